This design comes from an exercise in tuning for small area on the open sky130 flow, not from production work.
Where RTL was checked, it was by simulation tests only, not by an equivalence proof against the original.
The runs stand in the order in which they began. Some may have run side by side, so a run need not build on the results above it, and the first need not be the original design.
Some runs may be left out. An edit can pass the tests and still lose a function that they never use.
No functional check of the RTL was part of run 3.
No activity file was given, so power comes from the tool's default toggle rates.

==> constraint.sdc <==
create_clock -name core_clock -period 10.0 [get_ports {clk}]
set_input_delay 2.0000 -clock core_clock [delete_from_list [all_inputs] [get_ports {clk}]]
set_output_delay 2.0000 -clock core_clock [all_outputs]
set_load 0.01 [all_outputs]
==> config.mk <==
export PLATFORM = sky130hd
export DESIGN_NAME = top_module
export DESIGN_NICKNAME = top_module
export VERILOG_FILES = /design/flow/design.v
export SDC_FILE = /design/flow/constraint.sdc
export NUM_CORES = 4
export LEC_CHECK = 0
export CAP_MARGIN = 20
export CORE_MARGIN = 2
export CORE_UTILIZATION = 40
export PLACE_DENSITY = 0.6
export SLEW_MARGIN = 20
==> run.sh <==
#!/bin/bash
# synth_recipe.tcl (not shown) runs the flow's synth.tcl, then flattens the netlist and writes it again
# the make line also repeats each setting of config.mk as NAME=value (left out here)
make -C /OpenROAD-flow-scripts/flow DESIGN_CONFIG=/design/flow/config.mk WORK_HOME=/design/flow/orfs CLKGATE_MAP_FILE= SYNTH_SCRIPT=/design/flow/synth_recipe.tcl finish
==> design.v <==
`timescale 1ns / 1ps
module clk_divider(
	input clk_in,
	input rst,
	output reg divided_clk,
	output tick
    );
parameter toggle_value = 24;  
reg [24:0] cnt; 
assign tick = (cnt==toggle_value) && !divided_clk;
always@(posedge clk_in or posedge rst)
begin
	if (rst) begin
		cnt <= 0;
		divided_clk <= 0;
	end
	else begin
		if (cnt==toggle_value) begin
			cnt <= 0;
			divided_clk <= ~divided_clk;
		end
		else begin
			cnt <= cnt +1;
			divided_clk <= divided_clk;		
		end
	end
end
endmodule
`timescale 1ns / 1ps
module debouncer(
	input 		clk,
	input 		en,
	input 		rst,
	input 		noisy_in,  
	output reg 	clean_out  
    );
reg noisy_in_reg;
reg clean_out_tmp1;  
reg clean_out_tmp2;  
always@(posedge clk or posedge rst)
begin
	if (rst==1'b1) begin
		noisy_in_reg <= 0;
		clean_out_tmp1 <= 0;
		clean_out_tmp2 <= 0;
		clean_out <= 0;
	end
	else if (en) begin
		noisy_in_reg <= noisy_in; 
		clean_out_tmp1 <= noisy_in_reg;
		clean_out_tmp2 <= clean_out_tmp1;
		clean_out <= ~clean_out_tmp2 & clean_out_tmp1;  
	end
end
endmodule
`timescale 1ns / 1ps
module elevator(
input clk_50hz, rst,
input tick,
input floor_0_p,
floor_1_p,
floor_2_p,
floor_3_p,
floor_4_p,
direction_1,
direction_2,
direction_3,
floor_0_d,
floor_1_d,
floor_2_d,
floor_3_d,
floor_4_d,
output  led_inside_0,
led_inside_1,
led_inside_2,
led_inside_3,
led_inside_4,
led_outside_0,
led_outside_1,
led_outside_2,
led_outside_3,
led_outside_4,
led_busy,
output reg [7:0] a,b,c,d,e,f,g,p
);
reg led_busy_reg;
assign led_busy = led_busy_reg; 
	reg [4:0]Lig_All;
    reg [4:0]Elev_Put;
	reg PosLoc;
	reg [2:0] regression;
    assign led_inside_0 =Lig_All[0];
    assign led_inside_1 =Lig_All[1]; 
	assign led_inside_2 =Lig_All[2]; 
	assign led_inside_3 =Lig_All[3]; 
	assign led_inside_4 =Lig_All[4]; 
    reg Current_way,way_want,push_button;
	reg [9:0] Say;
	reg Layer1,Layer2,Layer3,Layer4,Layer5;
    reg [2:0] pressed,Inner_Me,DirMe,FinishPart;
    assign led_outside_0 = Elev_Put[0];
    assign led_outside_1 = Elev_Put[1]; 
	assign led_outside_2 = Elev_Put[2]; 
	assign led_outside_3 = Elev_Put[3]; 
	assign led_outside_4 = Elev_Put[4]; 
    reg first;
    always @ (posedge clk_50hz)
        begin
            if(rst==0) 
                begin
					first<=0;
					led_busy_reg<=0;
					Lig_All<=0;
					Elev_Put<=0;
                    push_button<=0;
                    Inner_Me<=7;
					PosLoc<=1;
                    Current_way<=0;
                    DirMe<=7;
                    FinishPart<=7;
                    regression<=0;
                    way_want<=0;
                    Say<=1;
                    pressed<=7;
                    Layer1<=0;
                    Layer2<=0;
                    Layer3<=0;
                    Layer4<=0;
                    Layer5<=0;
                end
            else if(tick)
                begin
                   	Layer1<=floor_0_d;
                    Layer2<=floor_1_d;
                    Layer3<=floor_2_d;
                    Layer4<=floor_3_d;
                    Layer5<=floor_4_d;
					p<=8'b11111111;
					a[7]<=1;
					b[7]<=1;
					c[7]<=1;
					d[7]<=1;
					a[6]<=1;
					b[6]<=1;
					c[6]<=1;
					d[6]<=1;
					e[6]<=1;
					f[6]<=1;
					g[6]<=0;
					e[7]<=1;
					f[7]<=1;
					g[7]<=0;
					if(PosLoc)
					   begin
                            a[5]<=1;
                            b[5]<=0;
                            c[5]<=0;
                            d[5]<=1;
                            e[5]<=1;
                            f[5]<=1;
                            g[5]<=1;					   
					   end
					else if(Current_way) 
					   begin
                            a[5]<=1;
                            b[5]<=0;
                            c[5]<=0;
                            d[5]<=0;
                            e[5]<=0;
                            f[5]<=1;
                            g[5]<=0;					   
					   end	
					else
					   begin
                            a[5]<=1;
                            b[5]<=0;
                            c[5]<=0;
                            d[5]<=0;
                            e[5]<=0;
                            f[5]<=0;
                            g[5]<=1;					   
					   end						   
					 if(PosLoc)
					   begin
                            a[4]<=1;
                            b[4]<=0;
                            c[4]<=0;
                            d[4]<=0;
                            e[4]<=0;
                            f[4]<=1;
                            g[4]<=0;					   
					   end							
					 else if(Current_way)
					   begin
                            a[4]<=0;
                            b[4]<=0;
                            c[4]<=0;
                            d[4]<=0;
                            e[4]<=0;
                            f[4]<=0;
                            g[4]<=1;					   
					   end									
				    else 
					   begin
                            a[4]<=0;
                            b[4]<=0;
                            c[4]<=1;
                            d[4]<=1;
                            e[4]<=0;
                            f[4]<=0;
                            g[4]<=0;					   
					   end
					a[3]<=0;
					b[3]<=1;
					c[3]<=1;
					d[3]<=1;
					e[3]<=0;
					f[3]<=0;
					g[3]<=0;
					a[2]<=1;
					b[2]<=1;
					c[2]<=1;
					d[2]<=0;
					e[2]<=0;
					f[2]<=0;
					g[2]<=1;					
					a[1]<=1;
					b[1]<=1;
					c[1]<=1;
					d[1]<=1;
					e[1]<=1;
					f[1]<=1;
					g[1]<=0;					
					if(regression==0)
					   begin
                            a[0]<=0;
                            b[0]<=0;
                            c[0]<=0;
                            d[0]<=0;
                            e[0]<=0;
                            f[0]<=0;
                            g[0]<=1;						   
					   end
					else if(regression==1)
					   begin
                            a[0]<=1;
                            b[0]<=0;
                            c[0]<=0;
                            d[0]<=1;
                            e[0]<=1;
                            f[0]<=1;
                            g[0]<=1;						   
					   end
					else if(regression==2)
					   begin
                            a[0]<=0;
                            b[0]<=0;
                            c[0]<=1;
                            d[0]<=0;
                            e[0]<=0;
                            f[0]<=1;
                            g[0]<=0;						   
					   end
					else if(regression==3)
					   begin
                            a[0]<=0;
                            b[0]<=0;
                            c[0]<=0;
                            d[0]<=0;
                            e[0]<=1;
                            f[0]<=1;
                            g[0]<=0;						   
					   end
					else
					   begin
                            a[0]<=1;
                            b[0]<=1;
                            c[0]<=0;
                            d[0]<=1;
                            e[0]<=1;
                            f[0]<=0;
                            g[0]<=0;						   
					   end					   					   					   					   
                    if(floor_0_p)
                        begin
							way_want<=0;
                            pressed<=0;
                        end
                    else if(floor_1_p)
                        begin
                            way_want<=direction_1;
							pressed<=1;
                        end                
                    else if(floor_2_p)
                        begin
                            way_want<=direction_2;
							pressed<=2;
                        end
                    else if(floor_3_p)
                        begin
							way_want<=direction_3;
                            pressed<=3;
                        end 
                    else if(floor_4_p)
                        begin
							way_want<=1;
                            pressed<=4;
                        end    
                    if(floor_0_d==1 && Layer1==0 ) 
                        begin
							push_button<=1;
                            Inner_Me<=0;
                        end 
                    else if(floor_1_d==1 && Layer2==0 ) 
                        begin
							push_button<=1;
                            Inner_Me<=1;
                        end
                    else if(floor_2_d==1 && Layer3==0 ) 
                        begin
							push_button<=1;
                            Inner_Me<=2;
                        end
                    else if(floor_3_d==1 && Layer4==0 ) 
                        begin
							push_button<=1;
                            Inner_Me<=3;
                        end
                    else if(floor_4_d==1 && Layer5==0 ) 
                        begin
							push_button<=1;
                            Inner_Me<=4;
                        end                                                                        
                    case(regression)
                        3'd0:
                            begin                  
                                if(Say<250)
                                    begin
                                        Say<=Say+1;
                                    end
                                else
                                    begin
										first<=0;
                                        pressed<=7;
                                        Say<=1;
                                        push_button<=0;
										DirMe<=7;
                                        if(pressed!=7 && pressed!=0) 
                                            begin
												regression<=regression+1;
                                                Current_way<=0;
                                                Elev_Put[pressed]<=1;
												PosLoc<=0;
                                                FinishPart<=pressed;   
                                            end     
                                        else if(push_button && Inner_Me!=0)
                                            begin
                                                Lig_All[Inner_Me]<=1;
												FinishPart<=Inner_Me;  
                                                regression<=regression+1;
                                                Current_way<=0;
												PosLoc<=0;
                                            end
										else
										  begin
											  PosLoc<=1;
											  Elev_Put[0]<=0;
										      Lig_All[0]<=0;
											if(first)
											 begin
											     led_busy_reg<=1;
											 end
											else
											     led_busy_reg<=0;
                                          end
                                    end
                            end
                        3'd1:
                            begin
								first<=1;
                                if(Say<250)
                                    begin
                                        Say<=Say+1;
                                    end
                                else
                                    begin       
                                        push_button<=0;
										Say<=1;
                                        pressed<=7;
                                        if(FinishPart==1 && PosLoc==0)    
                                            begin
												led_busy_reg<=1;
												PosLoc<=1;
												Elev_Put[1]<=0;
												FinishPart<=7;
												Lig_All[1]<=0;
                                            end
                                        else if(DirMe==1 && PosLoc==0)    
                                            begin
												led_busy_reg<=1;
                                                DirMe<=7;
												Elev_Put[1]<=0;
                                                Lig_All[1]<=0;
                                            end											
                                        else 
											begin
												led_busy_reg<=0;
												if(PosLoc==0)
													begin
														if(Current_way==0)
															regression<=regression+1;
														else
															regression<=regression-1;
													end
												if(pressed!=7 &&  pressed!=1) 
													begin
														if(PosLoc==1)
															begin
															    Elev_Put[pressed]<=1;
																FinishPart<=pressed;
																PosLoc<=0;
																DirMe<=7;
																if(pressed>1)
																	Current_way<=0;
																else
																	Current_way<=1;
															end
														else if(Current_way==0) 
															begin
																if(pressed<2) 
																    begin
																    end
																else if(pressed<FinishPart && way_want ==Current_way)
																	begin
																	   DirMe<=pressed;
																	   Elev_Put[pressed]<=1;
																	end
															end
														else
															begin
															end                                                    
													end
												else if(push_button && Inner_Me!=1)
													begin
														if(PosLoc==1)
															begin
															    Lig_All[Inner_Me]<=1;
																FinishPart<=Inner_Me;
																PosLoc<=0;
																DirMe<=7;
																if(Inner_Me>1)
																	Current_way<=0;
																else
																	Current_way<=1;
															end													
														else if(Current_way==0)
															begin
																if(Inner_Me<2)
																    begin
																    end
																else if(Inner_Me<FinishPart)
																    begin
																	   DirMe<=Inner_Me;
																	   Lig_All[Inner_Me]<=1;
																	end
															end
														else
															begin
															end
													end
											end
                                    end
                            end
                        3'd2:
                            begin
                                if(Say<250)
                                    begin
                                        Say<=Say+1;
                                    end
                                else
                                    begin   
                                        push_button<=0;
										Say<=1;
                                        pressed<=7;    
                                        if(FinishPart==2 && PosLoc==0)    
                                            begin
												led_busy_reg<=1;
                                                Lig_All[2]<=0;
												Elev_Put[2]<=0;
												FinishPart<=7;
												PosLoc<=1;
                                            end
                                        else if(DirMe==2 && PosLoc==0)    
                                            begin
												led_busy_reg<=1;
                                                Lig_All[2]<=0;
												DirMe<=7;
                                                Elev_Put[2]<=0;
                                            end											
                                        else 
											begin
												led_busy_reg<=0;
												if(PosLoc==0)
													begin
														if(Current_way==0)
															regression<=regression+1;
														else
															regression<=regression-1;
													end
												if(pressed!=7 &&  pressed!=2) 
													begin
														if(PosLoc==1)
															begin
															    Elev_Put[pressed]<=1;
																FinishPart<=pressed;
																PosLoc<=0;
																DirMe<=7;
																if(pressed>2)
																	Current_way<=0;
																else
																	Current_way<=1;
															end
														else if(Current_way==0) 
															begin
																if(pressed<3) 
																    begin
																    end
																else if(pressed<FinishPart && way_want ==Current_way)
																	begin
																		DirMe<=pressed;
																	    Elev_Put[pressed]<=1;
																	end
															end
														else
															begin
																if(pressed>=2) 
																    begin
																    end
																else if(pressed>FinishPart && way_want ==Current_way)
																	begin
																		DirMe<=pressed;
																	   Elev_Put[pressed]<=1;
																	end
															end                                                    
													end
												else if(push_button && Inner_Me!=2)
													begin
														if(PosLoc==1)
															begin
																FinishPart<=Inner_Me;
																PosLoc<=0;
															    Lig_All[Inner_Me]<=1;
																DirMe<=7;
																if(Inner_Me>2)
																	Current_way<=0;
																else
																	Current_way<=1;
															end													
														else if(Current_way==0) 
															begin
																if(Inner_Me<3)
																    begin
																    end
																else if(Inner_Me<FinishPart)
																    begin
																		DirMe<=Inner_Me;
																	   Lig_All[Inner_Me]<=1;
															         end		
															end
														else
															begin
																if(Inner_Me>=2) 
																    begin
																    end
																else if(Inner_Me>FinishPart)
																	begin
																		Lig_All[Inner_Me]<=1;
																		DirMe<=Inner_Me;
																	end
															end
													end
											end
                                    end
                            end				
                        3'd3:
                            begin
                                if(Say<250)
                                    begin
                                        Say<=Say+1;
                                    end
                                else
                                    begin  
                                        push_button<=0;  
                                        pressed<=7;   
										Say<=1;
                                        if(FinishPart==3 && PosLoc==0)    
                                            begin
												led_busy_reg<=1;
												PosLoc<=1;
												Elev_Put[3]<=0;
												FinishPart<=7;
												Lig_All[3]<=0;
                                            end
                                        else if(DirMe==3 && PosLoc==0)    
                                            begin
												led_busy_reg<=1;
                                                Lig_All[3]<=0;
												DirMe<=7;
                                                Elev_Put[3]<=0;
                                            end											
                                        else 
											begin
												led_busy_reg<=0;
												if(PosLoc==0)
													begin
														if(Current_way==0)
															regression<=regression+1;
														else
															regression<=regression-1;
													end
												if(pressed!=7 &&  pressed!=3)
													begin
														if(PosLoc==1)
															begin
															    Elev_Put[pressed]<=1;
																FinishPart<=pressed;
																PosLoc<=0;
																DirMe<=7;
																if(pressed>3)
																	Current_way<=0;
																else
																	Current_way<=1;
															end
														else if(Current_way==0) 
															begin
															end
														else
															begin
																if(pressed>=3) 
																    begin
																    end
																else if(pressed>FinishPart && way_want ==Current_way)
																	begin
																		DirMe<=pressed;
																	    Elev_Put[pressed]<=1;
																	end
															end                                                    
													end
												else if(push_button && Inner_Me!=3)
													begin
														if(PosLoc==1)
															begin
																FinishPart<=Inner_Me;
																PosLoc<=0;
															    Lig_All[Inner_Me]<=1;
																DirMe<=7;
																if(Inner_Me>3)
																	Current_way<=0;
																else
																	Current_way<=1;
															end													
														else if(Current_way==0)
															begin
															end
														else
															begin
																if(Inner_Me>=3)
																    begin
																    end
																else if(Inner_Me>FinishPart)
																	begin
																		DirMe<=Inner_Me;
																	   Lig_All[Inner_Me]<=1;
																	end
															end
													end
											end
                                    end
                            end				
                        3'd4:
                            begin
                                if(Say<250)
                                    begin
                                        Say<=Say+1;
                                    end
                                else
                                    begin   
                                        push_button<=0; 
                                        pressed<=7;   
										Say<=1;
                                        if(FinishPart==4 && PosLoc==0)    
                                            begin
												led_busy_reg<=1;
                                                FinishPart<=7;
												Lig_All[4]<=0;
												Elev_Put[4]<=0;
												PosLoc<=1;
                                            end
                                        else if(DirMe==3 && PosLoc==0)    
                                            begin
												led_busy_reg<=1;
												DirMe<=7;
                                                Lig_All[4]<=0;
                                                Elev_Put[4]<=0;
                                            end											
                                        else 
											begin
												led_busy_reg<=0;
												if(PosLoc==0)
													begin
														regression<=regression-1;
													end
												if(pressed!=7 &&  pressed!=4)
													begin
														if(PosLoc==1)
															begin
																FinishPart<=pressed;
																PosLoc<=0;
															    Elev_Put[pressed]<=1;
																DirMe<=7;
																Current_way<=1;
															end
														else if(Current_way==0) 
															begin
															end
														else
															begin
																if(pressed>FinishPart && way_want ==Current_way)
																	begin
																		DirMe<=pressed;
																	    Elev_Put[pressed]<=1;
																	end
															end                                                    
													end
												else if(push_button && Inner_Me!=4)
													begin
														if(PosLoc==1)
															begin
																FinishPart<=Inner_Me;
																PosLoc<=0;
															   Lig_All[Inner_Me]<=1;
																DirMe<=7;
																Current_way<=1;
															end													
														else if(Current_way==0)
															begin
															end
														else
															begin
																if(Inner_Me>FinishPart)
																	begin
																		Lig_All[Inner_Me]<=1;
																		DirMe<=Inner_Me;
																	end
															end
													end
											end
                                    end
                            end				            
                endcase
                end
        end
endmodule
`timescale 1ns / 1ps
module ssd(clk,reset,a,b,c,d,e,f,g,p,
		a_out,b_out,c_out,d_out,e_out,f_out,g_out,p_out,
		an
          );
input clk, reset; 
input [7:0] a,b,c,d,e,f,g,p;
output reg a_out,b_out,c_out,d_out,e_out,f_out,g_out,p_out;
output reg [7:0] an;
reg [3:0] state; 
reg [19:0] counter; 
always @ (posedge clk) begin  
	if(reset) begin	 
		state <= 0;  
		counter <= 0;
	end 
	else begin  
		if(counter == 20'h186A0) begin	  
			if (state == 4'b1000) 
				state <= 1;
			else
				state <= state + 1;
			counter <= 0;
		end
		else
			counter <= counter + 1;  
	end
end
always@(posedge clk)
begin
	if(reset) 
	begin
		an[7:0] <= 8'b11111111;
		a_out <= 1;
		b_out  <= 1;
		c_out  <= 1;
		d_out  <= 1;
		e_out  <= 1;
		f_out  <= 1;
		g_out  <= 1;
		p_out  <= 1;
	end
	else if(state == 4'b0001) 
	begin
		an[7:0] <= 8'b11111110;
		a_out  <= a[0];
		b_out  <= b[0];
		c_out  <= c[0];
		d_out  <= d[0];
		e_out  <= e[0];
		f_out  <= f[0];
		g_out  <= g[0];
		p_out  <= p[0];
	end
	else if(state == 4'b0010) 
	begin
		an[7:0] <= 8'b11111101;
		a_out  <= a[1];
		b_out  <= b[1];
		c_out  <= c[1];
		d_out  <= d[1];
		e_out  <= e[1];
		f_out  <= f[1];
		g_out  <= g[1];
		p_out  <= p[1];
	end
	else if(state == 4'b0011) 
	begin
		an[7:0] <= 8'b11111011;
		a_out  <= a[2];
		b_out  <= b[2];
		c_out  <= c[2];
		d_out  <= d[2];
		e_out  <= e[2];
		f_out  <= f[2];
		g_out  <= g[2];
		p_out  <= p[2];
	end
	else if(state == 4'b0100)	
	begin
		an[7:0] <= 8'b11110111;
		a_out  <= a[3];
		b_out  <= b[3];
		c_out  <= c[3];
		d_out  <= d[3];
		e_out  <= e[3];
		f_out  <= f[3];
		g_out  <= g[3];
		p_out  <= p[3];
	end
	else if(state == 4'b0101)	
	begin
		an[7:0] <= 8'b11101111;
		a_out  <= a[4];
		b_out  <= b[4];
		c_out  <= c[4];
		d_out  <= d[4];
		e_out  <= e[4];
		f_out  <= f[4];
		g_out  <= g[4];
		p_out  <= p[4];
	end
	else if(state == 4'b0110)	
	begin
		an[7:0] <= 8'b11011111;
		a_out  <= a[5];
		b_out  <= b[5];
		c_out  <= c[5];
		d_out  <= d[5];
		e_out  <= e[5];
		f_out  <= f[5];
		g_out  <= g[5];
		p_out  <= p[5];
	end
	else if(state == 4'b0111)	
	begin
		an[7:0] <= 8'b10111111;
		a_out  <= a[6];
		b_out  <= b[6];
		c_out  <= c[6];
		d_out  <= d[6];
		e_out  <= e[6];
		f_out  <= f[6];
		g_out  <= g[6];
		p_out  <= p[6];
	end
	else if(state == 4'b1000)	
	begin
		an[7:0] <= 8'b01111111;
		a_out  <= a[7];
		b_out  <= b[7];
		c_out  <= c[7];
		d_out  <= d[7];
		e_out  <= e[7];
		f_out  <= f[7];
		g_out  <= g[7];
		p_out  <= p[7];
	end
	else  
	begin
		an[7:0] <= 8'b11111111;
		a_out  <= 1;
		b_out  <= 1;
		c_out  <= 1;
		d_out  <= 1;
		e_out  <= 1;
		f_out  <= 1;
		g_out  <= 1;
		p_out  <= 1;
	end
end
endmodule
`timescale 1ns / 1ps
module top_module(
    input clk,
    rst,
    floor_0_p,
    floor_1_p,
    floor_2_p,
    floor_3_p,
    floor_4_p,
    direction_1,
    direction_2,
    direction_3,
    floor_0_d,
    floor_1_d,
    floor_2_d,
    floor_3_d,
    floor_4_d,
    output led_inside_0,
    led_inside_1,
    led_inside_2,
    led_inside_3,
    led_inside_4,
    led_outside_0,
    led_outside_1,
    led_outside_2,
    led_outside_3,
    led_outside_4,
    led_busy,
    a_out,b_out,c_out,d_out,e_out,f_out,g_out,p_out,
    output [7:0]an
);
 wire [7:0] a,b,c,d,e,f,g,p;
    wire clk50hz;
    wire tick50hz;
    wire floor_0_p_clean,floor_1_p_clean,floor_2_p_clean,floor_3_p_clean,floor_4_p_clean;
    clk_divider divider(.clk_in(clk), .rst(!rst), .divided_clk(clk50hz), .tick(tick50hz));
    debouncer pb0(.clk(clk), .en(tick50hz), .rst(!rst), .noisy_in(floor_0_p), .clean_out(floor_0_p_clean));
    debouncer pb1(.clk(clk), .en(tick50hz), .rst(!rst), .noisy_in(floor_1_p), .clean_out(floor_1_p_clean));
    debouncer pb2(.clk(clk), .en(tick50hz), .rst(!rst), .noisy_in(floor_2_p), .clean_out(floor_2_p_clean));
    debouncer pb3(.clk(clk), .en(tick50hz), .rst(!rst), .noisy_in(floor_3_p), .clean_out(floor_3_p_clean));
    debouncer pb4(.clk(clk), .en(tick50hz), .rst(!rst), .noisy_in(floor_4_p), .clean_out(floor_4_p_clean));
    ssd seven_segment_display(clk,!rst,a,b,c,d,e,f,g,p,
		a_out,b_out,c_out,d_out,e_out,f_out,g_out,p_out,
		an);
	elevator elev(
	clk,rst,tick50hz,
	floor_0_p_clean,floor_1_p_clean,floor_2_p_clean,floor_3_p_clean,floor_4_p_clean,
	direction_1,direction_2,direction_3,
	floor_0_d,floor_1_d,floor_2_d,floor_3_d,floor_4_d,
	led_inside_0,led_inside_1,led_inside_2,led_inside_3,led_inside_4,
	led_outside_0,led_outside_1,led_outside_2,led_outside_3,led_outside_4, led_busy,
	a,b,c,d,e,f,g,p);
endmodule
==> results of run 1 <==
## stage by stage
stage / hold slack, ns / cells / instance area [um2] / setup slack [ns]
6_report: 0.450 / 1379 / 9860 / 5.97
5_1_grt: 0.467 / 1379 / 9860 / 5.70
4_1_cts: 0.452 / 1379 / 9860 / 6.18
3_5_place_dp: 0.442 / 1347 / 9270 / 5.88
3_3_place_gp: 0.433 / 1347 / 9270 / 5.91
2_1_floorplan: 0.427 / 1077 / 8650 / 6.66
## Yosys cell counts (7+ instances only)
cell type / number / area [um2]
nand4_1: 18 / 113
nor2b_1: 12 / 75.1
inv_1: 36 / 135
buf_2: 7 / 35.0
or3_1: 13 / 81.3
o21ai_0: 59 / 295
dfxtp_1: 85 / 1700
nor4b_1: 7 / 61.3
xor2_1: 23 / 201
nand2_1: 149 / 559
nor2_1: 108 / 405
nor3_1: 26 / 130
nor3b_1: 8 / 60.1
nand2b_1: 15 / 93.8
xnor2_1: 27 / 236
and2_1: 7 / 43.8
dfrtp_1: 46 / 1150
ha_1: 36 / 450
nand3_1: 49 / 245
o31ai_1: 8 / 60.1
a211oi_1: 13 / 97.6
nor4_1: 16 / 100
a31oi_1: 10 / 62.6
a21oi_1: 77 / 385
edfxtp_1: 11 / 330
mux2i_1: 14 / 140
o211ai_1: 13 / 97.6
clkbuf_1: 48 / 180
and3_1: 19 / 119
nand3b_1: 8 / 60.1
## routing by layer
layer | vias to the layer above | wire length, um
met3 | 66 | 2260
li1 | 3896 | -
met2 | 394 | 10300
met5 | - | 0
met1 | 3679 | 11200
met4 | 0 | 900
## worst min path at each step
stage | startpoint | to | cells past startpoint
6_report | elev.Layer2$_SDFFE_PN0P_ | elev.Layer2$_SDFFE_PN0P_ | 2
5_1_grt | elev.Layer1$_SDFFE_PN0P_ | elev.Layer1$_SDFFE_PN0P_ | 2
4_1_cts | elev.Layer2$_SDFFE_PN0P_ | elev.Layer2$_SDFFE_PN0P_ | 2
3_5_place_dp | elev.Layer4$_SDFFE_PN0P_ | elev.Layer4$_SDFFE_PN0P_ | 2
3_3_place_gp | elev.Layer2$_SDFFE_PN0P_ | elev.Layer2$_SDFFE_PN0P_ | 2
2_1_floorplan | elev.Layer1$_SDFFE_PN0P_ | elev.Layer1$_SDFFE_PN0P_ | 2
## layout by cell type (no fill, tap or decap), types with 14 or more instances in the layout
master	n
nand4_1	18
nand2b_1	15
nor2_1	108
a21oi_1	77
inv_1	36
nand3_1	49
dfxtp_1	85
clkbuf_16	17
o21ai_0	59
and3_1	19
nor3_1	25
nand2_1	149
ha_1	36
clkdlybuf4s50_1	39
nor4_1	16
dfrtp_1	46
xor2_1	23
mux2i_1	14
buf_4	14
xnor2_1	27
## layout make-up
class	count	area, um2
Fill cell	2043	11300
Multi-Input combinational cell	839	5100
Sequential cell	142	3180
Timing Repair Buffer	54	500
Clock buffer	17	425
Tap cell	275	344
Clock inverter	15	170
Inverter	37	139
## tightest hold or removal path, cell delays in order, from the launching register on
cell	delay, ns
dfxtp_1	0.31
nand2_1	0.05
a21oi_1	0.05
## cell families (layout without fill, tap and decap cells)
group | Yosys count | after routing | share of synthesized area
AO/OA/AOI/OAI | 256 | 256 | 0.191
other | 1 | 1 | 0.000433
buffers and inverters | 96 | 123 | 0.0431
AND/OR/NAND/NOR | 479 | 479 | 0.275
multiplexers | 17 | 17 | 0.0201
flip-flops | 142 | 142 | 0.368
adder cells (fa/ha/maj) | 36 | 36 | 0.0521
XOR/XNOR | 50 | 50 | 0.0506
==> run summary, run 1 <==
Number of global-route vias before repair = 7513
Crit Path Max Fanout = 20
Number of I/O port buffers = 40
Family with the most delay on the worst path = compound AO/OA/AOI/OAI gates
Number of synthesized flops with an enable pin = 11
Critical path arrival = 4.35 ns
Gate count after technology mapping = 1077
Reg2Reg Capture Point = elev.DirMe[1]$_SDFFE_PN1P_
Number of endpoints failing setup at the final stage = 0
Maximum number of pins on one net before global-route repair = 41
Launching element of the worst setup path = elev.regression[2]$_SDFFE_PN0P_
Netlist cell types = 78
Status = no timing/DRC/antenna violations
Classification of the worst-slack hold path = flip-flop to flip-flop
Critical path launch point type = flip-flop
Crit path cell chain = inv_1, ha_1, a21oi_1, a21oi_1, a2111oi_0, a21boi_0, o221a_2, nand4_1, a211o_1
Final number of max-transition violations = 0
GP Congestion = 0.991
Reg-to-reg slack, setup = 5.97 ns
Number of buffers added by the clock tree synthesis step = 17
Source-to-sink clock delay at the later pin of the worst-skew pair = 0.44 ns
Critical path capture point = elev.DirMe[1]$_SDFFE_PN1P_
Part of the Yosys area used for sequential elements = 0.368
Cell at the root of the clock tree = clkbuf_16
Max transition margin = 0.197
Row count = 53
Setup Fix Bufs, Post-CTS = 0
DRT Wirelength = 24700 um
DRT iter0 DRCs = 726
Core area = 21200 um2
Reg-to-reg startpoint = elev.regression[2]$_SDFFE_PN0P_
Most heavily used metal layer in global routing = met2
Req. time, crit path = 10.32 ns
Vias after detailed routing = 8035
Timing-limited maximum frequency = 248 MHz
Stage delay of the slowest cell on the critical path = 0.82 ns
Kind of end point of the critical path = flip-flop
Reg2Reg Depth = 9
Overall overflow remaining after global route = 0
Flip-flop count of the largest register, all copies and words added = 25
Vertical extent of the die = 151 um
Regs by FF count = divider.cnt (25), seven_segment_display.counter (20), elev.Say (10)
Overall die width = 151 um
First-pass GRT wire length = 40000 um
Clock-pin slew on the worst setup and hold paths = 0.07 ns
Async set or reset register ratio after synthesis = 0.324
Global routing met3 resource utilization = 0.0596
Register ranked first by flip-flop count = divider.cnt
Critical Setup Path Class = flip-flop to flip-flop
Tot GR Track Use = 0.225
Total nets after synthesis = 1128
Routed wirelength normalized by instance count = 17.9 um
Transition at the pin with the smallest max-transition slack = 1.20 ns
Syn avg cell area = 8.03 um2
M1 GR Usage = 0.310
Layout cells sized above 1 = 0.0571
Number of top-level pins = 42
Count of final hold-check violations = 0
Clock H-tree levels = 4
Global routing met2 resource utilization = 0.330
Core utilization of the finished layout = 0.466
Flops & latches, synth = 142
CP bufs+invs = 1
Effective utilization at floorplan = 0.409
Cell type of the slowest stage on the worst timing path = a21oi_1
TritonCTS clock tree = yes
Final HPWL from detailed placement = 17100 um
Die Outline Area = 22800 um2
Detail Route Antenna Nets = 0
Ant. Diodes = 0
Post-layout nets = 1142
Netlist area before placement = 8650 um2
DRC viols = 0
Shortest period the worst path allows = 4.03 ns
Clock skew after layout = 0.0135 ns
Total stage count of the critical path = 9
Signed area change from the synthesized netlist to the final layout = 14.0%
Synthesis warning total = 4
Number of detailed-routing iterations run before antenna repair = 6
Via density per instance = 5.83
Total of max-cap violations = 0
Most used DFF post-synth = dfxtp_1
Maximum buffer depth of the clock tree = 2
Number of hold buffers added after cts = 0
Initial antenna violation count = 0
Cell repeated most along the worst path = a21oi_1
Unrepaired setup endpoints after global routing = no
Post-route setup TNS = 0 ns
# clock sinks = 142
Resized Gates After CTS = 0
Part of the cycle the worst path needs = 0.403
Power of run 1 is not shown: the default activity estimate is doubtful for this run.
==> run 2: changes to the inputs <==
==> design.v (replaced) <==
`timescale 1ns / 1ps
module clk_divider(
	input clk_in,
	input rst_n,
	output tick
    );
reg [5:0] q;
assign tick = &q;
always @(posedge clk_in or negedge rst_n)
begin
	if (!rst_n)
		q <= 6'd39;
	else if (tick)
		q <= 6'd14;
	else
		q <= q + 6'd1;
end
endmodule
`timescale 1ns / 1ps
module debouncer(
	input 		clk,
	input 		en,
	input 		rst_n,
	input 		noisy_in,
	output 		rise
    );
reg s0, s1, s2;
assign rise = s1 & ~s2;
always @(posedge clk or negedge rst_n)
begin
	if (!rst_n) begin
		s0 <= 1'b0;
		s1 <= 1'b0;
		s2 <= 1'b0;
	end
	else if (en) begin
		s0 <= noisy_in;
		s1 <= s0;
		s2 <= s1;
	end
end
endmodule
`timescale 1ns / 1ps
module elevator(
	input clk, rst,
	input tick,
	input [4:0] rise,         
	input direction_1, direction_2, direction_3,
	input [4:0] fd,           
	output reg [4:0] Lig_All,
	output reg [4:0] Elev_Put,
	output reg led_busy,
	output reg [4:0] disp     
);
reg [2:0] hall;
always @(posedge clk or negedge rst)
begin
	if (!rst)
		hall <= 3'd7;
	else if (tick)
		hall <= rise[0] ? 3'd0 : rise[1] ? 3'd1 : rise[2] ? 3'd2 :
		        rise[3] ? 3'd3 : rise[4] ? 3'd4 : 3'd7;
end
reg [7:0] Say;            
reg [2:0] pressed;        
reg way_want;
reg [2:0] inner;          
reg [4:0] Layer;
reg PosLoc, Current_way;
reg [2:0] regression;
reg [2:0] FinishPart;     
reg [1:0] DirMe;          
wire step = tick & (&Say);
wire [4:0] car = fd & ~Layer;
wire pv = (pressed != 3'd7) && (pressed != regression);
wire iv = (inner != 3'd7) && (inner != regression);
wire [1:0] dir_stop = (regression == 3'd4) ? 2'd3 : regression[1:0];
always @(posedge clk)
begin
	if (!rst) begin
		led_busy <= 1'b0;
		Lig_All <= 5'd0;
		Elev_Put <= 5'd0;
		inner <= 3'd7;
		PosLoc <= 1'b1;
		regression <= 3'd0;
		Say <= 8'd6;
		pressed <= 3'd7;
		Layer <= 5'd0;
	end
	else if (tick) begin
		Layer <= fd;
		disp <= {PosLoc, Current_way, regression};
		Say <= step ? 8'd6 : Say + 8'd1;
		if (hall != 3'd7) begin
			pressed <= hall;
			way_want <= hall[1] ? (hall[0] ? direction_3 : direction_2) : direction_1;
		end
		if (car[0])      inner <= 3'd0;
		else if (car[1]) inner <= 3'd1;
		else if (car[2]) inner <= 3'd2;
		else if (car[3]) inner <= 3'd3;
		else if (car[4]) inner <= 3'd4;
		if (step) begin
			pressed <= 3'd7;
			inner <= 3'd7;
			if (regression == 3'd0) begin
				if (pv) begin
					regression <= 3'd1;
					Current_way <= 1'b0;
					Elev_Put[pressed] <= 1'b1;
					PosLoc <= 1'b0;
					FinishPart <= pressed;
					DirMe <= 2'd0;
				end
				else if (iv) begin
					regression <= 3'd1;
					Current_way <= 1'b0;
					Lig_All[inner] <= 1'b1;
					PosLoc <= 1'b0;
					FinishPart <= inner;
					DirMe <= 2'd0;
				end
				else begin
					PosLoc <= 1'b1;
					Elev_Put[0] <= 1'b0;
					Lig_All[0] <= 1'b0;
					led_busy <= ~PosLoc;
				end
			end
			else if (!PosLoc && FinishPart == regression) begin
				led_busy <= 1'b1;
				PosLoc <= 1'b1;
				Elev_Put[regression] <= 1'b0;
				Lig_All[regression] <= 1'b0;
			end
			else if (!PosLoc && DirMe == dir_stop) begin
				led_busy <= 1'b1;
				DirMe <= 2'd0;
				Elev_Put[regression] <= 1'b0;
				Lig_All[regression] <= 1'b0;
			end
			else begin
				led_busy <= 1'b0;
				if (!PosLoc)
					regression <= (Current_way || regression == 3'd4) ? regression - 3'd1 : regression + 3'd1;
				if (pv) begin
					if (PosLoc) begin
						Elev_Put[pressed] <= 1'b1;
						FinishPart <= pressed;
						PosLoc <= 1'b0;
						DirMe <= 2'd0;
						Current_way <= !(pressed > regression);
					end
					else if (Current_way ? (pressed < regression && pressed > FinishPart && way_want)
					                     : (pressed > regression && pressed < FinishPart && !way_want)) begin
						DirMe <= pressed[1:0];
						Elev_Put[pressed] <= 1'b1;
					end
				end
				else if (iv) begin
					if (PosLoc) begin
						Lig_All[inner] <= 1'b1;
						FinishPart <= inner;
						PosLoc <= 1'b0;
						DirMe <= 2'd0;
						Current_way <= !(inner > regression);
					end
					else if (Current_way ? (inner < regression && inner > FinishPart)
					                     : (inner > regression && inner < FinishPart)) begin
						DirMe <= inner[1:0];
						Lig_All[inner] <= 1'b1;
					end
				end
			end
		end
	end
end
endmodule
`timescale 1ns / 1ps
module ssd(
	input clk,
	input rst,                  
	input [4:0] disp,           
	output reg a_out, b_out, c_out, d_out, e_out, f_out, g_out,
	output p_out,
	output [7:0] an
);
reg [16:0] cnt;
reg on;                         
reg [2:0] dig;                  
wire adv = &cnt;
wire on_n = rst & (on | adv);
wire [2:0] dig_n = !rst ? 3'd0 : (adv & on) ? dig + 3'd1 : dig;
always @(posedge clk)
begin
	if (!rst)
		cnt <= 17'd31070;
	else if (adv)
		cnt <= 17'd31071;
	else
		cnt <= cnt + 17'd1;
	on <= on_n;
	dig <= dig_n;
end
assign an = on ? ~(8'd1 << dig) : 8'hFF;
assign p_out = 1'b1;
reg [6:0] seg;
always @(*)
begin
	case (dig_n)
	3'd0: case (disp[2:0])
		3'd0: seg = 7'b0000001;
		3'd1: seg = 7'b1001111;
		3'd2: seg = 7'b0010010;
		3'd3: seg = 7'b0000110;
		default: seg = 7'b1101100;
		endcase
	3'd1: seg = 7'b1111110;
	3'd2: seg = 7'b1110001;
	3'd3: seg = 7'b0111000;
	3'd4: seg = disp[4] ? 7'b1000010 : disp[3] ? 7'b0000001 : 7'b0011000;
	3'd5: seg = disp[4] ? 7'b1001111 : disp[3] ? 7'b1000010 : 7'b1000001;
	default: seg = 7'b1111110;
	endcase
end
always @(posedge clk)
begin
	if (!on_n)
		{a_out, b_out, c_out, d_out, e_out, f_out, g_out} <= 7'b1111111;
	else
		{a_out, b_out, c_out, d_out, e_out, f_out, g_out} <= seg;
end
endmodule
`timescale 1ns / 1ps
module top_module(
    input clk,
    rst,
    floor_0_p,
    floor_1_p,
    floor_2_p,
    floor_3_p,
    floor_4_p,
    direction_1,
    direction_2,
    direction_3,
    floor_0_d,
    floor_1_d,
    floor_2_d,
    floor_3_d,
    floor_4_d,
    output led_inside_0,
    led_inside_1,
    led_inside_2,
    led_inside_3,
    led_inside_4,
    led_outside_0,
    led_outside_1,
    led_outside_2,
    led_outside_3,
    led_outside_4,
    led_busy,
    a_out,b_out,c_out,d_out,e_out,f_out,g_out,p_out,
    output [7:0]an
);
    wire tick;
    wire [4:0] rise;
    wire [4:0] disp;
    clk_divider divider(.clk_in(clk), .rst_n(rst), .tick(tick));
    debouncer pb0(.clk(clk), .en(tick), .rst_n(rst), .noisy_in(floor_0_p), .rise(rise[0]));
    debouncer pb1(.clk(clk), .en(tick), .rst_n(rst), .noisy_in(floor_1_p), .rise(rise[1]));
    debouncer pb2(.clk(clk), .en(tick), .rst_n(rst), .noisy_in(floor_2_p), .rise(rise[2]));
    debouncer pb3(.clk(clk), .en(tick), .rst_n(rst), .noisy_in(floor_3_p), .rise(rise[3]));
    debouncer pb4(.clk(clk), .en(tick), .rst_n(rst), .noisy_in(floor_4_p), .rise(rise[4]));
    elevator elev(
        .clk(clk), .rst(rst), .tick(tick), .rise(rise),
        .direction_1(direction_1), .direction_2(direction_2), .direction_3(direction_3),
        .fd({floor_4_d, floor_3_d, floor_2_d, floor_1_d, floor_0_d}),
        .Lig_All({led_inside_4, led_inside_3, led_inside_2, led_inside_1, led_inside_0}),
        .Elev_Put({led_outside_4, led_outside_3, led_outside_2, led_outside_1, led_outside_0}),
        .led_busy(led_busy),
        .disp(disp));
    ssd seven_segment_display(
        .clk(clk), .rst(rst), .disp(disp),
        .a_out(a_out), .b_out(b_out), .c_out(c_out), .d_out(d_out),
        .e_out(e_out), .f_out(f_out), .g_out(g_out), .p_out(p_out),
        .an(an));
endmodule
==> run 2 against run 1 <==
Against the previous run:
- highest routed layer unchanged
- cell area fell by 39%
- non-clock buffer count fell by 12
- setup slack improved by 0.33 ns
- register-to-register slack improved by 0.72 ns
- sequential share of layout area rose by 4.3 points
==> run summary, run 2 <==
Critical path launch point type = flip-flop
Effective utilization at floorplan = 0.413
Count of non-filler cells in the finished layout = 799
Status = no timing/DRC/antenna violations
Setup Fix Bufs, Post-CTS = 0
Total nets after synthesis = 647
Overall die width = 119 um
Final HPWL from detailed placement = 8120 um
First-pass GRT wire length = 18900 um
Proportion of netlist area held by the largest area contributor = 0.236
DRT iter0 DRCs = 211
Ant. Diodes = 0
Number of detailed-routing iterations run before antenna repair = 5
Part of the Yosys area used for sequential elements = 0.421
Multi-input combinational cell area = 2820 um2
Ranking of synthesized cells by area = dfxtp_1, ha_1, nand2_1
Vertical extent of the die = 119 um
Cell at the root of the clock tree = clkbuf_16
Maximum number of pins on one net before global-route repair = 70
Unrepaired setup endpoints after global routing = no
Sequential standard cell area = 2210 um2
Cell taking the most area after synthesis = dfxtp_1
Part of the cycle the worst path needs = 0.370
Number of I/O port buffers = 40
DRT Wirelength = 11200 um
Number of synthesized flops with an enable pin = 12
Post-Route Hold Slack = 0.458 ns
Die Outline Area = 14100 um2
Critical path arrival = 1.70 ns
Register ranked first by flip-flop count = seven_segment_display.cnt
Clock skew after layout = 0.00700 ns
Wire length on met1 = 5280 um
Routed length on met3 = 572 um
Post-layout nets = 675
Post-route setup TNS = 0 ns
TritonCTS clock tree = yes
Number of instances in the placed design = 783
Row count = 41
Req. time, crit path = 8.00 ns
Number of top-level pins = 42
Crit Path Max Fanout = 4
Initial antenna violation count = 0
Number of buffers added by the clock tree synthesis step = 9
Total power density per cell area = 132 nW/um2
Flip-flop count of the largest register, all copies and words added = 17
Tot GR Track Use = 0.167
Vias after detailed routing = 4125
Total of max-cap violations = 0
Placed instance area = 5740 um2
Most common cell after layout, fill and taps aside = nand2_1
Clock-pin slew on the worst setup and hold paths = 0.07 ns
Fillers = 1261
Number of endpoints failing setup at the final stage = 0
Shortest period the worst path allows = 3.70 ns
Kind of end point of the critical path = output pin
GP Congestion = 0.830
Netlist cell types = 69
Worst IR Drop VDD = 0.0000987 V
Flops & latches, synth = 98
Classification of the worst-slack hold path = flip-flop to flip-flop
Cell area after layout = 6040 um2
Most frequent cells in the layout = nand2_1, dfxtp_1, nor2_1
DRC viols = 0
Regs by FF count = seven_segment_display.cnt (17), elev.Say (8), divider.q (6)
Detail Route Antenna Nets = 0
Cell with the most instances after synthesis = nand2_1
Layout cells sized above 1 = 0.0606
Netlist area before placement = 5250 um2
Timing-limited maximum frequency = 270 MHz
Post-synth top cells = nand2_1, dfxtp_1, nor2_1
Number of hold buffers added after cts = 0
Routed wirelength normalized by instance count = 14.1 um
Count of final hold-check violations = 0
Synthesis warning total = 4
Final number of max-transition violations = 0
Static leakage = 0.00258 uW
Signed area change from the synthesized netlist to the final layout = 15.0%
Resized Gates After CTS = 0
Top routing layer in use = met4
Async set or reset register ratio after synthesis = 0.245
Maximum buffer depth of the clock tree = 2
Syn avg cell area = 8.84 um2
# clock sinks = 98
Overall overflow remaining after global route = 0
Source-to-sink clock delay at the later pin of the worst-skew pair = 0.36 ns
Met2 routed wirelength = 5220 um
Max transition margin = 0.364
Critical Setup Path Class = flip-flop to output pin
Clock H-tree levels = 3
Core area = 12700 um2
Via density per instance = 5.16
Total Power Consumption = 796 uW
Number of global-route vias before repair = 3941
Gate count after technology mapping = 594
Most used DFF post-synth = dfxtp_1
Transition at the pin with the smallest max-transition slack = 0.954 ns
==> run 2: cell families (layout without fill, tap and decap cells) <==
| family | after synthesis | count (layout) | share of synthesized area |
|---|---|---|---|
| and+or+nand+nor | 264 | 264 | 0.237 |
| AOI/OAI and AO/OA | 108 | 108 | 0.143 |
| DFF | 98 | 98 | 0.421 |
| buffers and inverters | 48 | 81 | 0.0431 |
| adders and majority gates | 38 | 38 | 0.0919 |
| xor gates and xnor gates | 32 | 32 | 0.0533 |
| muxes | 5 | 5 | 0.00953 |
| other | 1 | 1 | 0.000714 |
==> run 2: area by class of cell <==
type                    count  share of cell area
clock buffers              14              0.0472
clock inverters             2             0.00269
inverters                  23              0.0143
multi-input cells         448               0.466
flip-flops and latches     98               0.366
well taps                 172              0.0356
repair buffers             42              0.0679
==> run 2: final timing paths <==
kind,cells past startpoint,start,slack (ns),end
max in group asynchronous,2,rst,7.75,pb0.s2$_DFFE_PN0P_
worst min-delay path,2,elev.Layer[0]$_SDFFE_PN0P_,0.46,elev.Layer[0]$_SDFFE_PN0P_
min in group asynchronous,2,rst,1.79,divider.q[3]$_DFF_PN0_
worst max-delay path,4,seven_segment_display.dig[1]$_DFF_P_,6.30,an[3]
worst max register to register,7,elev.regression[0]$_SDFFE_PN0P_,6.69,elev.DirMe[1]$_SDFFCE_PP0P_
worst min register to register,2,elev.Layer[0]$_SDFFE_PN0P_,0.46,elev.Layer[0]$_SDFFE_PN0P_
==> run 2: worst max-delay path: stages (launching register included) <==
cell and delay [ns]:
dfxtp_1 0.35, ha_1 0.21, ha_1 0.20, nand2_1 0.06
clkdlybuf4s50_1 0.53
==> run 2: per-stage QoR <==
stage	util	setup slack (ns)
3_3_place_gp	0.451	6.17
4_1_cts	0.475	6.27
3_5_place_dp	0.451	6.07
5_1_grt	0.475	6.20
2_1_floorplan	-	6.66
6_report	0.475	6.30
==> run 2: metal layers <==
metal  track usage  up-vias
met2         0.268       85
met3        0.0507       17
li1              -     2113
met5             0        -
met4        0.0558        0
met1         0.215     1910
==> run 2: power by group <==
group / total [uW] / leakage (uW) / switching (uW) / internal, uW
registers: 407 / 0.000888 / 4.27 / 403
logic: 36.6 / 0.00154 / 20.6 / 16.0
clock network: 352 / 0.000150 / 153 / 199
total: 796 / 0.00258 / 178 / 618
==> run 3: changes to the inputs <==
--- a/design.v
+++ b/design.v
@@ -6,13 +6,12 @@
     );
 reg [5:0] q;
-assign tick = &q;
+assign tick = (q[5:1] == 5'b01101);
+wire fb = ~(q[5] ^ q[4]);
 always @(posedge clk_in or negedge rst_n)
 begin
 	if (!rst_n)
-		q <= 6'd39;
-	else if (tick)
-		q <= 6'd14;
+		q <= 6'd57;
 	else
-		q <= q + 6'd1;
+		q <= {q[4], q[3] ^ tick, q[2:0], fb};
 end
 endmodule
@@ -51,5 +50,5 @@
 	output reg [4:0] Elev_Put,
 	output reg led_busy,
-	output reg [4:0] disp     
+	output [4:0] disp         
 );
 reg [2:0] hall;
@@ -72,8 +71,17 @@
 reg [1:0] DirMe;          
 wire step = tick & (&Say);
+wire step_d = tick & (Say == 8'd6);    
 wire [4:0] car = fd & ~Layer;
 wire pv = (pressed != 3'd7) && (pressed != regression);
 wire iv = (inner != 3'd7) && (inner != regression);
 wire [1:0] dir_stop = (regression == 3'd4) ? 2'd3 : regression[1:0];
+wire in_r0 = (regression == 3'd0);
+wire arrive = !PosLoc && FinishPart == regression;
+wire dstop = !PosLoc && DirMe == dir_stop;
+wire p_mid = Current_way ? (pressed < regression && pressed > FinishPart && way_want)
+                         : (pressed > regression && pressed < FinishPart && !way_want);
+wire i_mid = Current_way ? (inner < regression && inner > FinishPart)
+                         : (inner > regression && inner < FinishPart);
+assign disp = {PosLoc, Current_way, regression};
 always @(posedge clk)
 begin
@@ -91,37 +99,24 @@
 	else if (tick) begin
 		Layer <= fd;
-		disp <= {PosLoc, Current_way, regression};
 		Say <= step ? 8'd6 : Say + 8'd1;
-		if (hall != 3'd7) begin
+		if (hall != 3'd7 && !step) begin
 			pressed <= hall;
 			way_want <= hall[1] ? (hall[0] ? direction_3 : direction_2) : direction_1;
 		end
-		if (car[0])      inner <= 3'd0;
-		else if (car[1]) inner <= 3'd1;
-		else if (car[2]) inner <= 3'd2;
-		else if (car[3]) inner <= 3'd3;
-		else if (car[4]) inner <= 3'd4;
+		else if (step_d)
+			pressed <= 3'd7;
+		if (car[0] && !step)      inner <= 3'd0;
+		else if (car[1] && !step) inner <= 3'd1;
+		else if (car[2] && !step) inner <= 3'd2;
+		else if (car[3] && !step) inner <= 3'd3;
+		else if (car[4] && !step) inner <= 3'd4;
+		else if (step_d)          inner <= 3'd7;
 		if (step) begin
-			pressed <= 3'd7;
-			inner <= 3'd7;
-			if (regression == 3'd0) begin
-				if (pv) begin
-					regression <= 3'd1;
-					Current_way <= 1'b0;
+			if (in_r0) begin
+				if (pv)
 					Elev_Put[pressed] <= 1'b1;
-					PosLoc <= 1'b0;
-					FinishPart <= pressed;
-					DirMe <= 2'd0;
-				end
-				else if (iv) begin
-					regression <= 3'd1;
-					Current_way <= 1'b0;
+				else if (iv)
 					Lig_All[inner] <= 1'b1;
-					PosLoc <= 1'b0;
-					FinishPart <= inner;
-					DirMe <= 2'd0;
-				end
 				else begin
-					PosLoc <= 1'b1;
 					Elev_Put[0] <= 1'b0;
 					Lig_All[0] <= 1'b0;
@@ -129,23 +124,42 @@
 				end
 			end
-			else if (!PosLoc && FinishPart == regression) begin
+			else if (arrive || dstop) begin
 				led_busy <= 1'b1;
-				PosLoc <= 1'b1;
 				Elev_Put[regression] <= 1'b0;
 				Lig_All[regression] <= 1'b0;
 			end
-			else if (!PosLoc && DirMe == dir_stop) begin
-				led_busy <= 1'b1;
-				DirMe <= 2'd0;
-				Elev_Put[regression] <= 1'b0;
-				Lig_All[regression] <= 1'b0;
-			end
 			else begin
 				led_busy <= 1'b0;
+				if (pv) begin
+					if (PosLoc || p_mid)
+						Elev_Put[pressed] <= 1'b1;
+				end
+				else if (iv) begin
+					if (PosLoc || i_mid)
+						Lig_All[inner] <= 1'b1;
+				end
+			end
+		end
+		if (step_d) begin
+			if (in_r0) begin
+				if (pv || iv) begin
+					regression <= 3'd1;
+					Current_way <= 1'b0;
+					PosLoc <= 1'b0;
+					FinishPart <= pv ? pressed : inner;
+					DirMe <= 2'd0;
+				end
+				else
+					PosLoc <= 1'b1;
+			end
+			else if (arrive)
+				PosLoc <= 1'b1;
+			else if (dstop)
+				DirMe <= 2'd0;
+			else begin
 				if (!PosLoc)
 					regression <= (Current_way || regression == 3'd4) ? regression - 3'd1 : regression + 3'd1;
 				if (pv) begin
 					if (PosLoc) begin
-						Elev_Put[pressed] <= 1'b1;
 						FinishPart <= pressed;
 						PosLoc <= 1'b0;
@@ -153,13 +167,9 @@
 						Current_way <= !(pressed > regression);
 					end
-					else if (Current_way ? (pressed < regression && pressed > FinishPart && way_want)
-					                     : (pressed > regression && pressed < FinishPart && !way_want)) begin
+					else if (p_mid)
 						DirMe <= pressed[1:0];
-						Elev_Put[pressed] <= 1'b1;
-					end
 				end
 				else if (iv) begin
 					if (PosLoc) begin
-						Lig_All[inner] <= 1'b1;
 						FinishPart <= inner;
 						PosLoc <= 1'b0;
@@ -167,9 +177,6 @@
 						Current_way <= !(inner > regression);
 					end
-					else if (Current_way ? (inner < regression && inner > FinishPart)
-					                     : (inner > regression && inner < FinishPart)) begin
+					else if (i_mid)
 						DirMe <= inner[1:0];
-						Lig_All[inner] <= 1'b1;
-					end
 				end
 			end
@@ -190,5 +197,8 @@
 reg on;                         
 reg [2:0] dig;                  
-wire adv = &cnt;
+localparam [16:0] TERM = 17'd85105;
+localparam [16:0] TMASK = ~17'h04004;
+wire adv = ((cnt ^ TERM) & TMASK) == 17'd0;
+wire fb = ~(cnt[16] ^ cnt[13]);
 wire on_n = rst & (on | adv);
 wire [2:0] dig_n = !rst ? 3'd0 : (adv & on) ? dig + 3'd1 : dig;
@@ -196,9 +206,7 @@
 begin
 	if (!rst)
-		cnt <= 17'd31070;
-	else if (adv)
-		cnt <= 17'd31071;
+		cnt <= 17'd117873;
 	else
-		cnt <= cnt + 17'd1;
+		cnt <= {cnt[15] ^ adv, cnt[14:0], fb};
 	on <= on_n;
 	dig <= dig_n;
==> run 3 against run 2 <==
Against the previous run:
- final cell count down 1.3%
- die area down 3.1%
- global-route usage up 2.1 points
- largest cell class unchanged
- setup slack worse by 0.49 ns
==> run summary, run 3 <==
Final number of max-transition violations = 0
Async set or reset register ratio after synthesis = 0.258
Transition at the pin with the smallest max-transition slack = 0.875 ns
Overall die width = 117 um
Max transition margin = 0.417
Switching component of the power = 180 uW
Number of I/O port buffers = 40
Core area = 12500 um2
Post-synth top cells = nand2_1, dfxtp_1, ha_1
Cell with the most instances after synthesis = nand2_1
Final Worst Setup Slack = 5.81 ns
Classification of the worst-slack hold path = flip-flop to flip-flop
Number of detailed-routing iterations run before antenna repair = 5
Critical path launch point type = flip-flop
Source-to-sink clock delay at the later pin of the worst-skew pair = 0.35 ns
Status = no timing/DRC/antenna violations
Layout cells sized above 1 = 0.0681
TritonCTS clock tree = yes
First-pass GRT wire length = 20100 um
DRC viols = 0
Unrepaired setup endpoints after global routing = no
Number of endpoints failing setup at the final stage = 0
Multi-input combinational cell area = 2830 um2
Cell taking the most area after synthesis = dfxtp_1
Most common cell after layout, fill and taps aside = nand2_1
GP Congestion = 0.847
Number of instances in the placed design = 773
DRT iter0 DRCs = 350
Cell area after layout = 5910 um2
Post-layout nets = 665
Count of non-filler cells in the finished layout = 789
Cell type of the slowest stage on the worst timing path = dfxtp_1
Number of buffers added by the clock tree synthesis step = 9
Cell at the root of the clock tree = clkbuf_16
Kind of end point of the critical path = output pin
Worst slack at placement = 6.02 ns
Vias after detailed routing = 4316
Initial antenna violation count = 0
Via density per instance = 5.47
Most used DFF post-synth = dfxtp_1
Critical Setup Path Class = flip-flop to output pin
Number of global-route vias before repair = 4040
Flip-flop count of the largest register, all copies and words added = 17
Fraction of power spent switching nets = 0.241
Fillers = 1252
Critical path capture point = an[4]
Ant. Diodes = 0
Total power density per cell area = 127 nW/um2
Reg2Reg Depth = 10
Routed wirelength normalized by instance count = 15.1 um
Reg-to-reg slack, setup = 6.54 ns
Most frequent cells in the layout = nand2_1, dfxtp_1, clkdlybuf4s50_1
Total nets after synthesis = 640
Syn avg cell area = 8.66 um2
Crit path cell chain = clkinv_1, ha_1, nand3_1, clkdlybuf4s50_1
# clock sinks = 93
Shortest period the worst path allows = 4.19 ns
Clock group share of total power = 0.458
Maximum number of pins on one net before global-route repair = 67
Launching element of the worst setup path = seven_segment_display.dig[0]$_DFF_P_
Comb pwr share = 0.029
Detail Route Antenna Nets = 0
Final HPWL from detailed placement = 8700 um
Crit Path Max Fanout = 12
Setup Fix Bufs, Post-CTS = 0
Pint = 568 uW
Resized Gates After CTS = 0
Overall overflow remaining after global route = 0
Regs by FF count = seven_segment_display.cnt (17), elev.Say (8), divider.q (6)
Proportion of netlist area held by the largest area contributor = 0.244
Tot GR Track Use = 0.188
DRT Wirelength = 12000 um
Clock skew after layout = 0.00891 ns
Effective utilization at floorplan = 0.406
Clock-pin slew on the worst setup and hold paths = 0.07 ns
Reg-to-reg startpoint = elev.regression[0]$_SDFFE_PN0P_
Vertical extent of the die = 117 um
Number of hold buffers added after cts = 0
Sequential standard cell area = 2060 um2
Part of the cycle the worst path needs = 0.419
Maximum buffer depth of the clock tree = 2
Flops & latches, synth = 93
Synthesis warning total = 4
Number of top-level pins = 42
Row count = 41
Clock H-tree levels = 3
Stage delay of the slowest cell on the critical path = 0.56 ns
Part of the Yosys area used for sequential elements = 0.405
Placed instance area = 5610 um2
Register ranked first by flip-flop count = seven_segment_display.cnt
Netlist cell types = 74
Static leakage = 0.00239 uW
Post-route setup TNS = 0 ns
Reg2Reg Capture Point = elev.Elev_Put[1]$_SDFFE_PN0P_
Number of synthesized flops with an enable pin = 7
Worst IR Drop VDD = 0.0000773 V
Die Outline Area = 13600 um2
Critical path arrival = 2.19 ns
Sequential cell fraction of total power = 0.513
Total of max-cap violations = 0
Gate count after technology mapping = 587
Count of final hold-check violations = 0
Req. time, crit path = 8.00 ns
Netlist area before placement = 5080 um2
Signed area change from the synthesized netlist to the final layout = 16.2%
Ranking of synthesized cells by area = dfxtp_1, ha_1, dfrtp_1
Timing-limited maximum frequency = 239 MHz
==> run 3: metal layers <==
metal  track usage  share of wire
met4        0.0816          0.020
met1         0.250           0.46
met3        0.0291          0.048
met5             0              0
met2         0.305           0.47
==> run 3: how the worst min path moves through the flow <==
stage,from,endpoint,slack (ns),cells past startpoint
detailed placement,divider.q[1]$_DFF_PN0_,divider.q[2]$_DFF_PN0_,0.37,0
floorplan,divider.q[1]$_DFF_PN0_,divider.q[2]$_DFF_PN0_,0.35,0
CTS,divider.q[1]$_DFF_PN0_,divider.q[2]$_DFF_PN0_,0.39,0
global route,divider.q[4]$_DFF_PN1_,divider.q[5]$_DFF_PN1_,0.40,0
finish,divider.q[1]$_DFF_PN0_,divider.q[2]$_DFF_PN0_,0.38,0
global placement,divider.q[1]$_DFF_PN0_,divider.q[2]$_DFF_PN0_,0.37,0
==> run 3: worst max-delay path: cells and delay by family, from the launching register on <==
kind          cells  cell delay, ns
fa+ha+maj         1            0.31
flops             1            0.56
buf+inv           2            0.88
simple gates      1            0.08
==> run 3: cell families after synthesis <==
family / after synthesis / synth area share
multiplexers: 8 / 0.0170
flip-flops: 93 / 0.405
AND/OR/NAND/NOR: 275 / 0.275
adder cells (fa/ha/maj): 38 / 0.0935
XOR/XNOR: 14 / 0.0241
other: 1 / 0.000738
buffers and inverters: 49 / 0.0379
AO/OA/AOI/OAI: 109 / 0.146
==> run 3: power by group through the flow <==
stage / sequential, uW / clock, uW / combinational (uW)
2_1_floorplan: 391 / 0 / 12.1
3_3_place_gp: 392 / 0 / 22.1
3_5_place_dp: 392 / 0 / 22.4
4_1_cts: 384 / 354 / 22.5
5_1_grt: 384 / 368 / 24.6
6_report: 384 / 343 / 22.1
==> run 3: area by class of cell <==
| type | count | area share |
|---|---|---|
| clock inverter | 7 | 0.0133 |
| tap | 172 | 0.0364 |
| inverter | 19 | 0.0121 |
| sequential | 93 | 0.349 |
| multi-input combinational | 445 | 0.479 |
| timing repair buffer | 44 | 0.0720 |
| clock buffer | 9 | 0.0381 |
==> run 3: per-stage QoR <==
step	power, uW	hold WS, ns	utilization
floorplan	403	0.347	-
global placement	414	0.371	0.448
detailed placement	414	0.372	0.448
CTS	760	0.388	0.472
global route	777	0.405	0.472
finish	748	0.383	0.472
==> run 4: changes to the inputs <==
--- a/design.v
+++ b/design.v
@@ -76,11 +76,14 @@
 wire iv = (inner != 3'd7) && (inner != regression);
 wire [1:0] dir_stop = (regression == 3'd4) ? 2'd3 : regression[1:0];
+wire qv = pv | iv;
+wire [2:0] q = pv ? pressed : inner;
+wire q_way_ok = !pv || (way_want == Current_way);
 wire in_r0 = (regression == 3'd0);
 wire arrive = !PosLoc && FinishPart == regression;
 wire dstop = !PosLoc && DirMe == dir_stop;
-wire p_mid = Current_way ? (pressed < regression && pressed > FinishPart && way_want)
-                         : (pressed > regression && pressed < FinishPart && !way_want);
-wire i_mid = Current_way ? (inner < regression && inner > FinishPart)
-                         : (inner > regression && inner < FinishPart);
+wire q_mid = q_way_ok && (Current_way ? (q < regression && q > FinishPart)
+                                      : (q > regression && q < FinishPart));
+wire start = qv && (in_r0 || PosLoc);
+wire take = start || (qv && !in_r0 && !arrive && !dstop && q_mid);
 assign disp = {PosLoc, Current_way, regression};
 always @(posedge clk)
@@ -114,9 +117,5 @@
 		if (step) begin
 			if (in_r0) begin
-				if (pv)
-					Elev_Put[pressed] <= 1'b1;
-				else if (iv)
-					Lig_All[inner] <= 1'b1;
-				else begin
+				if (!qv) begin
 					Elev_Put[0] <= 1'b0;
 					Lig_All[0] <= 1'b0;
@@ -129,27 +128,18 @@
 				Lig_All[regression] <= 1'b0;
 			end
-			else begin
+			else
 				led_busy <= 1'b0;
-				if (pv) begin
-					if (PosLoc || p_mid)
-						Elev_Put[pressed] <= 1'b1;
-				end
-				else if (iv) begin
-					if (PosLoc || i_mid)
-						Lig_All[inner] <= 1'b1;
-				end
+			if (take) begin
+				if (pv)
+					Elev_Put[q] <= 1'b1;
+				else
+					Lig_All[q] <= 1'b1;
 			end
 		end
 		if (step_d) begin
 			if (in_r0) begin
-				if (pv || iv) begin
+				if (qv)
 					regression <= 3'd1;
-					Current_way <= 1'b0;
-					PosLoc <= 1'b0;
-					FinishPart <= pv ? pressed : inner;
-					DirMe <= 2'd0;
-				end
-				else
-					PosLoc <= 1'b1;
+				PosLoc <= !qv;
 			end
 			else if (arrive)
@@ -157,28 +147,14 @@
 			else if (dstop)
 				DirMe <= 2'd0;
-			else begin
-				if (!PosLoc)
-					regression <= (Current_way || regression == 3'd4) ? regression - 3'd1 : regression + 3'd1;
-				if (pv) begin
-					if (PosLoc) begin
-						FinishPart <= pressed;
-						PosLoc <= 1'b0;
-						DirMe <= 2'd0;
-						Current_way <= !(pressed > regression);
-					end
-					else if (p_mid)
-						DirMe <= pressed[1:0];
-				end
-				else if (iv) begin
-					if (PosLoc) begin
-						FinishPart <= inner;
-						PosLoc <= 1'b0;
-						DirMe <= 2'd0;
-						Current_way <= !(inner > regression);
-					end
-					else if (i_mid)
-						DirMe <= inner[1:0];
-				end
-			end
+			else if (!PosLoc)
+				regression <= (Current_way || regression == 3'd4) ? regression - 3'd1 : regression + 3'd1;
+			if (start) begin
+				FinishPart <= q;
+				PosLoc <= 1'b0;
+				DirMe <= 2'd0;
+				Current_way <= !(q > regression);
+			end
+			else if (take)
+				DirMe <= q[1:0];
 		end
 	end
@@ -190,5 +166,5 @@
 	input rst,                  
 	input [4:0] disp,           
-	output reg a_out, b_out, c_out, d_out, e_out, f_out, g_out,
+	output a_out, b_out, c_out, d_out, e_out, f_out, g_out,
 	output p_out,
 	output [7:0] an
@@ -214,9 +190,12 @@
 assign an = on ? ~(8'd1 << dig) : 8'hFF;
 assign p_out = 1'b1;
+reg [4:0] disp_d;
+always @(posedge clk)
+	disp_d <= disp;
 reg [6:0] seg;
 always @(*)
 begin
-	case (dig_n)
-	3'd0: case (disp[2:0])
+	case (dig)
+	3'd0: case (disp_d[2:0])
 		3'd0: seg = 7'b0000001;
 		3'd1: seg = 7'b1001111;
@@ -228,16 +207,10 @@
 	3'd2: seg = 7'b1110001;
 	3'd3: seg = 7'b0111000;
-	3'd4: seg = disp[4] ? 7'b1000010 : disp[3] ? 7'b0000001 : 7'b0011000;
-	3'd5: seg = disp[4] ? 7'b1001111 : disp[3] ? 7'b1000010 : 7'b1000001;
+	3'd4: seg = disp_d[4] ? 7'b1000010 : disp_d[3] ? 7'b0000001 : 7'b0011000;
+	3'd5: seg = disp_d[4] ? 7'b1001111 : disp_d[3] ? 7'b1000010 : 7'b1000001;
 	default: seg = 7'b1111110;
 	endcase
 end
-always @(posedge clk)
-begin
-	if (!on_n)
-		{a_out, b_out, c_out, d_out, e_out, f_out, g_out} <= 7'b1111111;
-	else
-		{a_out, b_out, c_out, d_out, e_out, f_out, g_out} <= seg;
-end
+assign {a_out, b_out, c_out, d_out, e_out, f_out, g_out} = on ? seg : 7'b1111111;
 endmodule
 `timescale 1ns / 1ps
==> run 4 against run 3 <==
Against the previous run:
- still clean
- core utilization is 0.18 points higher
- clock power increased by 2%
- hold slack got worse by 0.00093 ns
- critical path depth is 4 higher
- first-iteration DRC count down 34%
- cell area is 8.0% lower
- clock skew down 0.0027 ns
- die area down 7.0%
- sequential share of layout area grew 2.3 points
- sequential power shrank 2%
- total power decreased by 0.46%
- global-route usage is 2.5 points lower
- critical path type unchanged
- critical endpoint is now c_out
==> run summary, run 4 <==
Status = no timing/DRC/antenna violations
Regs by FF count = seven_segment_display.cnt (17), elev.Say (8), divider.q (6)
Clock H-tree levels = 3
Overall die width = 113 um
Classification of the worst-slack hold path = flip-flop to flip-flop
Sequential standard cell area = 2020 um2
Flip-flop count of the largest register, all copies and words added = 17
GP Congestion = 0.890
DRT Wirelength = 10100 um
Unrepaired setup endpoints after global routing = no
Total of max-cap violations = 0
Placed instance area = 5130 um2
Cell area after layout = 5430 um2
Fillers = 1121
Critical path arrival = 2.57 ns
DRT iter0 DRCs = 232
Proportion of netlist area held by the largest area contributor = 0.255
Synthesis warning total = 4
Routed wirelength normalized by instance count = 14.3 um
Worst hold start = divider.q[4]$_DFF_PN1_
Reg-to-reg slack, setup = 5.50 ns
Detail Route Antenna Nets = 0
Multi-input combinational cell area = 2430 um2
Ranking of synthesized cells by area = dfxtp_1, dfrtp_1, nand2_1
Row count = 39
Critical path launch point type = flip-flop
Post-route setup TNS = 0 ns
Netlist cell types = 79
Dominant combinational cell family by area after synthesis = simple AND/OR/NAND/NOR gates
Kind of end point of the critical path = output pin
Post-synthesis adder-cell area fraction = 0.0600
Total power density per cell area = 137 nW/um2
Ant. Diodes = 0
# clock sinks = 91
Switching component of the power = 160 uW
Reg2Reg Capture Point = elev.Elev_Put[2]$_SDFFE_PN0P_
Initial antenna violation count = 0
Final number of max-transition violations = 0
Resized Gates After CTS = 0
Effective utilization at floorplan = 0.411
Cell taking the most area after synthesis = dfxtp_1
Max transition margin = 0.455
Setup Fix Bufs, Post-CTS = 0
Worst slack at placement = 5.56 ns
Post-layout nets = 594
Part of the cycle the worst path needs = 0.457
Most used DFF post-synth = dfxtp_1
Sequential cell fraction of total power = 0.504
Final Worst Setup Slack = 5.43 ns
Total nets after synthesis = 568
Clock skew after layout = 0.00621 ns
Reg-to-reg startpoint = elev.regression[1]$_SDFFE_PN0P_
Netlist area before placement = 4710 um2
Number of cells on the worst hold path = 0
Overall overflow remaining after global route = 0
Number of top-level pins = 42
Timing-limited maximum frequency = 219 MHz
Clock-pin slew on the worst setup and hold paths = 0.07 ns
Number of synthesized flops with an enable pin = 7
Cell with the most instances after synthesis = nand2_1
Endpoint of the worst hold path = divider.q[5]$_DFF_PN1_
Most common cell after layout, fill and taps aside = nand2_1
Cell at the root of the clock tree = clkbuf_16
Die Outline Area = 12700 um2
Clock group share of total power = 0.470
Req. time, crit path = 8.00 ns
Xor/xnor share of the synthesized area = 0.0372
Shortest period the worst path allows = 4.57 ns
TritonCTS clock tree = yes
Source-to-sink clock delay at the later pin of the worst-skew pair = 0.34 ns
Gate count after technology mapping = 531
Worst IR Drop VDD = 0.0000950 V
Count of final hold-check violations = 0
Number of detailed-routing iterations run before antenna repair = 4
Async set or reset register ratio after synthesis = 0.264
Share of cell area taken by muxes after synthesis = 0.0135
Signed area change from the synthesized netlist to the final layout = 15.3%
Reg2Reg Depth = 15
Comb pwr share = 0.026
Part of the Yosys area used for sequential elements = 0.429
Static leakage = 0.00211 uW
Register ranked first by flip-flop count = seven_segment_display.cnt
Number of hold buffers added after cts = 0
Via density per instance = 5.27
Maximum buffer depth of the clock tree = 2
Simple-gate share of the synthesized area = 0.254
Core area = 11500 um2
Critical Setup Path Class = flip-flop to output pin
Final HPWL from detailed placement = 7060 um
Vias after detailed routing = 3717
Pint = 585 uW
Number of endpoints failing setup at the final stage = 0
Fraction of power spent switching nets = 0.214
Crit Path Max Fanout = 18
Tot GR Track Use = 0.164
Share of the synthesized area in compound gates (AO/OA/AOI/OAI) = 0.148
Maximum number of pins on one net before global-route repair = 67
Flops & latches, synth = 91
Number of global-route vias before repair = 3618
Number of buffers added by the clock tree synthesis step = 9
Post-synth top cells = nand2_1, dfxtp_1, nor2_1
Layout cells sized above 1 = 0.0836
Number of I/O port buffers = 40
Syn avg cell area = 8.88 um2
DRC viols = 0
Transition at the pin with the smallest max-transition slack = 0.816 ns
Most frequent cells in the layout = nand2_1, dfxtp_1, clkdlybuf4s50_1
Vertical extent of the die = 113 um
First-pass GRT wire length = 16900 um
run 4: changes by cell type in the layout (fill, tap and decap cells not counted), sizes merged, moves of 4 or more:
cell    delta
nand4      -5
a21boi     -5
clkinv     -4
nand4b     -7
nor4       -6
o21ai     +10
nor2       +4
mux2       -5
nand2     -10
a21o       -4
inv        +4
ha        -17
nand3      +4
xnor2      +4
run 4: layout make-up:
cell class / instances / share of cell area
clock inverters: 6 / 0.0124
repair buffers: 43 / 0.0769
clock buffers: 10 / 0.0440
well taps: 143 / 0.0329
flip-flops and latches: 91 / 0.372
multi-input cells: 391 / 0.446
inverters: 21 / 0.0154
run 4: kinds of logic (layout without fill, tap and decap cells):
family                     count (synthesis)  count (layout)
AOI/OAI and AO/OA                        100             100
xor gates and xnor gates                  20              20
adders and majority gates                 22              22
buffers and inverters                     49              80
DFF                                       91              91
muxes                                      6               6
other                                      1               1
and+or+nand+nor                          242             242
run 4: power by group through the flow:
stage	registers (uW)	logic (uW)	clock network (uW)
5_1_grt	376	22.5	372
3_5_place_dp	383	20.2	0
4_1_cts	375	20.4	356
2_1_floorplan	382	10.3	0
3_3_place_gp	383	19.9	0
6_report	375	19.7	350
run 4: critical path, cell delays in order, from the launching register on:
cell	delay [ns]
dfxtp_1	0.66
inv_1	0.16
ha_1	0.25
a211oi_1	0.21
nand2_1	0.10
nand2_1	0.09
a311oi_1	0.07
nand3_1	0.14
clkdlybuf4s50_1	0.54
run 4: per-stage QoR:
stage	util	cells	total power [uW]	hold slack, ns
after floorplan	-	531	393	0.351
after global placement	0.447	689	403	0.372
after detailed placement	0.447	689	403	0.376
after CTS	0.474	705	752	0.383
after global routing	0.474	705	770	0.386
final	0.474	705	745	0.382
run 4: worst max-delay path by stage:
stage | startpoint | to | depth (start not counted) | slack [ns]
floorplan | elev.regression[1]$_SDFFE_PN0P_ | elev.DirMe[0]$_SDFFCE_PP0P_ | 15 | 6.44
global placement | elev.regression[1]$_SDFFE_PN0P_ | elev.DirMe[0]$_SDFFCE_PP0P_ | 14 | 5.79
detailed placement | elev.regression[1]$_SDFFE_PN0P_ | elev.Elev_Put[2]$_SDFFE_PN0P_ | 15 | 5.56
CTS | seven_segment_display.dig[2]$_SDFFE_PN0P_ | e_out | 7 | 5.47
global route | elev.regression[1]$_SDFFE_PN0P_ | elev.Lig_All[4]$_SDFFE_PN0P_ | 15 | 5.09
finish | seven_segment_display.dig[2]$_SDFFE_PN0P_ | c_out | 8 | 5.43
run 4: routing by layer:
| metal | part of all wire | global-route usage | vias up | wire [um] |
|---|---|---|---|---|
| li1 | - | - | 1885 | - |
| met1 | 0.47 | 0.209 | 1741 | 4730 |
| met2 | 0.47 | 0.279 | 77 | 4760 |
| met3 | 0.044 | 0.0248 | 14 | 444 |
| met4 | 0.014 | 0.0642 | 0 | 144 |
| met5 | 0 | 0 | - | 0 |
==> run 5: changes to the inputs <==
--- a/config.mk
+++ b/config.mk
@@ -9,4 +9,5 @@
 export CORE_MARGIN = 2
 export CORE_UTILIZATION = 40
+export CTS_BUF_LIST = sky130_fd_sc_hd__clkbuf_8
 export PLACE_DENSITY = 0.6
 export SLEW_MARGIN = 20
==> run 5 against run 4 <==
Against the previous run:
- highest routed layer unchanged
- global-route usage grew 0.082 points
- largest power group unchanged
- synthesized area is the same
- non-clock buffer count is the same
==> run summary, run 5 <==
Status = no timing/DRC/antenna violations
Critical Setup Path Class = flip-flop to output pin
TritonCTS clock tree = yes
First-pass GRT wire length = 16900 um
Routed wirelength normalized by instance count = 14.3 um
Number of hold buffers added after cts = 0
Setup Fix Bufs, Post-CTS = 0
Ant. Diodes = 0
GP Congestion = 0.890
Unrepaired setup endpoints after global routing = no
Via density per instance = 5.36
Part of the Yosys area used for sequential elements = 0.429
# clock sinks = 91
Detail Route Antenna Nets = 0
Number of detailed-routing iterations run before antenna repair = 4
Row count = 39
Number of synthesized flops with an enable pin = 7
Critical path launch point type = flip-flop
Max transition margin = 0.451
Cell at the root of the clock tree = clkbuf_8
Source-to-sink clock delay at the later pin of the worst-skew pair = 0.38 ns
Core utilization of the finished layout = 0.465
Final HPWL from detailed placement = 7060 um
Register ranked first by flip-flop count = seven_segment_display.cnt
Worst IR Drop VDD = 0.0000897 V
Most frequent cells in the layout = nand2_1, dfxtp_1, clkdlybuf4s50_1
Flops & latches, synth = 91
Number of I/O port buffers = 40
Total nets after synthesis = 568
Count of final hold-check violations = 0
Static leakage = 0.00207 uW
Gate count after technology mapping = 531
Total power density per cell area = 123 nW/um2
Vias after detailed routing = 3776
Maximum buffer depth of the clock tree = 2
Crit Path Max Fanout = 18
Clock-pin slew on the worst setup and hold paths = 0.09 ns
Most used DFF post-synth = dfxtp_1
Post-synth top cells = nand2_1, dfxtp_1, nor2_1
Tot GR Track Use = 0.165
Signed area change from the synthesized netlist to the final layout = 13.1%
Number of top-level pins = 42
Post-route setup TNS = 0 ns
Vertical extent of the die = 113 um
DRC viols = 0
Kind of end point of the critical path = output pin
Effective utilization at floorplan = 0.411
Regs by FF count = seven_segment_display.cnt (17), elev.Say (8), divider.q (6)
Core area = 11500 um2
Overall overflow remaining after global route = 0
Number of global-route vias before repair = 3580
Critical path arrival = 2.60 ns
Flip-flop count of the largest register, all copies and words added = 17
Shortest period the worst path allows = 4.60 ns
Clock H-tree levels = 3
Die Outline Area = 12700 um2
Final number of max-transition violations = 0
DRT Wirelength = 10100 um
Ranking of synthesized cells by area = dfxtp_1, dfrtp_1, nand2_1
Syn avg cell area = 8.88 um2
Resized Gates After CTS = 0
DRT iter0 DRCs = 284
Overall die width = 113 um
Timing-limited maximum frequency = 218 MHz
Netlist area before placement = 4710 um2
Number of endpoints failing setup at the final stage = 0
Total of max-cap violations = 0
Classification of the worst-slack hold path = flip-flop to flip-flop
Layout cells sized above 1 = 0.0836
Clock skew after layout = 0.0111 ns
Proportion of netlist area held by the largest area contributor = 0.255
Most common cell after layout, fill and taps aside = nand2_1
Transition at the pin with the smallest max-transition slack = 0.822 ns
Post-layout nets = 594
Async set or reset register ratio after synthesis = 0.264
Part of the cycle the worst path needs = 0.460
Req. time, crit path = 8.00 ns
Number of buffers added by the clock tree synthesis step = 9
Cell taking the most area after synthesis = dfxtp_1
Cell with the most instances after synthesis = nand2_1
Netlist cell types = 79
Synthesis warning total = 4
Initial antenna violation count = 0
Maximum number of pins on one net before global-route repair = 67
-- run 5: cell counts after synthesis --
No cell type changed its count.
-- run 5: final cells by class --
cell class                      count  area [um2]
Sequential cell                    91        2020
Multi-Input combinational cell    391        2430
Clock inverter                      6        67.6
Clock buffer                       10         138
Fill cell                        1127        6130
Timing Repair Buffer               43         418
Tap cell                          143         179
Inverter                           21        83.8
-- run 5: kinds of logic (layout without fill, tap and decap cells) --
logic type | Yosys count | in the layout | share of synthesized area
XOR/XNOR | 20 | 20 | 0.0372
flip-flops | 91 | 91 | 0.429
AND/OR/NAND/NOR | 242 | 242 | 0.254
multiplexers | 6 | 6 | 0.0135
AO/OA/AOI/OAI | 100 | 100 | 0.148
buffers and inverters | 49 | 80 | 0.0581
other | 1 | 1 | 0.000795
adder cells (fa/ha/maj) | 22 | 22 | 0.0600
-- run 5: metrics by stage --
stage | hold WS [ns] | std cells | total power, uW | setup slack [ns] | area, um2
4_1_cts | 0.388 | 705 | 665 | 5.42 | 5330
2_1_floorplan | 0.351 | 531 | 393 | 6.44 | 4710
3_5_place_dp | 0.376 | 689 | 403 | 5.56 | 5130
6_report | 0.386 | 705 | 658 | 5.40 | 5330
5_1_grt | 0.391 | 705 | 683 | 5.10 | 5330
3_3_place_gp | 0.372 | 689 | 403 | 5.79 | 5130
-- run 5: layer usage --
layer | global-route usage | up-vias | part of all wire
li1 | - | 1881 | -
met4 | 0.0642 | 0 | 0.016
met3 | 0.0286 | 15 | 0.056
met5 | 0 | - | 0
met2 | 0.273 | 106 | 0.47
met1 | 0.214 | 1774 | 0.46
-- run 5: power breakdown --
group | internal (uW) | total (uW) | switching, uW
combinational | 9.48 | 19.8 | 10.3
sequential | 373 | 375 | 2.25
clock | 125 | 263 | 138
total | 507 | 658 | 151
-- run 5: path summary, 6_finish.rpt --
check                                                          start                          end  slack (ns)  cells past startpoint
setup / recovery           seven_segment_display.dig[2]$_SDFFE_PN0P_                        c_out        5.40                      8
hold / removal                                divider.q[4]$_DFF_PN1_       divider.q[5]$_DFF_PN1_        0.39                      0
setup reg to reg                     elev.regression[1]$_SDFFE_PN0P_  elev.DirMe[1]$_SDFFCE_PP0P_        5.53                     14
hold reg to reg                               divider.q[4]$_DFF_PN1_       divider.q[5]$_DFF_PN1_        0.39                      0
max in group asynchronous                                        rst       divider.q[1]$_DFF_PN0_        7.77                      2
min in group asynchronous                                        rst           pb0.s2$_DFFE_PN0N_        1.75                      2
-- run 5: worst max-delay path, cell delays in order (launching register included) --
cell and delay, ns:
dfxtp_1 0.66, inv_1 0.16, ha_1 0.25, a211oi_1 0.21, nand2_1 0.10, nand2_1 0.09
a311oi_1 0.07, nand3_1 0.14, clkdlybuf4s50_1 0.54
==> run 6: changes to the inputs <==
==> flow/run.sh (new file) <==
#!/bin/bash
# The standard layout, with the port buffers made from the smallest buffer cell.
set -euo pipefail
export BUFFER_PORTS_ARGS="-buffer_cell sky130_fd_sc_hd__buf_1"
bash standard.sh > standard.log 2>&1
==> standard.sh (new file) <==
#!/bin/bash
# synth_recipe.tcl (not shown) runs the flow's synth.tcl, then flattens the netlist and writes it again
# the make line also repeats each setting of config.mk as NAME=value (left out here)
make -C /OpenROAD-flow-scripts/flow DESIGN_CONFIG=/design/flow/config.mk WORK_HOME=/design/flow/orfs CLKGATE_MAP_FILE= SYNTH_SCRIPT=/design/flow/synth_recipe.tcl "${@:-finish}"
removed: run.sh
==> run 6 against run 5 <==
Against the previous run:
- sequential share of layout area up 1.9 points
- clock power down 7%
- flip-flop and latch count unchanged
- largest power group unchanged
- count of clock-buffer cells in the layout down 1
- synthesized cell count unchanged
- sequential power about the same
- core utilization down 2.2 points
- synthesized area unchanged
- total power down 3.3%
- cell area down 4.8%
- global-route usage down 0.27 points
==> run summary, run 6 <==
Status = no timing/DRC/antenna violations
Ant. Diodes = 0
Gate count after technology mapping = 531
Critical path launch point type = flip-flop
Number of hold buffers added after cts = 0
Number of endpoints failing setup at the final stage = 0
Post-route setup TNS = 0 ns
Post-synth top cells = nand2_1, dfxtp_1, nor2_1
Crit Path Max Fanout = 16
Clock H-tree levels = 3
Initial antenna violation count = 0
Part of the cycle the worst path needs = 0.442
Max transition margin = 0.477
Worst IR Drop VDD = 0.0000746 V
Vertical extent of the die = 113 um
Row count = 39
Total power density per cell area = 125 nW/um2
Cell area after layout = 5080 um2
Req. time, crit path = 10.06 ns
CP bufs+invs = 2
Post-layout nets = 594
Cell type of the slowest stage on the worst timing path = dfxtp_1
Number of detailed-routing iterations run before antenna repair = 4
Number of global-route vias before repair = 3530
Ranking of synthesized cells by area = dfxtp_1, dfrtp_1, nand2_1
Count of final hold-check violations = 0
Timing-limited maximum frequency = 226 MHz
Clock skew after layout = 0.0124 ns
Vias after detailed routing = 3748
Total nets after synthesis = 568
Core area = 11500 um2
Maximum buffer depth of the clock tree = 2
Via density per instance = 5.32
Source-to-sink clock delay at the later pin of the worst-skew pair = 0.37 ns
First-pass GRT wire length = 17000 um
Async set or reset register ratio after synthesis = 0.264
Total of max-cap violations = 0
Number of synthesized flops with an enable pin = 7
Cell at the root of the clock tree = clkbuf_8
Netlist area before placement = 4710 um2
Overall overflow remaining after global route = 0
Die Outline Area = 12700 um2
Number of buffers added by the clock tree synthesis step = 9
Resized Gates After CTS = 0
Routed wirelength normalized by instance count = 14.1 um
Proportion of netlist area held by the largest area contributor = 0.255
Final number of max-transition violations = 0
DRC viols = 0
Setup Fix Bufs, Post-CTS = 0
Worst slack at placement = 5.68 ns
Part of the Yosys area used for sequential elements = 0.429
Critical path arrival = 4.48 ns
Maximum number of pins on one net before global-route repair = 67
Number of top-level pins = 42
Effective utilization at floorplan = 0.411
Register ranked first by flip-flop count = seven_segment_display.cnt
Number of I/O port buffers = 40
# clock sinks = 91
Signed area change from the synthesized netlist to the final layout = 7.70%
Final Worst Setup Slack = 5.58 ns
Shortest period the worst path allows = 4.42 ns
DRT iter0 DRCs = 208
Final HPWL from detailed placement = 6990 um
Netlist cell types = 79
Most frequent cells in the layout = nand2_1, dfxtp_1, buf_1
Placed instance area = 4880 um2
Number of instances in the placed design = 689
Detail Route Antenna Nets = 0
Flops & latches, synth = 91
Most used DFF post-synth = dfxtp_1
Most common cell after layout, fill and taps aside = nand2_1
Unrepaired setup endpoints after global routing = no
GP Congestion = 0.932
Tot GR Track Use = 0.162
Clock-pin slew on the worst setup and hold paths = 0.10 ns
Transition at the pin with the smallest max-transition slack = 0.784 ns
Cell repeated most along the worst path = inv_1
Overall die width = 113 um
Post-Route Hold Slack = 0.386 ns
TritonCTS clock tree = yes
Synthesis warning total = 4
Static leakage = 0.00195 uW
Flip-flop count of the largest register, all copies and words added = 17
Count of non-filler cells in the finished layout = 705
Classification of the worst-slack hold path = flip-flop to flip-flop
Family with the most delay on the worst path = compound AO/OA/AOI/OAI gates
Crit path cell chain = inv_1, a31oi_1, o32ai_2, nor2_2, mux2i_2, inv_1, ha_1, nand2_1, o21ai_0, mux2i_1, a211o_1, a21oi_4, o21bai_1, a21oi_1
Stage delay of the slowest cell on the critical path = 0.71 ns
Critical Setup Path Class = flip-flop to flip-flop
Kind of end point of the critical path = flip-flop
Layout cells sized above 1 = 0.0836
Syn avg cell area = 8.88 um2
Regs by FF count = seven_segment_display.cnt (17), elev.Say (8), divider.q (6)
Cell with the most instances after synthesis = nand2_1
DRT Wirelength = 9930 um
Cell taking the most area after synthesis = dfxtp_1
## run 6: cell count changes in the layout (fill, tap and decap cells not counted), sizes merged
cell,delta
clkdlybuf4s50,-39
buf,+38
clkinv,+2
bufinv,-1
## run 6: final cells by class
type	instances	area, um2
sequential	91	2020
inverter	21	83.8
fill	1114	6390
clock inverter	7	70.1
clock buffer	9	124
timing repair buffer	43	174
tap	143	179
multi-input combinational	391	2430
## run 6: cell families (layout without fill, tap and decap cells)
family / Yosys count / count (layout) / share of synthesized area
buffers and inverters: 49 / 80 / 0.0581
other: 1 / 1 / 0.000795
flip-flops: 91 / 91 / 0.429
XOR/XNOR: 20 / 20 / 0.0372
multiplexers: 6 / 6 / 0.0135
AO/OA/AOI/OAI: 100 / 100 / 0.148
AND/OR/NAND/NOR: 242 / 242 / 0.254
adder cells (fa/ha/maj): 22 / 22 / 0.0600
## run 6: routing by layer
| metal | vias to the layer above | share of wire | track usage | wire [um] |
|---|---|---|---|---|
| met5 | - | 0 | 0 | 0 |
| met4 | 0 | 0.018 | 0.0618 | 176 |
| met3 | 17 | 0.042 | 0.0270 | 420 |
| met2 | 86 | 0.47 | 0.256 | 4700 |
| met1 | 1762 | 0.47 | 0.222 | 4630 |
| li1 | 1883 | - | - | - |
## run 6: power breakdown
part | total (uW) | internal [uW] | switching, uW
registers | 375 | 373 | 2.32
logic | 16.3 | 6.06 | 10.3
clock network | 244 | 97.7 | 147
## run 6: worst paths after layout
path | end | cells past startpoint | slack, ns | from
worst min-delay path | divider.q[2]$_DFF_PN0_ | 0 | 0.39 | divider.q[1]$_DFF_PN0_
worst max register to register | elev.DirMe[1]$_SDFFCE_PP0P_ | 14 | 5.58 | elev.regression[1]$_SDFFE_PN0P_
min in group asynchronous | pb0.s2$_DFFE_PN0N_ | 2 | 1.76 | rst
worst min register to register | divider.q[2]$_DFF_PN0_ | 0 | 0.39 | divider.q[1]$_DFF_PN0_
worst max-delay path | elev.DirMe[1]$_SDFFCE_PP0P_ | 14 | 5.58 | elev.regression[1]$_SDFFE_PN0P_
max in group asynchronous | divider.q[1]$_DFF_PN0_ | 2 | 7.78 | rst
## run 6: worst reg2reg max path: cells and delay by family, from the launching register on
family,cells,cell delay (ns)
compound gates,7,1.57
mux,2,0.66
flops,1,0.71
buf+inv,2,0.52
fa+ha+maj,1,0.34
simple gates,2,0.32
## run 6: stage by stage
step                      utilization  power [uW]
after CTS                       0.443         647
after global placement          0.426         399
after global routing            0.443         665
after detailed placement        0.426         400
final                           0.443         636
after floorplan                     -         393
==> run 7: changes to the inputs <==
==> run.sh (new file) <==
#!/bin/bash
# synth_recipe.tcl (not shown) runs the flow's synth.tcl, then flattens the netlist and writes it again
# the make line also repeats each setting of config.mk as NAME=value (left out here)
make -C /OpenROAD-flow-scripts/flow DESIGN_CONFIG=/design/flow/config.mk WORK_HOME=/design/flow/orfs CLKGATE_MAP_FILE= SYNTH_SCRIPT=/design/flow/synth_recipe.tcl finish
--- a/config.mk
+++ b/config.mk
@@ -8,6 +8,6 @@
 export CAP_MARGIN = 20
 export CORE_MARGIN = 2
-export CORE_UTILIZATION = 40
+export CORE_UTILIZATION = 60
 export CTS_BUF_LIST = sky130_fd_sc_hd__clkbuf_8
-export PLACE_DENSITY = 0.6
+export PLACE_DENSITY = 0.7
 export SLEW_MARGIN = 20
removed: flow/run.sh
removed: standard.sh
==> run 7 against run 6 <==
Against the previous run:
- clock power increased by 8%
- non-clock buffer count did not move
- count of clock-buffer cells in the layout is 2 higher
- sequential share of layout area decreased by 1.5 points
- sequential power about the same
- critical path depth is 6 lower
- highest routed layer unchanged
==> run summary, run 7 <==
Status = no timing/DRC/antenna violations
Number of instances in the placed design = 648
Flops & latches, synth = 91
Part of the Yosys area used for sequential elements = 0.429
Cell taking the most area after synthesis = dfxtp_1
Layout cells sized above 1 = 0.0819
Flip-flop count of the largest register, all copies and words added = 17
Unrepaired setup endpoints after global routing = no
Routed wirelength normalized by instance count = 14.4 um
Maximum buffer depth of the clock tree = 2
Cell at the root of the clock tree = clkbuf_8
Static leakage = 0.00207 uW
Count of final hold-check violations = 0
Kind of end point of the critical path = output pin
Ranking of synthesized cells by area = dfxtp_1, dfrtp_1, nand2_1
Regs by FF count = seven_segment_display.cnt (17), elev.Say (8), divider.q (6)
Req. time, crit path = 8.00 ns
DRC viols = 0
Initial antenna violation count = 0
Critical Setup Path Class = flip-flop to output pin
Most common cell after layout, fill and taps aside = nand2_1
Fillers = 668
Maximum number of pins on one net before global-route repair = 67
Gate count after technology mapping = 531
Part of the cycle the worst path needs = 0.455
First-pass GRT wire length = 16400 um
Via density per instance = 5.73
Most used DFF post-synth = dfxtp_1
Resized Gates After CTS = 0
Cell repeated most along the worst path = nand2_1
Clock-pin slew on the worst setup and hold paths = 0.09 ns
Number of buffers added by the clock tree synthesis step = 9
DRT iter0 DRCs = 322
Post-layout nets = 594
Total power density per cell area = 125 nW/um2
Cell type of the slowest stage on the worst timing path = dfxtp_1
Most frequent cells in the layout = nand2_1, dfxtp_1, clkdlybuf4s50_1
Timing-limited maximum frequency = 220 MHz
Vias after detailed routing = 3808
Final HPWL from detailed placement = 6750 um
Ant. Diodes = 0
Clock skew after layout = 0.0109 ns
Transition at the pin with the smallest max-transition slack = 0.810 ns
Total nets after synthesis = 568
DRT Wirelength = 9570 um
Number of I/O port buffers = 40
# clock sinks = 91
Register ranked first by flip-flop count = seven_segment_display.cnt
Source-to-sink clock delay at the later pin of the worst-skew pair = 0.37 ns
Row count = 32
Effective utilization at floorplan = 0.613
Cell with the most instances after synthesis = nand2_1
Shortest period the worst path allows = 4.55 ns
Count of non-filler cells in the finished layout = 664
Crit Path Max Fanout = 18
Crit path cell chain = inv_1, ha_1, a211oi_1, nand2_1, nand2_1, a311oi_1, nand3_1, clkdlybuf4s50_1
Number of endpoints failing setup at the final stage = 0
Number of synthesized flops with an enable pin = 7
Critical path arrival = 2.55 ns
Number of top-level pins = 42
Final number of max-transition violations = 0
Worst IR Drop VDD = 0.0000886 V
Netlist cell types = 79
Post-synth top cells = nand2_1, dfxtp_1, nor2_1
Number of detailed-routing iterations run before antenna repair = 5
Core area = 7690 um2
GP Congestion = 0.891
Proportion of netlist area held by the largest area contributor = 0.255
Syn avg cell area = 8.88 um2
Synthesis warning total = 4
Max transition margin = 0.459
TritonCTS clock tree = yes
Critical path launch point type = flip-flop
Overall die width = 92.6 um
Die Outline Area = 8580 um2
Tot GR Track Use = 0.238
Stage delay of the slowest cell on the critical path = 0.67 ns
Detail Route Antenna Nets = 0
Clock H-tree levels = 3
Vertical extent of the die = 92.6 um
Netlist area before placement = 4710 um2
Setup Fix Bufs, Post-CTS = 0
Overall overflow remaining after global route = 0
Number of hold buffers added after cts = 0
Classification of the worst-slack hold path = flip-flop to flip-flop
Signed area change from the synthesized netlist to the final layout = 12.0%
Number of global-route vias before repair = 3526
Post-route setup TNS = 0 ns
Async set or reset register ratio after synthesis = 0.264
Total of max-cap violations = 0
[run 7: cell counts after synthesis]
No cell type changed its count.
[run 7: stage by stage]
| step | instance area (um2) | utilization | power [uW] | hold slack, ns | worst slack, ns |
|---|---|---|---|---|---|
| CTS | 5280 | 0.687 | 664 | 0.387 | 5.47 |
| finish | 5280 | 0.687 | 658 | 0.385 | 5.45 |
| floorplan | 4710 | - | 393 | 0.351 | 6.44 |
| detailed placement | 5070 | 0.660 | 403 | 0.369 | 5.69 |
| global route | 5280 | 0.687 | 679 | 0.394 | 5.22 |
| global placement | 5070 | 0.660 | 403 | 0.368 | 5.84 |
[run 7: cells by family after synthesis]
kind of cell	synth area share
and+or+nand+nor	0.254
AOI/OAI and AO/OA	0.148
DFF	0.429
buffers and inverters	0.0581
adders and majority gates	0.0600
xor gates and xnor gates	0.0372
muxes	0.0135
other	0.000795
[run 7: area by class of cell]
type | instances | area, um2 | area share
repair buffers | 43 | 418 | 0.0792
clock buffers | 11 | 151 | 0.0287
well taps | 102 | 128 | 0.0242
inverters | 21 | 83.8 | 0.0159
clock inverters | 5 | 57.6 | 0.0109
multi-input cells | 391 | 2420 | 0.458
flip-flops and latches | 91 | 2020 | 0.383
[run 7: layer usage]
layer,vias to the layer above,GRT usage,share of wire
li1,1884,-,-
met1,1823,0.317,0.46
met2,88,0.391,0.47
met3,13,0.0472,0.047
met4,0,0.0760,0.015
met5,-,0,0
[run 7: worst paths after layout]
check | from | to | slack, ns | cells past startpoint
worst min register to register | divider.q[1]$_DFF_PN0_ | divider.q[2]$_DFF_PN0_ | 0.38 | 0
worst max-delay path | seven_segment_display.dig[2]$_SDFFE_PN0P_ | c_out | 5.45 | 8
max in group asynchronous | rst | pb4.s1$_DFFE_PN0N_ | 7.81 | 2
worst max register to register | elev.regression[1]$_SDFFE_PN0P_ | elev.DirMe[0]$_SDFFCE_PP0P_ | 5.62 | 14
min in group asynchronous | rst | pb2.s1$_DFFE_PN0N_ | 1.74 | 2
worst min-delay path | divider.q[1]$_DFF_PN0_ | divider.q[2]$_DFF_PN0_ | 0.38 | 0
[run 7: power by group]
part / total, uW / internal (uW) / switching (uW) / leakage (uW)
clock: 263 / 130 / 133 / 0.000112
combinational: 19.5 / 9.48 / 9.99 / 0.00113
sequential: 375 / 373 / 2.37 / 0.000828
[run 7: worst max-delay path, delay by kind of cell (launching register included)]
kind | cells | cell delay [ns]
buf+inv | 2 | 0.68
flops | 1 | 0.67
simple gates | 3 | 0.32
fa+ha+maj | 1 | 0.26
compound gates | 2 | 0.25
==> run 8: changes to the inputs <==
==> flow/run.sh (new file) <==
#!/bin/bash
# The standard layout (standard.sh) with two changes:
#  - ABC maps the logic with an area-oriented script (flow/abc_area.script);
#    everything else in synthesis, the flip-flop mapping included, is the
#    standard synthesis (synth_recipe.tcl), so the registers are the same.
#  - the port buffers are made from the smallest buffer cell.
set -euo pipefail
W=$PWD
cat > "$W/synth_area.tcl" <<EOF
proc abc {args} {
  set i [lsearch \$args -script]
  if {\$i >= 0} { lset args [expr {\$i+1}] $W/flow/abc_area.script }
  yosys abc {*}\$args
}
source $W/synth_recipe.tcl
EOF
export BUFFER_PORTS_ARGS="-buffer_cell sky130_fd_sc_hd__buf_1"
bash standard.sh SYNTH_SCRIPT="$W/synth_area.tcl" finish > standard.log 2>&1
==> flow/abc_area.script (new file) <==
strash
ifraig
scorr
dc2
strash
dch -f
amap
topo
==> standard.sh (new file) <==
#!/bin/bash
# synth_recipe.tcl (not shown) runs the flow's synth.tcl, then flattens the netlist and writes it again
# the make line also repeats each setting of config.mk as NAME=value (left out here)
make -C /OpenROAD-flow-scripts/flow DESIGN_CONFIG=/design/flow/config.mk WORK_HOME=/design/flow/orfs CLKGATE_MAP_FILE= SYNTH_SCRIPT=/design/flow/synth_recipe.tcl "${@:-finish}"
--- a/config.mk
+++ b/config.mk
@@ -8,6 +8,6 @@
 export CAP_MARGIN = 20
 export CORE_MARGIN = 2
-export CORE_UTILIZATION = 60
+export CORE_UTILIZATION = 40
 export CTS_BUF_LIST = sky130_fd_sc_hd__clkbuf_8
-export PLACE_DENSITY = 0.7
+export PLACE_DENSITY = 0.6
 export SLEW_MARGIN = 20
removed: run.sh
==> run 8 against run 7 <==
Against the previous run:
- flip-flop and latch count did not move
- die area rose by 30%
- core utilization down 23 points
- cell area is 12% lower
- fmax fell by 7.1%
- setup slack worse by 0.35 ns
- synthesized cell count is 9.8% lower
- hold slack barely moved
- critical path depth rose by 11
- sequential share of layout area rose by 5.2 points
- critical endpoint is now elev.Elev_Put[4]$_SDFFE_PN0P_
==> run summary, run 8 <==
Most used DFF post-synth = dfxtp_1
Cell with the most instances after synthesis = nor2_1
Crit Path Max Fanout = 10
DRT iter0 DRCs = 186
Total nets after synthesis = 516
Detail Route Antenna Nets = 0
Total Power Consumption = 615 uW
Dominant combinational cell family by area after synthesis = simple AND/OR/NAND/NOR gates
Flip-flop count of the largest register, all copies and words added = 17
Req. time, crit path = 10.31 ns
Clock skew after layout = 0.0148 ns
Async set or reset register ratio after synthesis = 0.264
Reg-to-reg slack, setup = 5.10 ns
Effective utilization at floorplan = 0.407
Most common cell after layout, fill and taps aside = nor2_1
Netlist area before placement = 4140 um2
Number of endpoints failing setup at the final stage = 0
Launching element of the worst setup path = elev.regression[0]$_SDFFE_PN0P_
DRT Wirelength = 8940 um
First-pass GRT wire length = 15200 um
Vertical extent of the die = 106 um
Reg-to-reg startpoint = elev.regression[0]$_SDFFE_PN0P_
Resized Gates After CTS = 0
Reg2Reg Capture Point = elev.Elev_Put[4]$_SDFFE_PN0P_
Register ranked first by flip-flop count = seven_segment_display.cnt
Maximum number of pins on one net before global-route repair = 46
TritonCTS clock tree = yes
Ant. Diodes = 0
Maximum buffer depth of the clock tree = 2
Number of top-level pins = 42
Critical path arrival = 5.21 ns
Worst IR Drop VDD = 0.0000817 V
Via density per instance = 5.10
Syn avg cell area = 8.65 um2
Timing-limited maximum frequency = 204 MHz
GP Congestion = 0.910
Regs by FF count = seven_segment_display.cnt (17), elev.Say (8), divider.q (6)
Xor/xnor share of the synthesized area = 0
Placed instance area = 4470 um2
Gate count after technology mapping = 479
Die Outline Area = 11200 um2
Number of I/O port buffers = 40
Proportion of netlist area held by the largest area contributor = 0.290
Cell area after layout = 4650 um2
Critical path launch point type = flip-flop
Kind of end point of the critical path = flip-flop
Final HPWL from detailed placement = 6480 um
Overall overflow remaining after global route = 0
Stage delay of the slowest cell on the critical path = 0.58 ns
Status = no timing/DRC/antenna violations
Layout cells sized above 1 = 0.0449
Classification of the worst-slack hold path = flip-flop to flip-flop
Post-synthesis adder-cell area fraction = 0.0682
Total power density per cell area = 132 nW/um2
Number of hold buffers added after cts = 0
Share of cell area taken by muxes after synthesis = 0
Number of synthesized flops with an enable pin = 7
# clock sinks = 91
Reg2Reg Depth = 19
Tot GR Track Use = 0.172
Static leakage = 0.00169 uW
Synthesis warning total = 4
Ranking of synthesized cells by area = dfxtp_1, dfrtp_1, nor2_1
Clock-pin slew on the worst setup and hold paths = 0.09 ns
Cell at the root of the clock tree = clkbuf_8
Transition at the pin with the smallest max-transition slack = 0.828 ns
Post-layout nets = 567
Setup Fix Bufs, Post-CTS = 0
Number of detailed-routing iterations run before antenna repair = 4
Crit path cell chain = clkinv_1, a22oi_1, nor3_1, a31oi_1, clkinv_1, a21oi_1, ha_1, nand2_1, a21oi_1, o21a_1, or2_0, nor2_1, nor2_1, a2111oi_0, nor2b_1, or3_1, nor2_1, a21oi_1, nor2_1
Number of buffers added by the clock tree synthesis step = 9
Netlist cell types = 43
Unrepaired setup endpoints after global routing = no
Flops & latches, synth = 91
Shortest period the worst path allows = 4.90 ns
Max transition margin = 0.447
Simple-gate share of the synthesized area = 0.213
Vias after detailed routing = 3421
Clock H-tree levels = 3
Share of the synthesized area in compound gates (AO/OA/AOI/OAI) = 0.174
Most frequent cells in the layout = nor2_1, dfxtp_1, clkinv_1
Cell repeated most along the worst path = nor2_1
Total of max-cap violations = 0
DRC viols = 0
Count of final hold-check violations = 0
Part of the cycle the worst path needs = 0.490
Initial antenna violation count = 0
Part of the Yosys area used for sequential elements = 0.488
Cell taking the most area after synthesis = dfxtp_1
Fillers = 1022
Overall die width = 106 um
Row count = 37
Core area = 10200 um2
Critical Setup Path Class = flip-flop to flip-flop
Routed wirelength normalized by instance count = 13.3 um
Sequential standard cell area = 2020 um2
Signed area change from the synthesized netlist to the final layout = 12.1%
Post-synth top cells = nor2_1, dfxtp_1, clkinv_1
Post-route setup TNS = 0 ns
Worst hold start = divider.q[4]$_DFF_PN1_
Final number of max-transition violations = 0
Source-to-sink clock delay at the later pin of the worst-skew pair = 0.36 ns
Cell type of the slowest stage on the worst timing path = dfxtp_1
Critical path capture point = elev.Elev_Put[4]$_SDFFE_PN0P_
Number of global-route vias before repair = 3290
Multi-input combinational cell area = 1890 um2
run 8: cell count changes after synthesis, sizes merged, moves of 7 or more:
cell and delta:
o22ai +12, nand3 -18, and2 -13, nand2b -13
inv -21, clkbuf -15, o221ai +7, xnor2 -8
nand2 -55, nor2 +45, buf -9, clkinv +58
or2 +8, xor2 -12
run 8: power by group:
group	internal (uW)	switching (uW)
clock	95.6	128
combinational	5.95	11.2
sequential	373	1.84
total	474	141
run 8: per-stage QoR:
stage	hold slack, ns	worst slack [ns]	util	std cells
final	0.385	5.10	0.456	671
after detailed placement	0.369	5.14	0.439	655
after floorplan	0.353	6.10	-	479
after global placement	0.367	5.13	0.439	655
after global routing	0.391	4.54	0.456	671
after CTS	0.385	5.15	0.456	671
run 8: cells by family (layout without fill, tap and decap cells):
group / Yosys count / after routing
AOI/OAI and AO/OA: 110 / 110
adders and majority gates: 22 / 22
buffers and inverters: 61 / 117
DFF: 91 / 91
other: 1 / 1
and+or+nand+nor: 194 / 194
run 8: area by class of cell:
cell class | instances | area share
Clock buffer | 10 | 0.0296
Clock inverter | 6 | 0.00754
Inverter | 58 | 0.0469
Multi-Input combinational cell | 327 | 0.407
Sequential cell | 91 | 0.435
Tap cell | 136 | 0.0366
Timing Repair Buffer | 43 | 0.0374
run 8: worst max-delay path, delay by kind of cell (launching register included):
family | cells | cell delay (ns)
adders and majority gates | 1 | 0.34
AOI/OAI and AO/OA | 7 | 1.79
and+or+nand+nor | 9 | 1.47
DFF | 1 | 0.58
buffers and inverters | 2 | 0.66
run 8: worst min path at each step:
stage,endpoint,depth (start not counted),slack [ns]
floorplan,divider.q[2]$_DFF_PN0_,0,0.35
finish,divider.q[5]$_DFF_PN1_,0,0.39
CTS,divider.q[5]$_DFF_PN1_,0,0.39
global route,divider.q[5]$_DFF_PN1_,0,0.39
detailed placement,divider.q[3]$_DFF_PN1_,0,0.37
global placement,divider.q[5]$_DFF_PN1_,0,0.37
run 8: per-layer routing:
layer,vias to the layer above,GRT usage,share of wire
met5,-,0,0
met4,0,0.0714,0.020
met3,15,0.0421,0.047
met2,68,0.287,0.47
met1,1563,0.212,0.46
li1,1775,-,-
==> run 9: changes to the inputs <==
--- a/design.v
+++ b/design.v
@@ -70,10 +70,19 @@
 reg [2:0] FinishPart;     
 reg [1:0] DirMe;          
+function lt3;
+	input [2:0] a, b;
+	lt3 = ~a[2] & (b[2] | (~a[1] & b[1]) | ((~a[1] | b[1]) & ~a[0] & b[0]));
+endfunction
+function [4:0] dec5;
+	input [2:0] a;
+	dec5 = {a[2], ~a[2] & (a[1:0] == 2'd3), ~a[2] & (a[1:0] == 2'd2),
+	        ~a[2] & (a[1:0] == 2'd1), ~a[2] & (a[1:0] == 2'd0)};
+endfunction
 wire step = tick & (&Say);
 wire step_d = tick & (Say == 8'd6);    
 wire [4:0] car = fd & ~Layer;
-wire pv = (pressed != 3'd7) && (pressed != regression);
-wire iv = (inner != 3'd7) && (inner != regression);
-wire [1:0] dir_stop = (regression == 3'd4) ? 2'd3 : regression[1:0];
+wire pv = ~(pressed[2] & pressed[1]) && (pressed != regression);
+wire iv = ~(inner[2] & inner[1]) && (inner != regression);
+wire [1:0] dir_stop = regression[1:0] | {2{regression[2]}};
 wire qv = pv | iv;
 wire [2:0] q = pv ? pressed : inner;
@@ -82,6 +91,6 @@
 wire arrive = !PosLoc && FinishPart == regression;
 wire dstop = !PosLoc && DirMe == dir_stop;
-wire q_mid = q_way_ok && (Current_way ? (q < regression && q > FinishPart)
-                                      : (q > regression && q < FinishPart));
+wire q_mid = q_way_ok && (Current_way ? (lt3(q, regression) && lt3(FinishPart, q))
+                                      : (lt3(regression, q) && lt3(q, FinishPart)));
 wire start = qv && (in_r0 || PosLoc);
 wire take = start || (qv && !in_r0 && !arrive && !dstop && q_mid);
@@ -103,5 +112,5 @@
 		Layer <= fd;
 		Say <= step ? 8'd6 : Say + 8'd1;
-		if (hall != 3'd7 && !step) begin
+		if (~(hall[2] & hall[1]) && !step) begin
 			pressed <= hall;
 			way_want <= hall[1] ? (hall[0] ? direction_3 : direction_2) : direction_1;
@@ -116,24 +125,15 @@
 		else if (step_d)          inner <= 3'd7;
 		if (step) begin
-			if (in_r0) begin
-				if (!qv) begin
-					Elev_Put[0] <= 1'b0;
-					Lig_All[0] <= 1'b0;
-					led_busy <= ~PosLoc;
-				end
-			end
-			else if (arrive || dstop) begin
-				led_busy <= 1'b1;
-				Elev_Put[regression] <= 1'b0;
-				Lig_All[regression] <= 1'b0;
-			end
-			else
-				led_busy <= 1'b0;
-			if (take) begin
+			if (in_r0 ? !qv : (arrive || dstop)) begin
+				Elev_Put <= Elev_Put & ~dec5(regression);
+				Lig_All <= Lig_All & ~dec5(regression);
+			end
+			else if (take) begin
 				if (pv)
-					Elev_Put[q] <= 1'b1;
+					Elev_Put <= Elev_Put | dec5(q);
 				else
-					Lig_All[q] <= 1'b1;
-			end
+					Lig_All <= Lig_All | dec5(q);
+			end
+			led_busy <= in_r0 ? (qv ? led_busy : ~PosLoc) : (arrive || dstop);
 		end
 		if (step_d) begin
@@ -148,10 +148,10 @@
 				DirMe <= 2'd0;
 			else if (!PosLoc)
-				regression <= (Current_way || regression == 3'd4) ? regression - 3'd1 : regression + 3'd1;
+				regression <= (Current_way || regression[2]) ? regression - 3'd1 : regression + 3'd1;
 			if (start) begin
 				FinishPart <= q;
 				PosLoc <= 1'b0;
 				DirMe <= 2'd0;
-				Current_way <= !(q > regression);
+				Current_way <= !lt3(regression, q);
 			end
 			else if (take)
==> flow/abc_area.script (replaced) <==
strash
dch
amap
topo
dnsize
==> run 9 against run 8 <==
Against the previous run:
- still clean
- hold slack better by 0.0014 ns
- critical path type unchanged
- core utilization is 0.90 points higher
- flip-flop and latch count stayed put
- non-clock buffer count stayed put
- critical path depth is 3 lower
- via count is 2.4% lower
- final cell count is 2.8% lower
- combinational power is 6% higher
- setup slack worse by 0.39 ns
- largest cell class unchanged
==> run summary, run 9 <==
Total nets after synthesis = 486
Maximum buffer depth of the clock tree = 2
Flops & latches, synth = 91
Max transition margin = 0.506
# clock sinks = 91
Status = no timing/DRC/antenna violations
Kind of end point of the critical path = flip-flop
First-pass GRT wire length = 15100 um
Total Power Consumption = 630 uW
DRT iter0 DRCs = 193
Final HPWL from detailed placement = 6140 um
Regs by FF count = seven_segment_display.cnt (17), elev.Say (8), divider.q (6)
Placed instance area = 4310 um2
Routed wirelength normalized by instance count = 13.6 um
Crit path cell chain = clkinv_1, o22ai_1, o32ai_1, clkinv_1, o22ai_1, clkinv_1, o21ai_0, a31o_1, a31oi_1, a2111oi_0, or2_0, nor2_1, a211oi_1, clkinv_1, a311oi_1, nor3_1
Via density per instance = 5.12
Most common cell after layout, fill and taps aside = nor2_1
Core area = 9730 um2
DRC viols = 0
Dominant combinational cell family by area after synthesis = simple AND/OR/NAND/NOR gates
Synthesis warning total = 4
TritonCTS clock tree = yes
Post-synthesis adder-cell area fraction = 0.0333
Ant. Diodes = 0
Static leakage = 0.00163 uW
Stage delay of the slowest cell on the critical path = 0.69 ns
Cell area after layout = 4530 um2
Number of buffers added by the clock tree synthesis step = 9
Cell repeated most along the worst path = clkinv_1
Timing-limited maximum frequency = 189 MHz
Syn avg cell area = 8.64 um2
Netlist area before placement = 3990 um2
Transition at the pin with the smallest max-transition slack = 0.739 ns
Clock-pin slew on the worst setup and hold paths = 0.09 ns
Resized Gates After CTS = 0
Req. time, crit path = 10.25 ns
Final number of max-transition violations = 0
Total of max-cap violations = 0
Overall overflow remaining after global route = 0
Critical path arrival = 5.54 ns
Async set or reset register ratio after synthesis = 0.264
Simple-gate share of the synthesized area = 0.202
Family with the most delay on the worst path = compound AO/OA/AOI/OAI gates
Layout cells sized above 1 = 0.0539
Most frequent cells in the layout = nor2_1, clkinv_1, dfxtp_1
GP Congestion = 0.853
Share of the synthesized area in compound gates (AO/OA/AOI/OAI) = 0.197
Post-synth top cells = nor2_1, clkinv_1, dfxtp_1
Part of the Yosys area used for sequential elements = 0.507
Xor/xnor share of the synthesized area = 0
Clock skew after layout = 0.0109 ns
Flip-flop count of the largest register, all copies and words added = 17
Number of synthesized flops with an enable pin = 7
Final Worst Setup Slack = 4.71 ns
Share of cell area taken by muxes after synthesis = 0
Cell taking the most area after synthesis = dfxtp_1
Cell type of the slowest stage on the worst timing path = o32ai_1
Proportion of netlist area held by the largest area contributor = 0.301
Number of top-level pins = 42
Most used DFF post-synth = dfxtp_1
Detail Route Antenna Nets = 0
Worst slack at placement = 4.88 ns
Ranking of synthesized cells by area = dfxtp_1, dfrtp_1, nor2_1
Maximum number of pins on one net before global-route repair = 41
Clock H-tree levels = 3
Initial antenna violation count = 0
Cell with the most instances after synthesis = nor2_1
Classification of the worst-slack hold path = flip-flop to flip-flop
DRT Wirelength = 8860 um
Die Outline Area = 10800 um2
Post-route setup TNS = 0 ns
Count of final hold-check violations = 0
Number of hold buffers added after cts = 0
Row count = 36
Source-to-sink clock delay at the later pin of the worst-skew pair = 0.36 ns
Total power density per cell area = 139 nW/um2
Gate count after technology mapping = 461
Effective utilization at floorplan = 0.410
Worst IR Drop VDD = 0.0000686 V
Part of the cycle the worst path needs = 0.529
Register ranked first by flip-flop count = seven_segment_display.cnt
CP bufs+invs = 4
Signed area change from the synthesized netlist to the final layout = 13.6%
Crit Path Max Fanout = 10
Vias after detailed routing = 3340
Unrepaired setup endpoints after global routing = no
Overall die width = 104 um
Netlist cell types = 44
Critical Setup Path Class = flip-flop to flip-flop
Post-layout nets = 539
Number of I/O port buffers = 40
Number of global-route vias before repair = 3166
Shortest period the worst path allows = 5.29 ns
Tot GR Track Use = 0.170
Critical path launch point type = flip-flop
Number of endpoints failing setup at the final stage = 0
Setup Fix Bufs, Post-CTS = 0
Vertical extent of the die = 104 um
Cell at the root of the clock tree = clkbuf_8
Number of detailed-routing iterations run before antenna repair = 4
## run 9: changes by cell type in the layout (fill, tap and decap cells not counted), moves of 4 or more
cell / before / now
nor2_1: 85 / 72
ha_1: 21 / 9
a21oi_1: 25 / 18
clkinv_1: 58 / 62
o21a_1: 2 / 6
o21ai_0: 27 / 31
or4_1: 6 / 2
## run 9: final timing paths
kind / start / endpoint / slack [ns] / cells past startpoint
hold / removal: divider.q[2]$_DFF_PN0_ / divider.q[3]$_DFF_PN1_ / 0.39 / 0
min in group asynchronous: rst / pb1.s0$_DFFE_PN0N_ / 1.68 / 2
max in group asynchronous: rst / elev.hall[2]$_DFFE_PN1N_ / 7.96 / 2
hold reg to reg: divider.q[2]$_DFF_PN0_ / divider.q[3]$_DFF_PN1_ / 0.39 / 0
setup reg to reg: elev.regression[2]$_SDFFE_PN0P_ / elev.Lig_All[4]$_SDFFE_PN0P_ / 4.71 / 16
setup / recovery: elev.regression[2]$_SDFFE_PN0P_ / elev.Lig_All[4]$_SDFFE_PN0P_ / 4.71 / 16
## run 9: final cells by class
class	instances	area [um2]
Multi-Input combinational cell	307	1730
Fill cell	998	5200
Clock buffer	11	151
Clock inverter	5	33.8
Inverter	62	233
Sequential cell	91	2020
Tap cell	133	166
Timing Repair Buffer	43	194
## run 9: layer usage
layer / part of all wire / track usage
met3: 0.057 / 0.0403
met1: 0.49 / 0.234
met2: 0.45 / 0.266
met5: 0 / 0
met4: 0.012 / 0.0492
## run 9: cells by family after synthesis
| group | count (synthesis) |
|---|---|
| AOI/OAI and AO/OA | 118 |
| adders and majority gates | 10 |
| buffers and inverters | 63 |
| DFF | 91 |
| other | 1 |
| and+or+nand+nor | 178 |
## run 9: where the power goes
part	switching (uW)	internal (uW)	leakage, uW	total [uW]
Combinational	11.6	6.75	0.000712	18.3
Clock	132	105	0.000100	237
Sequential	2.12	373	0.000819	375
## run 9: per-stage QoR
| step | cells | hold WS [ns] | utilization |
|---|---|---|---|
| after CTS | 651 | 0.388 | 0.462 |
| final | 652 | 0.387 | 0.465 |
| after detailed placement | 635 | 0.373 | 0.443 |
| after global placement | 635 | 0.353 | 0.443 |
| after floorplan | 461 | 0.346 | - |
| after global routing | 652 | 0.392 | 0.465 |
==> run 10: changes to the inputs <==
--- a/config.mk
+++ b/config.mk
@@ -9,5 +9,7 @@
 export CORE_MARGIN = 2
 export CORE_UTILIZATION = 40
-export CTS_BUF_LIST = sky130_fd_sc_hd__clkbuf_8
+export CTS_BUF_LIST = sky130_fd_sc_hd__clkbuf_16
+export CTS_CLUSTER_DIAMETER = 200
+export CTS_CLUSTER_SIZE = 30
 export PLACE_DENSITY = 0.6
 export SLEW_MARGIN = 20
==> run 10 against run 9 <==
Against the previous run:
- clock skew shrank 0.0050 ns
- combinational power is essentially flat
- fmax grew 1.9%
- critical path type unchanged
- highest routed layer unchanged
==> run summary, run 10 <==
Number of global-route vias before repair = 3173
Post-synth top cells = nor2_1, clkinv_1, dfxtp_1
Synthesis warning total = 4
Post-synthesis adder-cell area fraction = 0.0333
GP Congestion = 0.853
Critical path arrival = 5.41 ns
Total of max-cap violations = 0
DRT iter0 DRCs = 227
Number of top-level pins = 42
Syn avg cell area = 8.64 um2
Row count = 36
Overall die width = 104 um
Dominant combinational cell family by area after synthesis = simple AND/OR/NAND/NOR gates
Cell at the root of the clock tree = clkbuf_16
Routed wirelength normalized by instance count = 13.5 um
Stage delay of the slowest cell on the critical path = 0.69 ns
Comb pwr share = 0.026
Vertical extent of the die = 104 um
Via density per instance = 5.11
Ant. Diodes = 0
Async set or reset register ratio after synthesis = 0.264
Die Outline Area = 10800 um2
Resized Gates After CTS = 0
Post-route setup TNS = 0 ns
Critical Setup Path Class = flip-flop to flip-flop
Overall overflow remaining after global route = 0
Post-layout nets = 539
Reg-to-reg startpoint = elev.regression[2]$_SDFFE_PN0P_
Static leakage = 0.00167 uW
Vias after detailed routing = 3329
Proportion of netlist area held by the largest area contributor = 0.301
Layout cells sized above 1 = 0.0501
Fraction of power spent switching nets = 0.218
Family with the most delay on the worst path = compound AO/OA/AOI/OAI gates
Number of detailed-routing iterations run before antenna repair = 4
Reg2Reg Capture Point = elev.Lig_All[4]$_SDFFE_PN0P_
Classification of the worst-slack hold path = flip-flop to flip-flop
Flops & latches, synth = 91
DRT Wirelength = 8810 um
Total nets after synthesis = 486
Number of buffers added by the clock tree synthesis step = 9
Shortest period the worst path allows = 5.19 ns
Initial antenna violation count = 0
Register ranked first by flip-flop count = seven_segment_display.cnt
Req. time, crit path = 10.22 ns
Share of cell area taken by muxes after synthesis = 0
Crit Path Max Fanout = 10
Worst IR Drop VDD = 0.0000854 V
Signed area change from the synthesized netlist to the final layout = 15.6%
Clock-pin slew on the worst setup and hold paths = 0.07 ns
Total power density per cell area = 152 nW/um2
Final HPWL from detailed placement = 6140 um
Cell with the most instances after synthesis = nor2_1
Clock group share of total power = 0.438
Part of the Yosys area used for sequential elements = 0.507
Share of the synthesized area in compound gates (AO/OA/AOI/OAI) = 0.197
Most common cell after layout, fill and taps aside = nor2_1
Endpoint of the worst hold path = divider.q[3]$_DFF_PN1_
Effective utilization at floorplan = 0.410
Critical path launch point type = flip-flop
Switching component of the power = 153 uW
Fillers = 983
CP bufs+invs = 4
Netlist area before placement = 3990 um2
Final number of max-transition violations = 0
Gate count after technology mapping = 461
DRC viols = 0
Xor/xnor share of the synthesized area = 0
Post-Route Hold Slack = 0.379 ns
Status = no timing/DRC/antenna violations
Number of I/O port buffers = 40
# clock sinks = 91
Unrepaired setup endpoints after global routing = no
Tot GR Track Use = 0.171
Clock H-tree levels = 3
Number of hold buffers added after cts = 0
Most frequent cells in the layout = nor2_1, clkinv_1, dfxtp_1
Maximum number of pins on one net before global-route repair = 41
Detail Route Antenna Nets = 0
Part of the cycle the worst path needs = 0.519
Cell taking the most area after synthesis = dfxtp_1
Simple-gate share of the synthesized area = 0.202
Reg-to-reg slack, setup = 4.81 ns
Ranking of synthesized cells by area = dfxtp_1, dfrtp_1, nor2_1
Pint = 547 uW
Timing-limited maximum frequency = 193 MHz
Max transition margin = 0.505
Netlist cell types = 44
Cell repeated most along the worst path = clkinv_1
Core area = 9730 um2
Reg2Reg Depth = 16
First-pass GRT wire length = 15200 um
Most used DFF post-synth = dfxtp_1
Source-to-sink clock delay at the later pin of the worst-skew pair = 0.33 ns
Regs by FF count = seven_segment_display.cnt (17), elev.Say (8), divider.q (6)
Flip-flop count of the largest register, all copies and words added = 17
TritonCTS clock tree = yes
Number of cells on the worst hold path = 0
Number of synthesized flops with an enable pin = 7
Number of endpoints failing setup at the final stage = 0
Count of final hold-check violations = 0
Transition at the pin with the smallest max-transition slack = 0.740 ns
Setup Fix Bufs, Post-CTS = 0
Crit path cell chain = clkinv_1, o22ai_1, o32ai_1, clkinv_1, o22ai_1, clkinv_1, o21ai_0, a31o_1, a31oi_1, a2111oi_0, or2_0, nor2_1, a211oi_1, clkinv_1, a311oi_1, nor3_1
Sequential cell fraction of total power = 0.536
Clock skew after layout = 0.00588 ns
Kind of end point of the critical path = flip-flop
Cell type of the slowest stage on the worst timing path = o32ai_1
Maximum buffer depth of the clock tree = 2
Worst hold start = divider.q[2]$_DFF_PN0_
-- run 10: cell counts after synthesis --
Identical to the previous run, type by type.
-- run 10: power by group through the flow --
stage	registers, uW	clock network (uW)	logic (uW)
after global routing	375	333	21.0
after floorplan	382	0	9.25
after global placement	383	0	17.0
after CTS	375	317	17.3
after detailed placement	383	0	17.2
final	375	307	18.2
-- run 10: kinds of logic (layout without fill, tap and decap cells) --
logic type      count (synthesis)  in the layout
simple gates                  178            178
compound gates                118            118
flops                          91             91
buf+inv                        63            121
fa+ha+maj                      10             10
other cells                     1              1
-- run 10: how the worst max path moves through the flow --
stage / startpoint / to / slack [ns] / cells after the start
2_1_floorplan: divider.q[4]$_DFF_PN1_ / elev.inner[2]$_SDFFE_PN1P_ / 5.18 / 16
3_3_place_gp: elev.regression[2]$_SDFFE_PN0P_ / elev.Lig_All[4]$_SDFFE_PN0P_ / 4.84 / 16
3_5_place_dp: elev.regression[2]$_SDFFE_PN0P_ / elev.Lig_All[4]$_SDFFE_PN0P_ / 4.88 / 16
4_1_cts: elev.regression[2]$_SDFFE_PN0P_ / elev.Lig_All[4]$_SDFFE_PN0P_ / 4.87 / 16
5_1_grt: elev.regression[2]$_SDFFE_PN0P_ / elev.Lig_All[4]$_SDFFE_PN0P_ / 4.27 / 16
6_report: elev.regression[2]$_SDFFE_PN0P_ / elev.Lig_All[4]$_SDFFE_PN0P_ / 4.81 / 16
-- run 10: metal layers --
layer / global-route usage / up-vias / share of wire / wire length (um)
li1: - / 1738 / - / -
met1: 0.234 / 1505 / 0.48 / 4230
met2: 0.269 / 80 / 0.46 / 4020
met3: 0.0415 / 6 / 0.056 / 496
met4: 0.0531 / 0 / 0.0077 / 68
met5: 0 / - / 0 / 0
-- run 10: cell type report --
class	instances	area, um2	area share
Multi-Input combinational cell	307	1730	0.375
Sequential cell	91	2020	0.439
Clock inverter	7	41.3	0.00896
Tap cell	133	166	0.0361
Clock buffer	9	225	0.0489
Inverter	62	233	0.0505
Timing Repair Buffer	43	194	0.0421
-- run 10: stage by stage --
step	setup WS (ns)	std cells	cell area, um2	total power, uW	utilization
final	4.81	652	4610	700	0.474
after global routing	4.27	652	4610	730	0.474
after CTS	4.87	651	4580	709	0.471
after detailed placement	4.88	635	4310	400	0.443
after global placement	4.84	635	4310	400	0.443
after floorplan	5.18	461	3990	391	-
==> run 11: changes to the inputs <==
--- a/config.mk
+++ b/config.mk
@@ -9,7 +9,7 @@
 export CORE_MARGIN = 2
 export CORE_UTILIZATION = 40
-export CTS_BUF_LIST = sky130_fd_sc_hd__clkbuf_16
-export CTS_CLUSTER_DIAMETER = 200
-export CTS_CLUSTER_SIZE = 30
+export CTS_BUF_LIST = sky130_fd_sc_hd__clkbuf_8
+export CTS_CLUSTER_DIAMETER = 150
+export CTS_CLUSTER_SIZE = 16
 export PLACE_DENSITY = 0.6
 export SLEW_MARGIN = 20
==> run 11 against run 10 <==
Against the previous run:
- global-route usage shrank 0.15 points
- synthesized cell count is the same
- critical path depth is the same
- setup slack lost 0.096 ns
- core utilization shrank 0.84 points
- flip-flop and latch count is the same
- synthesized area is the same
- largest cell class unchanged
==> run summary, run 11 <==
Max transition margin = 0.506
Maximum buffer depth of the clock tree = 2
Regs by FF count = seven_segment_display.cnt (17), elev.Say (8), divider.q (6)
GP Congestion = 0.853
Async set or reset register ratio after synthesis = 0.264
Routed length on met3 = 508 um
First-pass GRT wire length = 15100 um
Cell taking the most area after synthesis = dfxtp_1
Part of the Yosys area used for sequential elements = 0.507
Register ranked first by flip-flop count = seven_segment_display.cnt
Number of synthesized flops with an enable pin = 7
Count of final hold-check violations = 0
Number of buffers added by the clock tree synthesis step = 9
Resized Gates After CTS = 0
Top routing layer in use = met4
Placed instance area = 4310 um2
Ant. Diodes = 0
Vias after detailed routing = 3340
Ranking of synthesized cells by area = dfxtp_1, dfrtp_1, nor2_1
Flip-flop count of the largest register, all copies and words added = 17
Syn avg cell area = 8.64 um2
Netlist cell types = 44
Number of endpoints failing setup at the final stage = 0
Source-to-sink clock delay at the later pin of the worst-skew pair = 0.36 ns
Post-layout nets = 539
Die Outline Area = 10800 um2
Post-route setup TNS = 0 ns
Gate count after technology mapping = 461
Maximum number of pins on one net before global-route repair = 41
Transition at the pin with the smallest max-transition slack = 0.739 ns
Via density per instance = 5.12
Total Power Consumption = 630 uW
Cell area after layout = 4530 um2
Flops & latches, synth = 91
Proportion of netlist area held by the largest area contributor = 0.301
Total nets after synthesis = 486
Overall die width = 104 um
TritonCTS clock tree = yes
Core area = 9730 um2
Clock-pin slew on the worst setup and hold paths = 0.09 ns
Wire length on met1 = 4300 um
Final number of max-transition violations = 0
DRC viols = 0
Post-synth top cells = nor2_1, clkinv_1, dfxtp_1
Routed wirelength normalized by instance count = 13.6 um
Part of the cycle the worst path needs = 0.529
DRT Wirelength = 8860 um
Classification of the worst-slack hold path = flip-flop to flip-flop
Status = no timing/DRC/antenna violations
Critical Setup Path Class = flip-flop to flip-flop
Number of I/O port buffers = 40
Synthesis warning total = 4
Most used DFF post-synth = dfxtp_1
Crit Path Max Fanout = 10
Clock H-tree levels = 3
Row count = 36
Tot GR Track Use = 0.170
Worst IR Drop VDD = 0.0000686 V
Initial antenna violation count = 0
Most common cell after layout, fill and taps aside = nor2_1
Timing-limited maximum frequency = 189 MHz
Most frequent cells in the layout = nor2_1, clkinv_1, dfxtp_1
Req. time, crit path = 10.25 ns
Cell at the root of the clock tree = clkbuf_8
Number of top-level pins = 42
Overall overflow remaining after global route = 0
# clock sinks = 91
Final HPWL from detailed placement = 6140 um
Met2 routed wirelength = 3950 um
Number of hold buffers added after cts = 0
Setup Fix Bufs, Post-CTS = 0
Vertical extent of the die = 104 um
Number of global-route vias before repair = 3166
Total power density per cell area = 139 nW/um2
Post-Route Hold Slack = 0.387 ns
Detail Route Antenna Nets = 0
Number of detailed-routing iterations run before antenna repair = 4
Clock skew after layout = 0.0109 ns
Effective utilization at floorplan = 0.410
Total of max-cap violations = 0
DRT iter0 DRCs = 193
Cell with the most instances after synthesis = nor2_1
Netlist area before placement = 3990 um2
Unrepaired setup endpoints after global routing = no
Critical path launch point type = flip-flop
Critical path arrival = 5.54 ns
Layout cells sized above 1 = 0.0539
Shortest period the worst path allows = 5.29 ns
Kind of end point of the critical path = flip-flop
Static leakage = 0.00163 uW
Signed area change from the synthesized netlist to the final layout = 13.6%
-- run 11: cells by family (layout without fill, tap and decap cells) --
kind of cell | Yosys count | count (layout) | synth area share
simple gates | 178 | 178 | 0.202
compound gates | 118 | 118 | 0.197
flops | 91 | 91 | 0.507
buf+inv | 63 | 121 | 0.0603
fa+ha+maj | 10 | 10 | 0.0333
other cells | 1 | 1 | 0.000941
-- run 11: critical path, cell delays in order (launching register included) --
cell and delay (ns):
dfxtp_1 0.45, clkinv_1 0.25, o22ai_1 0.11, o32ai_1 0.69
clkinv_1 0.35, o22ai_1 0.56, clkinv_1 0.33, o21ai_0 0.28
a31o_1 0.13, a31oi_1 0.07, a2111oi_0 0.52, or2_0 0.26
nor2_1 0.09, a211oi_1 0.42, clkinv_1 0.31, a311oi_1 0.28
nor3_1 0.08
-- run 11: final timing paths --
| kind | to | from | slack, ns | cells after the start |
|---|---|---|---|---|
| min in group asynchronous | pb1.s0$_DFFE_PN0N_ | rst | 1.68 | 2 |
| max reg2reg | elev.Lig_All[4]$_SDFFE_PN0P_ | elev.regression[2]$_SDFFE_PN0P_ | 4.71 | 16 |
| min | divider.q[3]$_DFF_PN1_ | divider.q[2]$_DFF_PN0_ | 0.39 | 0 |
| min reg2reg | divider.q[3]$_DFF_PN1_ | divider.q[2]$_DFF_PN0_ | 0.39 | 0 |
| max | elev.Lig_All[4]$_SDFFE_PN0P_ | elev.regression[2]$_SDFFE_PN0P_ | 4.71 | 16 |
| max in group asynchronous | elev.hall[2]$_DFFE_PN1N_ | rst | 7.96 | 2 |
-- run 11: layout make-up --
class	instances	area, um2
multi-input combinational	307	1730
clock inverter	5	33.8
sequential	91	2020
clock buffer	11	151
fill	998	5200
timing repair buffer	43	194
inverter	62	233
tap	133	166
-- run 11: power by group --
group,leakage (uW),switching [uW],internal (uW)
logic,0.000712,11.6,6.75
clock network,0.000100,132,105
registers,0.000819,2.12,373
-- run 11: per-stage QoR --
stage / utilization / setup WS [ns] / cells
floorplan: - / 5.18 / 461
global placement: 0.443 / 4.84 / 635
detailed placement: 0.443 / 4.88 / 635
CTS: 0.462 / 4.87 / 651
global route: 0.465 / 4.26 / 652
finish: 0.465 / 4.71 / 652
-- run 11: routing by layer --
layer / vias to the layer above / track usage
li1: 1729 / -
met1: 1514 / 0.234
met2: 89 / 0.266
met3: 8 / 0.0403
met4: 0 / 0.0492
met5: - / 0
==> run 12: changes to the inputs <==
--- a/flow/run.sh
+++ b/flow/run.sh
@@ -4,4 +4,6 @@
 #    everything else in synthesis, the flip-flop mapping included, is the
 #    standard synthesis (synth_recipe.tcl), so the registers are the same.
+#    Yosys's full/half-adder extraction is skipped (ADDER_MAP_FILE empty), so
+#    ABC sees the adders' logic as plain gates.
 #  - the port buffers are made from the smallest buffer cell.
 set -euo pipefail
@@ -16,3 +18,3 @@
 EOF
 export BUFFER_PORTS_ARGS="-buffer_cell sky130_fd_sc_hd__buf_1"
-bash standard.sh SYNTH_SCRIPT="$W/synth_area.tcl" finish > standard.log 2>&1
+bash standard.sh SYNTH_SCRIPT="$W/synth_area.tcl" ADDER_MAP_FILE= finish > standard.log 2>&1
==> flow/abc_area.script (replaced) <==
strash
&get -n
&deepsyn -T 20 -S 7
&put
dch -f
amap
topo
--- a/config.mk
+++ b/config.mk
@@ -10,6 +10,4 @@
 export CORE_UTILIZATION = 40
 export CTS_BUF_LIST = sky130_fd_sc_hd__clkbuf_8
-export CTS_CLUSTER_DIAMETER = 150
-export CTS_CLUSTER_SIZE = 16
 export PLACE_DENSITY = 0.6
 export SLEW_MARGIN = 20
==> run 12 against run 11 <==
Against the previous run:
- synthesized area decreased by 5.5%
- hold slack got worse by 0.011 ns
- setup slack improved by 0.63 ns
- flip-flop and latch count unchanged
- critical endpoint is now elev.Lig_All[1]$_SDFFE_PN0P_
- die area decreased by 5.3%
- clock power increased by 7%
==> run summary, run 12 <==
Status = no timing/DRC/antenna violations
Setup Fix Bufs, Post-CTS = 0
Total power density per cell area = 155 nW/um2
Flip-flop count of the largest register, all copies and words added = 17
Reg2Reg Capture Point = elev.Lig_All[1]$_SDFFE_PN0P_
Wire length on met1 = 3820 um
Number of detailed-routing iterations run before antenna repair = 4
Tot GR Track Use = 0.173
Count of final hold-check violations = 0
Async set or reset register ratio after synthesis = 0.264
Number of cells on the worst hold path = 0
Reg-to-reg slack, setup = 5.34 ns
Post-synth top cells = nor2_1, clkinv_1, dfxtp_1
Pint = 506 uW
Req. time, crit path = 10.30 ns
Cell taking the most area after synthesis = dfxtp_1
Total Power Consumption = 660 uW
Routed wirelength normalized by instance count = 13.0 um
DRC viols = 0
Clock-pin slew on the worst setup and hold paths = 0.09 ns
DRT iter0 DRCs = 172
Worst IR Drop VDD = 0.0000871 V
Total stage count of the critical path = 22
Part of the cycle the worst path needs = 0.466
Most common cell after layout, fill and taps aside = nor2_1
Part of the Yosys area used for sequential elements = 0.537
Clock H-tree levels = 3
First-pass GRT wire length = 14000 um
Launching element of the worst setup path = elev.regression[0]$_SDFFE_PN0P_
Cell repeated most along the worst path = clkinv_1
Most frequent cells in the layout = nor2_1, clkinv_1, dfxtp_1
Post-route setup TNS = 0 ns
Netlist area before placement = 3760 um2
Synthesis warning total = 4
Kind of end point of the critical path = flip-flop
TritonCTS clock tree = yes
Max transition margin = 0.448
Flops & latches, synth = 91
Classification of the worst-slack hold path = flip-flop to flip-flop
Row count = 35
Effective utilization at floorplan = 0.409
Proportion of netlist area held by the largest area contributor = 0.319
Layout cells sized above 1 = 0.0504
Total nets after synthesis = 474
Critical path capture point = elev.Lig_All[1]$_SDFFE_PN0P_
DRT Wirelength = 8120 um
Critical Setup Path Class = flip-flop to flip-flop
Gate count after technology mapping = 459
Vias after detailed routing = 3236
Cell type of the slowest stage on the worst timing path = dfxtp_1
Top routing layer in use = met4
Critical path launch point type = flip-flop
Crit Path Max Fanout = 9
Die Outline Area = 10200 um2
Multi-input combinational cell area = 1480 um2
Number of synthesized flops with an enable pin = 7
Met2 routed wirelength = 3580 um
Post-layout nets = 526
Ranking of synthesized cells by area = dfxtp_1, dfrtp_1, nor2_1
Maximum buffer depth of the clock tree = 2
Ant. Diodes = 0
Static leakage = 0.00153 uW
GP Congestion = 0.955
Detail Route Antenna Nets = 0
Number of endpoints failing setup at the final stage = 0
Routed length on met3 = 466 um
Clock skew after layout = 0.0103 ns
Cell at the root of the clock tree = clkbuf_8
Signed area change from the synthesized netlist to the final layout = 13.3%
Fraction of power spent switching nets = 0.233
Timing-limited maximum frequency = 215 MHz
Regs by FF count = seven_segment_display.cnt (17), elev.Say (8), divider.q (6)
Core area = 9200 um2
Maximum number of pins on one net before global-route repair = 42
Number of I/O port buffers = 40
Core utilization of the finished layout = 0.464
Source-to-sink clock delay at the later pin of the worst-skew pair = 0.36 ns
CP bufs+invs = 5
Transition at the pin with the smallest max-transition slack = 0.823 ns
Worst hold start = divider.q[4]$_DFF_PN1_
Most used DFF post-synth = dfxtp_1
Vertical extent of the die = 101 um
Shortest period the worst path allows = 4.66 ns
Register ranked first by flip-flop count = seven_segment_display.cnt
Clock group share of total power = 0.384
Total of max-cap violations = 0
Resized Gates After CTS = 0
Switching component of the power = 154 uW
Final number of max-transition violations = 0
Critical path arrival = 4.96 ns
Number of hold buffers added after cts = 0
Via density per instance = 5.16
Reg2Reg Depth = 22
Crit path cell chain = clkinv_1, o22ai_1, clkinv_1, a31oi_1, clkinv_1, nand2_1, nand2_1, o21ai_0, clkinv_1, a21oi_1, nor2_1, o31ai_1, clkinv_1, nor4_1, a31oi_1, nor3_1, nor2b_1, or3_1, or3_1, nor2_1, nor2_1, nor2_1
Comb pwr share = 0.043
Netlist cell types = 36
Initial antenna violation count = 0
Number of buffers added by the clock tree synthesis step = 9
Stage delay of the slowest cell on the critical path = 0.51 ns
Overall die width = 101 um
Fillers = 953
Reg-to-reg startpoint = elev.regression[0]$_SDFFE_PN0P_
Number of top-level pins = 42
Family with the most delay on the worst path = simple AND/OR/NAND/NOR gates
Number of global-route vias before repair = 3098
Sequential standard cell area = 2020 um2
Cell with the most instances after synthesis = nor2_1
Final HPWL from detailed placement = 5780 um
Syn avg cell area = 8.20 um2
Sequential cell fraction of total power = 0.573
# clock sinks = 91
Unrepaired setup endpoints after global routing = no
Overall overflow remaining after global route = 0
## run 12: area by class of cell
cell class | instances | share of cell area
clock buffers | 10 | 0.0323
inverters | 70 | 0.0616
well taps | 111 | 0.0326
clock inverters | 6 | 0.0144
flip-flops and latches | 91 | 0.474
multi-input cells | 297 | 0.347
repair buffers | 42 | 0.0390
## run 12: worst reg2reg max path: cells and delay by family, from the launching register on
family,cells,cell delay [ns]
buffers and inverters,5,1.00
flip-flops,1,0.51
AO/OA/AOI/OAI,6,1.28
AND/OR/NAND/NOR,11,1.81
## run 12: metal layers
metal | up-vias | track usage
met1 | 1438 | 0.223
li1 | 1657 | -
met2 | 111 | 0.270
met3 | 30 | 0.0472
met5 | - | 0
met4 | 0 | 0.0852
## run 12: through the flow
step	worst slack (ns)	std cells	hold WS (ns)	instance area, um2
after CTS	5.48	627	0.376	4270
after global routing	4.87	627	0.389	4270
after global placement	5.66	611	0.367	4070
after detailed placement	5.55	611	0.370	4070
after floorplan	5.18	459	0.354	3760
final	5.34	627	0.375	4270
## run 12: cell families after synthesis
| kind of cell | synth area share |
|---|---|
| AO/OA/AOI/OAI | 0.170 |
| buffers and inverters | 0.0718 |
| flip-flops | 0.537 |
| other | 0.000996 |
| AND/OR/NAND/NOR | 0.220 |
## run 12: how the worst min path moves through the flow
stage / slack, ns / end
2_1_floorplan: 0.35 / divider.q[2]$_DFF_PN0_
3_3_place_gp: 0.37 / divider.q[2]$_DFF_PN0_
3_5_place_dp: 0.37 / divider.q[2]$_DFF_PN0_
4_1_cts: 0.38 / divider.q[5]$_DFF_PN1_
5_1_grt: 0.39 / divider.q[5]$_DFF_PN1_
6_report: 0.38 / divider.q[5]$_DFF_PN1_
## run 12: power groups by stage
stage	Clock [uW]	Sequential [uW]	Combinational, uW
final	254	378	28.2
after global routing	277	379	32.5
after CTS	262	378	28.3
after detailed placement	0	386	28.1
after global placement	0	386	27.8
after floorplan	0	385	17.9
==> run 13: changes to the inputs <==
--- a/config.mk
+++ b/config.mk
@@ -10,4 +10,6 @@
 export CORE_UTILIZATION = 40
 export CTS_BUF_LIST = sky130_fd_sc_hd__clkbuf_8
+export CTS_CLUSTER_DIAMETER = 300
+export CTS_CLUSTER_SIZE = 24
 export PLACE_DENSITY = 0.6
 export SLEW_MARGIN = 20
==> run 13 against run 12 <==
Against the previous run:
- count of clock-buffer cells in the layout decreased by 1
- fmax up 12%
- final cell count fell by 3.8%
- critical path depth decreased by 16
- hold slack improved by 0.0024 ns
- largest cell class unchanged
- total power up 2.4%
- global-route usage shrank 0.74 points
- sequential share of layout area is 0.42 points higher
- first-iteration DRC count is 15% lower
- wire length fell by 4.0%
- non-clock buffer count unchanged
- clock power rose by 6%
==> run summary, run 13 <==
Critical path arrival = 2.15 ns
Synthesis warning total = 4
Maximum buffer depth of the clock tree = 2
Signed area change from the synthesized netlist to the final layout = 14.0%
Req. time, crit path = 8.00 ns
Row count = 35
Layout cells sized above 1 = 0.0528
Ant. Diodes = 0
Clock group share of total power = 0.399
Vias after detailed routing = 3116
Ranking of synthesized cells by area = dfxtp_1, dfrtp_1, nor2_1
Total Power Consumption = 676 uW
Number of detailed-routing iterations run before antenna repair = 4
Netlist cell types = 38
Number of hold buffers added after cts = 0
Post-route setup TNS = 0 ns
Clock H-tree levels = 3
Share of the synthesized area in compound gates (AO/OA/AOI/OAI) = 0.182
Max transition margin = 0.537
Number of buffers added by the clock tree synthesis step = 9
Register ranked first by flip-flop count = seven_segment_display.cnt
Netlist area before placement = 3710 um2
Crit path cell chain = clkinv_1, nand2_1, o211ai_1, and3_1, or3_1, buf_1
Number of I/O port buffers = 40
Initial antenna violation count = 0
Final number of max-transition violations = 0
Fraction of power spent switching nets = 0.224
Setup Fix Bufs, Post-CTS = 0
Timing-limited maximum frequency = 241 MHz
Worst slack at placement = 5.84 ns
DRT Wirelength = 7800 um
Post-layout nets = 502
Shortest period the worst path allows = 4.15 ns
Tot GR Track Use = 0.166
Fillers = 921
Source-to-sink clock delay at the later pin of the worst-skew pair = 0.36 ns
Effective utilization at floorplan = 0.407
Unrepaired setup endpoints after global routing = no
Syn avg cell area = 8.53 um2
Die Outline Area = 10100 um2
Critical Setup Path Class = flip-flop to output pin
Xor/xnor share of the synthesized area = 0
Classification of the worst-slack hold path = flip-flop to flip-flop
Status = no timing/DRC/antenna violations
Switching component of the power = 151 uW
Worst IR Drop VDD = 0.000102 V
Cell with the most instances after synthesis = nor2_1
CP bufs+invs = 2
Number of top-level pins = 42
Comb pwr share = 0.042
Gate count after technology mapping = 435
Routed wirelength normalized by instance count = 12.9 um
Vertical extent of the die = 100 um
Share of cell area taken by muxes after synthesis = 0
Total nets after synthesis = 450
Dominant combinational cell family by area after synthesis = simple AND/OR/NAND/NOR gates
Family with the most delay on the worst path = simple AND/OR/NAND/NOR gates
Number of endpoints failing setup at the final stage = 0
Via density per instance = 5.17
Total of max-cap violations = 0
Critical path launch point type = flip-flop
TritonCTS clock tree = yes
Post-synthesis adder-cell area fraction = 0
Sequential cell fraction of total power = 0.559
Crit Path Max Fanout = 9
Final Worst Setup Slack = 5.85 ns
Most frequent cells in the layout = nor2_1, dfxtp_1, clkinv_1
Count of final hold-check violations = 0
Part of the Yosys area used for sequential elements = 0.545
DRC viols = 0
DRT iter0 DRCs = 146
Total power density per cell area = 160 nW/um2
Cell at the root of the clock tree = clkbuf_8
Most used DFF post-synth = dfxtp_1
Flops & latches, synth = 91
Transition at the pin with the smallest max-transition slack = 0.690 ns
Final HPWL from detailed placement = 5490 um
Clock-pin slew on the worst setup and hold paths = 0.08 ns
Post-synth top cells = nor2_1, dfxtp_1, clkinv_1
Number of global-route vias before repair = 2915
Cell taking the most area after synthesis = dfxtp_1
Core area = 9110 um2
Part of the cycle the worst path needs = 0.415
GP Congestion = 0.901
Resized Gates After CTS = 0
Maximum number of pins on one net before global-route repair = 47
First-pass GRT wire length = 13300 um
Number of synthesized flops with an enable pin = 7
Overall overflow remaining after global route = 0
Pint = 525 uW
# clock sinks = 91
Clock skew after layout = 0.00941 ns
Cell type of the slowest stage on the worst timing path = dfxtp_1
Detail Route Antenna Nets = 0
Async set or reset register ratio after synthesis = 0.264
Regs by FF count = seven_segment_display.cnt (17), elev.Say (8), divider.q (6)
Kind of end point of the critical path = output pin
Simple-gate share of the synthesized area = 0.210
Post-Route Hold Slack = 0.378 ns
Static leakage = 0.00151 uW
Most common cell after layout, fill and taps aside = nor2_1
Overall die width = 100 um
Flip-flop count of the largest register, all copies and words added = 17
Proportion of netlist area held by the largest area contributor = 0.324
Stage delay of the slowest cell on the critical path = 0.51 ns
## run 13: metal layers
layer  global-route usage  part of all wire  up-vias
met5                    0                 0        -
met4               0.0537             0.011        0
met3               0.0460             0.041        9
met2                0.280              0.49       50
met1                0.207              0.46     1460
li1                     -                 -     1597
## run 13: cell type report
class                      count  area [um2]  area share
tap                          111         139      0.0328
clock inverter                 7        92.6      0.0219
clock buffer                   9         124      0.0293
timing repair buffer          42         166      0.0393
multi-input combinational    284        1470       0.346
sequential                    91        2020       0.478
inverter                      59         221      0.0524
## run 13: per-stage QoR
stage / cells / utilization / cell area, um2
after floorplan: 435 / - / 3710
after global placement: 587 / 0.441 / 4010
after detailed placement: 587 / 0.441 / 4010
after CTS: 603 / 0.464 / 4230
after global routing: 603 / 0.464 / 4230
final: 603 / 0.464 / 4230
## run 13: kinds of logic after synthesis
kind of cell / after synthesis
buffers and inverters: 60
AND/OR/NAND/NOR: 174
flip-flops: 91
AO/OA/AOI/OAI: 109
other: 1
## run 13: power by group through the flow
stage               Sequential [uW]  Combinational, uW  Clock (uW)
floorplan                       385               18.5           0
global placement                386               28.0           0
detailed placement              386               28.6           0
CTS                             378               28.7         277
global route                    379               32.9         291
finish                          378               28.3         269
## run 13: path summary, 6_finish.rpt
path	cells after the start	start	end	slack [ns]
max	6	seven_segment_display.dig[2]$_SDFFE_PN0P_	a_out	5.85
min	0	divider.q[4]$_DFF_PN1_	divider.q[5]$_DFF_PN1_	0.38
max reg2reg	16	elev.regression[0]$_SDFFE_PN0P_	elev.Elev_Put[2]$_SDFFE_PN0P_	6.03
min reg2reg	0	divider.q[4]$_DFF_PN1_	divider.q[5]$_DFF_PN1_	0.38
max in group asynchronous	2	rst	divider.q[3]$_DFF_PN1_	7.94
min in group asynchronous	2	rst	pb3.s0$_DFFE_PN0N_	1.68
==> run 14: changes to the inputs <==
==> flow/run.sh (replaced) <==
#!/bin/bash
# The standard layout (standard.sh) with these changes:
#  - ABC maps the logic with an area-oriented script (&deepsyn, then dch and
#    amap), tried with a few random seeds; the smallest result is kept.
#    Everything else in synthesis, the flip-flop mapping included, is the
#    standard synthesis (synth_recipe.tcl), so the registers are the same.
#    Yosys's full/half-adder extraction is skipped (ADDER_MAP_FILE empty), so
#    ABC sees the adders' logic as plain gates.
#  - the port buffers are made from the smallest buffer cell.
#  - clock tree synthesis adds no dummy loads.
set -euo pipefail
W=$PWD
mkdir -p "$W/abc"
cat > "$W/synth_area.tcl" <<EOF
proc abc {args} {
  set i [lsearch \$args -script]
  set lib [lindex \$args [expr {[lsearch \$args -liberty] + 1}]]
  yosys design -save pre_abc
  set best ""
  foreach seed {7 11 2} {
    yosys design -load pre_abc
    set f $W/abc/seed\$seed.script
    set fh [open \$f w]
    puts \$fh "strash\n&get -n\n&deepsyn -T 20 -S \$seed\n&put\ndch -f\namap\ntopo"
    close \$fh
    lset args [expr {\$i + 1}] \$f
    yosys abc {*}\$args
    yosys tee -q -o $W/abc/stat\$seed.txt stat -liberty \$lib
    set fh [open $W/abc/stat\$seed.txt r]; set txt [read \$fh]; close \$fh
    regexp {Chip area for module [^:]*: ([0-9.]+)} \$txt -> a
    puts "abc seed \$seed: area \$a"
    if {\$best eq "" || \$a < \$best} { set best \$a; yosys design -save best_abc }
  }
  yosys design -load best_abc
}
source $W/synth_recipe.tcl
EOF
export BUFFER_PORTS_ARGS="-buffer_cell sky130_fd_sc_hd__buf_1"
export CTS_ARGS="-sink_clustering_enable -repair_clock_nets -buf_list sky130_fd_sc_hd__clkbuf_8 -dont_use_dummy_load"
bash standard.sh SYNTH_SCRIPT="$W/synth_area.tcl" ADDER_MAP_FILE= finish > standard.log 2>&1
--- a/config.mk
+++ b/config.mk
@@ -10,6 +10,4 @@
 export CORE_UTILIZATION = 40
 export CTS_BUF_LIST = sky130_fd_sc_hd__clkbuf_8
-export CTS_CLUSTER_DIAMETER = 300
-export CTS_CLUSTER_SIZE = 24
 export PLACE_DENSITY = 0.6
 export SLEW_MARGIN = 20
removed: flow/abc_area.script
==> run 14 against run 13 <==
Against the previous run:
- cell area is 2.2% lower
- wire length is 1.1% lower
- count of clock-buffer cells in the layout stayed put
- via count is 0.58% lower
- clock skew is 0.013 ns higher
- sequential power hardly changed
- first-iteration DRC count is 12% lower
- setup slack better by 0.016 ns
- flip-flop and latch count stayed put
- global-route usage is 0.10 points lower
- critical path type unchanged
- highest routed layer unchanged
==> run summary, run 14 <==
Status = no timing/DRC/antenna violations
Clock H-tree levels = 3
Number of synthesized flops with an enable pin = 7
Via density per instance = 5.20
Number of hold buffers added after cts = 0
Post-layout nets = 502
Req. time, crit path = 8.00 ns
Cell area after layout = 4140 um2
Critical path arrival = 2.13 ns
Number of endpoints failing setup at the final stage = 0
Timing-limited maximum frequency = 242 MHz
Regs by FF count = seven_segment_display.cnt (17), elev.Say (8), divider.q (6)
Most common cell after layout, fill and taps aside = nor2_1
Number of top-level pins = 42
Signed area change from the synthesized netlist to the final layout = 11.5%
Unrepaired setup endpoints after global routing = no
Synthesis warning total = 4
Transition at the pin with the smallest max-transition slack = 0.698 ns
Layout cells sized above 1 = 0.0412
Clock-pin slew on the worst setup and hold paths = 0.09 ns
Crit path cell chain = clkinv_1, nand2_1, o211ai_1, and3_1, or3_1, buf_1
DRT Wirelength = 7710 um
Most used DFF post-synth = dfxtp_1
Die Outline Area = 10100 um2
Core utilization of the finished layout = 0.454
Maximum buffer depth of the clock tree = 2
DRC viols = 0
Core area = 9110 um2
Number of buffers added by the clock tree synthesis step = 9
# clock sinks = 91
Cell at the root of the clock tree = clkbuf_8
Cell type of the slowest stage on the worst timing path = dfxtp_1
Most frequent cells in the layout = nor2_1, dfxtp_1, clkinv_1
Number of detailed-routing iterations run before antenna repair = 4
Final HPWL from detailed placement = 5490 um
Clock skew after layout = 0.0223 ns
Maximum number of pins on one net before global-route repair = 47
Ranking of synthesized cells by area = dfxtp_1, dfrtp_1, nor2_1
Final number of max-transition violations = 0
Ant. Diodes = 0
Async set or reset register ratio after synthesis = 0.264
Number of I/O port buffers = 40
Flip-flop count of the largest register, all copies and words added = 17
Setup Fix Bufs, Post-CTS = 0
Total of max-cap violations = 0
Part of the cycle the worst path needs = 0.413
Flops & latches, synth = 91
Tot GR Track Use = 0.165
Proportion of netlist area held by the largest area contributor = 0.324
Effective utilization at floorplan = 0.407
Static leakage = 0.00146 uW
Syn avg cell area = 8.53 um2
Placed instance area = 4010 um2
Crit Path Max Fanout = 9
Cell with the most instances after synthesis = nor2_1
Vertical extent of the die = 100 um
Max transition margin = 0.532
Number of global-route vias before repair = 2930
Netlist area before placement = 3710 um2
Kind of end point of the critical path = output pin
GP Congestion = 0.901
First-pass GRT wire length = 13300 um
Classification of the worst-slack hold path = flip-flop to flip-flop
TritonCTS clock tree = yes
Overall die width = 100 um
Gate count after technology mapping = 435
Routed wirelength normalized by instance count = 12.9 um
Cell taking the most area after synthesis = dfxtp_1
Part of the Yosys area used for sequential elements = 0.545
Initial antenna violation count = 0
Total nets after synthesis = 450
Worst IR Drop VDD = 0.0000934 V
Vias after detailed routing = 3098
Critical Setup Path Class = flip-flop to output pin
Detail Route Antenna Nets = 0
Resized Gates After CTS = 0
Count of final hold-check violations = 0
Stage delay of the slowest cell on the critical path = 0.50 ns
Register ranked first by flip-flop count = seven_segment_display.cnt
Netlist cell types = 38
DRT iter0 DRCs = 128
Shortest period the worst path allows = 4.13 ns
Post-route setup TNS = 0 ns
Overall overflow remaining after global route = 0
Source-to-sink clock delay at the later pin of the worst-skew pair = 0.35 ns
Critical path launch point type = flip-flop
Row count = 35
Post-synth top cells = nor2_1, dfxtp_1, clkinv_1
Total power density per cell area = 144 nW/um2
[run 14: cell counts after synthesis]
No cell type changed its count.
[run 14: layer usage]
metal  global-route usage  up-vias  share of wire
li1                     -     1591              -
met1                0.206     1437           0.45
met2                0.278       62           0.49
met3               0.0460        8          0.051
met4               0.0516        0          0.011
met5                    0        -              0
[run 14: layout make-up]
cell class,count,area [um2]
inverters,59,221
clock buffers,9,124
flip-flops and latches,91,2020
multi-input cells,284,1470
well taps,111,139
repair buffers,42,166
fillers,923,4970
[run 14: worst paths after layout]
check / start / endpoint / slack (ns) / depth (start not counted)
max: seven_segment_display.dig[2]$_SDFFE_PN0P_ / a_out / 5.87 / 6
min: divider.q[1]$_DFF_PN0_ / divider.q[2]$_DFF_PN0_ / 0.36 / 0
max reg2reg: elev.regression[0]$_SDFFE_PN0P_ / elev.Elev_Put[2]$_SDFFE_PN0P_ / 6.00 / 16
min reg2reg: divider.q[1]$_DFF_PN0_ / divider.q[2]$_DFF_PN0_ / 0.36 / 0
max in group asynchronous: rst / divider.q[3]$_DFF_PN1_ / 7.91 / 2
min in group asynchronous: rst / pb3.s0$_DFFE_PN0N_ / 1.68 / 2
[run 14: kinds of logic (layout without fill, tap and decap cells)]
| kind of cell | count (synthesis) | count (layout) | synth area share |
|---|---|---|---|
| compound gates | 109 | 109 | 0.182 |
| simple gates | 174 | 174 | 0.210 |
| flops | 91 | 91 | 0.545 |
| other cells | 1 | 1 | 0.00101 |
| buf+inv | 60 | 110 | 0.0617 |
[run 14: report_power, final]
group / leakage (uW) / internal [uW] / total (uW) / switching (uW)
clock network: 0.0000647 / 80.7 / 189 / 108
registers: 0.000835 / 375 / 378 / 3.49
logic: 0.000565 / 9.94 / 28.4 / 18.4
total: 0.00146 / 465 / 595 / 130
[run 14: worst max-delay path: cells and delay by family (launching register included)]
kind	cells	cell delay, ns
AND/OR/NAND/NOR	3	0.75
flip-flops	1	0.50
buffers and inverters	2	0.40
AO/OA/AOI/OAI	1	0.13
[run 14: through the flow]
stage / hold WS [ns] / total power [uW] / setup slack, ns / cells
2_1_floorplan: 0.354 / 403 / 5.42 / 435
3_3_place_gp: 0.362 / 414 / 5.90 / 587
3_5_place_dp: 0.368 / 414 / 5.84 / 587
4_1_cts: 0.369 / 605 / 5.85 / 596
5_1_grt: 0.382 / 622 / 5.63 / 596
6_report: 0.364 / 595 / 5.87 / 596
==> run 15: changes to the inputs <==
--- a/flow/run.sh
+++ b/flow/run.sh
@@ -37,4 +37,4 @@
 EOF
 export BUFFER_PORTS_ARGS="-buffer_cell sky130_fd_sc_hd__buf_1"
-export CTS_ARGS="-sink_clustering_enable -repair_clock_nets -buf_list sky130_fd_sc_hd__clkbuf_8 -dont_use_dummy_load"
+export CTS_ARGS="-sink_clustering_enable -repair_clock_nets -buf_list sky130_fd_sc_hd__clkbuf_4 -root_buf sky130_fd_sc_hd__clkbuf_8 -sink_clustering_size 8 -sink_clustering_max_diameter 60 -dont_use_dummy_load"
 bash standard.sh SYNTH_SCRIPT="$W/synth_area.tcl" ADDER_MAP_FILE= finish > standard.log 2>&1
==> run 15 against run 14 <==
Against the previous run:
- still clean
- synthesized cell count did not move
- combinational power barely moved
- non-clock buffer count is the same
- fmax is the same
- synthesized area is the same
- count of clock-buffer cells in the layout unchanged
- critical path type unchanged
- critical endpoint unchanged
==> run summary, run 15 <==
Via density per instance = 5.20
Share of cell area taken by muxes after synthesis = 0
Regs by FF count = seven_segment_display.cnt (17), elev.Say (8), divider.q (6)
Critical path arrival = 2.13 ns
Reg-to-reg startpoint = elev.regression[0]$_SDFFE_PN0P_
Kind of end point of the critical path = output pin
Cell at the root of the clock tree = clkbuf_8
Worst IR Drop VDD = 0.0000934 V
Reg-to-reg slack, setup = 6.00 ns
Signed area change from the synthesized netlist to the final layout = 11.5%
Clock H-tree levels = 3
Timing-limited maximum frequency = 242 MHz
Die Outline Area = 10100 um2
DRT Wirelength = 7710 um
Post-synth top cells = nor2_1, dfxtp_1, clkinv_1
Number of synthesized flops with an enable pin = 7
Post-route setup TNS = 0 ns
Critical Setup Path Class = flip-flop to output pin
Number of instances in the placed design = 587
Most frequent cells in the layout = nor2_1, dfxtp_1, clkinv_1
Classification of the worst-slack hold path = flip-flop to flip-flop
Register ranked first by flip-flop count = seven_segment_display.cnt
Setup Fix Bufs, Post-CTS = 0
Endpoint of the worst hold path = divider.q[2]$_DFF_PN0_
Multi-input combinational cell area = 1470 um2
Core area = 9110 um2
Worst hold start = divider.q[1]$_DFF_PN0_
Source-to-sink clock delay at the later pin of the worst-skew pair = 0.35 ns
Number of top-level pins = 42
First-pass GRT wire length = 13300 um
Sequential standard cell area = 2020 um2
Effective utilization at floorplan = 0.407
Proportion of netlist area held by the largest area contributor = 0.324
Vertical extent of the die = 100 um
Post-synthesis adder-cell area fraction = 0
Overall overflow remaining after global route = 0
Total of max-cap violations = 0
Gate count after technology mapping = 435
Count of final hold-check violations = 0
Total Power Consumption = 595 uW
Layout cells sized above 1 = 0.0412
Switching component of the power = 130 uW
Total power density per cell area = 144 nW/um2
DRT iter0 DRCs = 128
Clock-pin slew on the worst setup and hold paths = 0.09 ns
Stage delay of the slowest cell on the critical path = 0.50 ns
Part of the Yosys area used for sequential elements = 0.545
Comb pwr share = 0.048
Xor/xnor share of the synthesized area = 0
Number of I/O port buffers = 40
Crit path cell chain = clkinv_1, nand2_1, o211ai_1, and3_1, or3_1, buf_1
GP Congestion = 0.901
Maximum number of pins on one net before global-route repair = 47
Synthesis warning total = 4
Fraction of power spent switching nets = 0.219
Cell taking the most area after synthesis = dfxtp_1
CP bufs+invs = 2
Family with the most delay on the worst path = simple AND/OR/NAND/NOR gates
Flip-flop count of the largest register, all copies and words added = 17
Pint = 465 uW
Most used DFF post-synth = dfxtp_1
Routed wirelength normalized by instance count = 12.9 um
Tot GR Track Use = 0.165
Clock skew after layout = 0.0223 ns
Unrepaired setup endpoints after global routing = no
Reg2Reg Depth = 16
Number of cells on the worst hold path = 0
Post-Route Hold Slack = 0.364 ns
Static leakage = 0.00146 uW
# clock sinks = 91
Netlist cell types = 38
Cell with the most instances after synthesis = nor2_1
Final number of max-transition violations = 0
Reg2Reg Capture Point = elev.Elev_Put[2]$_SDFFE_PN0P_
Transition at the pin with the smallest max-transition slack = 0.698 ns
Simple-gate share of the synthesized area = 0.210
Flops & latches, synth = 91
Critical path launch point type = flip-flop
Resized Gates After CTS = 0
Req. time, crit path = 8.00 ns
Netlist area before placement = 3710 um2
Number of buffers added by the clock tree synthesis step = 9
Number of hold buffers added after cts = 0
Number of global-route vias before repair = 2930
Fillers = 923
Max transition margin = 0.532
Total nets after synthesis = 450
Final HPWL from detailed placement = 5490 um
Cell type of the slowest stage on the worst timing path = dfxtp_1
Dominant combinational cell family by area after synthesis = simple AND/OR/NAND/NOR gates
Syn avg cell area = 8.53 um2
DRC viols = 0
Number of endpoints failing setup at the final stage = 0
Crit Path Max Fanout = 9
Clock group share of total power = 0.317
Count of non-filler cells in the finished layout = 596
Post-layout nets = 502
Overall die width = 100 um
Sequential cell fraction of total power = 0.635
Shortest period the worst path allows = 4.13 ns
Async set or reset register ratio after synthesis = 0.264
Status = no timing/DRC/antenna violations
Row count = 35
TritonCTS clock tree = yes
Share of the synthesized area in compound gates (AO/OA/AOI/OAI) = 0.182
Ranking of synthesized cells by area = dfxtp_1, dfrtp_1, nor2_1
Number of detailed-routing iterations run before antenna repair = 4
Ant. Diodes = 0
Most common cell after layout, fill and taps aside = nor2_1
Detail Route Antenna Nets = 0
Vias after detailed routing = 3098
Part of the cycle the worst path needs = 0.413
Maximum buffer depth of the clock tree = 2
Initial antenna violation count = 0
==> run 15: routing by layer <==
layer | global-route usage | share of wire | vias up
met3 | 0.0460 | 0.051 | 8
li1 | - | - | 1591
met5 | 0 | 0 | -
met2 | 0.278 | 0.49 | 62
met1 | 0.206 | 0.45 | 1437
met4 | 0.0516 | 0.011 | 0
==> run 15: power by group through the flow <==
stage / clock (uW) / sequential (uW) / combinational (uW)
2_1_floorplan: 0 / 385 / 18.5
3_3_place_gp: 0 / 386 / 28.0
3_5_place_dp: 0 / 386 / 28.6
4_1_cts: 198 / 378 / 28.7
5_1_grt: 210 / 379 / 32.9
6_report: 189 / 378 / 28.4
==> run 15: layout make-up <==
type                       count  share of cell area
sequential                    91               0.489
multi-input combinational    284               0.354
inverter                      59              0.0535
timing repair buffer          42              0.0402
tap                          111              0.0336
clock buffer                   9              0.0299
==> run 15: per-stage QoR <==
stage	util	cell area [um2]	setup WS, ns
2_1_floorplan	-	3710	5.42
3_3_place_gp	0.441	4010	5.90
3_5_place_dp	0.441	4010	5.84
4_1_cts	0.454	4140	5.85
5_1_grt	0.454	4140	5.63
6_report	0.454	4140	5.87
==> run 15: worst max path at each step <==
stage	from	to	slack [ns]	cells after the start
after floorplan	divider.q[4]$_DFF_PN1_	elev.pressed[0]$_SDFFE_PN1P_	5.42	17
after global placement	rst	elev.inner[1]$_SDFFE_PN1P_	5.90	7
after detailed placement	rst	elev.inner[0]$_SDFFE_PN1P_	5.84	7
after CTS	seven_segment_display.on$_DFF_P_	a_out	5.85	6
after global routing	seven_segment_display.dig[1]$_SDFFE_PN0P_	d_out	5.63	6
final	seven_segment_display.dig[2]$_SDFFE_PN0P_	a_out	5.87	6
==> run 15: worst reg2reg max path: stages (launching register included) <==
cell and delay (ns):
dfxtp_1 0.52, clkinv_1 0.36, nand2_1 0.15, o21ai_0 0.08, a31oi_1 0.19, nor2_1 0.09
o21ai_0 0.51, clkinv_1 0.28, or2_0 0.33, o211ai_1 0.29, o221ai_1 0.21, nor2b_1 0.21
nor2_1 0.26, nand2_1 0.20, nor2_1 0.15, nor2_1 0.05, nor2_1 0.07
==> run 15: cell families after synthesis <==
logic type,after synthesis
flops,91
compound gates,109
buf+inv,60
other cells,1
simple gates,174
==> run 16: changes to the inputs <==
--- a/design.v
+++ b/design.v
@@ -24,18 +24,12 @@
 	output 		rise
     );
-reg s0, s1, s2;
-assign rise = s1 & ~s2;
+reg s0;
+assign rise = noisy_in & ~s0;
 always @(posedge clk or negedge rst_n)
 begin
-	if (!rst_n) begin
+	if (!rst_n)
 		s0 <= 1'b0;
-		s1 <= 1'b0;
-		s2 <= 1'b0;
-	end
-	else if (en) begin
+	else if (en)
 		s0 <= noisy_in;
-		s1 <= s0;
-		s2 <= s1;
-	end
 end
 endmodule
@@ -52,12 +46,18 @@
 	output [4:0] disp         
 );
-reg [2:0] hall;
+reg [2:0] hall0, hall1, hall;
 always @(posedge clk or negedge rst)
 begin
-	if (!rst)
+	if (!rst) begin
+		hall0 <= 3'd7;
+		hall1 <= 3'd7;
 		hall <= 3'd7;
-	else if (tick)
-		hall <= rise[0] ? 3'd0 : rise[1] ? 3'd1 : rise[2] ? 3'd2 :
-		        rise[3] ? 3'd3 : rise[4] ? 3'd4 : 3'd7;
+	end
+	else if (tick) begin
+		hall0 <= rise[0] ? 3'd0 : rise[1] ? 3'd1 : rise[2] ? 3'd2 :
+		         rise[3] ? 3'd3 : rise[4] ? 3'd4 : 3'd7;
+		hall1 <= hall0;
+		hall <= hall1;
+	end
 end
 reg [7:0] Say;            
--- a/flow/run.sh
+++ b/flow/run.sh
@@ -37,4 +37,4 @@
 EOF
 export BUFFER_PORTS_ARGS="-buffer_cell sky130_fd_sc_hd__buf_1"
-export CTS_ARGS="-sink_clustering_enable -repair_clock_nets -buf_list sky130_fd_sc_hd__clkbuf_4 -root_buf sky130_fd_sc_hd__clkbuf_8 -sink_clustering_size 8 -sink_clustering_max_diameter 60 -dont_use_dummy_load"
+export CTS_ARGS="-sink_clustering_enable -repair_clock_nets -buf_list sky130_fd_sc_hd__clkbuf_8 -dont_use_dummy_load"
 bash standard.sh SYNTH_SCRIPT="$W/synth_area.tcl" ADDER_MAP_FILE= finish > standard.log 2>&1
==> run 16 against run 15 <==
Against the previous run:
- clock skew shrank 0.0024 ns
- still clean on timing, DRC and antenna
- critical endpoint is now elev.Lig_All[2]$_SDFFE_PN0P_
- clock power down 3%
- count of clock-buffer cells in the layout unchanged
- sequential power down 5%
- global-route usage shrank 0.35 points
- synthesized area down 2.6%
- cell area down 2.5%
- largest power group unchanged
- total power down 5.6%
==> run summary, run 16 <==
TritonCTS clock tree = yes
Core utilization of the finished layout = 0.463
Number of I/O port buffers = 40
Gate count after technology mapping = 434
Cell taking the most area after synthesis = dfxtp_1
Netlist cell types = 36
Die Outline Area = 9810 um2
Req. time, crit path = 10.27 ns
Most used DFF post-synth = dfxtp_1
Clock skew after layout = 0.0200 ns
Number of global-route vias before repair = 2772
Clock H-tree levels = 3
Status = no timing/DRC/antenna violations
Reg-to-reg slack, setup = 5.79 ns
Most common cell after layout, fill and taps aside = nor2_1
Total of max-cap violations = 0
Number of synthesized flops with an enable pin = 7
GP Congestion = 0.890
Shortest period the worst path allows = 4.21 ns
Number of top-level pins = 42
Resized Gates After CTS = 0
Vertical extent of the die = 99.0 um
Static leakage = 0.00143 uW
Proportion of netlist area held by the largest area contributor = 0.333
Total nets after synthesis = 449
Register ranked first by flip-flop count = seven_segment_display.cnt
Count of final hold-check violations = 0
Critical path launch point type = flip-flop
Row count = 34
Multi-input combinational cell area = 1450 um2
DRC viols = 0
Crit path cell chain = clkinv_1, nand2_1, o21ai_0, a31oi_1, nor2_1, nor2_1, clkinv_1, o22ai_1, clkinv_1, a21oi_1, nor2_1, nor3_1, nor2_1, nor4b_1, o21ai_0, nand2_1, nand3_1, nor2_1, nor2_1, nor2_1
Part of the cycle the worst path needs = 0.421
Maximum buffer depth of the clock tree = 2
Clock-pin slew on the worst setup and hold paths = 0.07 ns
Post-layout nets = 501
Number of endpoints failing setup at the final stage = 0
# clock sinks = 87
Kind of end point of the critical path = flip-flop
Post-synth top cells = nor2_1, clkinv_1, dfxtp_1
Max transition margin = 0.554
Number of detailed-routing iterations run before antenna repair = 4
Regs by FF count = seven_segment_display.cnt (17), elev.Say (8), divider.q (6)
Transition at the pin with the smallest max-transition slack = 0.665 ns
Crit Path Max Fanout = 10
Number of hold buffers added after cts = 0
Part of the Yosys area used for sequential elements = 0.534
Final number of max-transition violations = 0
Flip-flop count of the largest register, all copies and words added = 17
Netlist area before placement = 3610 um2
Fillers = 861
Post-Route Hold Slack = 0.380 ns
Post-route setup TNS = 0 ns
Routed wirelength normalized by instance count = 12.5 um
Ant. Diodes = 0
Number of buffers added by the clock tree synthesis step = 9
Most frequent cells in the layout = nor2_1, clkinv_1, dfxtp_1
Classification of the worst-slack hold path = flip-flop to flip-flop
Signed area change from the synthesized netlist to the final layout = 11.7%
First-pass GRT wire length = 12800 um
Final HPWL from detailed placement = 5280 um
Cell at the root of the clock tree = clkbuf_8
Final Worst Setup Slack = 5.79 ns
Ranking of synthesized cells by area = dfxtp_1, dfstp_2, nor2_1
Number of instances in the placed design = 583
Core area = 8720 um2
CP bufs+invs = 3
Family with the most delay on the worst path = simple AND/OR/NAND/NOR gates
Count of non-filler cells in the finished layout = 592
Initial antenna violation count = 0
Unrepaired setup endpoints after global routing = no
Worst IR Drop VDD = 0.0000807 V
Via density per instance = 5.08
Syn avg cell area = 8.32 um2
Timing-limited maximum frequency = 237 MHz
Overall overflow remaining after global route = 0
DRT Wirelength = 7410 um
Layout cells sized above 1 = 0.0537
Critical path arrival = 4.48 ns
Overall die width = 99.0 um
Cell type of the slowest stage on the worst timing path = dfxtp_1
Maximum number of pins on one net before global-route repair = 41
Total power density per cell area = 139 nW/um2
Critical Setup Path Class = flip-flop to flip-flop
Async set or reset register ratio after synthesis = 0.230
Vias after detailed routing = 3007
Worst slack at placement = 5.62 ns
Tot GR Track Use = 0.162
Effective utilization at floorplan = 0.414
Stage delay of the slowest cell on the critical path = 0.55 ns
Detail Route Antenna Nets = 0
DRT iter0 DRCs = 144
Synthesis warning total = 4
Setup Fix Bufs, Post-CTS = 0
Cell with the most instances after synthesis = nor2_1
Flops & latches, synth = 87
Cell repeated most along the worst path = nor2_1
Source-to-sink clock delay at the later pin of the worst-skew pair = 0.35 ns
Sequential standard cell area = 1930 um2
run 16: cell types whose count changed after synthesis, sizes merged, moves of 4 or more:
cell | before | now
nor2 | 74 | 91
nor2b | 10 | 6
a31oi | 7 | 2
a211oi | 4 | 8
dfrtp | 17 | 7
dfstp | 7 | 13
run 16: routing by layer:
layer | track usage | wire length, um | vias up
met2 | 0.247 | 3260 | 67
met1 | 0.224 | 3690 | 1344
met5 | 0 | 0 | -
met4 | 0.0432 | 49 | 0
li1 | - | - | 1592
met3 | 0.0482 | 403 | 4
run 16: layout make-up:
type,instances,area share
Sequential cell,87,0.478
Tap cell,108,0.0335
Multi-Input combinational cell,285,0.360
Clock buffer,9,0.0307
Inverter,61,0.0567
Timing Repair Buffer,42,0.0412
run 16: metrics by stage:
stage          power (uW)  area, um2
6_report              562       4040
5_1_grt               586       4040
4_1_cts               572       4040
3_5_place_dp          386       3910
3_3_place_gp          385       3910
2_1_floorplan         377       3610
run 16: power by group:
| part | internal [uW] | switching [uW] | total, uW |
|---|---|---|---|
| clock network | 80.6 | 104 | 184 |
| logic | 6.63 | 12.0 | 18.7 |
| registers | 357 | 2.34 | 359 |
run 16: final timing paths:
kind / startpoint / endpoint / cells after the start
min reg2reg: divider.q[1]$_DFF_PN0_ / divider.q[2]$_DFF_PN0_ / 0
min: divider.q[1]$_DFF_PN0_ / divider.q[2]$_DFF_PN0_ / 0
max reg2reg: elev.regression[0]$_SDFFE_PN0P_ / elev.Lig_All[2]$_SDFFE_PN0P_ / 20
max in group asynchronous: rst / divider.q[0]$_DFF_PN1_ / 2
min in group asynchronous: rst / pb0.s0$_DFFE_PN0N_ / 2
max: elev.regression[0]$_SDFFE_PN0P_ / elev.Lig_All[2]$_SDFFE_PN0P_ / 20
run 16: kinds of logic (layout without fill, tap and decap cells):
| family | after synthesis | after routing | synth area share |
|---|---|---|---|
| AO/OA/AOI/OAI | 100 | 100 | 0.175 |
| buffers and inverters | 62 | 112 | 0.0655 |
| flip-flops | 87 | 87 | 0.534 |
| other | 1 | 1 | 0.00104 |
| AND/OR/NAND/NOR | 184 | 184 | 0.224 |
==> run 17: changes to the inputs <==
--- a/config.mk
+++ b/config.mk
@@ -8,6 +8,6 @@
 export CAP_MARGIN = 20
 export CORE_MARGIN = 2
-export CORE_UTILIZATION = 40
+export CORE_UTILIZATION = 55
 export CTS_BUF_LIST = sky130_fd_sc_hd__clkbuf_8
-export PLACE_DENSITY = 0.6
+export PLACE_DENSITY = 0.75
 export SLEW_MARGIN = 20
==> run 17 against run 16 <==
Against the previous run:
- critical endpoint is now elev.Elev_Put[3]$_SDFFE_PN0P_
- sequential share of layout area is 0.69 points higher
- via count is 2.1% higher
- synthesized area is 0.52% lower
==> run summary, run 17 <==
Number of global-route vias before repair = 2766
Transition at the pin with the smallest max-transition slack = 0.975 ns
Source-to-sink clock delay at the later pin of the worst-skew pair = 0.35 ns
Worst IR Drop VDD = 0.0000903 V
Part of the cycle the worst path needs = 0.495
Number of buffers added by the clock tree synthesis step = 9
First-pass GRT wire length = 12500 um
Crit path cell chain = clkinv_1, nand2_1, nand2_1, nor2_1, a21oi_1, a2111oi_0, nor2_1, nor2_1, clkinv_1, o22ai_1, o221ai_1, o211ai_1, o221ai_1, and2_0, nor3_1, a21oi_1, or4_1, o21ai_0, o32ai_1
GP Congestion = 0.943
Resized Gates After CTS = 0
Synthesis warning total = 4
Async set or reset register ratio after synthesis = 0.230
# clock sinks = 87
Classification of the worst-slack hold path = flip-flop to flip-flop
Total power density per cell area = 141 nW/um2
Via density per instance = 5.62
Register ranked first by flip-flop count = seven_segment_display.cnt
Row count = 29
Crit Path Max Fanout = 9
Cell taking the most area after synthesis = dfxtp_1
Gate count after technology mapping = 419
Critical path launch point type = flip-flop
Worst slack at placement = 5.20 ns
Fraction of power spent switching nets = 0.207
Routed wirelength normalized by instance count = 13.6 um
Core utilization of the finished layout = 0.626
Critical Setup Path Class = flip-flop to flip-flop
Maximum number of pins on one net before global-route repair = 40
Total nets after synthesis = 434
Cell type of the slowest stage on the worst timing path = a2111oi_0
Kind of end point of the critical path = flip-flop
Req. time, crit path = 10.20 ns
Final HPWL from detailed placement = 5390 um
Sequential cell fraction of total power = 0.641
Netlist cell types = 38
Post-layout nets = 486
Proportion of netlist area held by the largest area contributor = 0.334
Unrepaired setup endpoints after global routing = no
Status = no timing/DRC/antenna violations
Number of synthesized flops with an enable pin = 7
Most frequent cells in the layout = nor2_1, clkinv_1, dfxtp_1
Final Worst Setup Slack = 5.05 ns
Max transition margin = 0.333
Switching component of the power = 116 uW
Post-route setup TNS = 0 ns
Count of final hold-check violations = 0
Clock-pin slew on the worst setup and hold paths = 0.07 ns
Tot GR Track Use = 0.217
Comb pwr share = 0.033
Clock group share of total power = 0.326
Most used DFF post-synth = dfxtp_1
Number of top-level pins = 42
Pint = 444 uW
Static leakage = 0.00139 uW
Flops & latches, synth = 87
Number of detailed-routing iterations run before antenna repair = 5
Signed area change from the synthesized netlist to the final layout = 10.7%
Maximum buffer depth of the clock tree = 2
Number of I/O port buffers = 40
Number of cells on the worst hold path = 0
Die Outline Area = 7200 um2
Cell at the root of the clock tree = clkbuf_8
Cell with the most instances after synthesis = nor2_1
Clock H-tree levels = 3
Flip-flop count of the largest register, all copies and words added = 17
Setup Fix Bufs, Post-CTS = 0
Core area = 6350 um2
Timing-limited maximum frequency = 202 MHz
Overall overflow remaining after global route = 0
Post-synth top cells = nor2_1, clkinv_1, dfxtp_1
Part of the Yosys area used for sequential elements = 0.537
Detail Route Antenna Nets = 0
Shortest period the worst path allows = 4.95 ns
Total of max-cap violations = 0
Critical path arrival = 5.15 ns
Number of hold buffers added after cts = 0
Layout cells sized above 1 = 0.0554
Reg2Reg Depth = 19
Clock skew after layout = 0.0281 ns
Post-Route Hold Slack = 0.376 ns
DRT Wirelength = 7420 um
Overall die width = 84.8 um
Most common cell after layout, fill and taps aside = nor2_1
Ranking of synthesized cells by area = dfxtp_1, dfstp_2, nor2_1
Netlist area before placement = 3590 um2
Number of endpoints failing setup at the final stage = 0
Initial antenna violation count = 0
Vias after detailed routing = 3070
DRC viols = 0
Vertical extent of the die = 84.8 um
TritonCTS clock tree = yes
Cell repeated most along the worst path = nor2_1
Stage delay of the slowest cell on the critical path = 0.76 ns
Final number of max-transition violations = 0
Fillers = 569
Syn avg cell area = 8.58 um2
DRT iter0 DRCs = 369
Regs by FF count = seven_segment_display.cnt (17), elev.Say (8), divider.q (6)
Ant. Diodes = 0
Effective utilization at floorplan = 0.566
run 17: cell count changes after synthesis, moves of 4 or more:
| cell | before | now |
|---|---|---|
| a2111oi_0 | 0 | 4 |
| a21oi_1 | 23 | 30 |
| nand2_1 | 40 | 27 |
| nand3_1 | 8 | 2 |
| nor2_1 | 91 | 76 |
| nor3_1 | 11 | 21 |
| o21ai_0 | 23 | 18 |
run 17: power groups by stage:
stage | Clock (uW) | Combinational (uW) | Sequential (uW)
2_1_floorplan | 0 | 11.0 | 366
3_3_place_gp | 0 | 18.2 | 366
3_5_place_dp | 0 | 18.6 | 366
4_1_cts | 190 | 18.7 | 359
5_1_grt | 204 | 20.9 | 359
6_report | 183 | 18.3 | 359
run 17: routing by layer:
layer  GRT usage  wire length [um]  vias to the layer above
met4      0.0794                97                        0
met3      0.0545               380                        9
li1            -                 -                     1566
met1       0.299              3560                     1399
met5           0                 0                        -
met2       0.335              3390                       96
run 17: critical path: cells and delay by family, from the launching register on:
family                 cells  cell delay, ns
DFF                        1            0.45
buffers and inverters      2            0.42
and+or+nand+nor            8            1.60
AOI/OAI and AO/OA          9            2.34
run 17: logic make-up after synthesis:
kind of cell | Yosys count | synth area share
other cells | 1 | 0.00104
flops | 87 | 0.537
simple gates | 161 | 0.202
compound gates | 109 | 0.195
buf+inv | 61 | 0.0648
run 17: layout make-up:
cell class	instances	area [um2]	area share
Tap cell	77	96.3	0.0242
Timing Repair Buffer	42	166	0.0418
Sequential cell	87	1930	0.485
Inverter	60	225	0.0566
Multi-Input combinational cell	271	1440	0.361
Clock buffer	9	124	0.0311
run 17: worst paths after layout:
path | endpoint | slack, ns | from
setup / recovery | elev.Elev_Put[3]$_SDFFE_PN0P_ | 5.05 | elev.regression[2]$_SDFFE_PN0P_
hold / removal | divider.q[5]$_DFF_PN1_ | 0.38 | divider.q[4]$_DFF_PN1_
setup reg to reg | elev.Elev_Put[3]$_SDFFE_PN0P_ | 5.05 | elev.regression[2]$_SDFFE_PN0P_
hold reg to reg | divider.q[5]$_DFF_PN1_ | 0.38 | divider.q[4]$_DFF_PN1_
max in group asynchronous | divider.q[3]$_DFF_PN1_ | 7.99 | rst
min in group asynchronous | pb0.s0$_DFFE_PN0N_ | 1.68 | rst
run 17: metrics by stage:
step	cell area [um2]	instances	power (uW)
2_1_floorplan	3590	419	377
3_3_place_gp	3850	537	385
3_5_place_dp	3850	537	385
4_1_cts	3980	546	568
5_1_grt	3980	546	585
6_report	3980	546	560
==> run 18: changes to the inputs <==
--- a/flow/run.sh
+++ b/flow/run.sh
@@ -37,4 +37,4 @@
 EOF
 export BUFFER_PORTS_ARGS="-buffer_cell sky130_fd_sc_hd__buf_1"
-export CTS_ARGS="-sink_clustering_enable -repair_clock_nets -buf_list sky130_fd_sc_hd__clkbuf_8 -dont_use_dummy_load"
+export CTS_ARGS="-repair_clock_nets -buf_list sky130_fd_sc_hd__clkbuf_8 -dont_use_dummy_load"
 bash standard.sh SYNTH_SCRIPT="$W/synth_area.tcl" ADDER_MAP_FILE= finish > standard.log 2>&1
--- a/config.mk
+++ b/config.mk
@@ -8,6 +8,6 @@
 export CAP_MARGIN = 20
 export CORE_MARGIN = 2
-export CORE_UTILIZATION = 55
+export CORE_UTILIZATION = 40
 export CTS_BUF_LIST = sky130_fd_sc_hd__clkbuf_8
-export PLACE_DENSITY = 0.75
+export PLACE_DENSITY = 0.6
 export SLEW_MARGIN = 20
==> run 18 against run 17 <==
Against the previous run:
- critical path depth down 3
- synthesized cell count increased by 2.1%
- register-to-register slack improved by 0.50 ns
- sequential share of layout area shrank 0.27 points
- sequential power is essentially flat
- die area grew 35%
- via count decreased by 2.5%
- final cell count grew 7.3%
- non-clock buffer count is the same
- count of clock-buffer cells in the layout unchanged
- synthesized area is 0.28% lower
- clock skew shrank 0.0099 ns
==> run summary, run 18 <==
Initial antenna violation count = 0
Post-route setup TNS = 0 ns
Total nets after synthesis = 443
Fillers = 852
CP bufs+invs = 2
Most frequent cells in the layout = clkinv_1, nor2_1, dfxtp_1
Proportion of netlist area held by the largest area contributor = 0.335
Async set or reset register ratio after synthesis = 0.230
Overall die width = 98.7 um
Effective utilization at floorplan = 0.411
Regs by FF count = seven_segment_display.cnt (17), elev.Say (8), divider.q (6)
DRC viols = 0
Number of synthesized flops with an enable pin = 7
Worst hold start = divider.q[4]$_DFF_PN1_
Ranking of synthesized cells by area = dfxtp_1, dfstp_2, clkinv_1
DRT iter0 DRCs = 100
Clock H-tree levels = 3
Most common cell after layout, fill and taps aside = clkinv_1
Total of max-cap violations = 0
Post-synth top cells = clkinv_1, nor2_1, dfxtp_1
Flops & latches, synth = 87
Req. time, crit path = 10.26 ns
DRT Wirelength = 7230 um
Syn avg cell area = 8.37 um2
Vertical extent of the die = 98.7 um
Count of non-filler cells in the finished layout = 586
Critical path arrival = 4.72 ns
Count of final hold-check violations = 0
Max transition margin = 0.502
Synthesis warning total = 4
Core area = 8720 um2
Final number of max-transition violations = 0
# clock sinks = 87
Row count = 34
Status = no timing/DRC/antenna violations
Reg-to-reg startpoint = elev.regression[2]$_SDFFE_PN0P_
Total power density per cell area = 145 nW/um2
Maximum buffer depth of the clock tree = 2
GP Congestion = 0.871
Part of the cycle the worst path needs = 0.446
Number of endpoints failing setup at the final stage = 0
Layout cells sized above 1 = 0.0502
Timing-limited maximum frequency = 224 MHz
Ant. Diodes = 0
Cell with the most instances after synthesis = clkinv_1
Number of instances in the placed design = 577
Part of the Yosys area used for sequential elements = 0.538
Cell type of the slowest stage on the worst timing path = dfxtp_1
Crit Path Max Fanout = 13
Vias after detailed routing = 2994
Maximum number of pins on one net before global-route repair = 36
Cell repeated most along the worst path = nor2_1
Most used DFF post-synth = dfxtp_1
Overall overflow remaining after global route = 0
Gate count after technology mapping = 428
Cell at the root of the clock tree = clkbuf_8
Number of global-route vias before repair = 2825
Netlist area before placement = 3580 um2
Register ranked first by flip-flop count = seven_segment_display.cnt
Detail Route Antenna Nets = 0
Number of top-level pins = 42
Number of hold buffers added after cts = 0
Flip-flop count of the largest register, all copies and words added = 17
Family with the most delay on the worst path = simple AND/OR/NAND/NOR gates
TritonCTS clock tree = yes
Critical path launch point type = flip-flop
Cell taking the most area after synthesis = dfxtp_1
Critical Setup Path Class = flip-flop to flip-flop
Routed wirelength normalized by instance count = 12.3 um
Final Worst Setup Slack = 5.54 ns
Static leakage = 0.00138 uW
Clock skew after layout = 0.0182 ns
Post-layout nets = 495
Stage delay of the slowest cell on the critical path = 0.44 ns
Unrepaired setup endpoints after global routing = no
Core utilization of the finished layout = 0.459
Setup Fix Bufs, Post-CTS = 0
Source-to-sink clock delay at the later pin of the worst-skew pair = 0.35 ns
Tot GR Track Use = 0.159
Kind of end point of the critical path = flip-flop
Number of buffers added by the clock tree synthesis step = 9
Via density per instance = 5.11
First-pass GRT wire length = 12800 um
Classification of the worst-slack hold path = flip-flop to flip-flop
Crit path cell chain = nor2_1, clkinv_1, or3_1, a31oi_1, nor2_1, nor2_1, nand2_1, o21ai_0, clkinv_1, a311oi_1, nor2_1, o32a_1, nor4_1, o211ai_1, or3_1, o22ai_1
Netlist cell types = 42
Final HPWL from detailed placement = 5280 um
Worst slack at placement = 5.48 ns
Resized Gates After CTS = 0
Clock-pin slew on the worst setup and hold paths = 0.08 ns
Number of I/O port buffers = 40
Launching element of the worst setup path = elev.regression[2]$_SDFFE_PN0P_
Die Outline Area = 9730 um2
Transition at the pin with the smallest max-transition slack = 0.739 ns
Worst IR Drop VDD = 0.0000678 V
Number of detailed-routing iterations run before antenna repair = 4
Signed area change from the synthesized netlist to the final layout = 11.6%
Shortest period the worst path allows = 4.46 ns
run 18: cell count changes in the layout (fill, tap and decap cells not counted), moves of 3 or more:
cell,previous run,this run
a211o_1,3,0
o22ai_1,21,27
o21ai_0,18,25
clkinv_1,60,73
nand2_1,27,44
nor2b_1,8,5
a21oi_1,30,15
nor2_1,76,69
o22a_1,5,1
run 18: logic make-up after synthesis:
family	Yosys count	share of synthesized area
DFF	87	0.538
other	1	0.00105
buffers and inverters	74	0.0786
and+or+nand+nor	165	0.203
AOI/OAI and AO/OA	99	0.175
xor gates and xnor gates	2	0.00489
run 18: routing by layer:
| layer | wire length [um] | GRT usage | up-vias |
|---|---|---|---|
| li1 | - | - | 1565 |
| met1 | 3520 | 0.219 | 1337 |
| met2 | 3250 | 0.248 | 83 |
| met3 | 354 | 0.0262 | 9 |
| met4 | 105 | 0.0674 | 0 |
| met5 | 0 | 0 | - |
run 18: power by group:
part           leakage, uW  internal (uW)  switching (uW)
clock network    0.0000647           80.7             107
registers         0.000773            359            3.24
logic             0.000541           10.1            20.9
total              0.00138            449             131
run 18: final timing paths:
kind	endpoint	cells after the start	slack [ns]
min	divider.q[5]$_DFF_PN1_	0	0.38
max in group asynchronous	elev.hall1[1]$_DFFE_PN1N_	2	8.02
max	elev.Elev_Put[0]$_SDFFE_PN0P_	16	5.54
min reg2reg	divider.q[5]$_DFF_PN1_	0	0.38
min in group asynchronous	pb4.s0$_DFFE_PN0N_	2	1.66
max reg2reg	elev.Elev_Put[0]$_SDFFE_PN0P_	16	5.54
run 18: layout make-up:
cell class / count / area (um2) / share of cell area
clock buffers: 9 / 124 / 0.0310
inverters: 73 / 274 / 0.0685
multi-input cells: 267 / 1370 / 0.343
flip-flops and latches: 87 / 1930 / 0.482
well taps: 108 / 135 / 0.0338
repair buffers: 42 / 165 / 0.0413
run 18: through the flow:
step | instance area (um2) | total power, uW | hold WS [ns]
after floorplan | 3580 | 389 | 0.354
after global placement | 3880 | 400 | 0.361
after detailed placement | 3880 | 400 | 0.366
after CTS | 4000 | 587 | 0.376
after global routing | 4000 | 605 | 0.382
final | 4000 | 580 | 0.375
==> run 19: changes to the inputs <==
--- a/flow/run.sh
+++ b/flow/run.sh
@@ -37,4 +37,4 @@
 EOF
 export BUFFER_PORTS_ARGS="-buffer_cell sky130_fd_sc_hd__buf_1"
-export CTS_ARGS="-repair_clock_nets -buf_list sky130_fd_sc_hd__clkbuf_8 -dont_use_dummy_load"
+export CTS_ARGS="-sink_clustering_enable -repair_clock_nets -buf_list sky130_fd_sc_hd__clkbuf_8 -dont_use_dummy_load -sink_clustering_size 22 -sink_clustering_max_diameter 300 -sink_buffer_max_cap_derate 1.0"
 bash standard.sh SYNTH_SCRIPT="$W/synth_area.tcl" ADDER_MAP_FILE= finish > standard.log 2>&1
==> run 19 against run 18 <==
Against the previous run:
- final cell count is 0.34% higher
- critical path type is now input pin to flip-flop
- synthesized cell count rose by 0.47%
- sequential power about the same
- clock skew grew 0.0053 ns
- fmax up 3.4%
==> run summary, run 19 <==
Register ranked first by flip-flop count = seven_segment_display.cnt
Worst IR Drop VDD = 0.0000656 V
Post-layout nets = 497
# clock sinks = 87
TritonCTS clock tree = yes
Number of buffers added by the clock tree synthesis step = 9
Unrepaired setup endpoints after global routing = no
Cell area after layout = 4030 um2
Detail Route Antenna Nets = 0
Classification of the worst-slack hold path = flip-flop to flip-flop
Layout cells sized above 1 = 0.0542
Critical Setup Path Class = input pin to flip-flop
Status = no timing/DRC/antenna violations
Setup Fix Bufs, Post-CTS = 0
Syn avg cell area = 8.38 um2
Static leakage = 0.00141 uW
Flip-flop count of the largest register, all copies and words added = 17
Max transition margin = 0.455
Number of I/O port buffers = 40
Count of final hold-check violations = 0
DRT iter0 DRCs = 105
Total power density per cell area = 139 nW/um2
Row count = 34
Kind of end point of the critical path = flip-flop
Netlist cell types = 41
Cell taking the most area after synthesis = dfxtp_1
Ranking of synthesized cells by area = dfxtp_1, dfstp_2, nor2_1
Req. time, crit path = 9.98 ns
Most frequent cells in the layout = nor2_1, clkinv_1, dfxtp_1
Worst slack at placement = 5.23 ns
Number of hold buffers added after cts = 0
Clock group share of total power = 0.327
Async set or reset register ratio after synthesis = 0.230
Most used DFF post-synth = dfxtp_1
Fraction of power spent switching nets = 0.209
Number of global-route vias before repair = 2848
Shortest period the worst path allows = 4.31 ns
Sequential cell fraction of total power = 0.640
DRT Wirelength = 7470 um
Netlist area before placement = 3600 um2
Total nets after synthesis = 445
Multi-input combinational cell area = 1420 um2
Resized Gates After CTS = 0
Vias after detailed routing = 3037
Maximum number of pins on one net before global-route repair = 44
Number of endpoints failing setup at the final stage = 0
Initial antenna violation count = 0
Fillers = 869
Crit Path Max Fanout = 43
Number of detailed-routing iterations run before antenna repair = 4
Critical path launch point type = input pin
Post-synth top cells = nor2_1, clkinv_1, dfxtp_1
Sequential standard cell area = 1930 um2
Clock H-tree levels = 3
Routed wirelength normalized by instance count = 12.7 um
Synthesis warning total = 4
DRC viols = 0
Clock-pin slew on the worst setup and hold paths = 0.07 ns
Source-to-sink clock delay at the later pin of the worst-skew pair = 0.35 ns
Overall die width = 98.9 um
Comb pwr share = 0.033
Final number of max-transition violations = 0
Flops & latches, synth = 87
Cell at the root of the clock tree = clkbuf_8
Number of synthesized flops with an enable pin = 7
Vertical extent of the die = 98.9 um
Part of the Yosys area used for sequential elements = 0.535
GP Congestion = 0.900
Signed area change from the synthesized netlist to the final layout = 11.7%
Most common cell after layout, fill and taps aside = nor2_1
Placed instance area = 3900 um2
Critical path arrival = 4.29 ns
Via density per instance = 5.16
Maximum buffer depth of the clock tree = 2
Pint = 444 uW
Gate count after technology mapping = 430
Final Worst Setup Slack = 5.69 ns
Core area = 8720 um2
Post-route setup TNS = 0 ns
Tot GR Track Use = 0.165
Regs by FF count = seven_segment_display.cnt (17), elev.Say (8), divider.q (6)
Effective utilization at floorplan = 0.413
First-pass GRT wire length = 13000 um
Part of the cycle the worst path needs = 0.431
Timing-limited maximum frequency = 232 MHz
Cell with the most instances after synthesis = nor2_1
Final HPWL from detailed placement = 5440 um
Proportion of netlist area held by the largest area contributor = 0.333
Die Outline Area = 9790 um2
Total of max-cap violations = 0
Number of top-level pins = 42
Transition at the pin with the smallest max-transition slack = 0.808 ns
Overall overflow remaining after global route = 0
Clock skew after layout = 0.0235 ns
Switching component of the power = 117 uW
Ant. Diodes = 0
run 19: cell types whose count changed after synthesis, sizes merged, moves of 3 or more:
cell | previous run | this run
nand4 | 6 | 9
o22a | 1 | 4
nor2 | 69 | 87
o22ai | 27 | 14
nor3 | 19 | 15
a21oi | 15 | 31
o21ai | 25 | 31
nand2 | 44 | 25
clkinv | 73 | 67
run 19: cell families after synthesis:
| logic type | synth area share |
|---|---|
| AND/OR/NAND/NOR | 0.199 |
| AO/OA/AOI/OAI | 0.194 |
| flip-flops | 0.535 |
| buffers and inverters | 0.0719 |
| other | 0.00104 |
run 19: worst paths after layout:
kind | from | endpoint | slack (ns) | cells past startpoint
min in group asynchronous | rst | divider.q[1]$_DFF_PN0_ | 1.69 | 2
setup reg to reg | elev.regression[0]$_SDFFE_PN0P_ | elev.Lig_All[2]$_SDFFE_PN0P_ | 5.87 | 16
hold reg to reg | divider.q[4]$_DFF_PN1_ | divider.q[5]$_DFF_PN1_ | 0.37 | 0
hold / removal | divider.q[4]$_DFF_PN1_ | divider.q[5]$_DFF_PN1_ | 0.37 | 0
setup / recovery | rst | elev.Current_way$_DFFE_PP_ | 5.69 | 6
max in group asynchronous | rst | elev.hall[0]$_DFFE_PN1N_ | 7.96 | 2
run 19: final cells by class:
type | count | share of cell area
Sequential cell | 87 | 0.479
Inverter | 67 | 0.0624
Clock buffer | 9 | 0.0308
Timing Repair Buffer | 42 | 0.0413
Tap cell | 108 | 0.0336
Multi-Input combinational cell | 275 | 0.353
run 19: power by group through the flow:
stage / sequential, uW / combinational (uW) / clock (uW)
floorplan: 366 / 11.2 / 0
global placement: 367 / 18.6 / 0
detailed placement: 367 / 19.0 / 0
CTS: 359 / 19.1 / 193
global route: 360 / 21.7 / 210
finish: 359 / 18.6 / 184
run 19: worst max-delay path, cell delays in order:
cell,delay (ns)
clkbuf_2,0.07
buf_4,0.38
clkinv_1,0.75
nor2_1,0.37
clkinv_1,0.13
nor3_1,0.57
run 19: per-stage QoR:
stage	hold WS (ns)	utilization	power [uW]	std cells
floorplan	0.354	-	377	430
global placement	0.359	0.448	385	579
detailed placement	0.362	0.448	386	579
CTS	0.375	0.462	571	588
global route	0.381	0.462	591	588
finish	0.374	0.462	561	588
run 19: routing by layer:
metal	GRT usage	vias to the layer above	part of all wire
li1	-	1580	-
met1	0.212	1372	0.47
met2	0.261	71	0.45
met3	0.0376	14	0.051
met4	0.0801	0	0.024
met5	0	-	0
==> run 20: changes to the inputs <==
--- a/flow/run.sh
+++ b/flow/run.sh
@@ -18,5 +18,5 @@
   yosys design -save pre_abc
   set best ""
-  foreach seed {7 11 2} {
+  foreach seed {7 11 2 3 5 13} {
     yosys design -load pre_abc
     set f $W/abc/seed\$seed.script
@@ -37,4 +37,4 @@
 EOF
 export BUFFER_PORTS_ARGS="-buffer_cell sky130_fd_sc_hd__buf_1"
-export CTS_ARGS="-sink_clustering_enable -repair_clock_nets -buf_list sky130_fd_sc_hd__clkbuf_8 -dont_use_dummy_load -sink_clustering_size 22 -sink_clustering_max_diameter 300 -sink_buffer_max_cap_derate 1.0"
+export CTS_ARGS="-sink_clustering_enable -repair_clock_nets -buf_list sky130_fd_sc_hd__clkbuf_8 -dont_use_dummy_load"
 bash standard.sh SYNTH_SCRIPT="$W/synth_area.tcl" ADDER_MAP_FILE= finish > standard.log 2>&1
==> run 20 against run 19 <==
Against the previous run:
- via count is 1.3% higher
- wire length is 0.54% lower
- sequential power is 1% higher
- critical path type is now flip-flop to flip-flop
- non-clock buffer count stayed put
- critical path depth is 13 higher
- register-to-register slack worse by 0.57 ns
- first-iteration DRC count is 2.9% higher
- flip-flop and latch count stayed put
- setup slack worse by 0.39 ns
- count of clock-buffer cells in the layout stayed put
==> run summary, run 20 <==
Via density per instance = 5.22
Critical path arrival = 4.98 ns
Layout cells sized above 1 = 0.0541
Max transition margin = 0.503
Die Outline Area = 9750 um2
Post-layout nets = 498
Worst hold start = divider.q[4]$_DFF_PN1_
Clock skew after layout = 0.0182 ns
Reg2Reg Capture Point = elev.Lig_All[0]$_SDFFE_PN0P_
Critical Setup Path Class = flip-flop to flip-flop
Fillers = 878
Vertical extent of the die = 98.8 um
Routed wirelength normalized by instance count = 12.6 um
Most frequent cells in the layout = nor2_1, clkinv_1, dfxtp_1
Number of detailed-routing iterations run before antenna repair = 4
Detail Route Antenna Nets = 0
Resized Gates After CTS = 0
GP Congestion = 0.940
Core area = 8720 um2
Total power density per cell area = 146 nW/um2
Classification of the worst-slack hold path = flip-flop to flip-flop
Synthesis warning total = 4
DRT Wirelength = 7430 um
Signed area change from the synthesized netlist to the final layout = 11.8%
Final HPWL from detailed placement = 5470 um
Kind of end point of the critical path = flip-flop
Reg-to-reg startpoint = elev.regression[2]$_SDFFE_PN0P_
Effective utilization at floorplan = 0.412
First-pass GRT wire length = 12700 um
Most common cell after layout, fill and taps aside = nor2_1
DRC viols = 0
Vias after detailed routing = 3076
Ranking of synthesized cells by area = dfxtp_1, nor2_1, dfstp_2
Part of the cycle the worst path needs = 0.470
Number of buffers added by the clock tree synthesis step = 9
Maximum buffer depth of the clock tree = 2
Total nets after synthesis = 446
Post-synth top cells = nor2_1, clkinv_1, dfxtp_1
Reg2Reg Depth = 19
Register ranked first by flip-flop count = seven_segment_display.cnt
Flip-flop count of the largest register, all copies and words added = 17
Number of synthesized flops with an enable pin = 7
Setup Fix Bufs, Post-CTS = 0
TritonCTS clock tree = yes
Static leakage = 0.00141 uW
Async set or reset register ratio after synthesis = 0.230
Unrepaired setup endpoints after global routing = no
Netlist cell types = 37
Clock H-tree levels = 3
Number of endpoints failing setup at the final stage = 0
Number of instances in the placed design = 580
Flops & latches, synth = 87
Crit Path Max Fanout = 10
Req. time, crit path = 10.27 ns
Tot GR Track Use = 0.160
Cell with the most instances after synthesis = nor2_1
Transition at the pin with the smallest max-transition slack = 0.740 ns
Row count = 34
Status = no timing/DRC/antenna violations
Number of global-route vias before repair = 2806
Post-route setup TNS = 0 ns
Cell at the root of the clock tree = clkbuf_8
Number of hold buffers added after cts = 0
Most used DFF post-synth = dfxtp_1
Total of max-cap violations = 0
DRT iter0 DRCs = 108
Count of non-filler cells in the finished layout = 589
Critical path launch point type = flip-flop
Multi-input combinational cell area = 1430 um2
Timing-limited maximum frequency = 213 MHz
Ant. Diodes = 0
Part of the Yosys area used for sequential elements = 0.537
Overall die width = 98.8 um
Proportion of netlist area held by the largest area contributor = 0.334
Endpoint of the worst hold path = divider.q[5]$_DFF_PN1_
Reg-to-reg slack, setup = 5.30 ns
# clock sinks = 87
Cell taking the most area after synthesis = dfxtp_1
Number of I/O port buffers = 40
Sequential standard cell area = 1930 um2
Initial antenna violation count = 0
Clock-pin slew on the worst setup and hold paths = 0.08 ns
Gate count after technology mapping = 431
Overall overflow remaining after global route = 0
Worst IR Drop VDD = 0.0000722 V
Count of final hold-check violations = 0
Syn avg cell area = 8.33 um2
Netlist area before placement = 3590 um2
Source-to-sink clock delay at the later pin of the worst-skew pair = 0.35 ns
Regs by FF count = seven_segment_display.cnt (17), elev.Say (8), divider.q (6)
Number of top-level pins = 42
Shortest period the worst path allows = 4.70 ns
Final number of max-transition violations = 0
Maximum number of pins on one net before global-route repair = 37
Number of cells on the worst hold path = 0
run 20: cell types whose count changed in the layout (fill, tap and decap cells not counted), sizes merged, moves of 3 or more:
cell	before	now
o21ai	31	18
nor2	87	99
clkinv	67	62
a2111oi	0	4
nand2	25	29
o21a	1	5
o221ai	5	1
or3	2	6
a21oi	31	28
nand4	9	6
run 20: power breakdown:
| part | internal (uW) | switching, uW | total (uW) |
|---|---|---|---|
| clock network | 80.7 | 106 | 187 |
| logic | 11.3 | 22.1 | 33.4 |
| registers | 359 | 4.52 | 364 |
| total | 451 | 133 | 584 |
run 20: routing by layer:
metal | wire length [um] | GRT usage
met4 | 138 | 0.0611
met2 | 3220 | 0.247
met5 | 0 | 0
met1 | 3640 | 0.216
met3 | 423 | 0.0411
run 20: per-stage QoR:
step	power, uW	area [um2]	hold slack, ns	setup slack (ns)	util
2_1_floorplan	392	3590	0.354	6.04	-
3_3_place_gp	405	3890	0.364	5.55	0.446
3_5_place_dp	405	3890	0.370	5.34	0.446
4_1_cts	592	4010	0.382	5.35	0.460
5_1_grt	613	4010	0.391	4.69	0.460
6_report	584	4010	0.381	5.30	0.460
run 20: worst max path at each step:
| stage | from | endpoint | slack [ns] | cells past startpoint |
|---|---|---|---|---|
| 6_report | elev.regression[2]$_SDFFE_PN0P_ | elev.Lig_All[0]$_SDFFE_PN0P_ | 5.30 | 19 |
| 5_1_grt | elev.regression[2]$_SDFFE_PN0P_ | elev.Lig_All[1]$_SDFFE_PN0P_ | 4.69 | 19 |
| 4_1_cts | elev.regression[2]$_SDFFE_PN0P_ | elev.Lig_All[0]$_SDFFE_PN0P_ | 5.35 | 19 |
| 3_5_place_dp | elev.regression[2]$_SDFFE_PN0P_ | elev.Lig_All[1]$_SDFFE_PN0P_ | 5.34 | 19 |
| 3_3_place_gp | elev.regression[2]$_SDFFE_PN0P_ | elev.Lig_All[1]$_SDFFE_PN0P_ | 5.55 | 19 |
| 2_1_floorplan | elev.regression[2]$_SDFFE_PN0P_ | elev.Lig_All[0]$_SDFFE_PN0P_ | 6.04 | 19 |
run 20: worst max-delay path: stages (launching register included):
cell and delay, ns:
dfxtp_1 0.52, clkinv_1 0.23, a22oi_1 0.24, nor2_1 0.07, a211oi_1 0.24, nor2_1 0.10
nor2_1 0.19, clkinv_1 0.16, o22ai_1 0.44, clkinv_1 0.29, a31oi_1 0.27, nor2_1 0.08
o32a_1 0.19, a2111oi_0 0.44, nor2b_1 0.17, or3_1 0.46, or3_1 0.35, nor2_1 0.09
nor2_1 0.04, nor2_1 0.07
run 20: area by class of cell:
| type | count | area share |
|---|---|---|
| clock buffer | 9 | 0.0309 |
| inverter | 62 | 0.0580 |
| sequential | 87 | 0.480 |
| timing repair buffer | 42 | 0.0415 |
| multi-input combinational | 281 | 0.356 |
| tap | 108 | 0.0337 |
run 20: logic make-up after synthesis:
family                 count (synthesis)  share of synthesized area
AO/OA/AOI/OAI                         97                      0.171
AND/OR/NAND/NOR                      183                      0.224
buffers and inverters                 63                     0.0669
flip-flops                            87                      0.537
other                                  1                    0.00104
==> run 21: changes to the inputs <==
--- a/design.v
+++ b/design.v
@@ -80,5 +80,5 @@
 endfunction
 wire step = tick & (&Say);
-wire step_d = tick & (Say == 8'd6);    
+wire step_d = tick & ~|Say[7:3] & ~Say[0];
 wire [4:0] car = fd & ~Layer;
 wire pv = ~(pressed[2] & pressed[1]) && (pressed != regression);
@@ -188,5 +188,5 @@
 	dig <= dig_n;
 end
-assign an = on ? ~(8'd1 << dig) : 8'hFF;
+assign an = ~({7'd0, on} << dig);
 assign p_out = 1'b1;
 reg [4:0] disp_d;
@@ -197,5 +197,7 @@
 begin
 	case (dig)
-	3'd0: case (disp_d[2:0])
+	3'd0: if (!on)
+		seg = 7'b1111111;
+	      else case (disp_d[2:0])
 		3'd0: seg = 7'b0000001;
 		3'd1: seg = 7'b1001111;
@@ -212,5 +214,5 @@
 	endcase
 end
-assign {a_out, b_out, c_out, d_out, e_out, f_out, g_out} = on ? seg : 7'b1111111;
+assign {a_out, b_out, c_out, d_out, e_out, f_out, g_out} = seg;
 endmodule
 `timescale 1ns / 1ps
==> run 21 against run 20 <==
Against the previous run:
- total power shrank 3.7%
- final cell count shrank 3.7%
- count of clock-buffer cells in the layout is the same
- critical path type unchanged
- sequential power shrank 1%
- still clean
- largest cell class unchanged
==> run summary, run 21 <==
Status = no timing/DRC/antenna violations
Register ranked first by flip-flop count = seven_segment_display.cnt
Regs by FF count = seven_segment_display.cnt (17), elev.Say (8), divider.q (6)
Core utilization of the finished layout = 0.458
GP Congestion = 0.948
Routed wirelength normalized by instance count = 12.9 um
Proportion of netlist area held by the largest area contributor = 0.340
Reg2Reg Capture Point = elev.Lig_All[0]$_SDFFE_PN0P_
Kind of end point of the critical path = flip-flop
Ant. Diodes = 0
Part of the Yosys area used for sequential elements = 0.545
Effective utilization at floorplan = 0.409
Total Power Consumption = 563 uW
Number of synthesized flops with an enable pin = 7
Vias after detailed routing = 2955
Reg-to-reg slack, setup = 5.46 ns
Total of max-cap violations = 0
Top routing layer in use = met4
Overall die width = 98.0 um
DRT iter0 DRCs = 144
Part of the cycle the worst path needs = 0.454
Number of top-level pins = 42
Reg2Reg Depth = 19
Req. time, crit path = 10.27 ns
Wire length on met1 = 3470 um
Signed area change from the synthesized netlist to the final layout = 12.0%
Tot GR Track Use = 0.163
Flip-flop count of the largest register, all copies and words added = 17
Unrepaired setup endpoints after global routing = no
Number of global-route vias before repair = 2860
Maximum number of pins on one net before global-route repair = 38
Core area = 8640 um2
Setup Fix Bufs, Post-CTS = 0
Clock-pin slew on the worst setup and hold paths = 0.08 ns
Crit Path Max Fanout = 6
Row count = 34
Static leakage = 0.00139 uW
Maximum buffer depth of the clock tree = 2
DRC viols = 0
Sequential standard cell area = 1930 um2
Async set or reset register ratio after synthesis = 0.230
Number of endpoints failing setup at the final stage = 0
Number of I/O port buffers = 40
Routed length on met3 = 425 um
DRT Wirelength = 7340 um
Initial antenna violation count = 0
Post-layout nets = 476
Total nets after synthesis = 424
Most common cell after layout, fill and taps aside = nor2_1
Number of detailed-routing iterations run before antenna repair = 5
Most frequent cells in the layout = nor2_1, clkinv_1, dfxtp_1
Total power density per cell area = 142 nW/um2
Worst IR Drop VDD = 0.0000577 V
Critical path arrival = 4.82 ns
Cell taking the most area after synthesis = dfxtp_1
Via density per instance = 5.21
Critical path launch point type = flip-flop
Overall overflow remaining after global route = 0
Number of cells on the worst hold path = 0
Shortest period the worst path allows = 4.54 ns
Clock skew after layout = 0.0183 ns
Number of hold buffers added after cts = 0
Critical Setup Path Class = flip-flop to flip-flop
Timing-limited maximum frequency = 220 MHz
Reg-to-reg startpoint = elev.regression[1]$_SDFFE_PN0P_
Cell with the most instances after synthesis = nor2_1
Synthesis warning total = 4
First-pass GRT wire length = 12800 um
Vertical extent of the die = 98.0 um
Classification of the worst-slack hold path = flip-flop to flip-flop
Launching element of the worst setup path = elev.regression[1]$_SDFFE_PN0P_
Final number of max-transition violations = 0
Source-to-sink clock delay at the later pin of the worst-skew pair = 0.34 ns
Worst hold start = divider.q[4]$_DFF_PN1_
Post-route setup TNS = 0 ns
Post-synth top cells = nor2_1, clkinv_1, dfxtp_1
Most used DFF post-synth = dfxtp_1
Resized Gates After CTS = 0
Gate count after technology mapping = 409
TritonCTS clock tree = yes
# clock sinks = 87
Netlist cell types = 41
Number of buffers added by the clock tree synthesis step = 9
Flops & latches, synth = 87
Netlist area before placement = 3530 um2
Clock H-tree levels = 3
Cell at the root of the clock tree = clkbuf_8
Final HPWL from detailed placement = 5310 um
Syn avg cell area = 8.64 um2
Ranking of synthesized cells by area = dfxtp_1, dfstp_2, nor2_1
Fillers = 839
Multi-input combinational cell area = 1370 um2
Count of final hold-check violations = 0
Layout cells sized above 1 = 0.0566
Transition at the pin with the smallest max-transition slack = 0.750 ns
Met2 routed wirelength = 3300 um
Die Outline Area = 9600 um2
Endpoint of the worst hold path = divider.q[5]$_DFF_PN1_
Max transition margin = 0.495
Detail Route Antenna Nets = 0
## run 21: cell types whose count changed after synthesis, moves of 4 or more
cell / change
o21ai_0: +10
nor2_1: -33
a21oi_1: -4
nor2b_1: +5
nor3_1: -5
## run 21: area by class of cell
| cell class | instances | area share |
|---|---|---|
| clock buffers | 9 | 0.0313 |
| inverters | 63 | 0.0598 |
| multi-input cells | 258 | 0.346 |
| flip-flops and latches | 87 | 0.487 |
| well taps | 108 | 0.0341 |
| repair buffers | 42 | 0.0420 |
## run 21: power breakdown
part | total [uW] | switching (uW) | leakage (uW) | internal (uW)
Combinational | 18.0 | 11.7 | 0.000551 | 6.29
Clock | 186 | 105 | 0.0000647 | 80.7
Sequential | 359 | 2.22 | 0.000778 | 357
## run 21: cell families (layout without fill, tap and decap cells)
family | after synthesis | after routing | synth area share
AO/OA/AOI/OAI | 108 | 108 | 0.191
buffers and inverters | 64 | 114 | 0.0690
other | 1 | 1 | 0.00106
flip-flops | 87 | 87 | 0.545
AND/OR/NAND/NOR | 149 | 149 | 0.193
## run 21: per-layer routing
layer | global-route usage | vias to the layer above
li1 | - | 1500
met1 | 0.209 | 1339
met2 | 0.262 | 102
met3 | 0.0394 | 14
met4 | 0.0769 | 0
met5 | 0 | -
## run 21: worst max-delay path by stage
| stage | endpoint | slack, ns | cells past startpoint |
|---|---|---|---|
| finish | elev.Lig_All[0]$_SDFFE_PN0P_ | 5.46 | 19 |
| global route | elev.Lig_All[0]$_SDFFE_PN0P_ | 4.95 | 19 |
| CTS | elev.Lig_All[0]$_SDFFE_PN0P_ | 5.58 | 19 |
| detailed placement | elev.Lig_All[0]$_SDFFE_PN0P_ | 5.49 | 7 |
| global placement | elev.Lig_All[1]$_SDFFE_PN0P_ | 5.54 | 7 |
| floorplan | elev.Lig_All[0]$_SDFFE_PN0P_ | 5.48 | 14 |
## run 21: through the flow
stage | worst slack, ns | hold WS (ns) | cells | cell area, um2
floorplan | 5.48 | 0.354 | 409 | 3530
global placement | 5.54 | 0.364 | 558 | 3830
detailed placement | 5.49 | 0.369 | 558 | 3830
CTS | 5.58 | 0.384 | 567 | 3960
global route | 4.95 | 0.389 | 567 | 3960
finish | 5.46 | 0.381 | 567 | 3960
## run 21: worst max-delay path: stages, from the launching register on
cell,delay [ns]
dfxtp_1,0.35
nor2_1,0.23
clkinv_1,0.15
or3_1,0.32
a31oi_1,0.22
nor2_1,0.13
nor2_1,0.24
clkinv_1,0.18
o22ai_1,0.46
clkinv_1,0.28
nand2_1,0.18
o21ai_0,0.09
a21oi_1,0.24
a21oi_1,0.10
nor2_1,0.13
nor2b_1,0.08
nor3_1,0.39
nand2_1,0.19
or3_1,0.38
o22ai_1,0.12
==> run 22: changes to the inputs <==
--- a/design.v
+++ b/design.v
@@ -46,17 +46,18 @@
 	output [4:0] disp         
 );
-reg [2:0] hall0, hall1, hall;
+reg [2:0] nhall0, nhall1, nhall;
+wire [2:0] hall = ~nhall;
 always @(posedge clk or negedge rst)
 begin
 	if (!rst) begin
-		hall0 <= 3'd7;
-		hall1 <= 3'd7;
-		hall <= 3'd7;
+		nhall0 <= 3'd0;
+		nhall1 <= 3'd0;
+		nhall <= 3'd0;
 	end
 	else if (tick) begin
-		hall0 <= rise[0] ? 3'd0 : rise[1] ? 3'd1 : rise[2] ? 3'd2 :
-		         rise[3] ? 3'd3 : rise[4] ? 3'd4 : 3'd7;
-		hall1 <= hall0;
-		hall <= hall1;
+		nhall0 <= ~(rise[0] ? 3'd0 : rise[1] ? 3'd1 : rise[2] ? 3'd2 :
+		            rise[3] ? 3'd3 : rise[4] ? 3'd4 : 3'd7);
+		nhall1 <= nhall0;
+		nhall <= nhall1;
 	end
 end
==> run 22 against run 21 <==
Against the previous run:
- still clean on timing, DRC and antenna
- wire length shrank 4.5%
- total power fell by 0.14%
- count of clock-buffer cells in the layout unchanged
- core utilization hardly changed
- cell area about the same
- die area about the same
- largest cell class unchanged
==> run summary, run 22 <==
Status = no timing/DRC/antenna violations
Number of endpoints failing setup at the final stage = 0
Die Outline Area = 9600 um2
Switching component of the power = 118 uW
Sequential cell fraction of total power = 0.638
Ant. Diodes = 0
Detail Route Antenna Nets = 0
Cell area after layout = 3960 um2
Core utilization of the finished layout = 0.458
Maximum number of pins on one net before global-route repair = 39
Clock skew after layout = 0.0170 ns
Ranking of synthesized cells by area = dfxtp_1, dfrtp_1, nor2_1
Classification of the worst-slack hold path = flip-flop to flip-flop
Crit path cell chain = clkinv_1, nor2_1, a21oi_1, a311oi_1, nor2_1, o22ai_1, clkinv_1, a21oi_1, nor2_1, nor2_1, o21ai_0, clkinv_1, o221ai_1, and2_0, or2_0, or3_1, o22ai_1
Syn avg cell area = 8.51 um2
Post-layout nets = 482
Total Power Consumption = 562 uW
Cell with the most instances after synthesis = nor2_1
Final HPWL from detailed placement = 5030 um
Initial antenna violation count = 0
Routed wirelength normalized by instance count = 12.2 um
Total of max-cap violations = 0
Family with the most delay on the worst path = compound AO/OA/AOI/OAI gates
Placed instance area = 3830 um2
Worst IR Drop VDD = 0.0000692 V
Most frequent cells in the layout = nor2_1, clkinv_1, dfxtp_1
Flip-flop count of the largest register, all copies and words added = 17
Critical path launch point type = flip-flop
Total power density per cell area = 142 nW/um2
GP Congestion = 0.922
Total nets after synthesis = 430
Row count = 34
Layout cells sized above 1 = 0.0366
Proportion of netlist area held by the largest area contributor = 0.340
Critical path arrival = 4.68 ns
Part of the Yosys area used for sequential elements = 0.542
Unrepaired setup endpoints after global routing = no
Most used DFF post-synth = dfxtp_1
Req. time, crit path = 10.26 ns
Clock group share of total power = 0.330
Number of synthesized flops with an enable pin = 7
Tot GR Track Use = 0.155
Overall die width = 98.0 um
Critical Setup Path Class = flip-flop to flip-flop
Core area = 8640 um2
Post-synth top cells = nor2_1, clkinv_1, dfxtp_1
Clock-pin slew on the worst setup and hold paths = 0.08 ns
Count of final hold-check violations = 0
Cell type of the slowest stage on the worst timing path = a311oi_1
Cell taking the most area after synthesis = dfxtp_1
Gate count after technology mapping = 415
Pint = 444 uW
DRT Wirelength = 7010 um
Number of top-level pins = 42
Overall overflow remaining after global route = 0
Final number of max-transition violations = 0
Effective utilization at floorplan = 0.409
CP bufs+invs = 3
Register ranked first by flip-flop count = seven_segment_display.cnt
DRT iter0 DRCs = 81
Netlist cell types = 37
Part of the cycle the worst path needs = 0.441
Number of hold buffers added after cts = 0
TritonCTS clock tree = yes
Number of detailed-routing iterations run before antenna repair = 4
DRC viols = 0
Comb pwr share = 0.032
Static leakage = 0.00143 uW
Async set or reset register ratio after synthesis = 0.230
Vertical extent of the die = 98.0 um
Regs by FF count = seven_segment_display.cnt (17), elev.Say (8), divider.q (6)
Setup Fix Bufs, Post-CTS = 0
Most common cell after layout, fill and taps aside = nor2_1
Max transition margin = 0.513
Kind of end point of the critical path = flip-flop
Signed area change from the synthesized netlist to the final layout = 12.0%
Synthesis warning total = 4
Via density per instance = 5.11
Number of buffers added by the clock tree synthesis step = 9
Vias after detailed routing = 2928
Post-route setup TNS = 0 ns
Source-to-sink clock delay at the later pin of the worst-skew pair = 0.35 ns
Transition at the pin with the smallest max-transition slack = 0.725 ns
Shortest period the worst path allows = 4.41 ns
Stage delay of the slowest cell on the critical path = 0.52 ns
Maximum buffer depth of the clock tree = 2
Number of global-route vias before repair = 2838
Timing-limited maximum frequency = 227 MHz
Number of instances in the placed design = 564
Count of non-filler cells in the finished layout = 573
Clock H-tree levels = 3
Crit Path Max Fanout = 11
Netlist area before placement = 3530 um2
Number of I/O port buffers = 40
Cell repeated most along the worst path = nor2_1
Fraction of power spent switching nets = 0.211
First-pass GRT wire length = 12200 um
Cell at the root of the clock tree = clkbuf_8
Resized Gates After CTS = 0
# clock sinks = 87
Flops & latches, synth = 87
Reg-to-reg slack, setup = 5.59 ns
[run 22: cell types whose count changed in the layout (fill, tap and decap cells not counted), moves of 5 or more]
| cell | change |
|---|---|
| nor2_1 | +12 |
| nand2_1 | -5 |
| dfstp_2 | -9 |
| o22a_1 | +5 |
| dfrtp_1 | +9 |
[run 22: cells by family after synthesis]
logic type,synth area share
compound gates,0.183
buf+inv,0.0733
flops,0.542
other cells,0.00106
simple gates,0.200
[run 22: final cells by class]
type	count	area, um2
Timing Repair Buffer	42	166
Fill cell	858	4680
Inverter	67	251
Multi-Input combinational cell	260	1360
Clock buffer	9	124
Tap cell	108	135
Sequential cell	87	1920
[run 22: path summary, 6_finish.rpt]
path / from / endpoint / depth (start not counted)
max in group asynchronous: rst / divider.q[5]$_DFF_PN1_ / 2
setup / recovery: elev.regression[0]$_SDFFE_PN0P_ / elev.Elev_Put[1]$_SDFFE_PN0P_ / 17
hold reg to reg: divider.q[4]$_DFF_PN1_ / divider.q[5]$_DFF_PN1_ / 0
min in group asynchronous: rst / elev.nhall1[1]$_DFFE_PN0N_ / 2
hold / removal: divider.q[4]$_DFF_PN1_ / divider.q[5]$_DFF_PN1_ / 0
setup reg to reg: elev.regression[0]$_SDFFE_PN0P_ / elev.Elev_Put[1]$_SDFFE_PN0P_ / 17
[run 22: routing by layer]
metal / global-route usage / vias up / routed length (um)
li1: - / 1527 / -
met1: 0.198 / 1328 / 3380
met2: 0.246 / 66 / 3150
met3: 0.0458 / 7 / 376
met4: 0.0609 / 0 / 95
met5: 0 / - / 0
[run 22: power groups by stage]
| stage | Combinational, uW | Clock, uW | Sequential (uW) |
|---|---|---|---|
| floorplan | 11.0 | 0 | 366 |
| global route | 21.0 | 208 | 359 |
| global placement | 18.0 | 0 | 366 |
| CTS | 18.4 | 194 | 359 |
| detailed placement | 18.3 | 0 | 366 |
| finish | 18.0 | 185 | 359 |
[run 22: metrics by stage]
stage	hold slack, ns	setup slack [ns]
floorplan	0.354	5.44
global placement	0.364	5.69
detailed placement	0.360	5.57
CTS	0.377	5.71
global route	0.380	5.37
finish	0.376	5.59
==> run 23: changes to the inputs <==
--- a/design.v
+++ b/design.v
@@ -172,12 +172,10 @@
 );
 reg [16:0] cnt;
-reg on;                         
-reg [2:0] dig;                  
+reg [3:0] st;                   
 localparam [16:0] TERM = 17'd85105;
 localparam [16:0] TMASK = ~17'h04004;
 wire adv = ((cnt ^ TERM) & TMASK) == 17'd0;
 wire fb = ~(cnt[16] ^ cnt[13]);
-wire on_n = rst & (on | adv);
-wire [2:0] dig_n = !rst ? 3'd0 : (adv & on) ? dig + 3'd1 : dig;
+wire [3:0] st_n = !rst ? 4'd0 : !adv ? st : st[3] ? 4'd1 : st + 4'd1;
 always @(posedge clk)
 begin
@@ -186,8 +184,13 @@
 	else
 		cnt <= {cnt[15] ^ adv, cnt[14:0], fb};
-	on <= on_n;
-	dig <= dig_n;
-end
-assign an = ~({7'd0, on} << dig);
+	st <= st_n;
+end
+assign an[7] = ~st[3];
+genvar i;
+generate
+	for (i = 0; i < 7; i = i + 1) begin : g_an
+		assign an[i] = (st[2:0] != i + 1);
+	end
+endgenerate
 assign p_out = 1'b1;
 reg [4:0] disp_d;
@@ -197,8 +200,7 @@
 always @(*)
 begin
-	case (dig)
-	3'd0: if (!on)
-		seg = 7'b1111111;
-	      else case (disp_d[2:0])
+	case (st[2:0])
+	3'd0: seg = {6'b111111, ~st[3]};    
+	3'd1: case (disp_d[2:0])
 		3'd0: seg = 7'b0000001;
 		3'd1: seg = 7'b1001111;
@@ -207,9 +209,9 @@
 		default: seg = 7'b1101100;
 		endcase
-	3'd1: seg = 7'b1111110;
-	3'd2: seg = 7'b1110001;
-	3'd3: seg = 7'b0111000;
-	3'd4: seg = disp_d[4] ? 7'b1000010 : disp_d[3] ? 7'b0000001 : 7'b0011000;
-	3'd5: seg = disp_d[4] ? 7'b1001111 : disp_d[3] ? 7'b1000010 : 7'b1000001;
+	3'd2: seg = 7'b1111110;
+	3'd3: seg = 7'b1110001;
+	3'd4: seg = 7'b0111000;
+	3'd5: seg = disp_d[4] ? 7'b1000010 : disp_d[3] ? 7'b0000001 : 7'b0011000;
+	3'd6: seg = disp_d[4] ? 7'b1001111 : disp_d[3] ? 7'b1000010 : 7'b1000001;
 	default: seg = 7'b1111110;
 	endcase
==> run 23 against run 22 <==
Against the previous run:
- still clean on timing, DRC and antenna
- non-clock buffer count unchanged
- fmax up 11%
- combinational power up 4%
- wire length up 0.88%
- die area up 0.10%
- flip-flop and latch count unchanged
- cell area about the same
- total power about the same
- count of clock-buffer cells in the layout unchanged
- final cell count down 1.0%
- first-iteration DRC count up 110%
- critical path depth down 9
- critical endpoint is now d_out
- largest cell class unchanged
- largest power group unchanged
==> run summary, run 23 <==
Unrepaired setup endpoints after global routing = no
Critical path arrival = 1.98 ns
Number of cells on the worst hold path = 0
Ranking of synthesized cells by area = dfxtp_1, dfrtp_1, clkinv_1
Reg-to-reg slack, setup = 6.04 ns
Setup Fix Bufs, Post-CTS = 0
TritonCTS clock tree = yes
Number of detailed-routing iterations run before antenna repair = 5
Multi-input combinational cell area = 1370 um2
Classification of the worst-slack hold path = flip-flop to flip-flop
Via density per instance = 5.20
Post-synth top cells = clkinv_1, dfxtp_1, nor2_1
Most common cell after layout, fill and taps aside = clkinv_1
Critical path launch point type = flip-flop
Post-Route Hold Slack = 0.381 ns
Overall die width = 98.0 um
Clock skew after layout = 0.0222 ns
Total of max-cap violations = 0
Number of top-level pins = 42
GP Congestion = 0.898
Final HPWL from detailed placement = 5310 um
Final number of max-transition violations = 0
Total power density per cell area = 142 nW/um2
Part of the cycle the worst path needs = 0.398
Row count = 34
DRT iter0 DRCs = 169
Netlist area before placement = 3540 um2
Cell taking the most area after synthesis = dfxtp_1
# clock sinks = 87
Static leakage = 0.00139 uW
Regs by FF count = seven_segment_display.cnt (17), elev.Say (8), divider.q (6)
Sequential standard cell area = 1920 um2
Syn avg cell area = 8.65 um2
Post-layout nets = 476
Shortest period the worst path allows = 3.98 ns
Kind of end point of the critical path = output pin
Count of final hold-check violations = 0
Routed wirelength normalized by instance count = 12.5 um
Number of I/O port buffers = 40
Proportion of netlist area held by the largest area contributor = 0.340
Req. time, crit path = 8.00 ns
Source-to-sink clock delay at the later pin of the worst-skew pair = 0.34 ns
Core area = 8640 um2
Timing-limited maximum frequency = 251 MHz
Crit Path Max Fanout = 7
Reg-to-reg startpoint = elev.regression[2]$_SDFFE_PN0P_
Number of synthesized flops with an enable pin = 7
Maximum number of pins on one net before global-route repair = 40
Maximum buffer depth of the clock tree = 2
Critical Setup Path Class = flip-flop to output pin
Part of the Yosys area used for sequential elements = 0.542
Max transition margin = 0.511
Flops & latches, synth = 87
Resized Gates After CTS = 0
Fillers = 868
Post-route setup TNS = 0 ns
Overall overflow remaining after global route = 0
Most used DFF post-synth = dfxtp_1
Tot GR Track Use = 0.157
Async set or reset register ratio after synthesis = 0.230
Netlist cell types = 39
Layout cells sized above 1 = 0.0370
Gate count after technology mapping = 409
Most frequent cells in the layout = clkinv_1, dfxtp_1, nor2_1
Worst hold start = divider.q[1]$_DFF_PN0_
Vertical extent of the die = 98.0 um
Detail Route Antenna Nets = 0
Clock-pin slew on the worst setup and hold paths = 0.08 ns
DRT Wirelength = 7070 um
Total nets after synthesis = 424
Reg2Reg Capture Point = elev.Lig_All[0]$_SDFFE_PN0P_
Number of global-route vias before repair = 2702
Status = no timing/DRC/antenna violations
Cell with the most instances after synthesis = clkinv_1
Flip-flop count of the largest register, all copies and words added = 17
Signed area change from the synthesized netlist to the final layout = 12.0%
Number of hold buffers added after cts = 0
Transition at the pin with the smallest max-transition slack = 0.727 ns
Effective utilization at floorplan = 0.410
Worst IR Drop VDD = 0.0000688 V
Clock H-tree levels = 3
Number of endpoints failing setup at the final stage = 0
Endpoint of the worst hold path = divider.q[2]$_DFF_PN0_
Vias after detailed routing = 2948
DRC viols = 0
Cell at the root of the clock tree = clkbuf_8
Die Outline Area = 9610 um2
Synthesis warning total = 4
Initial antenna violation count = 0
Number of buffers added by the clock tree synthesis step = 9
Ant. Diodes = 0
First-pass GRT wire length = 12400 um
Reg2Reg Depth = 19
Register ranked first by flip-flop count = seven_segment_display.cnt
## run 23: worst max-delay path, stage by stage (launching register included)
cell,delay [ns]
dfxtp_1,0.43
clkinv_1,0.22
nor2_1,0.23
nand2_1,0.14
o211ai_1,0.13
nor2_1,0.09
a21oi_1,0.19
a211oi_1,0.07
buf_1,0.14
## run 23: area by class of cell
class                      count  area share
inverter                      66      0.0626
sequential                    87       0.484
multi-input combinational    255       0.346
tap                          108      0.0341
clock buffer                   9      0.0313
timing repair buffer          42      0.0420
## run 23: cell families after synthesis
logic type | after synthesis | share of synthesized area
AO/OA/AOI/OAI | 107 | 0.195
AND/OR/NAND/NOR | 147 | 0.190
buffers and inverters | 67 | 0.0722
flip-flops | 87 | 0.542
other | 1 | 0.00106
## run 23: report_power, final
group	leakage, uW	total (uW)	switching, uW	internal (uW)
clock network	0.0000647	185	104	80.6
registers	0.000800	359	2.13	357
logic	0.000528	18.8	12.1	6.68
## run 23: layer usage
| layer | track usage | vias up | wire, um |
|---|---|---|---|
| li1 | - | 1516 | - |
| met5 | 0 | - | 0 |
| met3 | 0.0394 | 7 | 277 |
| met4 | 0.0556 | 0 | 82 |
| met2 | 0.250 | 64 | 3260 |
| met1 | 0.207 | 1361 | 3450 |
## run 23: worst max path at each step
stage	startpoint	to	slack, ns	cells after the start
4_1_cts	seven_segment_display.st[0]$_SDFFE_PN0P_	d_out	6.00	8
2_1_floorplan	divider.q[4]$_DFF_PN1_	elev.Lig_All[3]$_SDFFE_PN0P_	6.36	14
3_3_place_gp	rst	elev.Lig_All[0]$_SDFFE_PN0P_	5.82	6
6_report	seven_segment_display.st[0]$_SDFFE_PN0P_	d_out	6.02	8
5_1_grt	elev.regression[0]$_SDFFE_PN0P_	elev.Lig_All[4]$_SDFFE_PN0P_	5.54	19
3_5_place_dp	rst	elev.Lig_All[0]$_SDFFE_PN0P_	5.76	6
## run 23: through the flow
step	instances	util	power [uW]	setup slack [ns]	cell area [um2]
global placement	558	0.444	385	5.82	3840
floorplan	409	-	377	6.36	3540
global route	567	0.459	587	5.54	3960
CTS	567	0.459	572	6.00	3960
finish	567	0.459	562	6.02	3960
detailed placement	558	0.444	386	5.76	3840
==> run 24: changes to the inputs <==
--- a/config.mk
+++ b/config.mk
@@ -6,8 +6,8 @@
 export NUM_CORES = 4
 export LEC_CHECK = 0
-export CAP_MARGIN = 20
+export CAP_MARGIN = 0
 export CORE_MARGIN = 2
 export CORE_UTILIZATION = 40
 export CTS_BUF_LIST = sky130_fd_sc_hd__clkbuf_8
 export PLACE_DENSITY = 0.6
-export SLEW_MARGIN = 20
+export SLEW_MARGIN = 0
==> run 24 against run 23 <==
Against the previous run:
- still clean on timing, DRC and antenna
- setup slack unchanged
- clock power about the same
- sequential share of layout area unchanged
- highest routed layer unchanged
==> run summary, run 24 <==
Status = no timing/DRC/antenna violations
Worst slack at placement = 5.76 ns
Cell at the root of the clock tree = clkbuf_8
Resized Gates After CTS = 0
Detail Route Antenna Nets = 0
Met2 routed wirelength = 3260 um
Shortest period the worst path allows = 3.98 ns
Vias after detailed routing = 2948
# clock sinks = 87
Regs by FF count = seven_segment_display.cnt (17), elev.Say (8), divider.q (6)
Row count = 34
Vertical extent of the die = 98.0 um
Number of detailed-routing iterations run before antenna repair = 5
Total of max-cap violations = 0
Worst IR Drop VDD = 0.0000688 V
Syn avg cell area = 8.65 um2
Signed area change from the synthesized netlist to the final layout = 12.0%
Cell with the most instances after synthesis = clkinv_1
Tot GR Track Use = 0.157
Routed length on met3 = 277 um
Ranking of synthesized cells by area = dfxtp_1, dfrtp_1, clkinv_1
DRC viols = 0
Total power density per cell area = 142 nW/um2
Clock group share of total power = 0.329
Max transition margin = 0.511
Clock H-tree levels = 3
Critical path arrival = 1.98 ns
Top routing layer in use = met4
Setup Fix Bufs, Post-CTS = 0
Source-to-sink clock delay at the later pin of the worst-skew pair = 0.34 ns
Async set or reset register ratio after synthesis = 0.230
Part of the Yosys area used for sequential elements = 0.542
Number of global-route vias before repair = 2702
Ant. Diodes = 0
Netlist area before placement = 3540 um2
Timing-limited maximum frequency = 251 MHz
Core area = 8640 um2
Cell taking the most area after synthesis = dfxtp_1
Total nets after synthesis = 424
Most frequent cells in the layout = clkinv_1, dfxtp_1, nor2_1
Sequential cell fraction of total power = 0.638
Post-synth top cells = clkinv_1, dfxtp_1, nor2_1
Pint = 444 uW
Number of top-level pins = 42
Critical path launch point type = flip-flop
Comb pwr share = 0.033
Maximum buffer depth of the clock tree = 2
Cell area after layout = 3960 um2
Routed wirelength normalized by instance count = 12.5 um
Post-layout nets = 476
Kind of end point of the critical path = output pin
Proportion of netlist area held by the largest area contributor = 0.340
Count of final hold-check violations = 0
Unrepaired setup endpoints after global routing = no
Register ranked first by flip-flop count = seven_segment_display.cnt
Layout cells sized above 1 = 0.0370
Part of the cycle the worst path needs = 0.398
Number of synthesized flops with an enable pin = 7
Number of hold buffers added after cts = 0
Overall die width = 98.0 um
Via density per instance = 5.20
DRT Wirelength = 7070 um
TritonCTS clock tree = yes
Classification of the worst-slack hold path = flip-flop to flip-flop
Fraction of power spent switching nets = 0.211
Overall overflow remaining after global route = 0
Req. time, crit path = 8.00 ns
Clock skew after layout = 0.0222 ns
Wire length on met1 = 3450 um
Number of buffers added by the clock tree synthesis step = 9
DRT iter0 DRCs = 169
First-pass GRT wire length = 12400 um
Most used DFF post-synth = dfxtp_1
Post-route setup TNS = 0 ns
Most common cell after layout, fill and taps aside = clkinv_1
Static leakage = 0.00139 uW
Clock-pin slew on the worst setup and hold paths = 0.08 ns
Final number of max-transition violations = 0
Final Worst Setup Slack = 6.02 ns
Final HPWL from detailed placement = 5310 um
Number of I/O port buffers = 40
GP Congestion = 0.898
Gate count after technology mapping = 409
Placed instance area = 3840 um2
Die Outline Area = 9610 um2
Initial antenna violation count = 0
Synthesis warning total = 4
Transition at the pin with the smallest max-transition slack = 0.727 ns
Maximum number of pins on one net before global-route repair = 40
Switching component of the power = 118 uW
Critical Setup Path Class = flip-flop to output pin
Effective utilization at floorplan = 0.410
Netlist cell types = 39
Number of endpoints failing setup at the final stage = 0
Total Power Consumption = 562 uW
Core utilization of the finished layout = 0.459
Flops & latches, synth = 87
Crit Path Max Fanout = 7
Flip-flop count of the largest register, all copies and words added = 17
[run 24: layout make-up]
class / instances / area (um2)
timing repair buffer: 42 / 166
sequential: 87 / 1920
clock buffer: 9 / 124
fill: 868 / 4680
tap: 108 / 135
multi-input combinational: 255 / 1370
inverter: 66 / 248
[run 24: metrics by stage]
step	hold slack (ns)	instances
after floorplan	0.354	409
after global placement	0.362	558
after detailed placement	0.367	558
after CTS	0.382	567
after global routing	0.392	567
final	0.381	567
[run 24: final timing paths]
check	depth (start not counted)	start	end	slack, ns
setup / recovery	8	seven_segment_display.st[0]$_SDFFE_PN0P_	d_out	6.02
hold / removal	0	divider.q[1]$_DFF_PN0_	divider.q[2]$_DFF_PN0_	0.38
setup reg to reg	19	elev.regression[2]$_SDFFE_PN0P_	elev.Lig_All[0]$_SDFFE_PN0P_	6.04
hold reg to reg	0	divider.q[1]$_DFF_PN0_	divider.q[2]$_DFF_PN0_	0.38
max in group asynchronous	2	rst	divider.q[5]$_DFF_PN1_	7.97
min in group asynchronous	2	rst	pb0.s0$_DFFE_PN0N_	1.68
[run 24: layer usage]
metal | track usage | up-vias
met2 | 0.250 | 64
met1 | 0.207 | 1361
li1 | - | 1516
met4 | 0.0556 | 0
met5 | 0 | -
met3 | 0.0394 | 7
[run 24: logic make-up after synthesis]
family | share of synthesized area
AND/OR/NAND/NOR | 0.190
AO/OA/AOI/OAI | 0.195
flip-flops | 0.542
buffers and inverters | 0.0722
other | 0.00106
[run 24: critical path: stages (launching register included)]
cell	delay, ns
dfxtp_1	0.43
clkinv_1	0.22
nor2_1	0.23
nand2_1	0.14
o211ai_1	0.13
nor2_1	0.09
a21oi_1	0.19
a211oi_1	0.07
buf_1	0.14
[run 24: power by group through the flow]
stage,sequential [uW],clock (uW),combinational (uW)
after floorplan,366,0,11.2
after global placement,366,0,18.8
after detailed placement,366,0,19.2
after CTS,359,194,19.3
after global routing,359,207,21.8
final,359,185,18.8
==> run 25: changes to the inputs <==
--- a/config.mk
+++ b/config.mk
@@ -6,8 +6,9 @@
 export NUM_CORES = 4
 export LEC_CHECK = 0
-export CAP_MARGIN = 0
+export CAP_MARGIN = 20
 export CORE_MARGIN = 2
 export CORE_UTILIZATION = 40
 export CTS_BUF_LIST = sky130_fd_sc_hd__clkbuf_8
+export GPL_TIMING_DRIVEN = 0
 export PLACE_DENSITY = 0.6
-export SLEW_MARGIN = 0
+export SLEW_MARGIN = 20
==> run 25 against run 24 <==
Against the previous run:
- synthesized cell count unchanged
- core utilization increased by 0.23 points
- synthesized area unchanged
- non-clock buffer count increased by 1
- sequential power about the same
- via count increased by 0.20%
- first-iteration DRC count decreased by 29%
- clock power about the same
- global-route usage increased by 0.25 points
- flip-flop and latch count unchanged
- final cell count increased by 0.18%
- critical endpoint is now elev.Lig_All[0]$_SDFFE_PN0P_
- largest cell class unchanged
- largest power group unchanged
==> run summary, run 25 <==
Number of buffers added by the clock tree synthesis step = 9
Unrepaired setup endpoints after global routing = no
Routed wirelength normalized by instance count = 12.6 um
Source-to-sink clock delay at the later pin of the worst-skew pair = 0.35 ns
Core area = 8640 um2
Crit path cell chain = clkinv_1, nand2_1, or3_1, a31oi_1, nor2_1, o21ai_0, clkinv_1, nor2_1, clkinv_1, o21ai_0, o21ai_0, o21ai_0, nor2_1, nor4_1, o21ai_0, o21a_1, nor3_1, nand2_1, o22ai_1
Critical path arrival = 4.37 ns
Cell with the most instances after synthesis = clkinv_1
Via density per instance = 5.20
DRC viols = 0
Final number of max-transition violations = 0
TritonCTS clock tree = yes
Clock H-tree levels = 3
Vias after detailed routing = 2954
Worst slack at placement = 5.80 ns
Count of final hold-check violations = 0
Most frequent cells in the layout = clkinv_1, dfxtp_1, nor2_1
Post-synthesis adder-cell area fraction = 0
Static leakage = 0.00140 uW
Post-route setup TNS = 0 ns
Fillers = 861
Post-synth top cells = clkinv_1, dfxtp_1, nor2_1
Proportion of netlist area held by the largest area contributor = 0.340
# clock sinks = 87
Number of I/O port buffers = 40
Dominant combinational cell family by area after synthesis = compound AO/OA/AOI/OAI gates
Total power density per cell area = 142 nW/um2
Clock skew after layout = 0.0289 ns
Syn avg cell area = 8.65 um2
DRT Wirelength = 7150 um
Netlist cell types = 39
Total nets after synthesis = 424
Die Outline Area = 9610 um2
Req. time, crit path = 10.26 ns
Netlist area before placement = 3540 um2
Resized Gates After CTS = 0
Tot GR Track Use = 0.159
Timing-limited maximum frequency = 243 MHz
Stage delay of the slowest cell on the critical path = 0.42 ns
Vertical extent of the die = 98.0 um
Flip-flop count of the largest register, all copies and words added = 17
Signed area change from the synthesized netlist to the final layout = 12.5%
Number of global-route vias before repair = 2844
Xor/xnor share of the synthesized area = 0
Cell taking the most area after synthesis = dfxtp_1
Number of hold buffers added after cts = 0
Part of the Yosys area used for sequential elements = 0.542
Cell type of the slowest stage on the worst timing path = dfxtp_1
Flops & latches, synth = 87
DRT iter0 DRCs = 120
Total of max-cap violations = 0
Most used DFF post-synth = dfxtp_1
Post-layout nets = 477
Effective utilization at floorplan = 0.410
Max transition margin = 0.440
Number of detailed-routing iterations run before antenna repair = 7
First-pass GRT wire length = 12600 um
Number of endpoints failing setup at the final stage = 0
Worst IR Drop VDD = 0.0000719 V
Multi-input combinational cell area = 1370 um2
Total Power Consumption = 565 uW
Shortest period the worst path allows = 4.11 ns
Overall overflow remaining after global route = 0
Most common cell after layout, fill and taps aside = clkinv_1
Row count = 34
Initial antenna violation count = 0
Share of the synthesized area in compound gates (AO/OA/AOI/OAI) = 0.195
Detail Route Antenna Nets = 0
Core utilization of the finished layout = 0.461
Simple-gate share of the synthesized area = 0.190
Kind of end point of the critical path = flip-flop
Transition at the pin with the smallest max-transition slack = 0.834 ns
Cell at the root of the clock tree = clkbuf_8
Register ranked first by flip-flop count = seven_segment_display.cnt
Sequential standard cell area = 1920 um2
Final Worst Setup Slack = 5.89 ns
Status = no timing/DRC/antenna violations
Part of the cycle the worst path needs = 0.411
Layout cells sized above 1 = 0.0391
Critical path launch point type = flip-flop
Clock-pin slew on the worst setup and hold paths = 0.08 ns
Cell area after layout = 3980 um2
Classification of the worst-slack hold path = flip-flop to flip-flop
Share of cell area taken by muxes after synthesis = 0
Gate count after technology mapping = 409
Cell repeated most along the worst path = o21ai_0
Setup Fix Bufs, Post-CTS = 0
Final HPWL from detailed placement = 5320 um
Async set or reset register ratio after synthesis = 0.230
Ranking of synthesized cells by area = dfxtp_1, dfrtp_1, clkinv_1
Number of synthesized flops with an enable pin = 7
Number of top-level pins = 42
Critical Setup Path Class = flip-flop to flip-flop
Maximum number of pins on one net before global-route repair = 28
Crit Path Max Fanout = 9
Regs by FF count = seven_segment_display.cnt (17), elev.Say (8), divider.q (6)
Ant. Diodes = 0
Placed instance area = 3860 um2
Overall die width = 98.0 um
Maximum buffer depth of the clock tree = 2
Synthesis warning total = 4
GP Congestion = 0.874
run 25: cell count changes in the layout (fill, tap and decap cells not counted), sizes merged:
cell	before	now
clkbuf	10	9
buf	41	43
run 25: path summary, 6_finish.rpt:
kind / start / endpoint / slack, ns / depth (start not counted)
max: elev.regression[1]$_SDFFE_PN0P_ / elev.Lig_All[0]$_SDFFE_PN0P_ / 5.89 / 19
min: divider.q[4]$_DFF_PN1_ / divider.q[5]$_DFF_PN1_ / 0.38 / 0
max reg2reg: elev.regression[1]$_SDFFE_PN0P_ / elev.Lig_All[0]$_SDFFE_PN0P_ / 5.89 / 19
min reg2reg: divider.q[4]$_DFF_PN1_ / divider.q[5]$_DFF_PN1_ / 0.38 / 0
max in group asynchronous: rst / divider.q[3]$_DFF_PN1_ / 7.94 / 2
min in group asynchronous: rst / pb0.s0$_DFFE_PN0N_ / 1.54 / 1
run 25: routing by layer:
metal / vias up / track usage / wire (um) / part of all wire
li1: 1522 / - / - / -
met1: 1343 / 0.204 / 3380 / 0.47
met2: 78 / 0.264 / 3280 / 0.46
met3: 11 / 0.0293 / 357 / 0.050
met4: 0 / 0.0662 / 133 / 0.019
met5: - / 0 / 0 / 0
run 25: cells by family (layout without fill, tap and decap cells):
group,Yosys count,in the layout
simple gates,147,147
compound gates,107,107
flops,87,87
buf+inv,67,118
other cells,1,1
run 25: power by group:
group	switching [uW]	internal (uW)
sequential	2.04	357
combinational	12.2	7.47
clock	106	80.7
total	120	445
run 25: cell type report:
class,count,share of cell area
Sequential cell,87,0.482
Multi-Input combinational cell,255,0.344
Inverter,66,0.0622
Timing Repair Buffer,42,0.0450
Tap cell,108,0.0340
Clock buffer,9,0.0311
Buffer,1,0.00189
run 25: critical path, delay by kind of cell, from the launching register on:
kind            cells  cell delay (ns)
simple gates        8             1.69
flops               1             0.42
buf+inv             3             0.50
compound gates      8             1.40
run 25: through the flow:
step / instances / hold WS (ns)
5_1_grt: 568 / 0.383
4_1_cts: 568 / 0.379
6_report: 568 / 0.375
3_3_place_gp: 557 / 0.361
3_5_place_dp: 559 / 0.369
2_1_floorplan: 409 / 0.354

afterwards: timing with drivers on the ports:
The results above use ideal ports. As a check the final layouts listed here were re-extracted and re-timed, cells and wires unchanged. Step 1, drivers: a clkbuf_16 drives clk and a buf_2 each remaining input, both assumed. Step 2 also shifts input and output timing later by t, the mid clock arrival at the registers, as if the neighbouring blocks saw the same clock. a / b / c = ideal ports / drivers / drivers and shift; a / b = the first two.
| run | t, ns | setup WS [ns] | worst setup path at the end |
|---|---|---|---|
| run 1 | 0.480 | 5.966 / 5.966 / 5.942 | input to register |
| run 2 | 0.394 | 6.299 / 6.260 / 6.120 | input to register |
| run 3 | 0.387 | 5.812 / 5.773 / 6.035 | input to register |
| run 4 | 0.376 | 5.428 / 5.391 / 5.501 | register to register |
| run 5 | 0.403 | 5.405 / 5.372 / 5.532 | register to register |
| run 6 | 0.392 | 5.584 / 5.584 / 5.584 | register to register |
| run 7 | 0.394 | 5.446 / 5.414 / 5.623 | register to register |
| run 8 | 0.388 | 5.096 / 5.096 / 5.096 | register to register |
| run 9 | 0.386 | 4.710 / 4.710 / 4.710 | register to register |
| run 10 | 0.366 | 4.806 / 4.806 / 4.806 | register to register |
| run 11 | 0.386 | 4.710 / 4.710 / 4.710 | register to register |
| run 12 | 0.387 | 5.344 / 5.344 / 5.344 | register to register |
| run 13 | 0.383 | 5.854 / 5.823 / 5.880 | input to register |
| run 14 | 0.371 | 5.870 / 5.839 / 5.878 | input to register |
| run 15 | 0.371 | 5.870 / 5.839 / 5.878 | input to register |
| run 16 | 0.368 | 5.789 / 5.789 / 5.669 | input to register |
| run 17 | 0.366 | 5.047 / 5.047 / 5.047 | register to register |
| run 18 | 0.366 | 5.543 / 5.543 / 5.507 | input to register |
| run 19 | 0.376 | 5.690 / 5.699 / 5.324 | input to register |
| run 20 | 0.368 | 5.298 / 5.298 / 5.298 | register to register |
| run 21 | 0.365 | 5.458 / 5.458 / 5.458 | register to register |
| run 22 | 0.371 | 5.585 / 5.585 / 5.585 | register to register |
| run 23 | 0.367 | 6.021 / 5.990 / 5.794 | input to register |
| run 24 | 0.367 | 6.021 / 5.990 / 5.794 | input to register |
| run 25 | 0.365 | 5.889 / 5.889 / 5.845 | input to register |
After both steps every run listed still meets setup and hold. For run 19, which loses most, drivers alone change the setup slack by +0.009 ns; drivers and shift together by -0.366 ns.
